Source: an optimization exercise on an open RTL-to-GDS flow (aim: small area, a short achievable clock period and few clock cycles per item). Production flows keep margins and buffers that such runs may drop.
RTL that was checked went through simulation tests only; none was proved equivalent to the original.
Runs are listed by start time; runs that overlapped did not see each other's results, and the first one shown may already differ from the original design.
Some runs may be left out. An edit can pass the tests and still lose a function that they never use.
No functional check of the RTL was part of runs 2 to 11, 15, 16 and 19.
Power is estimated from default activity; no workload was simulated.

<file path="constraint.sdc">
create_clock -name core_clock -period 9.0 [get_ports {clk}]
set_input_delay 1.8000 -clock core_clock [delete_from_list [all_inputs] [get_ports {clk}]]
set_output_delay 1.8000 -clock core_clock [all_outputs]
set_load 0.01 [all_outputs]
</file>
<file path="config.mk">
export PLATFORM = sky130hd
export DESIGN_NAME = PipeIntMul
export DESIGN_NICKNAME = PipeIntMul
export VERILOG_FILES = /design/flow/design.v
export SDC_FILE = /design/flow/constraint.sdc
export NUM_CORES = 4
export LEC_CHECK = 0
export CAP_MARGIN = 20
export CORE_MARGIN = 2
export CORE_UTILIZATION = 40
export SLEW_MARGIN = 20
</file>
<file path="run.sh">
#!/bin/bash
# synth_recipe.tcl (not shown) runs the flow's synth.tcl, then flattens the netlist and writes it again
# the make line also repeats each setting of config.mk as NAME=value (left out here)
make -C /OpenROAD-flow-scripts/flow DESIGN_CONFIG=/design/flow/config.mk WORK_HOME=/design/flow/orfs CLKGATE_MAP_FILE= SYNTH_SCRIPT=/design/flow/synth_recipe.tcl finish
</file>
<file path="design.v">
module PipeIntMul(
  input  [31:0] intA,
  input  [31:0] intB,
  output [63:0] longP,
  input         val_op,
  output        commit,
  output        oprand_rdy,
  input         clk,
  input         reset
);
  reg [31:0] a_r, b_r;
  reg [63:0] p_r;
  reg v1, v2;
  assign oprand_rdy = 1'b1;
  assign commit = v2;
  assign longP = p_r;
  always @(posedge clk) begin
    a_r <= intA;
    b_r <= intB;
    p_r <= a_r * b_r;
  end
  always @(posedge clk) begin
    if (reset) begin
      v1 <= 1'b0;
      v2 <= 1'b0;
    end else begin
      v1 <= val_op;
      v2 <= v1;
    end
  end
endmodule
</file>
==> run summary, run 1 <==
- Max Fclk: 117 MHz
- Met2 usage: 0.388
- Top Usage Layer GRT: met2
- Met1 usage: 0.281
- Max-Cap Viols: 0
- Rows: 109
- PostCTS Resize Cnt: 0
- Cts hold-fix bufs: 0
- Worst Path Arrival: 8.96 ns
- Slew HR: 0.282
- Ports: 133
- Setup TNS: 0 ns
- Most common library cells after synthesis: 896 x fa_1, 861 x inv_1, 599 x and2_1, 473 x nand2_1, 263 x ha_1
- Slew at the pin with the worst max-slew slack: 1.07 ns
- Worst Path Buf+Inv: 4
- Worst Path Max Fanout: 18
- Largest stage delay on the critical path: 0.69 ns
- Most common cell in the synthesized netlist: fa_1
- GRT overflow: 0
- Post-DP HPWL: 79.9 mm
- Worst setup margin: 0.443 ns
- Share of cells above drive strength 1: 0.0450
- Synthesized cell area: 0.0359 mm2
- Largest net degree at the start of global routing: 33
- Sequential fraction of the synthesis area: 0.0725
- Number of global-route vias before repair: 27500
- CTS clk-pin slew, worst paths: 0.08 ns
- Synthesis-to-layout area growth: 9.47%
- Crit path max-delay cell type: dfxtp_1
- Most frequent CP cell: fa_1
- Status: finished clean
- Per-cell routed wire length: 18.9 um
- Post-CTS Setup Inserts: 0
- Critical path cell sequence: buf_4 > and2_1 > fa_1 > fa_1 > inv_1 > fa_1 > fa_1 > inv_1 > fa_1 > fa_1 > fa_1 > fa_1 > ha_1 > a21oi_1 > nor2_1 > a211o_2 > a2111o_1 > a32oi_1 > buf_4 > a31oi_1 > a221o_1 > a221oi_1 > o21ai_1 > xor2_1
- EDFF count, synth: 0
- Post-layout min period: 8.56 ns
- Die span in x: 304 um
- Core Footprint: 0.0886 mm2
- Place WS: 0.458 ns
- Post-synth top area share: 0.500
- Hold Violations, Final: 0
- Port Buf Inserts: 131
- Synth warnings: 1
- Final setup violation count: 0
- Min-delay worst type: register to register
- Clock Sinks: 130
- Critical path class: register to register
- Crit path required time: 9.40 ns
- Longest Clk Path Bufs: 2
- Cell family with most CP delay: adder cells
- Worst hold margin: 0.449 ns
- Die ar.: 0.0921 mm2
- GR Util met3: 0.0311
- Total CTS buffers: 17
- All-Layer GR Usage: 0.222
- Tcrit/Tclk final: 0.951
- Flops & latches, synth: 130
- NumNets Final: 5081
- Root Driver: clkbuf_16
- Pre-Repair DR Iteration Count: 5
- Clk_skew: 0.0217 ns
- H-tree Lvls: 4
- Syn avg cell area: 9.45 um2
- Slew Viols, Final: 0
- Setup crit end kind: register
- RSZ-0062 raised after global routing: false
- CTS tree: done
- ANT cells: 0
- Total Wirelength: 95.0 mm
- DRT iter0 DRCs: 1149
- Leading post-synthesis cells by cell area: fa_1 50%, and2_1 10%, ha_1 9.2%, inv_1 9.0%, dfxtp_1 7.3%
- Post-layout util: 0.443
- Crit start category: register
- Initial Util: 0.405
- Area leader, netlist: fa_1
- Post-synth top flop: dfxtp_1
- GPL Wtd Cong: 0.895
- Die height: 304 um
- Clk latency of the worst-skew pair: 0.53 ns
- Yosys cell types: 72
- Layout filler cell count: 8671
- DRC viols: 0
- Mapped Cells: 3797
- Synth async-reset ratio: 0
- First-pass GRT wire length: 154 mm
- Initial antenna violation count: 1
- Vias: 24800
- Post-route ant nets: 0
- Routed vias/inst: 4.93
-- through the flow --
stage	cells	cell area (um2)
6_report	5033	39300
3_3_place_gp	5001	38700
3_5_place_dp	5001	38700
2_1_floorplan	3797	35900
5_1_grt	5033	39300
4_1_cts	5033	39300
-- path summary, 6_finish.rpt --
check / end / start / depth (start not counted) / slack, ns
max: p_r[60] / b_r[8] / 24 / 0.44
min: v2 / v1 / 1 / 0.45
max reg2reg: p_r[60] / b_r[8] / 24 / 0.44
min reg2reg: v2 / v1 / 1 / 0.45
-- cell type report --
cell class,count,area [um2],area share
Timing Repair Buffer,254,2230,0.0569
Inverter,861,3230,0.0823
Multi-Input combinational cell,2591,29100,0.742
Sequential cell,130,2600,0.0663
Clock buffer,18,439,0.0112
Tap cell,1165,1460,0.0371
Clock inverter,14,166,0.00424
-- cells by family (layout without fill, tap and decap cells) --
family | Yosys count | after routing | share of synthesized area
mux | 1 | 1 | 0.000279
fa+ha+maj | 1159 | 1159 | 0.592
flops | 130 | 130 | 0.0725
other cells | 1 | 1 | 0.000105
buf+inv | 1076 | 1147 | 0.115
xor+xnor | 62 | 62 | 0.0151
compound gates | 202 | 202 | 0.0370
simple gates | 1166 | 1166 | 0.168
-- flip-flops by register name, indices dropped and copies added (netlist names) --
name / flops
v2: 1
p_r: 64
a_r: 32
b_r: 32
v1: 1
-- cells in the final DEF, fill, tap and decap left out, types with 35 or more instances in the layout --
master | synthesis | layout
clkdlybuf4s50_1 | 0 | 131
inv_1 | 861 | 861
buf_4 | 5 | 123
ha_1 | 263 | 263
nand2_1 | 473 | 473
and2_1 | 599 | 599
a21oi_1 | 65 | 65
o21ai_0 | 36 | 36
xnor2_1 | 35 | 35
fa_1 | 896 | 896
dfxtp_1 | 130 | 130
-- routing by layer --
metal,vias up,wire (um)
li1,11100,-
met1,12900,38600
met2,644,48800
met3,147,4330
met4,0,3210
met5,-,0
Testbench counts, summed over its fixed seeds: cycles 808, items 800.
Power of run 1 is left out: the tool's default activity adds up to more than one toggle a clock period on the data nets, which glitch-free logic cannot reach.
## Run 2: large edit since run 1, in outline
design.v: 31 -> 5925 lines; modules unchanged: 0
  PipeIntMul: edited, 31 -> 5925 lines, shown in part
==> module PipeIntMul, changes in run 2, first 104 of 5931 lines <==
@@ -9,23 +9,5917 @@
   input         reset
 );
-  reg [31:0] a_r, b_r;
+  reg [31:0] an_r, bn_r;
+  reg [124:0] m_r;
   reg [63:0] p_r;
-  reg v1, v2;
+  reg [2:0] val_r;
   assign oprand_rdy = 1'b1;
-  assign commit = v2;
+  assign commit = val_r[2];
   assign longP = p_r;
+  wire pp_0_0;
+  wire pp_0_1;
+  wire pp_0_2;
+  wire pp_0_3;
+  wire pp_0_4;
+  wire pp_0_5;
+  wire pp_0_6;
+  wire pp_0_7;
+  wire pp_0_8;
+  wire pp_0_9;
+  wire pp_0_10;
+  wire pp_0_11;
+  wire pp_0_12;
+  wire pp_0_13;
+  wire pp_0_14;
+  wire pp_0_15;
+  wire pp_0_16;
+  wire pp_0_17;
+  wire pp_0_18;
+  wire pp_0_19;
+  wire pp_0_20;
+  wire pp_0_21;
+  wire pp_0_22;
+  wire pp_0_23;
+  wire pp_0_24;
+  wire pp_0_25;
+  wire pp_0_26;
+  wire pp_0_27;
+  wire pp_0_28;
+  wire pp_0_29;
+  wire pp_0_30;
+  wire pp_0_31;
+  wire pp_1_0;
+  wire pp_1_1;
+  wire pp_1_2;
+  wire pp_1_3;
+  wire pp_1_4;
+  wire pp_1_5;
+  wire pp_1_6;
+  wire pp_1_7;
+  wire pp_1_8;
+  wire pp_1_9;
+  wire pp_1_10;
+  wire pp_1_11;
+  wire pp_1_12;
+  wire pp_1_13;
+  wire pp_1_14;
+  wire pp_1_15;
+  wire pp_1_16;
+  wire pp_1_17;
+  wire pp_1_18;
+  wire pp_1_19;
+  wire pp_1_20;
+  wire pp_1_21;
+  wire pp_1_22;
+  wire pp_1_23;
+  wire pp_1_24;
+  wire pp_1_25;
+  wire pp_1_26;
+  wire pp_1_27;
+  wire pp_1_28;
+  wire pp_1_29;
+  wire pp_1_30;
+  wire pp_1_31;
+  wire pp_2_0;
+  wire pp_2_1;
+  wire pp_2_2;
+  wire pp_2_3;
+  wire pp_2_4;
+  wire pp_2_5;
+  wire pp_2_6;
+  wire pp_2_7;
+  wire pp_2_8;
+  wire pp_2_9;
+  wire pp_2_10;
+  wire pp_2_11;
+  wire pp_2_12;
+  wire pp_2_13;
+  wire pp_2_14;
+  wire pp_2_15;
+  wire pp_2_16;
+  wire pp_2_17;
+  wire pp_2_18;
+  wire pp_2_19;
+  wire pp_2_20;
+  wire pp_2_21;
+  wire pp_2_22;
+  wire pp_2_23;
+  wire pp_2_24;
+  wire pp_2_25;
+  wire pp_2_26;
==> run 2 against run 1 <==
Net effect:
- clock skew increased by 0.011 ns
- still clean
- final area is 2.1% higher
- routed wire length is 19% higher
- critical path depth decreased by 10
- flip-flop and latch count up 126
- global-route usage grew 3.1 points
- count of clock-buffer cells in the layout is 30 higher
- register-to-register slack better by 3.1 ns
- die area increased by 1.0%
- sequential share of layout area increased by 6.2 points
- utilization rose by 0.31 points
- synthesized cell count rose by 1.4%
- critical path type unchanged
==> run summary, run 2 <==
- Max FFs per register: 125
- DRT iter0 DRCs: 2106
- H-tree Lvls: 2
- Initial antenna violation count: 1
- R2R depth: 14
- Power, Total: 13.8 mW
- Port Buf Inserts: 131
- Most common library cells after synthesis: 944 x inv_1, 900 x fa_1, 604 x nor2_1, 455 x or2_2, 256 x dfxtp_1
- Post-CTS Setup Inserts: 0
- Max Fclk: 183 MHz
- Synthesis-to-layout area growth: 10.6%
- Xor/xnor share of the synthesized area: 0.0138
- EDFF count, synth: 0
- Crit path to: m_r[58]
- Setup TNS: 0 ns
- Flops & latches, synth: 256
- Clk_skew: 0.0323 ns
- Sequential fraction of the synthesis area: 0.141
- Min-delay worst type: register to register
- RR Startpoint: bn_r[13]
- Slew Viols, Final: 0
- First-pass GRT wire length: 175 mm
- DRC viols: 0
- Post-synth top area share: 0.497
- Reg with most FFs: m_r
- Most frequent cells in the layout: 944 x inv_1, 900 x fa_1, 604 x nor2_1
- Worst Path Max Fanout: 22
- Die ar.: 0.0931 mm2
- Slew at the pin with the worst max-slew slack: 1.01 ns
- Synthesized cell area: 0.0363 mm2
- R2R Path End: m_r[58]
- All-Layer GR Usage: 0.253
- NumNets Final: 4934
- Mux cell area share after synthesis: 0.000276
- Post-layout util: 0.446
- GPL Wtd Cong: 0.852
- Complex-gate fraction of the synthesized area: 0.0375
- Most common cell after layout, fill and taps aside: inv_1
- Routed vias/inst: 5.08
- Largest net degree at the start of global routing: 33
- Post-synthesis simple-gate area fraction: 0.158
- Final instance area: 0.0401 mm2
- Leading post-synthesis cells by cell area: fa_1 50%, dfxtp_1 14%, inv_1 9.8%, or2_2 7.9%, nor2_1 6.3%
- Sw Ratio: 0.490
- Pre-Repair DR Iteration Count: 5
- PD cells: 343 mW/mm2
- Total CTS buffers: 38
- Rows: 110
- CTS tree: done
- Clock Sinks: 256
- Longest Clk Path Bufs: 3
- Vias: 25800
- Critical path class: register to register
- Status: finished clean
- Most common cell in the synthesized netlist: inv_1
- Synth warnings: 1
- Syn avg cell area: 9.42 um2
- Core Footprint: 0.0899 mm2
- Die span in x: 305 um
- Leak: 19.0 nW
- Max-Cap Viols: 0
- Tcrit/Tclk final: 0.606
- Yosys cell types: 57
- CTS clk-pin slew, worst paths: 0.06 ns
- Number of global-route vias before repair: 28700
- PostCTS Resize Cnt: 0
- Crit start category: register
- Crit path required time: 9.46 ns
- Sequential Power Share: 0.143
- Ports: 133
- Largest regs: m_r: 125 flops, p_r: 64 flops
- Hold Violations, Final: 0
- Initial Util: 0.403
- Place WS: 3.62 ns
- Cts hold-fix bufs: 0
- Worst VDD drop: 0.000269 V
- Sw power: 6.74 mW
- Per-cell routed wire length: 22.3 um
- Largest family of logic cells by synthesized area: adder cells
- Slew HR: 0.326
- Post-layout min period: 5.45 ns
- Clk latency of the worst-skew pair: 0.61 ns
- Mapped Cells: 3849
- Post-synth top flop: dfxtp_1
- R2R setup slack: 3.55 ns
- Area leader, netlist: fa_1
- Worst setup margin: 3.55 ns
- Clock share of power: 0.120
- Die height: 305 um
- Final setup violation count: 0
- Post-DP HPWL: 76.7 mm
- Setup crit end kind: register
- Total Wirelength: 113 mm
- Worst Path Arrival: 5.91 ns
- Synth async-reset ratio: 0
- Post-Synth Adder-Cell Area: 0.529
- Share of cells above drive strength 1: 0.153
- CP Launch Point: bn_r[13]
- GRT overflow: 0
- Gate power share: 0.737
- RSZ-0062 raised after global routing: false
- Root Driver: clkbuf_16
- Internal power: 7.02 mW
- Post-route ant nets: 0
- DP Area: 0.0387 mm2
[run 2: cells by family after synthesis]
group,count (synthesis)
mux,1
buf+inv,1154
fa+ha+maj,993
xor+xnor,57
compound gates,204
flops,256
other cells,1
simple gates,1183
[run 2: layout make-up]
cell class	instances	area [um2]
fillers	8712	49800
multi-input cells	2439	26800
flip-flops and latches	256	5130
inverters	944	3540
repair buffers	195	1790
well taps	1176	1470
clock buffers	48	1050
clock inverters	22	323
diodes	1	2.50
[run 2: power groups by stage]
stage / combinational (mW) / sequential [mW] / clock [mW]
after floorplan: 6.56 / 2.00 / 0
after global placement: 9.91 / 1.99 / 0
after detailed placement: 10.2 / 1.99 / 0
after CTS: 10.3 / 1.97 / 1.72
after global routing: 11.7 / 2.00 / 1.76
final: 10.1 / 1.96 / 1.65
[run 2: through the flow]
step,instances,hold slack [ns]
CTS,5080,0.328
global route,5080,0.340
global placement,5010,0.311
finish,5081,0.324
floorplan,3849,0.310
detailed placement,5010,0.316
[run 2: worst max-delay path, cell delays in order, from the launching register on]
cell,delay [ns]
dfxtp_1,0.77
buf_4,0.49
nor2_1,0.13
fa_1,0.55
fa_1,0.54
inv_1,0.06
fa_1,0.41
fa_1,0.50
inv_1,0.06
fa_1,0.41
inv_1,0.08
fa_1,0.44
fa_1,0.54
inv_1,0.04
ha_1,0.28
[run 2: per-layer routing]
layer / GRT usage / up-vias / routed length (um)
li1: - / 11000 / -
met4: 0.108 / 0 / 5170
met2: 0.412 / 1253 / 53100
met3: 0.0496 / 296 / 10400
met5: 0 / - / 0
met1: 0.329 / 13300 / 44800
[run 2: worst min-delay path by stage]
stage / from / to / slack (ns) / cells after the start
final: m_r[0] / p_r[0] / 0.32 / 0
after global routing: m_r[0] / p_r[0] / 0.34 / 0
after CTS: m_r[0] / p_r[0] / 0.33 / 0
after detailed placement: m_r[0] / p_r[0] / 0.32 / 0
after global placement: m_r[0] / p_r[0] / 0.31 / 0
after floorplan: m_r[0] / p_r[0] / 0.31 / 0
--- run 3: outline of the changes from run 2 ---
design.v: 5925 -> 4627 lines; modules unchanged: 0
  PipeIntMul: edited, 5925 -> 4627 lines, shown in part
==> module PipeIntMul, changes in run 3, first 104 of 7404 lines <==
@@ -9,6 +9,9 @@
   input         reset
 );
-  reg [31:0] an_r, bn_r;
-  reg [124:0] m_r;
+  reg [31:0] a_r;
+  reg [15:0] one_r, two_r, neg_r;
+  reg b31_r;
+  wire [32:0] bx = {intB, 1'b0};
+  reg [126:0] m_r;
   reg [63:0] p_r;
   reg [2:0] val_r;
@@ -48,4 +51,6 @@
   wire pp_0_30;
   wire pp_0_31;
+  wire pp_0_32;
+  wire ns1;
   wire pp_1_0;
   wire pp_1_1;
@@ -80,4 +85,6 @@
   wire pp_1_30;
   wire pp_1_31;
+  wire pp_1_32;
+  wire ns2;
   wire pp_2_0;
   wire pp_2_1;
@@ -112,4 +119,6 @@
   wire pp_2_30;
   wire pp_2_31;
+  wire pp_2_32;
+  wire ns3;
   wire pp_3_0;
   wire pp_3_1;
@@ -144,4 +153,6 @@
   wire pp_3_30;
   wire pp_3_31;
+  wire pp_3_32;
+  wire ns4;
   wire pp_4_0;
   wire pp_4_1;
@@ -176,4 +187,6 @@
   wire pp_4_30;
   wire pp_4_31;
+  wire pp_4_32;
+  wire ns5;
   wire pp_5_0;
   wire pp_5_1;
@@ -208,4 +221,6 @@
   wire pp_5_30;
   wire pp_5_31;
+  wire pp_5_32;
+  wire ns6;
   wire pp_6_0;
   wire pp_6_1;
@@ -240,4 +255,6 @@
   wire pp_6_30;
   wire pp_6_31;
+  wire pp_6_32;
+  wire ns7;
   wire pp_7_0;
   wire pp_7_1;
@@ -272,4 +289,6 @@
   wire pp_7_30;
   wire pp_7_31;
+  wire pp_7_32;
+  wire ns8;
   wire pp_8_0;
   wire pp_8_1;
@@ -304,4 +323,6 @@
   wire pp_8_30;
   wire pp_8_31;
+  wire pp_8_32;
+  wire ns9;
   wire pp_9_0;
   wire pp_9_1;
@@ -336,4 +357,6 @@
   wire pp_9_30;
   wire pp_9_31;
+  wire pp_9_32;
+  wire ns10;
   wire pp_10_0;
   wire pp_10_1;
@@ -368,4 +391,6 @@
   wire pp_10_30;
   wire pp_10_31;
+  wire pp_10_32;
+  wire ns11;
   wire pp_11_0;
   wire pp_11_1;
@@ -400,4 +425,6 @@
   wire pp_11_30;
   wire pp_11_31;
+  wire pp_11_32;
+  wire ns12;
   wire pp_12_0;
   wire pp_12_1;
@@ -432,4 +459,6 @@
   wire pp_12_30;
   wire pp_12_31;
+  wire pp_12_32;
+  wire ns13;
   wire pp_13_0;
   wire pp_13_1;
@@ -464,4 +493,6 @@
==> run 3 against run 2 <==
Net effect:
- largest cell class unchanged
- still clean
- critical endpoint is now m_r[74]
- final area decreased by 14%
- hold slack improved by 0.12 ns
- non-clock buffer count rose by 28
- highest routed layer is now met5
- utilization decreased by 0.20 points
- flip-flop and latch count is 18 higher
==> run summary, run 3 <==
- Min-delay worst type: register to register
- Total CTS buffers: 34
- First-pass GRT wire length: 163 mm
- Post-route ant nets: 0
- Worst Path Max Fanout: 14
- Synth async-reset ratio: 0
- Initial antenna violation count: 0
- Critical path class: register to register
- Yosys cell types: 72
- Clk_skew: 0.0292 ns
- Crit path max-delay cell type: dfxtp_1
- Mapped Cells: 3227
- Clock Sinks: 274
- Post-synth top flop: dfxtp_1
- Slew Viols, Final: 0
- Max FFs per register: 127
- Share of cells above drive strength 1: 0.0644
- EDFF count, synth: 0
- Area leader, netlist: fa_1
- Tcrit/Tclk final: 0.632
- Ports: 133
- Most frequent cells in the layout: 496 x a22oi_1, 487 x xnor2_1, 463 x fa_1
- Leading post-synthesis cells by cell area: fa_1 30%, dfxtp_1 18%, xnor2_1 14%, a22oi_1 12%, inv_1 5.4%
- CTS tree: done
- H-tree Lvls: 2
- GRT overflow: 0
- Synth warnings: 1
- Post-DP HPWL: 70.2 mm
- Crit start category: register
- Setup TNS: 0 ns
- Max Fclk: 176 MHz
- Largest regs: m_r: 127 flops, p_r: 64 flops, a_r: 32 flops
- Syn avg cell area: 9.66 um2
- Sequential fraction of the synthesis area: 0.176
- Slew at the pin with the worst max-slew slack: 1.01 ns
- Flops & latches, synth: 274
- Cell family with most CP delay: adder cells
- Largest stage delay on the critical path: 0.85 ns
- Most common cell in the synthesized netlist: a22oi_1
- Cts hold-fix bufs: 0
- Number of global-route vias before repair: 26000
- RR Startpoint: neg_r[9]
- Pre-Repair DR Iteration Count: 9
- DRC viols: 0
- GPL Wtd Cong: 0.918
- Worst Path Buf+Inv: 7
- Die height: 283 um
- PostCTS Resize Cnt: 0
- Largest net degree at the start of global routing: 39
- Die span in x: 283 um
- Layout filler cell count: 7512
- Hold Violations, Final: 0
- ANT cells: 0
- NumNets Final: 3834
- Most common library cells after synthesis: 496 x a22oi_1, 487 x xnor2_1, 463 x fa_1, 449 x inv_1, 274 x dfxtp_1
- Max-Cap Viols: 0
- CP Launch Point: neg_r[9]
- Core Footprint: 0.0773 mm2
- Worst Path Arrival: 6.09 ns
- Most common cell after layout, fill and taps aside: a22oi_1
- Post-CTS Setup Inserts: 0
- CTS clk-pin slew, worst paths: 0.06 ns
- RSZ-0062 raised after global routing: false
- All-Layer GR Usage: 0.266
- Per-cell routed wire length: 25.3 um
- Die ar.: 0.0802 mm2
- Worst hold margin: 0.442 ns
- Root Driver: clkbuf_16
- Synthesized cell area: 0.0312 mm2
- Clk latency of the worst-skew pair: 0.56 ns
- Critical path cell sequence: clkinv_1 > buf_4 > xnor2_1 > fa_1 > fa_1 > inv_1 > fa_1 > inv_1 > fa_1 > inv_1 > fa_1 > inv_1 > fa_1 > inv_1 > fa_1
- Final setup violation count: 0
- Post-layout min period: 5.68 ns
- Vias: 24600
- Longest Clk Path Bufs: 3
- Rows: 102
- Setup crit end kind: register
- Post-synth top area share: 0.297
- Routed vias/inst: 5.81
- Total Wirelength: 107 mm
- Most frequent CP cell: fa_1
- Reg with most FFs: m_r
- Synthesis-to-layout area growth: 10.2%
- HP Start: val_r[0]
- DRT iter0 DRCs: 2987
- Crit path required time: 9.41 ns
- Slew HR: 0.327
- Status: finished clean
- Initial Util: 0.403
- Port Buf Inserts: 131
## run 3: cell types whose count changed in the layout (fill, tap and decap cells not counted), sizes merged, moves of 437 or more
cell | before | now
fa | 900 | 463
inv | 951 | 454
xnor2 | 36 | 487
or2 | 455 | 2
nor2 | 604 | 34
a22oi | 0 | 496
## run 3: kinds of logic (layout without fill, tap and decap cells)
kind of cell	count (synthesis)	count (layout)	share of synthesized area
adders and majority gates	588	588	0.347
AOI/OAI and AO/OA	728	728	0.168
buffers and inverters	763	737	0.0949
DFF	274	274	0.176
xor gates and xnor gates	605	605	0.170
other	1	1	0.000120
and+or+nand+nor	268	268	0.0432
## run 3: worst paths after layout
path                   end  slack [ns]  cells past startpoint
hold / removal    val_r[1]        0.44                      1
setup / recovery   m_r[74]        3.32                     15
hold reg to reg   val_r[1]        0.44                      1
setup reg to reg   m_r[74]        3.32                     15
## run 3: cell type report
| type | instances | area (um2) | area share |
|---|---|---|---|
| clock inverters | 13 | 138 | 0.00401 |
| multi-input cells | 2190 | 22700 | 0.662 |
| flip-flops and latches | 274 | 5530 | 0.161 |
| repair buffers | 223 | 2000 | 0.0583 |
| inverters | 456 | 1710 | 0.0498 |
| clock buffers | 45 | 942 | 0.0274 |
| well taps | 1040 | 1300 | 0.0379 |
## run 3: metrics by stage
step           setup slack, ns  utilization  area (um2)  cells
6_report                  3.32        0.444       34400   4241
5_1_grt                   3.06        0.444       34400   4241
4_1_cts                   3.33        0.444       34400   4241
3_5_place_dp              3.36        0.430       33300   4183
3_3_place_gp              3.48        0.430       33300   4183
2_1_floorplan             4.07            -       31200   3227
## run 3: layer usage
| layer | vias to the layer above | GRT usage | share of wire |
|---|---|---|---|
| li1 | 10400 | - | - |
| met1 | 12100 | 0.344 | 0.39 |
| met2 | 1765 | 0.403 | 0.43 |
| met3 | 394 | 0.0866 | 0.13 |
| met4 | 4 | 0.118 | 0.048 |
| met5 | - | 0.0173 | 0.0018 |
Power of run 3 is not shown: the default activity estimate is doubtful for this run.
## Run 4: large edit since run 3, in outline
design.v: 4627 -> 5001 lines; modules unchanged: 0
  PipeIntMul: edited, 4627 -> 4995 lines, shown in part
  mul_fa: new, 3 lines
  mul_ha: new, 3 lines
==> module PipeIntMul as of run 4, first 108 of 4995 lines <==
module PipeIntMul(
  input  [31:0] intA,
  input  [31:0] intB,
  output [63:0] longP,
  input         val_op,
  output        commit,
  output        oprand_rdy,
  input         clk,
  input         reset
);
  reg [31:0] an_r, bn_r;
  reg [124:0] m_r;
  reg [63:0] p_r;
  reg [2:0] val_r;
  assign oprand_rdy = 1'b1;
  assign commit = val_r[2];
  assign longP = p_r;
  wire pp_0_0;
  wire pp_0_1;
  wire pp_0_2;
  wire pp_0_3;
  wire pp_0_4;
  wire pp_0_5;
  wire pp_0_6;
  wire pp_0_7;
  wire pp_0_8;
  wire pp_0_9;
  wire pp_0_10;
  wire pp_0_11;
  wire pp_0_12;
  wire pp_0_13;
  wire pp_0_14;
  wire pp_0_15;
  wire pp_0_16;
  wire pp_0_17;
  wire pp_0_18;
  wire pp_0_19;
  wire pp_0_20;
  wire pp_0_21;
  wire pp_0_22;
  wire pp_0_23;
  wire pp_0_24;
  wire pp_0_25;
  wire pp_0_26;
  wire pp_0_27;
  wire pp_0_28;
  wire pp_0_29;
  wire pp_0_30;
  wire pp_0_31;
  wire pp_1_0;
  wire pp_1_1;
  wire pp_1_2;
  wire pp_1_3;
  wire pp_1_4;
  wire pp_1_5;
  wire pp_1_6;
  wire pp_1_7;
  wire pp_1_8;
  wire pp_1_9;
  wire pp_1_10;
  wire pp_1_11;
  wire pp_1_12;
  wire pp_1_13;
  wire pp_1_14;
  wire pp_1_15;
  wire pp_1_16;
  wire pp_1_17;
  wire pp_1_18;
  wire pp_1_19;
  wire pp_1_20;
  wire pp_1_21;
  wire pp_1_22;
  wire pp_1_23;
  wire pp_1_24;
  wire pp_1_25;
  wire pp_1_26;
  wire pp_1_27;
  wire pp_1_28;
  wire pp_1_29;
  wire pp_1_30;
  wire pp_1_31;
  wire pp_2_0;
  wire pp_2_1;
  wire pp_2_2;
  wire pp_2_3;
  wire pp_2_4;
  wire pp_2_5;
  wire pp_2_6;
  wire pp_2_7;
  wire pp_2_8;
  wire pp_2_9;
  wire pp_2_10;
  wire pp_2_11;
  wire pp_2_12;
  wire pp_2_13;
  wire pp_2_14;
  wire pp_2_15;
  wire pp_2_16;
  wire pp_2_17;
  wire pp_2_18;
  wire pp_2_19;
  wire pp_2_20;
  wire pp_2_21;
  wire pp_2_22;
  wire pp_2_23;
  wire pp_2_24;
  wire pp_2_25;
  wire pp_2_26;
==> module mul_fa as of run 4 <==
module mul_fa(input a, input b, input c, output s, output co);
  assign {co, s} = a + b + c;
endmodule
==> module mul_ha as of run 4 <==
module mul_ha(input a, input b, output s, output co);
  assign {co, s} = a + b;
endmodule
--- a/config.mk
+++ b/config.mk
@@ -10,2 +10,4 @@
 export CORE_UTILIZATION = 40
 export SLEW_MARGIN = 20
+export SYNTH_HIERARCHICAL = 1
+export SYNTH_MINIMUM_KEEP_SIZE = 0
==> run 4 against run 3 <==
Net effect:
- die area rose by 3.8%
- count of clock-buffer cells in the layout fell by 9
- routed wire length rose by 3.6%
- synthesized cell count fell by 4.6%
==> run summary, run 4 <==
- Power, Total: 13.7 mW
- Clk latency of the worst-skew pair: 0.61 ns
- Syn avg cell area: 10.5 um2
- Min-delay worst type: register to register
- Slew Viols, Final: 0
- DRC viols: 0
- Tcrit/Tclk final: 0.580
- Post-Place Cells: 4105
- Clock share of power: 0.095
- Post-layout min period: 5.22 ns
- Port Buf Inserts: 131
- DRT iter0 DRCs: 2405
- Yosys cell types: 70
- Max Fclk: 192 MHz
- Sw power: 6.74 mW
- Synthesis-to-layout area growth: 10.2%
- Clk_skew: 0.0223 ns
- Setup TNS: 0 ns
- NumNets Final: 4137
- Hold Violations, Final: 0
- EDFF count, synth: 0
- Largest regs: m_r: 125 flops, p_r: 64 flops
- Most common cell after layout, fill and taps aside: nor2_1
- Per-cell routed wire length: 26.7 um
- Most common library cells after synthesis: 1069 x nor2_1, 900 x fa_1, 256 x dfxtp_1, 224 x clkbuf_1, 93 x ha_1
- Crit path required time: 9.49 ns
- Synthesized cell area: 0.0324 mm2
- Die span in x: 289 um
- Leading post-synthesis cells by cell area: fa_1 56%, dfxtp_1 16%, nor2_1 12%, ha_1 3.6%, clkbuf_1 2.6%
- Worst VDD drop: 0.000321 V
- Total CTS buffers: 30
- Final setup violation count: 0
- Pre-Repair DR Iteration Count: 6
- Max FFs per register: 125
- Worst Path Max Fanout: 19
- Status: finished clean
- Slew at the pin with the worst max-slew slack: 1.06 ns
- Most frequent CP cell: fa_1
- Place WS: 3.89 ns
- Initial antenna violation count: 3
- Longest Clk Path Bufs: 3
- Most frequent cells in the layout: 1069 x nor2_1, 900 x fa_1, 256 x dfxtp_1
- Post-synth top area share: 0.556
- Sequential Power Share: 0.149
- Post-layout util: 0.445
- Ports: 133
- Vias: 24000
- Sequential fraction of the synthesis area: 0.158
- Internal power: 6.96 mW
- Number of global-route vias before repair: 26500
- Largest stage delay on the critical path: 0.70 ns
- Total Wirelength: 111 mm
- Layout filler cell count: 7560
- Slew HR: 0.290
- GRT overflow: 0
- Post-synth top flop: dfxtp_1
- Die ar.: 0.0833 mm2
- Sw Ratio: 0.492
- CTS clk-pin slew, worst paths: 0.06 ns
- Gate power share: 0.756
- Initial Util: 0.403
- Cts hold-fix bufs: 0
- Most common cell in the synthesized netlist: nor2_1
- PostCTS Resize Cnt: 0
- Reg with most FFs: m_r
- Routed vias/inst: 5.77
- Flops & latches, synth: 256
- Post-DP HPWL: 74.8 mm
- Die height: 289 um
- GPL Wtd Cong: 0.946
- Core Footprint: 0.0803 mm2
- Leak: 15.9 nW
- Setup crit end kind: register
- RSZ-0062 raised after global routing: false
- Rows: 104
- Worst Path Arrival: 5.71 ns
- Worst setup margin: 3.78 ns
- Max-Cap Viols: 0
- Crit start category: register
- Largest net degree at the start of global routing: 33
- Synth async-reset ratio: 0
- Final std cells w/o fill: 4160
- All-Layer GR Usage: 0.274
- Clock Sinks: 256
- PD cells: 384 mW/mm2
- CTS tree: done
- Post-route ant nets: 0
- Critical path cell sequence: buf_4 > nor2_1 > fa_1 > fa_1 > fa_1 > fa_1 > fa_1 > fa_1 > fa_1 > fa_1
- Synth warnings: 7
- Area leader, netlist: fa_1
- First-pass GRT wire length: 168 mm
- Crit path max-delay cell type: dfxtp_1
- Root Driver: clkbuf_16
- H-tree Lvls: 1
- Mapped Cells: 3077
- Post-CTS Setup Inserts: 0
- ANT cells: 0
- Critical path class: register to register
- Share of cells above drive strength 1: 0.0452
## run 4: changes by cell type after synthesis, moves of 32 or more
cell	delta
a22oi_1	-495
clkbuf_1	-38
fa_1	+437
ha_1	-32
inv_1	-362
nand2_1	-43
nor2_1	+1035
xnor2_1	-449
xor2_1	-101
## run 4: kinds of logic (layout without fill, tap and decap cells)
| group | after synthesis | in the layout | share of synthesized area |
|---|---|---|---|
| adders and majority gates | 993 | 993 | 0.592 |
| muxes | 3 | 3 | 0.000966 |
| AOI/OAI and AO/OA | 227 | 227 | 0.0471 |
| DFF | 256 | 256 | 0.158 |
| and+or+nand+nor | 1228 | 1228 | 0.150 |
| xor gates and xnor gates | 55 | 55 | 0.0149 |
| buffers and inverters | 314 | 337 | 0.0368 |
| other | 1 | 1 | 0.000116 |
## run 4: worst paths after layout
kind,start,endpoint,slack (ns),depth (start not counted)
min reg2reg,m_r[0],p_r[0],0.33,0
max reg2reg,an_r[9],m_r[66],3.78,10
min,m_r[0],p_r[0],0.33,0
max,an_r[9],m_r[66],3.78,10
## run 4: stage by stage
stage	hold WS (ns)	cell area, um2
3_3_place_gp	0.313	34600
5_1_grt	0.342	35700
2_1_floorplan	0.310	32400
3_5_place_dp	0.323	34600
4_1_cts	0.337	35700
6_report	0.334	35700
## run 4: critical path: cells and delay by family, from the launching register on
family / cells / cell delay (ns)
fa+ha+maj: 8 / 3.83
flops: 1 / 0.70
buf+inv: 1 / 0.46
simple gates: 1 / 0.12
## run 4: per-module statistics from Yosys (local to each module, per instance)
| module | area, um2 | cells | copies in the design | flops+latches |
|---|---|---|---|---|
| PipeIntMul | 14000 | 2147 | 1 | 256 |
| mul_fa | 20.0 | 1 | 899 | 0 |
| mul_ha | 12.5 | 1 | 31 | 0 |
## run 4: cell type report
cell class | count | area (um2) | share of cell area
flip-flops and latches | 256 | 5120 | 0.144
clock inverters | 19 | 235 | 0.00659
repair buffers | 195 | 1790 | 0.0502
multi-input cells | 2507 | 26100 | 0.731
inverters | 87 | 327 | 0.00915
clock buffers | 36 | 813 | 0.0228
well taps | 1060 | 1330 | 0.0372
## run 4: metal layers
| layer | vias to the layer above | global-route usage | share of wire |
|---|---|---|---|
| met5 | - | 0 | 0.00036 |
| met4 | 6 | 0.0953 | 0.039 |
| met3 | 323 | 0.0712 | 0.12 |
| met2 | 1660 | 0.433 | 0.46 |
| li1 | 9476 | - | - |
| met1 | 12600 | 0.366 | 0.38 |
## run 4: power groups by stage
stage          Combinational [mW]  Sequential, mW  Clock [mW]
6_report                     10.4            2.04        1.30
5_1_grt                      11.4            2.06        1.37
4_1_cts                      10.2            2.03        1.33
3_5_place_dp                 10.1            2.06           0
3_3_place_gp                 9.87            2.05           0
2_1_floorplan                6.22            2.00           0
--- run 5: outline of the changes from run 4 ---
design.v: 5001 -> 4107 lines; modules unchanged: 2
  PipeIntMul: edited, 4995 -> 4101 lines, shown in part
==> module PipeIntMul, changes in run 5, first 104 of 5949 lines <==
@@ -9,6 +9,9 @@
   input         reset
 );
-  reg [31:0] an_r, bn_r;
-  reg [124:0] m_r;
+  reg [31:0] a_r;
+  reg [15:0] one_r, two_r, neg_r;
+  reg b31_r;
+  wire [32:0] bx = {intB, 1'b0};
+  reg [126:0] m_r;
   reg [63:0] p_r;
   reg [2:0] val_r;
@@ -48,4 +51,6 @@
   wire pp_0_30;
   wire pp_0_31;
+  wire pp_0_32;
+  wire ns1;
   wire pp_1_0;
   wire pp_1_1;
@@ -80,4 +85,6 @@
   wire pp_1_30;
   wire pp_1_31;
+  wire pp_1_32;
+  wire ns2;
   wire pp_2_0;
   wire pp_2_1;
@@ -112,4 +119,6 @@
   wire pp_2_30;
   wire pp_2_31;
+  wire pp_2_32;
+  wire ns3;
   wire pp_3_0;
   wire pp_3_1;
@@ -144,4 +153,6 @@
   wire pp_3_30;
   wire pp_3_31;
+  wire pp_3_32;
+  wire ns4;
   wire pp_4_0;
   wire pp_4_1;
@@ -176,4 +187,6 @@
   wire pp_4_30;
   wire pp_4_31;
+  wire pp_4_32;
+  wire ns5;
   wire pp_5_0;
   wire pp_5_1;
@@ -208,4 +221,6 @@
   wire pp_5_30;
   wire pp_5_31;
+  wire pp_5_32;
+  wire ns6;
   wire pp_6_0;
   wire pp_6_1;
@@ -240,4 +255,6 @@
   wire pp_6_30;
   wire pp_6_31;
+  wire pp_6_32;
+  wire ns7;
   wire pp_7_0;
   wire pp_7_1;
@@ -272,4 +289,6 @@
   wire pp_7_30;
   wire pp_7_31;
+  wire pp_7_32;
+  wire ns8;
   wire pp_8_0;
   wire pp_8_1;
@@ -304,4 +323,6 @@
   wire pp_8_30;
   wire pp_8_31;
+  wire pp_8_32;
+  wire ns9;
   wire pp_9_0;
   wire pp_9_1;
@@ -336,4 +357,6 @@
   wire pp_9_30;
   wire pp_9_31;
+  wire pp_9_32;
+  wire ns10;
   wire pp_10_0;
   wire pp_10_1;
@@ -368,4 +391,6 @@
   wire pp_10_30;
   wire pp_10_31;
+  wire pp_10_32;
+  wire ns11;
   wire pp_11_0;
   wire pp_11_1;
@@ -400,4 +425,6 @@
   wire pp_11_30;
   wire pp_11_31;
+  wire pp_11_32;
+  wire ns12;
   wire pp_12_0;
   wire pp_12_1;
@@ -432,4 +459,6 @@
   wire pp_12_30;
   wire pp_12_31;
+  wire pp_12_32;
+  wire ns13;
   wire pp_13_0;
   wire pp_13_1;
@@ -464,4 +493,6 @@
==> run 5 against run 4 <==
Net effect:
- still clean on timing, DRC and antenna
- flip-flop and latch count is 18 higher
- sequential share of layout area is 2.6 points higher
- sequential power is 5% higher
- final area is 8.8% lower
- maximum frequency is 4.2% higher
- cell count is 11% lower
- power is 3.9% higher
- global-route usage is 0.31 points lower
- via count is 6.5% lower
- synthesized area is 9.5% lower
- count of clock-buffer cells in the layout is 13 higher
- critical path depth is 1 lower
- critical path type unchanged
- critical endpoint is now m_r[70]
- largest cell class unchanged
- highest routed layer unchanged
==> run summary, run 5 <==
- Hold Path Depth: 1
- Die span in x: 275 um
- RSZ-0062 raised after global routing: false
- Critical path class: register to register
- Most common cell in the synthesized netlist: xnor2_1
- Slew Viols, Final: 0
- Clk_skew: 0.0242 ns
- DRC viols: 0
- Setup crit end kind: register
- First-pass GRT wire length: 154 mm
- Crit path required time: 9.43 ns
- Port Buf Inserts: 131
- Slew HR: 0.299
- Post-synth top area share: 0.328
- GPL Wtd Cong: 0.890
- Worst VDD drop: 0.000239 V
- Largest stage delay on the critical path: 0.86 ns
- Most frequent CP cell: fa_1
- Core Footprint: 0.0727 mm2
- Crit start category: register
- Min-delay worst type: register to register
- Initial Util: 0.403
- DRT iter0 DRCs: 2562
- Sequential fraction of the synthesis area: 0.187
- R2R depth: 9
- NumNets Final: 3356
- GRT overflow: 0
- Root Driver: clkbuf_16
- Post-route ant nets: 0
- Clk latency of the worst-skew pair: 0.57 ns
- EDFF count, synth: 0
- CTS tree: done
- Hold Violations, Final: 0
- Die ar.: 0.0755 mm2
- DP Area: 0.0313 mm2
- Die height: 275 um
- Most common library cells after synthesis: 571 x xnor2_1, 497 x a22oi_1, 480 x fa_1, 274 x dfxtp_1, 269 x clkbuf_1
- Initial antenna violation count: 2
- Largest regs: m_r: 127 flops, p_r: 64 flops, a_r: 32 flops
- Mapped Cells: 2745
- Worst Path Max Fanout: 35
- Total Wirelength: 102 mm
- PD cells: 437 mW/mm2
- Sw power: 6.58 mW
- CTS clk-pin slew, worst paths: 0.06 ns
- Vias: 22500
- Most common cell after layout, fill and taps aside: xnor2_1
- Synthesis-to-layout area growth: 11.0%
- Total CTS buffers: 36
- Post-CTS Setup Inserts: 0
- Most frequent cells in the layout: 571 x xnor2_1, 497 x a22oi_1, 480 x fa_1
- Sequential Power Share: 0.150
- Final setup violation count: 0
- Flops & latches, synth: 274
- Clock Sinks: 274
- Routed vias/inst: 6.09
- Synth async-reset ratio: 0
- Syn avg cell area: 10.7 um2
- Synth warnings: 7
- Slew at the pin with the worst max-slew slack: 1.05 ns
- All-Layer GR Usage: 0.270
- Leak: 11.9 nW
- Gate power share: 0.746
- Ports: 133
- Post-layout min period: 5.01 ns
- Tcrit/Tclk final: 0.556
- Critical path cell sequence: buf_4 > and2_1 > fa_1 > fa_1 > fa_1 > fa_1 > fa_1 > fa_1 > fa_1
- Area leader, netlist: fa_1
- Max FFs per register: 127
- Largest net degree at the start of global routing: 36
- Share of cells above drive strength 1: 0.0612
- Yosys cell types: 59
- Max Fclk: 200 MHz
- Leading post-synthesis cells by cell area: fa_1 33%, dfxtp_1 19%, xnor2_1 17%, a22oi_1 13%, ha_1 4.7%
- Layout filler cell count: 6658
- PostCTS Resize Cnt: 0
- Clock share of power: 0.104
- Synthesized cell area: 0.0293 mm2
- Crit path max-delay cell type: dfxtp_2
- Max-Cap Viols: 0
- H-tree Lvls: 2
- Sw Ratio: 0.462
- Final instance area: 0.0325 mm2
- Pre-Repair DR Iteration Count: 6
- Status: finished clean
- Cts hold-fix bufs: 0
- Post-synth top flop: dfxtp_1
- Setup TNS: 0 ns
- Number of global-route vias before repair: 24600
- Per-cell routed wire length: 27.5 um
- Longest Clk Path Bufs: 3
- Post-DP HPWL: 64.8 mm
- Worst Path Arrival: 5.44 ns
- Rows: 99
- Reg with most FFs: m_r
- Internal power: 7.65 mW
[run 5: changes by cell type in the layout (fill, tap and decap cells not counted), moves of 17 or more]
cell      previous run  this run
nand2_1             68        85
nor2_1            1069        25
o21ai_0             27        44
xnor2_1             38       571
nand2b_1             3        21
a22oi_1              1       497
and2_1               2        33
dfxtp_2              0        21
fa_1               900       480
inv_1               87        34
[run 5: power by group through the flow]
stage	clock network, mW	logic (mW)	registers (mW)
floorplan	0	7.01	2.20
global placement	0	10.4	2.17
detailed placement	0	10.5	2.17
CTS	1.53	10.6	2.14
global route	1.57	12.1	2.18
finish	1.48	10.6	2.14
[run 5: path summary, 6_finish.rpt]
kind             start  endpoint  slack (ns)
max          neg_r[15]   m_r[70]        3.99
min           val_r[1]  val_r[2]        0.44
max reg2reg  neg_r[15]   m_r[70]        3.99
min reg2reg   val_r[1]  val_r[2]        0.44
[run 5: per-stage QoR]
stage	power [mW]	util	setup WS [ns]	instances	hold slack (ns)
floorplan	9.20	-	4.55	2761	0.329
global placement	12.5	0.431	4.14	3621	0.420
detailed placement	12.7	0.431	4.09	3621	0.429
CTS	14.3	0.448	4.08	3686	0.449
global route	15.8	0.448	3.88	3686	0.456
finish	14.2	0.448	3.99	3688	0.443
[run 5: layout make-up]
cell class / instances / area (um2) / share of cell area
inverter: 34 / 128 / 0.00392
clock buffer: 49 / 1030 / 0.0317
tap: 959 / 1200 / 0.0369
multi-input combinational: 2147 / 22600 / 0.694
timing repair buffer: 207 / 1880 / 0.0578
clock inverter: 16 / 190 / 0.00584
antenna: 2 / 5.00 / 0.000154
sequential: 274 / 5510 / 0.169
[run 5: cells by family after synthesis]
logic type | synth area share
AOI/OAI and AO/OA | 0.173
xor gates and xnor gates | 0.180
adders and majority gates | 0.374
buffers and inverters | 0.0440
DFF | 0.187
muxes | 0.000683
other | 0.000128
and+or+nand+nor | 0.0404
[run 5: layer usage]
layer / vias up / track usage / share of wire
met5: - / 0 / 0.000089
met4: 2 / 0.129 / 0.045
met3: 318 / 0.0748 / 0.11
met2: 1461 / 0.418 / 0.45
met1: 11400 / 0.350 / 0.39
li1: 9294 / - / -
[run 5: worst max-delay path, delay by kind of cell (launching register included)]
kind | cells | cell delay [ns]
adder cells (fa/ha/maj) | 7 | 3.21
buffers and inverters | 1 | 0.55
flip-flops | 1 | 0.86
AND/OR/NAND/NOR | 1 | 0.22
[run 5: Yosys stat by module (local to each module, per instance)]
module | copies in the design | cells inside | area (um2)
PipeIntMul | 1 | 2219 | 19100
mul_fa | 480 | 1 | 20.0
mul_ha | 46 | 1 | 12.5
==> run 6, diff against run 5 <==
--- a/config.mk
+++ b/config.mk
@@ -9,5 +9,7 @@
 export CORE_MARGIN = 2
 export CORE_UTILIZATION = 40
+export SETUP_SLACK_MARGIN = 5
 export SLEW_MARGIN = 20
 export SYNTH_HIERARCHICAL = 1
 export SYNTH_MINIMUM_KEEP_SIZE = 0
+export TNS_END_PERCENT = 100
==> run 6 against run 5 <==
Net effect:
- final area up 13%
- count of clock-buffer cells in the layout unchanged
- cell count is 3.4% higher
- power rose by 3.6%
- sequential share of layout area down 1.6 points
- clock skew increased by 0.023 ns
- non-clock buffer count up 127
- critical path depth increased by 1
- largest cell class unchanged
- highest routed layer unchanged
==> run summary, run 6 <==
- Post-layout util: 0.505
- Mapped Cells: 2745
- Yosys cell types: 59
- CTS clk-pin slew, worst paths: 0.05 ns
- Worst Path Arrival: 4.57 ns
- Vias: 24000
- Clock Sinks: 274
- Share of cells above drive strength 1: 0.182
- Place WS: 4.34 ns
- Max-Cap Viols: 0
- Die height: 275 um
- Leading post-synthesis cells by cell area: fa_1 33%, dfxtp_1 19%, xnor2_1 17%, a22oi_1 13%, ha_1 4.7%
- Syn avg cell area: 10.7 um2
- Post-DP HPWL: 62.6 mm
- Worst VDD drop: 0.000305 V
- Total CTS buffers: 36
- Post-route ant nets: 0
- Leak: 13.7 nW
- Layout filler cell count: 6313
- Synth warnings: 7
- Most frequent cells in the layout: 554 x xnor2_1, 429 x a22oi_1, 394 x fa_1
- Largest net degree at the start of global routing: 36
- Min-delay worst type: register to register
- Multi-input logic area: 0.0233 mm2
- Clock share of power: 0.097
- FF/Latch Area: 0.00564 mm2
- Die ar.: 0.0755 mm2
- Sw power: 6.75 mW
- Largest regs: m_r: 127 flops, p_r: 64 flops, a_r: 32 flops
- Sw Ratio: 0.458
- Most common cell in the synthesized netlist: xnor2_1
- Final setup violation count: 0
- Total Wirelength: 112 mm
- Setup crit end kind: register
- Root Driver: clkbuf_16
- Sequential fraction of the synthesis area: 0.187
- PD cells: 401 mW/mm2
- All-Layer GR Usage: 0.290
- Core Footprint: 0.0727 mm2
- Initial antenna violation count: 2
- Per-cell routed wire length: 29.3 um
- Slew Viols, Final: 0
- Max FFs per register: 127
- Setup TNS: 0 ns
- First-pass GRT wire length: 162 mm
- Initial Util: 0.403
- Synthesis-to-layout area growth: 25.3%
- Post-synth top area share: 0.328
- Gate power share: 0.755
- Sequential Power Share: 0.148
- Area leader, netlist: fa_1
- Routed vias/inst: 6.28
- Rows: 99
- CTS tree: done
- ANT cells: 0
- NumNets Final: 3483
- GPL Wtd Cong: 0.883
- Internal power: 8.00 mW
- Clk latency of the worst-skew pair: 0.59 ns
- DRC viols: 0
- Flops & latches, synth: 274
- Pre-Repair DR Iteration Count: 7
- Clk_skew: 0.0472 ns
- Ports: 133
- Most common library cells after synthesis: 571 x xnor2_1, 497 x a22oi_1, 480 x fa_1, 274 x dfxtp_1, 269 x clkbuf_1
- Tcrit/Tclk final: 0.460
- Longest Clk Path Bufs: 3
- Crit path required time: 9.43 ns
- Max Fclk: 242 MHz
- Number of global-route vias before repair: 25300
- Most common cell after layout, fill and taps aside: xnor2_1
- GRT overflow: 0
- Worst setup margin: 4.86 ns
- Die span in x: 275 um
- Status: finished clean
- Port Buf Inserts: 131
- EDFF count, synth: 0
- H-tree Lvls: 2
- Final std cells w/o fill: 3812
- Reg with most FFs: m_r
- Slew at the pin with the worst max-slew slack: 0.819 ns
- Synthesized cell area: 0.0293 mm2
- RSZ-0062 raised after global routing: true
- Post-Place Cells: 3625
- Post-synth top flop: dfxtp_1
- Hold Violations, Final: 0
- Crit start category: register
- Synth async-reset ratio: 0
- Post-layout min period: 4.14 ns
- Worst Path Max Fanout: 14
- DRT iter0 DRCs: 2972
- Critical path class: register to register
- Slew HR: 0.449
==> run 6: cell counts after synthesis <==
Identical to the previous run, type by type.
==> run 6: timing repair <==
action	CTS	global route
setup buffers	49	17
cloned	52	5
gates resized for setup	345	126
endpoints found under the hold margin	0	0
pin swaps	33	42
hold buffers	0	0
endpoints found under the setup margin	62	38
==> run 6: metal layers <==
| layer | GRT usage | wire length, um | up-vias |
|---|---|---|---|
| met4 | 0.188 | 8440 | 2 |
| li1 | - | - | 9588 |
| met3 | 0.0898 | 14500 | 533 |
| met5 | 0 | 12 | - |
| met1 | 0.350 | 39100 | 11900 |
| met2 | 0.449 | 49800 | 1947 |
==> run 6: per-stage QoR <==
stage	hold slack, ns	total power, mW	instance area [um2]
2_1_floorplan	0.330	9.23	29700
3_3_place_gp	0.427	12.5	31400
3_5_place_dp	0.427	12.7	31400
4_1_cts	0.451	14.6	36000
5_1_grt	0.460	16.1	36700
6_report	0.446	14.7	36700
==> run 6: power groups by stage <==
stage / sequential (mW) / combinational [mW] / clock (mW)
2_1_floorplan: 2.20 / 7.03 / 0
3_3_place_gp: 2.18 / 10.3 / 0
3_5_place_dp: 2.18 / 10.5 / 0
4_1_cts: 2.19 / 11.0 / 1.47
5_1_grt: 2.21 / 12.4 / 1.52
6_report: 2.18 / 11.1 / 1.43
==> run 6: layout make-up <==
class	count	area share
clock buffers	49	0.0278
clock inverters	15	0.00436
inverters	34	0.00347
multi-input cells	2147	0.634
flip-flops and latches	274	0.153
well taps	959	0.0327
repair buffers	334	0.144
==> run 6: path summary, 6_finish.rpt <==
kind | startpoint | endpoint | slack, ns | cells after the start
max reg2reg | one_r[5] | m_r[70] | 4.86 | 10
min reg2reg | val_r[0] | val_r[1] | 0.45 | 1
min | val_r[0] | val_r[1] | 0.45 | 1
max | one_r[5] | m_r[70] | 4.86 | 10
==> run 6: cell families after synthesis <==
| family | synth area share |
|---|---|
| muxes | 0.000683 |
| buffers and inverters | 0.0440 |
| AOI/OAI and AO/OA | 0.173 |
| adders and majority gates | 0.374 |
| and+or+nand+nor | 0.0404 |
| xor gates and xnor gates | 0.180 |
| other | 0.000128 |
| DFF | 0.187 |
==> run 6: critical path: stages (launching register included) <==
cell and delay (ns):
dfxtp_2 0.42, buf_12 0.19, a22oi_2 0.10, xnor2_1 0.15, fa_2 0.43, fa_2 0.62
fa_1 0.46, fa_2 0.38, fa_1 0.46, fa_2 0.35, fa_1 0.42
==> run 6: per-module statistics from Yosys, one instance, submodules excluded <==
module      cell area [um2]  cells inside
PipeIntMul            19100          2219
mul_fa                 20.0             1
mul_ha                 12.5             1
==> run 7, diff against run 6 <==
==> design.v: back to that of run 4 <==
==> run 7 against run 6 <==
Net effect:
- utilization rose by 3.2 points
- flip-flop and latch count decreased by 18
- critical path depth did not move
- highest routed layer unchanged
- hold slack worse by 0.12 ns
- largest power group unchanged
- routed wire length grew 21%
==> run summary, run 7 <==
- CTS tree: done
- All-Layer GR Usage: 0.320
- Clock Sinks: 256
- Core Footprint: 0.0803 mm2
- Per-cell routed wire length: 30.2 um
- Post-DP HPWL: 73.5 mm
- Slew HR: 0.573
- Number of global-route vias before repair: 28700
- CTS clk-pin slew, worst paths: 0.08 ns
- Routed vias/inst: 6.03
- Ports: 133
- Post-layout util: 0.537
- Flops & latches, synth: 256
- Max FFs per register: 125
- Pre-Repair DR Iteration Count: 7
- EDFF count, synth: 0
- Synth warnings: 7
- Reg with most FFs: m_r
- Post-route ant nets: 0
- Die ar.: 0.0833 mm2
- Synth async-reset ratio: 0
- Total CTS buffers: 31
- Final std cells w/o fill: 4488
- PD cells: 370 mW/mm2
- Total Wirelength: 136 mm
- Post-Place Cells: 4080
- Die span in x: 289 um
- Cts hold-fix bufs: 0
- Setup crit end kind: register
- First-pass GRT wire length: 191 mm
- Crit start category: register
- Root Driver: clkbuf_16
- GRT overflow: 0
- Synthesis-to-layout area growth: 33.2%
- Port Buf Inserts: 131
- Most frequent CP cell: fa_2
- Post-layout min period: 4.63 ns
- Most frequent cells in the layout: 881 x nor2_1, 492 x fa_1, 408 x fa_2
- Final setup violation count: 0
- Initial Util: 0.403
- DRT iter0 DRCs: 3247
- Longest Clk Path Bufs: 3
- Setup TNS: 0 ns
- Die height: 289 um
- NumNets Final: 4454
- Worst VDD drop: 0.000344 V
- Crit path max-delay cell type: fa_1
- Critical path class: register to register
- Most common cell in the synthesized netlist: nor2_1
- Tcrit/Tclk final: 0.514
- Slew Viols, Final: 0
- Crit path required time: 9.54 ns
- Clk latency of the worst-skew pair: 0.66 ns
- Post-synth top area share: 0.556
- Largest stage delay on the critical path: 0.55 ns
- Clk_skew: 0.0556 ns
- Mapped Cells: 3077
- Max Fclk: 216 MHz
- Max-Cap Viols: 0
- Status: finished clean
- Hold Violations, Final: 0
- Share of cells above drive strength 1: 0.331
- Leak: 18.1 nW
- Initial antenna violation count: 12
- Worst Path Max Fanout: 7
- Critical path cell sequence: bufbuf_16 > nor2_1 > fa_1 > fa_2 > fa_2 > fa_2 > fa_1 > fa_2 > fa_1 > ha_2
- GPL Wtd Cong: 0.902
- Rows: 104
- Largest regs: m_r: 125 flops, p_r: 64 flops
- Worst Path Arrival: 5.17 ns
- Vias: 27100
- Slew at the pin with the worst max-slew slack: 0.639 ns
- Syn avg cell area: 10.5 um2
- Most common library cells after synthesis: 1069 x nor2_1, 900 x fa_1, 256 x dfxtp_1, 224 x clkbuf_1, 93 x ha_1
- Area leader, netlist: fa_1
- RSZ-0062 raised after global routing: true
- Sequential fraction of the synthesis area: 0.158
- Yosys cell types: 70
- DRC viols: 0
- Worst Path Buf+Inv: 1
- Leading post-synthesis cells by cell area: fa_1 56%, dfxtp_1 16%, nor2_1 12%, ha_1 3.6%, clkbuf_1 2.6%
- H-tree Lvls: 1
- Min-delay worst type: register to register
- Largest net degree at the start of global routing: 33
- Most common cell after layout, fill and taps aside: nor2_1
- Cell family with most CP delay: adder cells
- Synthesized cell area: 0.0324 mm2
- Post-synth top flop: dfxtp_1
==> run 7: cell types whose count changed after synthesis, moves of 18 or more <==
cell | previous run | this run
nor2_1 | 25 | 1069
xnor2_1 | 571 | 38
a22oi_1 | 497 | 1
fa_1 | 480 | 900
inv_1 | 34 | 87
clkbuf_1 | 269 | 224
buf_1 | 33 | 0
and2_1 | 33 | 2
dfxtp_1 | 274 | 256
nand2b_1 | 21 | 3
==> run 7: cell families after synthesis <==
kind of cell             count (synthesis)  share of synthesized area
flip-flops                             256                      0.158
buffers and inverters                  314                     0.0368
XOR/XNOR                                55                     0.0149
AND/OR/NAND/NOR                       1228                      0.150
other                                    1                   0.000116
AO/OA/AOI/OAI                          227                     0.0471
multiplexers                             3                   0.000966
adder cells (fa/ha/maj)                993                      0.592
==> run 7: per-module statistics from Yosys, one instance, submodules excluded <==
module / area [um2] / cells / flip-flops and latches
PipeIntMul: 14000 / 2147 / 256
mul_fa: 20.0 / 1 / 0
mul_ha: 12.5 / 1 / 0
==> run 7: final timing paths <==
check             startpoint  endpoint  slack (ns)  depth (start not counted)
setup / recovery    bn_r[11]   m_r[56]        4.37                         10
hold / removal        m_r[0]    p_r[0]        0.33                          0
setup reg to reg    bn_r[11]   m_r[56]        4.37                         10
hold reg to reg       m_r[0]    p_r[0]        0.33                          0
==> run 7: power breakdown <==
| group | internal [mW] | switching [mW] |
|---|---|---|
| registers | 1.80 | 0.262 |
| logic | 5.69 | 6.86 |
| clock network | 0.772 | 0.567 |
==> run 7: what timing repair did <==
| item | 4_1_cts | 5_1_grt |
|---|---|---|
| pin swaps | 175 | 196 |
| gates cloned | 40 | 5 |
| buffers inserted | 231 | 65 |
| gates resized for setup | 597 | 214 |
| endpoints found under the setup margin | 78 | 76 |
==> run 7: layout make-up <==
type / count / area, um2
fill: 6606 / 37100
multi-input combinational: 2507 / 28000
timing repair buffer: 511 / 7040
sequential: 256 / 5330
tap: 1060 / 1330
clock buffer: 42 / 867
inverter: 87 / 327
clock inverter: 16 / 208
antenna: 9 / 22.5
==> run 7: through the flow <==
step	power [mW]	area (um2)	setup slack (ns)	hold slack, ns
2_1_floorplan	8.40	33700	4.76	0.310
4_1_cts	15.0	41800	4.50	0.328
3_5_place_dp	12.5	34900	3.95	0.313
3_3_place_gp	12.3	34900	4.05	0.312
6_report	15.9	43100	4.37	0.328
5_1_grt	17.0	43100	4.32	0.330
==> run 7: per-layer routing <==
metal  GRT usage  vias to the layer above  part of all wire
met2       0.464                     2455              0.41
met4       0.205                       14             0.087
met1       0.383                    13600              0.34
met5    0.000568                        -            0.0020
li1            -                    10200                 -
met3       0.152                      825              0.16
## Run 8: large edit since run 7, in outline
design.v: 5001 -> 4277 lines; modules unchanged: 2
  PipeIntMul: edited, 4995 -> 4271 lines, shown in part
==> module PipeIntMul, changes in run 8, first 104 of 6122 lines <==
@@ -9,6 +9,14 @@
   input         reset
 );
-  reg [31:0] an_r, bn_r;
-  reg [124:0] m_r;
+  reg [31:0] a0_r;
+  reg [31:0] a1_r;
+  reg [15:0] one0_r;
+  reg [15:0] one1_r;
+  reg [15:0] two0_r;
+  reg [15:0] two1_r;
+  reg [15:0] neg0_r;
+  reg [15:0] neg1_r;
+  reg b31_r;
+  reg [242:0] m0_r;
   reg [63:0] p_r;
   reg [2:0] val_r;
@@ -48,4 +56,6 @@
   wire pp_0_30;
   wire pp_0_31;
+  wire pp_0_32;
+  wire ns1;
   wire pp_1_0;
   wire pp_1_1;
@@ -80,4 +90,6 @@
   wire pp_1_30;
   wire pp_1_31;
+  wire pp_1_32;
+  wire ns2;
   wire pp_2_0;
   wire pp_2_1;
@@ -112,4 +124,6 @@
   wire pp_2_30;
   wire pp_2_31;
+  wire pp_2_32;
+  wire ns3;
   wire pp_3_0;
   wire pp_3_1;
@@ -144,4 +158,6 @@
   wire pp_3_30;
   wire pp_3_31;
+  wire pp_3_32;
+  wire ns4;
   wire pp_4_0;
   wire pp_4_1;
@@ -176,4 +192,6 @@
   wire pp_4_30;
   wire pp_4_31;
+  wire pp_4_32;
+  wire ns5;
   wire pp_5_0;
   wire pp_5_1;
@@ -208,4 +226,6 @@
   wire pp_5_30;
   wire pp_5_31;
+  wire pp_5_32;
+  wire ns6;
   wire pp_6_0;
   wire pp_6_1;
@@ -240,4 +260,6 @@
   wire pp_6_30;
   wire pp_6_31;
+  wire pp_6_32;
+  wire ns7;
   wire pp_7_0;
   wire pp_7_1;
@@ -272,4 +294,6 @@
   wire pp_7_30;
   wire pp_7_31;
+  wire pp_7_32;
+  wire ns8;
   wire pp_8_0;
   wire pp_8_1;
@@ -304,4 +328,6 @@
   wire pp_8_30;
   wire pp_8_31;
+  wire pp_8_32;
+  wire ns9;
   wire pp_9_0;
   wire pp_9_1;
@@ -336,4 +362,6 @@
   wire pp_9_30;
   wire pp_9_31;
+  wire pp_9_32;
+  wire ns10;
   wire pp_10_0;
   wire pp_10_1;
@@ -368,4 +396,6 @@
   wire pp_10_30;
   wire pp_10_31;
+  wire pp_10_32;
+  wire ns11;
   wire pp_11_0;
   wire pp_11_1;
@@ -400,4 +430,6 @@
   wire pp_11_30;
   wire pp_11_31;
+  wire pp_11_32;
+  wire ns12;
   wire pp_12_0;
   wire pp_12_1;
@@ -432,4 +464,6 @@
   wire pp_12_30;
   wire pp_12_31;
==> run 8 against run 7 <==
Net effect:
- sequential share of layout area up 9.6 points
- critical path type unchanged
- die area decreased by 2.3%
- global-route usage is 5.7 points lower
- worst setup slack improved by 0.58 ns
- synthesized cell count decreased by 6.9%
- utilization decreased by 8.1 points
- first-iteration DRC count shrank 9.1%
- cell count shrank 13%
- via count fell by 11%
- highest routed layer is now met4
- flip-flop and latch count increased by 134
- count of clock-buffer cells in the layout increased by 16
==> run summary, run 8 <==
- Slew HR: 0.227
- Layout filler cell count: 7184
- Core Footprint: 0.0786 mm2
- H-tree Lvls: 2
- NumNets Final: 3490
- R2R depth: 13
- R2R Path End: p_r[60]
- Ports: 133
- RR Startpoint: m0_r[44]
- Post-synth top flop: dfxtp_1
- Multi-input logic area: 0.0230 mm2
- Die span in x: 285 um
- Port Buf Inserts: 131
- Most common library cells after synthesis: 570 x xnor2_1, 496 x a22oi_1, 480 x fa_1, 390 x dfxtp_1, 265 x clkbuf_1
- CP Launch Point: m0_r[44]
- Synth warnings: 7
- Yosys cell types: 62
- Synthesis-to-layout area growth: 13.5%
- Total Wirelength: 109 mm
- Final setup violation count: 0
- Leading post-synthesis cells by cell area: fa_1 30%, dfxtp_1 25%, xnor2_1 16%, a22oi_1 12%, ha_1 4.3%
- Clock Sinks: 390
- Per-cell routed wire length: 27.7 um
- Post-DP HPWL: 66.2 mm
- Mapped Cells: 2864
- Die ar.: 0.0813 mm2
- Slew Viols, Final: 0
- Longest Clk Path Bufs: 3
- Initial antenna violation count: 1
- HP Start: val_r[1]
- First-pass GRT wire length: 163 mm
- Largest net degree at the start of global routing: 46
- Die height: 285 um
- Hold Violations, Final: 0
- Pre-Repair DR Iteration Count: 7
- Share of cells above drive strength 1: 0.102
- Critical path class: register to register
- Largest regs: m0_r: 243 flops, p_r: 64 flops, a0_r: 32 flops
- Status: finished clean
- Syn avg cell area: 11.0 um2
- RSZ-0062 raised after global routing: true
- FF/Latch Area: 0.00788 mm2
- Most common cell after layout, fill and taps aside: xnor2_1
- Max FFs per register: 243
- CTS clk-pin slew, worst paths: 0.06 ns
- Worst Path Arrival: 4.55 ns
- Setup TNS: 0 ns
- DRT iter0 DRCs: 2951
- Post-layout min period: 4.05 ns
- Max-Cap Viols: 0
- CTS tree: done
- Most frequent cells in the layout: 570 x xnor2_1, 496 x a22oi_1, 477 x fa_1
- Setup crit end kind: register
- All-Layer GR Usage: 0.263
- Reg with most FFs: m0_r
- Crit path required time: 9.50 ns
- Slew at the pin with the worst max-slew slack: 1.16 ns
- Largest stage delay on the critical path: 0.56 ns
- Root Driver: clkbuf_16
- GPL Wtd Cong: 0.906
- DRC viols: 0
- Vias: 24000
- Post-route ant nets: 0
- Most common cell in the synthesized netlist: xnor2_1
- Number of global-route vias before repair: 26200
- Tcrit/Tclk final: 0.450
- Routed vias/inst: 6.12
- Crit path max-delay cell type: fa_1
- Critical path cell sequence: fa_1 > fa_1 > ha_4 > nand2_2 > or4_4 > o21ai_4 > a41oi_4 > a221o_2 > buf_6 > buf_6 > o31ai_4 > a21oi_2 > xnor2_1
- Post-synth top area share: 0.304
- Min-delay worst type: register to register
- Synthesized cell area: 0.0316 mm2
- Sequential fraction of the synthesis area: 0.247
- GRT overflow: 0
- Rows: 103
- Total CTS buffers: 47
- Initial Util: 0.402
- Crit path to: p_r[60]
- Max Fclk: 247 MHz
- Synth async-reset ratio: 0
- Flops & latches, synth: 390
- Clk latency of the worst-skew pair: 0.61 ns
- EDFF count, synth: 0
- Clk_skew: 0.0349 ns
- R2R setup slack: 4.95 ns
- Worst Path Max Fanout: 4
- Cts hold-fix bufs: 0
- Crit start category: register
- Area leader, netlist: fa_1
[run 8: cell types whose count changed after synthesis, moves of 31 or more]
cell | before | now
inv_1 | 87 | 34
clkbuf_1 | 224 | 265
dfxtp_1 | 256 | 390
and2_1 | 2 | 33
a22oi_1 | 1 | 496
fa_1 | 900 | 480
buf_1 | 0 | 33
nor2_1 | 1069 | 32
xnor2_1 | 38 | 570
[run 8: worst min path at each step]
stage | endpoint | slack [ns] | cells after the start
2_1_floorplan | m0_r[0] | 0.33 | 0
3_3_place_gp | val_r[1] | 0.42 | 1
3_5_place_dp | val_r[2] | 0.45 | 1
4_1_cts | val_r[2] | 0.45 | 1
5_1_grt | val_r[2] | 0.48 | 1
6_report | val_r[2] | 0.44 | 1
[run 8: cell families after synthesis]
logic type / after synthesis / synth area share
AND/OR/NAND/NOR: 237 / 0.0371
XOR/XNOR: 603 / 0.167
adder cells (fa/ha/maj): 589 / 0.347
flip-flops: 390 / 0.247
buffers and inverters: 336 / 0.0405
multiplexers: 1 / 0.000317
AO/OA/AOI/OAI: 707 / 0.161
other: 1 / 0.000119
[run 8: through the flow]
step                setup slack [ns]  instances  utilization  cell area, um2  hold slack [ns]
floorplan                       5.23       2880            -           31700            0.329
global placement                4.43       3819        0.428           33700            0.422
detailed placement              4.37       3819        0.428           33700            0.446
CTS                             4.90       3912        0.453           35600            0.452
global route                    4.89       3923        0.456           35900            0.476
finish                          4.95       3924        0.457           35900            0.442
[run 8: critical path, delay by kind of cell (launching register included)]
kind                     cells  cell delay, ns
adder cells (fa/ha/maj)      3            1.34
XOR/XNOR                     1            0.13
flip-flops                   1            0.32
buffers and inverters        2            0.27
AND/OR/NAND/NOR              2            0.60
AO/OA/AOI/OAI                5            1.29
[run 8: cell type report]
cell class / instances / share of cell area
clock buffers: 58 / 0.0365
multi-input cells: 2154 / 0.641
clock inverters: 29 / 0.0100
inverters: 34 / 0.00356
repair buffers: 207 / 0.0529
flip-flops and latches: 390 / 0.220
well taps: 1050 / 0.0366
diodes: 2 / 0.000139
[run 8: metal layers]
layer | vias to the layer above | part of all wire | global-route usage
met3 | 398 | 0.12 | 0.0900
met1 | 12200 | 0.38 | 0.324
met4 | 0 | 0.042 | 0.107
met2 | 1702 | 0.46 | 0.423
met5 | - | 0 | 0.000581
li1 | 9710 | - | -
[run 8: modules after synthesis, one instance, submodules excluded]
| module | cell area [um2] | flip-flops and latches |
|---|---|---|
| PipeIntMul | 21400 | 390 |
| mul_fa | 20.0 | 0 |
| mul_ha | 12.5 | 0 |
[run 8: timing repair]
action | in CTS | in global routing
buffers inserted | 6 | 10
pin swaps | 11 | 33
resized for setup | 36 | 50
setup endpoints to repair | 23 | 22
Power of run 8 is left out: the tool's default activity adds up to more than one toggle a clock period on the data nets, which glitch-free logic cannot reach.
==> run 9: too many edits to list; what changed since run 8 <==
design.v: 4277 -> 4503 lines; modules unchanged: 2
  PipeIntMul: edited, 4271 -> 4497 lines, shown in part
==> module PipeIntMul, changes in run 9, first 37 of 1768 lines <==
@@ -18,9 +18,10 @@
   reg [15:0] neg1_r;
   reg b31_r;
-  reg [242:0] m0_r;
+  reg [340:0] m0_r;
+  reg [126:0] m1_r;
   reg [63:0] p_r;
-  reg [2:0] val_r;
+  reg [3:0] val_r;
   assign oprand_rdy = 1'b1;
-  assign commit = val_r[2];
+  assign commit = val_r[3];
   assign longP = p_r;
   wire pp_0_0;
@@ -2808,532 +2809,532 @@
   assign pp_16_30 = b31_r & a1_r[30];
   assign pp_16_31 = b31_r & a1_r[31];
-  mul_ha us17 (.a(neg1_r[3]), .b(pp_0_6), .s(s17), .co(c18));
-  mul_ha us19 (.a(pp_0_7), .b(pp_1_5), .s(s19), .co(c20));
-  mul_fa us21 (.a(neg1_r[4]), .b(pp_0_8), .c(pp_1_6), .s(s21), .co(c22));
-  mul_ha us23 (.a(pp_2_4), .b(pp_3_2), .s(s23), .co(c24));
-  mul_fa us25 (.a(pp_0_9), .b(pp_1_7), .c(pp_2_5), .s(s25), .co(c26));
-  mul_ha us27 (.a(pp_3_3), .b(pp_4_1), .s(s27), .co(c28));
-  mul_fa us29 (.a(neg1_r[5]), .b(pp_0_10), .c(pp_1_8), .s(s29), .co(c30));
-  mul_fa us31 (.a(pp_2_6), .b(pp_3_4), .c(pp_4_2), .s(s31), .co(c32));
-  mul_ha us33 (.a(pp_5_0), .b(c28), .s(s33), .co(c34));
-  mul_fa us35 (.a(pp_0_11), .b(pp_1_9), .c(pp_2_7), .s(s35), .co(c36));
-  mul_fa us37 (.a(pp_3_5), .b(pp_4_3), .c(pp_5_1), .s(s37), .co(c38));
-  mul_ha us39 (.a(c30), .b(c32), .s(s39), .co(c40));
-  mul_fa us41 (.a(neg1_r[6]), .b(pp_0_12), .c(pp_1_10), .s(s41), .co(c42));
-  mul_fa us43 (.a(pp_2_8), .b(pp_3_6), .c(pp_4_4), .s(s43), .co(c44));
-  mul_fa us45 (.a(pp_5_2), .b(pp_6_0), .c(c36), .s(s45), .co(c46));
-  mul_ha us47 (.a(c38), .b(s41), .s(s47), .co(c48));
-  mul_fa us49 (.a(pp_0_13), .b(pp_1_11), .c(pp_2_9), .s(s49), .co(c50));
-  mul_fa us51 (.a(pp_3_7), .b(pp_4_5), .c(pp_5_3), .s(s51), .co(c52));
-  mul_fa us53 (.a(pp_6_1), .b(c42), .c(c44), .s(s53), .co(c54));
-  mul_ha us55 (.a(s49), .b(s51), .s(s55), .co(c56));
==> run 9 against run 8 <==
Net effect:
- still clean
- routed wire length increased by 6.6%
- flip-flop and latch count increased by 226
- maximum frequency increased by 9.0%
- first-iteration DRC count decreased by 7.1%
- global-route usage decreased by 1.6 points
- critical path depth decreased by 2
- via count increased by 3.8%
- hold slack got worse by 0.12 ns
- critical endpoint is now p_r[62]
==> run summary, run 9 <==
- Synth warnings: 7
- Longest Clk Path Bufs: 3
- Clk latency of the worst-skew pair: 0.63 ns
- Slew at the pin with the worst max-slew slack: 1.11 ns
- Total CTS buffers: 70
- Mapped Cells: 3095
- EDFF count, synth: 0
- Vias: 24900
- DP Area: 0.0384 mm2
- Post-synthesis simple-gate area fraction: 0.0324
- Syn avg cell area: 11.7 um2
- H-tree Lvls: 3
- Initial Util: 0.403
- Slew HR: 0.258
- Worst Path Arrival: 4.28 ns
- Worst Path Max Fanout: 5
- Crit start category: register
- Initial antenna violation count: 7
- Ports: 133
- Most common cell in the synthesized netlist: dfxtp_1
- Layout filler cell count: 8282
- RR Startpoint: m1_r[5]
- Slew Viols, Final: 0
- Die ar.: 0.0928 mm2
- All-Layer GR Usage: 0.248
- PD cells: 386 mW/mm2
- FF/Latch Area: 0.0124 mm2
- Root Driver: clkbuf_16
- CTS clk-pin slew, worst paths: 0.06 ns
- Worst hold margin: 0.326 ns
- Final std cells w/o fill: 4305
- Largest stage delay on the critical path: 0.56 ns
- Most common library cells after synthesis: 616 x dfxtp_1, 571 x xnor2_1, 497 x a22oi_1, 480 x fa_1, 269 x clkbuf_1
- Min-delay worst type: register to register
- Post-layout util: 0.454
- Post-layout min period: 3.72 ns
- Sequential fraction of the synthesis area: 0.341
- Critical path class: register to register
- Setup crit end kind: register
- Most frequent cells in the layout: 571 x xnor2_1, 568 x dfxtp_1, 497 x a22oi_1
- Tcrit/Tclk final: 0.413
- Post-CTS Setup Inserts: 0
- Synth async-reset ratio: 0
- Worst setup margin: 5.28 ns
- PostCTS Resize Cnt: 0
- Area leader, netlist: dfxtp_1
- CTS tree: done
- Flops & latches, synth: 616
- Crit path max-delay cell type: a31oi_2
- Place WS: 5.09 ns
- Total Wirelength: 116 mm
- Complex-gate fraction of the synthesized area: 0.140
- Post-DP HPWL: 69.8 mm
- Setup TNS: 0 ns
- Die span in x: 305 um
- Post-synth top flop: dfxtp_1
- Multi-input logic area: 0.0226 mm2
- Post-Place Cells: 4178
- Largest family of logic cells by synthesized area: adder cells
- First-pass GRT wire length: 172 mm
- Max Fclk: 269 MHz
- Die height: 305 um
- Worst VDD drop: 0.000182 V
- NumNets Final: 3730
- Largest net degree at the start of global routing: 49
- Largest regs: m0_r: 341 flops, m1_r: 127 flops, p_r: 64 flops
- Post-synth top area share: 0.341
- Synthesis-to-layout area growth: 12.8%
- Critical path cell sequence: ha_1 > a21oi_1 > a32oi_2 > a31oi_2 > o21ai_4 > a41oi_2 > a221o_1 > o22a_4 > o31ai_4 > a221oi_2 > xnor2_1
- Final instance area: 0.0408 mm2
- Crit path to: p_r[62]
- R2R Path End: p_r[62]
- Post-route ant nets: 0
- R2R setup slack: 5.28 ns
- Mux cell area share after synthesis: 0.000554
- Leak: 15.3 nW
- Pre-Repair DR Iteration Count: 6
- Leading post-synthesis cells by cell area: dfxtp_1 34%, fa_1 27%, xnor2_1 14%, a22oi_1 10%, ha_1 3.8%
- DRT iter0 DRCs: 2742
- CP Launch Point: m1_r[5]
- Share of cells above drive strength 1: 0.0770
- R2R depth: 11
- Max-Cap Viols: 0
- Number of global-route vias before repair: 26600
- Post-Synth Adder-Cell Area: 0.304
- Routed vias/inst: 5.79
- Power, Total: 15.7 mW
- Xor/xnor share of the synthesized area: 0.146
- Max FFs per register: 341
- Crit path required time: 9.56 ns
- Rows: 110
- Most common cell after layout, fill and taps aside: xnor2_1
- Core Footprint: 0.0897 mm2
- Reg with most FFs: m0_r
- Port Buf Inserts: 131
- Per-cell routed wire length: 26.9 um
- Yosys cell types: 59
- GPL Wtd Cong: 0.851
- DRC viols: 0
- Final setup violation count: 0
- Clk_skew: 0.0363 ns
- Cts hold-fix bufs: 0
- RSZ-0062 raised after global routing: false
- GRT overflow: 0
- Hold Violations, Final: 0
- Clock Sinks: 616
- Status: finished clean
- Synthesized cell area: 0.0361 mm2
==> run 9: cell types whose count changed after synthesis, moves of 2 or more <==
cell and change:
nor3_1 -2, nor2b_1 +2, nand2_1 +5, o21bai_1 -2, nand4_1 +3, a211oi_1 -2, clkbuf_1 +4, and3_1 -2
a21oi_1 -2, dfxtp_1 +226
==> run 9: layer usage <==
layer	track usage	vias to the layer above	wire length [um]
met5	0	-	73
met4	0.0892	10	3880
met3	0.0764	329	12500
met2	0.388	1499	52600
met1	0.323	12600	46700
li1	-	10400	-
==> run 9: final cells by class <==
cell class / instances / share of cell area
clock buffers: 88 / 0.0472
diodes: 1 / 0.0000614
flip-flops and latches: 616 / 0.304
inverters: 34 / 0.00313
multi-input cells: 2155 / 0.554
well taps: 1176 / 0.0361
clock inverters: 38 / 0.0111
repair buffers: 197 / 0.0443
==> run 9: cells by family (layout without fill, tap and decap cells) <==
family	Yosys count	after routing
other	1	18
DFF	616	616
muxes	2	2
AOI/OAI and AO/OA	704	704
buffers and inverters	340	357
adders and majority gates	589	589
xor gates and xnor gates	604	604
and+or+nand+nor	239	239
==> run 9: worst min-delay path by stage <==
stage                     startpoint  endpoint  slack [ns]  depth (start not counted)
after detailed placement     m0_r[0]   m1_r[0]        0.31                          0
final                        m0_r[0]   m1_r[0]        0.33                          0
after global routing         m0_r[0]   m1_r[0]        0.34                          0
after CTS                    m0_r[0]   m1_r[0]        0.33                          0
after global placement       m0_r[0]   m1_r[0]        0.32                          0
after floorplan              m0_r[0]   m1_r[0]        0.31                          0
==> run 9: modules after synthesis, one instance, submodules excluded <==
module | cells | copies in the design | flip-flops and latches
PipeIntMul | 2569 | 1 | 616
mul_ha | 1 | 46 | 0
mul_fa | 1 | 480 | 0
==> run 9: power by group <==
part	internal [mW]	switching, mW
clock network	1.76	1.19
logic	3.68	4.57
registers	3.97	0.567
==> run 9: worst max-delay path, delay by kind of cell (launching register included) <==
kind / cells / cell delay (ns)
xor gates and xnor gates: 1 / 0.14
adders and majority gates: 1 / 0.34
DFF: 1 / 0.30
AOI/OAI and AO/OA: 9 / 2.86
--- run 10: outline of the changes from run 9 ---
design.v: 4503 -> 4224 lines; modules unchanged: 2
  PipeIntMul: edited, 4497 -> 4218 lines, shown in part
==> module PipeIntMul as of run 10, first 108 of 4218 lines <==
module PipeIntMul(
  input  [31:0] intA,
  input  [31:0] intB,
  output [63:0] longP,
  input         val_op,
  output        commit,
  output        oprand_rdy,
  input         clk,
  input         reset
);
  reg [31:0] a0_r;
  reg [15:0] one0_r;
  reg [15:0] two0_r;
  reg [15:0] neg0_r;
  reg b31_r;
  reg [242:0] m0_r;
  reg [63:0] p_r;
  reg [2:0] val_r;
  assign oprand_rdy = 1'b1;
  assign commit = val_r[2];
  assign longP = p_r;
  wire pp_0_0;
  wire pp_0_1;
  wire pp_0_2;
  wire pp_0_3;
  wire pp_0_4;
  wire pp_0_5;
  wire pp_0_6;
  wire pp_0_7;
  wire pp_0_8;
  wire pp_0_9;
  wire pp_0_10;
  wire pp_0_11;
  wire pp_0_12;
  wire pp_0_13;
  wire pp_0_14;
  wire pp_0_15;
  wire pp_0_16;
  wire pp_0_17;
  wire pp_0_18;
  wire pp_0_19;
  wire pp_0_20;
  wire pp_0_21;
  wire pp_0_22;
  wire pp_0_23;
  wire pp_0_24;
  wire pp_0_25;
  wire pp_0_26;
  wire pp_0_27;
  wire pp_0_28;
  wire pp_0_29;
  wire pp_0_30;
  wire pp_0_31;
  wire pp_0_32;
  wire ns1;
  wire pp_1_0;
  wire pp_1_1;
  wire pp_1_2;
  wire pp_1_3;
  wire pp_1_4;
  wire pp_1_5;
  wire pp_1_6;
  wire pp_1_7;
  wire pp_1_8;
  wire pp_1_9;
  wire pp_1_10;
  wire pp_1_11;
  wire pp_1_12;
  wire pp_1_13;
  wire pp_1_14;
  wire pp_1_15;
  wire pp_1_16;
  wire pp_1_17;
  wire pp_1_18;
  wire pp_1_19;
  wire pp_1_20;
  wire pp_1_21;
  wire pp_1_22;
  wire pp_1_23;
  wire pp_1_24;
  wire pp_1_25;
  wire pp_1_26;
  wire pp_1_27;
  wire pp_1_28;
  wire pp_1_29;
  wire pp_1_30;
  wire pp_1_31;
  wire pp_1_32;
  wire ns2;
  wire pp_2_0;
  wire pp_2_1;
  wire pp_2_2;
  wire pp_2_3;
  wire pp_2_4;
  wire pp_2_5;
  wire pp_2_6;
  wire pp_2_7;
  wire pp_2_8;
  wire pp_2_9;
  wire pp_2_10;
  wire pp_2_11;
  wire pp_2_12;
  wire pp_2_13;
  wire pp_2_14;
  wire pp_2_15;
  wire pp_2_16;
  wire pp_2_17;
  wire pp_2_18;
==> run 10 against run 9 <==
Net effect:
- utilization fell by 0.12 points
- maximum frequency fell by 8.4%
- non-clock buffer count up 2
- final area decreased by 13%
- first-iteration DRC count up 4.8%
- critical path depth up 2
- routed wire length down 6.5%
- hold slack better by 0.11 ns
- die area fell by 12%
- cell count fell by 9.3%
- sequential share of layout area shrank 8.3 points
- critical endpoint unchanged
==> run summary, run 10 <==
- Longest Clk Path Bufs: 3
- Clk_skew: 0.0377 ns
- RSZ-0062 raised after global routing: true
- Root Driver: clkbuf_16
- Critical path class: register to register
- Most common library cells after synthesis: 571 x xnor2_1, 497 x a22oi_1, 480 x fa_1, 390 x dfxtp_1, 269 x clkbuf_1
- Largest regs: m0_r: 243 flops, p_r: 64 flops, a0_r: 32 flops
- Max-Cap Viols: 0
- Ports: 133
- Slew at the pin with the worst max-slew slack: 1.21 ns
- Mapped Cells: 2861
- Sequential fraction of the synthesis area: 0.247
- NumNets Final: 3474
- H-tree Lvls: 2
- Largest net degree at the start of global routing: 49
- Post-DP HPWL: 65.7 mm
- Routed vias/inst: 6.10
- Pre-Repair DR Iteration Count: 9
- GPL Wtd Cong: 0.921
- Die span in x: 285 um
- Synthesized cell area: 0.0316 mm2
- Setup crit end kind: register
- Initial antenna violation count: 1
- Final setup violation count: 0
- Post-layout min period: 4.06 ns
- Total CTS buffers: 46
- First-pass GRT wire length: 162 mm
- Cts hold-fix bufs: 0
- Synthesis-to-layout area growth: 12.6%
- Slew Viols, Final: 0
- Max FFs per register: 243
- Share of cells above drive strength 1: 0.0943
- DRT iter0 DRCs: 2873
- Min-delay worst type: register to register
- Initial Util: 0.402
- Most common cell in the synthesized netlist: xnor2_1
- Die ar.: 0.0814 mm2
- Crit path required time: 9.49 ns
- Reg with most FFs: m0_r
- Crit start category: register
- Worst Path Arrival: 4.55 ns
- Slew HR: 0.191
- Port Buf Inserts: 131
- CTS clk-pin slew, worst paths: 0.06 ns
- Core Footprint: 0.0786 mm2
- Leading post-synthesis cells by cell area: fa_1 30%, dfxtp_1 25%, xnor2_1 16%, a22oi_1 12%, ha_1 4.3%
- Number of global-route vias before repair: 26200
- Die height: 285 um
- Post-route ant nets: 0
- Total Wirelength: 108 mm
- All-Layer GR Usage: 0.263
- Setup TNS: 0 ns
- Synth warnings: 7
- Area leader, netlist: fa_1
- Post-synth top area share: 0.304
- R2R setup slack: 4.94 ns
- Max Fclk: 246 MHz
- Most frequent cells in the layout: 571 x xnor2_1, 497 x a22oi_1, 478 x fa_1
- CTS tree: done
- Yosys cell types: 59
- Most common cell after layout, fill and taps aside: xnor2_1
- Syn avg cell area: 11.1 um2
- Synth async-reset ratio: 0
- GRT overflow: 0
- Tcrit/Tclk final: 0.451
- Per-cell routed wire length: 27.7 um
- DRC viols: 0
- Hold Violations, Final: 0
- Post-synth top flop: dfxtp_1
- ANT cells: 0
- Rows: 103
- Flops & latches, synth: 390
- EDFF count, synth: 0
- Clk latency of the worst-skew pair: 0.60 ns
- Status: finished clean
- Vias: 23800
- Worst Path Max Fanout: 5
- Clock Sinks: 390
[run 10: cell types whose count changed after synthesis]
cell	previous run	this run
nor2_1	32	25
dfxtp_1	616	390
nor2b_1	8	7
nand2_1	99	85
nand3b_1	10	17
nand2b_1	14	21
[run 10: metal layers]
metal / part of all wire / track usage
met5: 0.00012 / 0
met4: 0.041 / 0.107
met3: 0.13 / 0.0961
met2: 0.46 / 0.420
met1: 0.37 / 0.322
[run 10: cell families (layout without fill, tap and decap cells)]
kind of cell / after synthesis / in the layout / share of synthesized area
compound gates: 704 / 704 / 0.160
xor+xnor: 604 / 604 / 0.167
fa+ha+maj: 589 / 589 / 0.347
buf+inv: 340 / 316 / 0.0407
flops: 390 / 390 / 0.247
mux: 2 / 2 / 0.000633
other cells: 1 / 17 / 0.000119
simple gates: 231 / 231 / 0.0374
[run 10: worst paths after layout]
path              cells past startpoint        to      from
hold / removal                        1  val_r[2]  val_r[1]
setup reg to reg                     13   p_r[62]  m0_r[43]
hold reg to reg                       1  val_r[2]  val_r[1]
setup / recovery                     13   p_r[62]  m0_r[43]
[run 10: final cells by class]
cell class                      count  area, um2
Sequential cell                   390       7890
Inverter                           34        128
Timing Repair Buffer              199       1840
Fill cell                        7212      43000
Clock buffer                       64       1350
Tap cell                         1050       1310
Clock inverter                     19        180
Multi-Input combinational cell   2147      22900
[run 10: repair_timing]
action,4_1_cts,5_1_grt
setup buffers,7,7
gates resized for setup,32,37
setup endpoints to repair,26,18
pin swaps,7,12
[run 10: critical path, cell delays in order, from the launching register on]
cell,delay [ns]
dfxtp_1,0.31
fa_1,0.56
fa_2,0.48
ha_4,0.31
nand2_1,0.08
or4_4,0.55
o21ai_4,0.22
a41oi_4,0.15
buf_12,0.17
a221o_2,0.44
o22a_4,0.24
o31ai_4,0.22
a221oi_2,0.10
xnor2_1,0.13
[run 10: modules after synthesis, one instance, submodules excluded]
module / cells inside / copies in the design / flops+latches / cell area [um2]
PipeIntMul: 2335 / 1 / 390 / 21500
mul_fa: 1 / 480 / 0 / 20.0
mul_ha: 1 / 46 / 0 / 12.5
[run 10: per-stage QoR]
stage                      util  instance area, um2  setup slack [ns]  cells  hold slack [ns]
after floorplan               -               31700              5.22   2877            0.329
after global placement    0.428               33600              4.41   3806            0.415
after detailed placement  0.428               33600              4.38   3806            0.427
after CTS                 0.450               35400              4.96   3896            0.440
after global routing      0.453               35600              4.82   3903            0.457
final                     0.453               35600              4.94   3903            0.436
Power of run 10 is left out: the tool's default activity adds up to more than one toggle a clock period on the data nets, which glitch-free logic cannot reach.
==> run 11, diff against run 10 <==
--- a/design.v
+++ b/design.v
@@ -15,8 +15,9 @@
   reg b31_r;
   reg [242:0] m0_r;
+  reg [126:0] m1_r;
   reg [63:0] p_r;
-  reg [2:0] val_r;
+  reg [3:0] val_r;
   assign oprand_rdy = 1'b1;
-  assign commit = val_r[2];
+  assign commit = val_r[3];
   assign longP = p_r;
   wire pp_0_0;
@@ -3330,6 +3331,6 @@
   mul_ha us1065 (.a(c1060), .b(s1063), .s(s1065), .co(c1066));
   mul_fa us1067 (.a(m0_r[241]), .b(m0_r[242]), .c(c1064), .s(s1067), .co(c1068));
-  wire [63:0] opx = {c1066, s1065, c1058, c1054, c1050, c1046, c1042, c1038, c1034, c1030, c1026, c1022, c1018, c1014, c1010, c1006, c1002, c998, c994, c990, c986, c982, c978, c974, c970, c966, c962, c958, c954, c950, c946, c942, c938, c934, c930, c926, c922, c918, c914, c910, c906, c902, c898, c894, c890, c886, c882, c878, c874, c870, c866, c862, c858, c854, c850, c846, c842, c838, s835, s831, c828, m0_r[5], m0_r[2], m0_r[0]};
-  wire [63:0] opy = {s1067, c1062, s1061, s1057, s1053, s1049, s1045, s1041, s1037, s1033, s1029, s1025, s1021, s1017, s1013, s1009, s1005, s1001, s997, s993, s989, s985, s981, s977, s973, s969, s965, s961, s957, s953, s949, s945, s941, s937, s933, s929, s925, s921, s917, s913, s909, s905, s901, s897, s893, s889, s885, s881, s877, s873, s869, s865, s861, s857, s853, s849, s845, s841, s837, s833, s829, s827, 1'b0, m0_r[1]};
+  wire [63:0] opx = {m1_r[125], m1_r[123], m1_r[121], m1_r[119], m1_r[117], m1_r[115], m1_r[113], m1_r[111], m1_r[109], m1_r[107], m1_r[105], m1_r[103], m1_r[101], m1_r[99], m1_r[97], m1_r[95], m1_r[93], m1_r[91], m1_r[89], m1_r[87], m1_r[85], m1_r[83], m1_r[81], m1_r[79], m1_r[77], m1_r[75], m1_r[73], m1_r[71], m1_r[69], m1_r[67], m1_r[65], m1_r[63], m1_r[61], m1_r[59], m1_r[57], m1_r[55], m1_r[53], m1_r[51], m1_r[49], m1_r[47], m1_r[45], m1_r[43], m1_r[41], m1_r[39], m1_r[37], m1_r[35], m1_r[33], m1_r[31], m1_r[29], m1_r[27], m1_r[25], m1_r[23], m1_r[21], m1_r[19], m1_r[17], m1_r[15], m1_r[13], m1_r[11], m1_r[9], m1_r[7], m1_r[5], m1_r[3], m1_r[2], m1_r[0]};
+  wire [63:0] opy = {m1_r[126], m1_r[124], m1_r[122], m1_r[120], m1_r[118], m1_r[116], m1_r[114], m1_r[112], m1_r[110], m1_r[108], m1_r[106], m1_r[104], m1_r[102], m1_r[100], m1_r[98], m1_r[96], m1_r[94], m1_r[92], m1_r[90], m1_r[88], m1_r[86], m1_r[84], m1_r[82], m1_r[80], m1_r[78], m1_r[76], m1_r[74], m1_r[72], m1_r[70], m1_r[68], m1_r[66], m1_r[64], m1_r[62], m1_r[60], m1_r[58], m1_r[56], m1_r[54], m1_r[52], m1_r[50], m1_r[48], m1_r[46], m1_r[44], m1_r[42], m1_r[40], m1_r[38], m1_r[36], m1_r[34], m1_r[32], m1_r[30], m1_r[28], m1_r[26], m1_r[24], m1_r[22], m1_r[20], m1_r[18], m1_r[16], m1_r[14], m1_r[12], m1_r[10], m1_r[8], m1_r[6], m1_r[4], 1'b0, m1_r[1]};
   wire [63:0] g0 = opx & opy;
   wire [63:0] p0 = opx ^ opy;
@@ -4208,11 +4209,138 @@
     m0_r[241] <= ns16;
     m0_r[242] <= pp_16_31;
+    m1_r[0] <= m0_r[0];
+    m1_r[1] <= m0_r[1];
+    m1_r[2] <= m0_r[2];
+    m1_r[3] <= m0_r[5];
+    m1_r[4] <= s827;
+    m1_r[5] <= c828;
+    m1_r[6] <= s829;
+    m1_r[7] <= s831;
+    m1_r[8] <= s833;
+    m1_r[9] <= s835;
+    m1_r[10] <= s837;
+    m1_r[11] <= c838;
+    m1_r[12] <= s841;
+    m1_r[13] <= c842;
+    m1_r[14] <= s845;
+    m1_r[15] <= c846;
+    m1_r[16] <= s849;
+    m1_r[17] <= c850;
+    m1_r[18] <= s853;
+    m1_r[19] <= c854;
+    m1_r[20] <= s857;
+    m1_r[21] <= c858;
+    m1_r[22] <= s861;
+    m1_r[23] <= c862;
+    m1_r[24] <= s865;
+    m1_r[25] <= c866;
+    m1_r[26] <= s869;
+    m1_r[27] <= c870;
+    m1_r[28] <= s873;
+    m1_r[29] <= c874;
+    m1_r[30] <= s877;
+    m1_r[31] <= c878;
+    m1_r[32] <= s881;
+    m1_r[33] <= c882;
+    m1_r[34] <= s885;
+    m1_r[35] <= c886;
+    m1_r[36] <= s889;
+    m1_r[37] <= c890;
+    m1_r[38] <= s893;
+    m1_r[39] <= c894;
+    m1_r[40] <= s897;
+    m1_r[41] <= c898;
+    m1_r[42] <= s901;
+    m1_r[43] <= c902;
+    m1_r[44] <= s905;
+    m1_r[45] <= c906;
+    m1_r[46] <= s909;
+    m1_r[47] <= c910;
+    m1_r[48] <= s913;
+    m1_r[49] <= c914;
+    m1_r[50] <= s917;
+    m1_r[51] <= c918;
+    m1_r[52] <= s921;
+    m1_r[53] <= c922;
+    m1_r[54] <= s925;
+    m1_r[55] <= c926;
+    m1_r[56] <= s929;
+    m1_r[57] <= c930;
+    m1_r[58] <= s933;
+    m1_r[59] <= c934;
+    m1_r[60] <= s937;
+    m1_r[61] <= c938;
+    m1_r[62] <= s941;
+    m1_r[63] <= c942;
+    m1_r[64] <= s945;
+    m1_r[65] <= c946;
+    m1_r[66] <= s949;
+    m1_r[67] <= c950;
+    m1_r[68] <= s953;
+    m1_r[69] <= c954;
+    m1_r[70] <= s957;
+    m1_r[71] <= c958;
+    m1_r[72] <= s961;
+    m1_r[73] <= c962;
+    m1_r[74] <= s965;
+    m1_r[75] <= c966;
+    m1_r[76] <= s969;
+    m1_r[77] <= c970;
+    m1_r[78] <= s973;
+    m1_r[79] <= c974;
+    m1_r[80] <= s977;
+    m1_r[81] <= c978;
+    m1_r[82] <= s981;
+    m1_r[83] <= c982;
+    m1_r[84] <= s985;
+    m1_r[85] <= c986;
+    m1_r[86] <= s989;
+    m1_r[87] <= c990;
+    m1_r[88] <= s993;
+    m1_r[89] <= c994;
+    m1_r[90] <= s997;
+    m1_r[91] <= c998;
+    m1_r[92] <= s1001;
+    m1_r[93] <= c1002;
+    m1_r[94] <= s1005;
+    m1_r[95] <= c1006;
+    m1_r[96] <= s1009;
+    m1_r[97] <= c1010;
+    m1_r[98] <= s1013;
+    m1_r[99] <= c1014;
+    m1_r[100] <= s1017;
+    m1_r[101] <= c1018;
+    m1_r[102] <= s1021;
+    m1_r[103] <= c1022;
+    m1_r[104] <= s1025;
+    m1_r[105] <= c1026;
+    m1_r[106] <= s1029;
+    m1_r[107] <= c1030;
+    m1_r[108] <= s1033;
+    m1_r[109] <= c1034;
+    m1_r[110] <= s1037;
+    m1_r[111] <= c1038;
+    m1_r[112] <= s1041;
+    m1_r[113] <= c1042;
+    m1_r[114] <= s1045;
+    m1_r[115] <= c1046;
+    m1_r[116] <= s1049;
+    m1_r[117] <= c1050;
+    m1_r[118] <= s1053;
+    m1_r[119] <= c1054;
+    m1_r[120] <= s1057;
+    m1_r[121] <= c1058;
+    m1_r[122] <= s1061;
+    m1_r[123] <= s1065;
+    m1_r[124] <= c1062;
+    m1_r[125] <= c1066;
+    m1_r[126] <= s1067;
     p_r <= prod;
   end
   always @(posedge clk) begin
     if (reset)
-      val_r <= 3'd0;
+      val_r <= 4'd0;
     else
-      val_r <= {val_r[1:0], val_op};
+      val_r <= {val_r[2:0], val_op};
   end
 endmodule
==> flow/run.sh (new file) <==
#!/bin/bash
set -euo pipefail
MARGIN=$(cat flow/margin.txt 2>/dev/null || echo 5)
bash standard.sh SETUP_SLACK_MARGIN="$MARGIN" TNS_END_PERCENT=100 finish > flow_make.log 2>&1
==> flow/margin.txt (new file) <==
6
==> standard.sh (new file) <==
#!/bin/bash
# synth_recipe.tcl (not shown) runs the flow's synth.tcl, then flattens the netlist and writes it again
# the make line also repeats each setting of config.mk as NAME=value (left out here)
make -C /OpenROAD-flow-scripts/flow DESIGN_CONFIG=/design/flow/config.mk WORK_HOME=/design/flow/orfs CLKGATE_MAP_FILE= SYNTH_SCRIPT=/design/flow/synth_recipe.tcl "${@:-finish}"
--- a/config.mk
+++ b/config.mk
@@ -9,7 +9,5 @@
 export CORE_MARGIN = 2
 export CORE_UTILIZATION = 40
-export SETUP_SLACK_MARGIN = 5
 export SLEW_MARGIN = 20
 export SYNTH_HIERARCHICAL = 1
 export SYNTH_MINIMUM_KEEP_SIZE = 0
-export TNS_END_PERCENT = 100
removed: run.sh
==> run 11 against run 10 <==
Net effect:
- still clean
- die area up 8.0%
- critical path depth down 2
- routed wire length up 15%
- cell count up 11%
- critical path type unchanged
- largest cell class unchanged
- highest routed layer unchanged
==> run summary, run 11 <==
- Mapped Cells: 2990
- GRT overflow: 0
- Crit path required time: 9.51 ns
- GPL Wtd Cong: 0.917
- Port Buf Inserts: 131
- Min-delay worst type: register to register
- Vias: 26300
- FF/Latch Area: 0.0106 mm2
- Tcrit/Tclk final: 0.349
- Max Fclk: 318 MHz
- RSZ-0062 raised after global routing: true
- Status: finished clean
- Worst hold margin: 0.329 ns
- Final std cells w/o fill: 4347
- Sw power: 6.27 mW
- Sequential fraction of the synthesis area: 0.303
- Setup crit end kind: register
- Total Wirelength: 125 mm
- Area leader, netlist: dfxtp_1
- Leak: 16.2 nW
- First-pass GRT wire length: 176 mm
- Post-route ant nets: 0
- Die ar.: 0.0879 mm2
- Multi-input logic area: 0.0237 mm2
- Post-synth top flop: dfxtp_1
- Clk_skew: 0.0343 ns
- Synth async-reset ratio: 0
- Power, Total: 15.0 mW
- Clock share of power: 0.158
- Ports: 133
- Final setup violation count: 0
- Clock Sinks: 518
- Slew Viols, Final: 0
- Per-cell routed wire length: 28.7 um
- Final instance area: 0.0429 mm2
- Synthesis-to-layout area growth: 25.5%
- Most common cell in the synthesized netlist: xnor2_1
- Initial antenna violation count: 4
- Most common library cells after synthesis: 571 x xnor2_1, 518 x dfxtp_1, 497 x a22oi_1, 480 x fa_1, 269 x clkbuf_1
- Post-DP HPWL: 67.0 mm
- Post-Place Cells: 4024
- Sw Ratio: 0.417
- Root Driver: clkbuf_16
- Largest net degree at the start of global routing: 36
- Worst Path Max Fanout: 5
- Die height: 296 um
- Setup TNS: 0 ns
- Reg with most FFs: m0_r
- Post-layout min period: 3.14 ns
- Post-synth top area share: 0.303
- Synth warnings: 7
- Internal power: 8.76 mW
- Yosys cell types: 59
- Slew at the pin with the worst max-slew slack: 0.760 ns
- Syn avg cell area: 11.4 um2
- DRC viols: 0
- Sequential Power Share: 0.261
- All-Layer GR Usage: 0.273
- Clk latency of the worst-skew pair: 0.63 ns
- NumNets Final: 3812
- Routed vias/inst: 6.06
- Most common cell after layout, fill and taps aside: xnor2_1
- Most frequent cells in the layout: 550 x xnor2_1, 447 x a22oi_1, 431 x dfxtp_1
- H-tree Lvls: 2
- Rows: 107
- DRT iter0 DRCs: 3288
- Share of cells above drive strength 1: 0.217
- Die span in x: 296 um
- Max-Cap Viols: 0
- Number of global-route vias before repair: 27400
- CTS clk-pin slew, worst paths: 0.06 ns
- Critical path class: register to register
- Gate power share: 0.581
- Leading post-synthesis cells by cell area: dfxtp_1 30%, fa_1 28%, xnor2_1 15%, a22oi_1 11%, ha_1 4.0%
- Longest Clk Path Bufs: 3
- Initial Util: 0.402
- Largest regs: m0_r: 243 flops, m1_r: 127 flops, p_r: 64 flops
- Layout filler cell count: 7252
- Max FFs per register: 243
- Worst VDD drop: 0.000183 V
- R2R setup slack: 5.86 ns
- Slew HR: 0.488
- Flops & latches, synth: 518
- Synthesized cell area: 0.0342 mm2
- Total CTS buffers: 57
- CTS tree: done
- Crit start category: register
- DP Area: 0.0363 mm2
- Worst setup margin: 5.86 ns
- Post-layout util: 0.505
- Hold Violations, Final: 0
- Pre-Repair DR Iteration Count: 9
- Core Footprint: 0.0850 mm2
- Place WS: 5.19 ns
- Worst Path Arrival: 3.65 ns
- PD cells: 350 mW/mm2
- EDFF count, synth: 0
-- run 11: changes by cell type after synthesis, sizes merged --
cell	delta
dfxtp	+128
nor2b	+1
-- run 11: layer usage --
metal	global-route usage	routed length, um	part of all wire	up-vias
li1	-	-	-	10500
met1	0.333	44900	0.36	13100
met2	0.425	55000	0.44	2136
met3	0.0878	16400	0.13	595
met4	0.156	8430	0.068	6
met5	0	64	0.00051	-
-- run 11: power groups by stage --
stage,Combinational [mW],Sequential (mW),Clock [mW]
2_1_floorplan,4.96,3.86,0
3_3_place_gp,7.51,4.02,0
3_5_place_dp,7.67,4.04,0
4_1_cts,8.09,3.94,2.42
5_1_grt,9.54,4.02,2.52
6_report,8.73,3.92,2.37
-- run 11: cell type report --
| cell class | count | share of cell area |
|---|---|---|
| antenna | 2 | 0.000117 |
| clock buffer | 78 | 0.0374 |
| clock inverter | 26 | 0.00708 |
| inverter | 34 | 0.00297 |
| multi-input combinational | 2148 | 0.551 |
| sequential | 518 | 0.247 |
| tap | 1144 | 0.0333 |
| timing repair buffer | 397 | 0.121 |
-- run 11: final timing paths --
kind                               from       to  depth (start not counted)
worst max-delay path            m1_r[6]  p_r[62]                         11
worst min-delay path            m0_r[0]  m1_r[0]                          0
worst max register to register  m1_r[6]  p_r[62]                         11
worst min register to register  m0_r[0]  m1_r[0]                          0
-- run 11: timing repair --
| action | 4_1_cts | 5_1_grt |
|---|---|---|
| cloned | 11 | 10 |
| buffers inserted | 98 | 98 |
| endpoints found under the setup margin | 200 | 88 |
| hold buffers | 0 | 0 |
| gates resized for setup | 387 | 240 |
| pin swaps | 19 | 114 |
-- run 11: cells by family (layout without fill, tap and decap cells) --
family | Yosys count | in the layout | synth area share
flip-flops | 518 | 518 | 0.303
other | 1 | 19 | 0.000110
AND/OR/NAND/NOR | 232 | 232 | 0.0348
buffers and inverters | 340 | 535 | 0.0377
AO/OA/AOI/OAI | 704 | 704 | 0.148
adder cells (fa/ha/maj) | 589 | 589 | 0.321
XOR/XNOR | 604 | 604 | 0.155
multiplexers | 2 | 2 | 0.000585
-- run 11: worst max-delay path: stages (launching register included) --
cell	delay [ns]
dfxtp_1	0.33
ha_4	0.31
nand3_4	0.08
a32oi_4	0.29
a31oi_4	0.20
o21ai_4	0.32
a41oi_4	0.24
a221o_2	0.53
o22a_4	0.24
o31ai_4	0.28
a221oi_2	0.09
xnor2_1	0.13
-- run 11: per-module statistics from Yosys (local to each module, per instance) --
module	cells	cell area (um2)	times used
PipeIntMul	2464	24000	1
mul_fa	1	20.0	480
mul_ha	1	12.5	46
## Run 12: large edit since run 11, in outline
design.v: 4352 -> 4169 lines; modules unchanged: 2
  PipeIntMul: edited, 4346 -> 4163 lines, shown in part
==> module PipeIntMul, changes in run 12, first 37 of 1616 lines <==
@@ -14,10 +14,9 @@
   reg [15:0] neg0_r;
   reg b31_r;
-  reg [242:0] m0_r;
-  reg [126:0] m1_r;
+  reg [187:0] m0_r;
   reg [63:0] p_r;
-  reg [3:0] val_r;
+  reg [2:0] val_r;
   assign oprand_rdy = 1'b1;
-  assign commit = val_r[3];
+  assign commit = val_r[2];
   assign longP = p_r;
   wire pp_0_0;
@@ -2805,192 +2804,192 @@
   assign pp_16_30 = b31_r & a0_r[30];
   assign pp_16_31 = b31_r & a0_r[31];
-  mul_ha us17 (.a(neg0_r[3]), .b(pp_0_6), .s(s17), .co(c18));
-  mul_ha us19 (.a(pp_0_7), .b(pp_1_5), .s(s19), .co(c20));
-  mul_fa us21 (.a(neg0_r[4]), .b(pp_0_8), .c(pp_1_6), .s(s21), .co(c22));
-  mul_ha us23 (.a(pp_2_4), .b(pp_3_2), .s(s23), .co(c24));
-  mul_fa us25 (.a(pp_0_9), .b(pp_1_7), .c(pp_2_5), .s(s25), .co(c26));
-  mul_ha us27 (.a(pp_3_3), .b(pp_4_1), .s(s27), .co(c28));
-  mul_fa us29 (.a(neg0_r[5]), .b(pp_0_10), .c(pp_1_8), .s(s29), .co(c30));
-  mul_fa us31 (.a(pp_2_6), .b(pp_3_4), .c(pp_4_2), .s(s31), .co(c32));
-  mul_ha us33 (.a(pp_5_0), .b(c28), .s(s33), .co(c34));
-  mul_fa us35 (.a(pp_0_11), .b(pp_1_9), .c(pp_2_7), .s(s35), .co(c36));
-  mul_fa us37 (.a(pp_3_5), .b(pp_4_3), .c(pp_5_1), .s(s37), .co(c38));
-  mul_ha us39 (.a(c30), .b(c32), .s(s39), .co(c40));
-  mul_fa us41 (.a(neg0_r[6]), .b(pp_0_12), .c(pp_1_10), .s(s41), .co(c42));
-  mul_fa us43 (.a(pp_2_8), .b(pp_3_6), .c(pp_4_4), .s(s43), .co(c44));
-  mul_fa us45 (.a(pp_5_2), .b(pp_6_0), .c(c36), .s(s45), .co(c46));
-  mul_ha us47 (.a(c38), .b(s41), .s(s47), .co(c48));
-  mul_fa us49 (.a(pp_0_13), .b(pp_1_11), .c(pp_2_9), .s(s49), .co(c50));
-  mul_fa us51 (.a(pp_3_7), .b(pp_4_5), .c(pp_5_3), .s(s51), .co(c52));
-  mul_fa us53 (.a(pp_6_1), .b(c42), .c(c44), .s(s53), .co(c54));
-  mul_ha us55 (.a(s49), .b(s51), .s(s55), .co(c56));
==> run 12 against run 11 <==
Net effect:
- still clean on timing, DRC and antenna
- critical path depth rose by 2
- global-route usage rose by 3.5 points
- maximum frequency shrank 13%
- final area rose by 0.41%
- utilization grew 6.4 points
- via count fell by 0.63%
- register-to-register slack worse by 0.47 ns
- flip-flop and latch count shrank 183
- synthesized cell count shrank 6.2%
- routed wire length rose by 1.5%
- sequential share of layout area down 8.6 points
- count of clock-buffer cells in the layout is 24 lower
- critical path type unchanged
==> run summary, run 12 <==
- Worst Path Arrival: 4.10 ns
- Tcrit/Tclk final: 0.401
- Final setup violation count: 0
- Rows: 101
- Slew Viols, Final: 0
- Die height: 280 um
- Largest regs: m0_r: 188 flops, p_r: 64 flops, a0_r: 32 flops
- Clock Sinks: 335
- Root Driver: clkbuf_16
- Post-layout util: 0.569
- Sequential fraction of the synthesis area: 0.220
- Max FFs per register: 188
- Most common cell after layout, fill and taps aside: xnor2_1
- Critical path cell sequence: fa_1 > ha_4 > nand2_2 > or4_4 > o21ai_4 > a41oi_4 > buf_12 > a221o_2 > o22a_4 > buf_6 > o21ai_2 > a21oi_2 > xnor2_2
- Mapped Cells: 2806
- Total Wirelength: 127 mm
- Per-cell routed wire length: 30.7 um
- Total CTS buffers: 41
- Setup TNS: 0 ns
- Status: finished clean
- Leading post-synthesis cells by cell area: fa_1 31%, dfxtp_1 22%, xnor2_1 16%, a22oi_1 12%, ha_1 4.5%
- Worst Path Buf+Inv: 2
- Port Buf Inserts: 131
- Vias: 26200
- Initial Util: 0.403
- Worst setup margin: 5.39 ns
- Cell family with most CP delay: compound AO/OA/AOI/OAI gates
- Share of cells above drive strength 1: 0.400
- Min-delay worst type: register to register
- Flops & latches, synth: 335
- Critical path class: register to register
- GRT overflow: 0
- Clk latency of the worst-skew pair: 0.62 ns
- Post-layout min period: 3.61 ns
- Area leader, netlist: fa_1
- DRC viols: 0
- Post-Place Cells: 3694
- Crit path required time: 9.49 ns
- Die ar.: 0.0786 mm2
- Pre-Repair DR Iteration Count: 9
- H-tree Lvls: 2
- Reg with most FFs: m0_r
- Syn avg cell area: 10.9 um2
- Synthesized cell area: 0.0305 mm2
- Max-Cap Viols: 0
- All-Layer GR Usage: 0.308
- Post-synth top area share: 0.315
- EDFF count, synth: 0
- Number of global-route vias before repair: 27400
- RSZ-0062 raised after global routing: true
- Post-synth top flop: dfxtp_1
- Routed vias/inst: 6.35
- Final std cells w/o fill: 4120
- Place WS: 4.68 ns
- Ports: 133
- Slew HR: 0.487
- Hold Violations, Final: 0
- Longest Clk Path Bufs: 3
- Core Footprint: 0.0757 mm2
- Worst Path Max Fanout: 3
- Yosys cell types: 59
- CTS tree: done
- Largest stage delay on the critical path: 0.53 ns
- Max Fclk: 277 MHz
- Crit start category: register
- Most frequent cells in the layout: 476 x xnor2_1, 316 x a22oi_1, 251 x dfxtp_1
- DRT iter0 DRCs: 3258
- Clk_skew: 0.0250 ns
- Crit path max-delay cell type: or4_4
- Synthesis-to-layout area growth: 41.1%
- CTS clk-pin slew, worst paths: 0.06 ns
- Most common library cells after synthesis: 571 x xnor2_1, 497 x a22oi_1, 480 x fa_1, 335 x dfxtp_1, 269 x clkbuf_1
- GPL Wtd Cong: 0.889
- Synth async-reset ratio: 0
- Synth warnings: 7
- Post-route ant nets: 0
- Slew at the pin with the worst max-slew slack: 0.764 ns
- Most common cell in the synthesized netlist: xnor2_1
- Largest net degree at the start of global routing: 38
- First-pass GRT wire length: 178 mm
- NumNets Final: 3764
- Initial antenna violation count: 1
- Setup crit end kind: register
- Die span in x: 280 um
- Post-DP HPWL: 64.5 mm
-- run 12: changes by cell type in the layout (fill, tap and decap cells not counted), sizes merged --
cell           before  now
dlygate4sd2         0   29
nor2b               8    7
dfxtp             518  335
bufinv              5    3
clkbuf            103   68
diode               2    1
clkinvlp            4    5
buf               266  387
clkdlybuf4s15      29   34
bufbuf             11   19
clkinv             13   10
-- run 12: worst register-to-register path, delay by kind of cell, from the launching register on --
family                     cells  cell delay [ns]
and+or+nand+nor                2             0.59
AOI/OAI and AO/OA              6             1.29
DFF                            1             0.32
buffers and inverters          2             0.31
xor gates and xnor gates       1             0.14
adders and majority gates      2             0.82
-- run 12: path summary, 6_finish.rpt --
| check | end | depth (start not counted) | from | slack, ns |
|---|---|---|---|---|
| max | p_r[56] | 13 | m0_r[43] | 5.39 |
| min | val_r[2] | 1 | val_r[1] | 0.45 |
| max reg2reg | p_r[56] | 13 | m0_r[43] | 5.39 |
| min reg2reg | val_r[2] | 1 | val_r[1] | 0.45 |
-- run 12: area by class of cell --
cell class	count	area, um2
fillers	5978	32600
multi-input cells	2147	26100
repair buffers	549	7350
flip-flops and latches	335	6930
well taps	978	1220
clock buffers	54	1140
clock inverters	22	253
inverters	34	128
diodes	1	2.50
-- run 12: logic make-up (layout without fill, tap and decap cells) --
family	after synthesis	after routing	synth area share
DFF	335	335	0.220
AOI/OAI and AO/OA	704	704	0.166
buffers and inverters	340	659	0.0422
and+or+nand+nor	231	231	0.0388
other	1	18	0.000123
xor gates and xnor gates	604	604	0.173
adders and majority gates	589	589	0.359
muxes	2	2	0.000656
-- run 12: what timing repair did --
item,in CTS,in global routing
hold buffers,0,0
endpoints found under the setup margin,209,166
pin swaps,194,280
gates cloned,43,11
setup buffers,196,99
resized for setup,772,371
-- run 12: per-stage QoR --
| step | cell area, um2 | hold slack [ns] |
|---|---|---|
| after floorplan | 32000 | 0.330 |
| after global placement | 33000 | 0.425 |
| after detailed placement | 33000 | 0.443 |
| after CTS | 40300 | 0.453 |
| after global routing | 43100 | 0.455 |
| final | 43100 | 0.451 |
-- run 12: routing by layer --
layer / global-route usage / vias to the layer above / share of wire
met3: 0.0953 / 697 / 0.12
met5: 0.00500 / - / 0.00084
met4: 0.199 / 6 / 0.085
li1: - / 10300 / -
met2: 0.479 / 2085 / 0.44
met1: 0.368 / 13100 / 0.35
-- run 12: per-module statistics from Yosys (local to each module, per instance) --
module | times used | cells
mul_ha | 46 | 1
mul_fa | 480 | 1
PipeIntMul | 1 | 2280
Testbench counts for the RTL of run 12, summed over its fixed seeds: cycles 816, items 800.
Power of run 12 is not shown: the default activity estimate is doubtful for this run.
==> run 13, diff against run 12 <==
==> run.sh (new file) <==
#!/bin/bash
# synth_recipe.tcl (not shown) runs the flow's synth.tcl, then flattens the netlist and writes it again
# the make line also repeats each setting of config.mk as NAME=value (left out here)
make -C /OpenROAD-flow-scripts/flow DESIGN_CONFIG=/design/flow/config.mk WORK_HOME=/design/flow/orfs CLKGATE_MAP_FILE= SYNTH_SCRIPT=/design/flow/synth_recipe.tcl finish
--- a/config.mk
+++ b/config.mk
@@ -9,5 +9,7 @@
 export CORE_MARGIN = 2
 export CORE_UTILIZATION = 40
+export SETUP_SLACK_MARGIN = 5
 export SLEW_MARGIN = 20
 export SYNTH_HIERARCHICAL = 1
 export SYNTH_MINIMUM_KEEP_SIZE = 0
+export TNS_END_PERCENT = 100
removed: flow/run.sh
removed: flow/margin.txt
removed: standard.sh
==> run 13 against run 12 <==
Net effect:
- maximum frequency fell by 8.7%
- hold slack got worse by 0.010 ns
- synthesized area did not move
- sequential share of layout area rose by 4.0 points
- count of clock-buffer cells in the layout rose by 4
- register-to-register slack got worse by 0.35 ns
- flip-flop and latch count did not move
- clock skew fell by 0.00095 ns
- critical endpoint is now m0_r[91]
- utilization fell by 12 points
- critical path depth fell by 4
- cell count fell by 8.7%
- via count fell by 11%
==> run summary, run 13 <==
- Total CTS buffers: 39
- Die span in x: 280 um
- Area leader, netlist: fa_1
- Setup crit end kind: register
- Root Driver: clkbuf_16
- Flops & latches, synth: 335
- Vias: 23200
- Cts hold-fix bufs: 0
- Port Buf Inserts: 131
- Die height: 280 um
- All-Layer GR Usage: 0.263
- Hold Violations, Final: 0
- Routed vias/inst: 6.17
- Post-layout min period: 3.96 ns
- NumNets Final: 3409
- Reg with most FFs: m0_r
- Clock Sinks: 335
- Longest Clk Path Bufs: 3
- Slew Viols, Final: 0
- Clk_skew: 0.0241 ns
- CTS clk-pin slew, worst paths: 0.06 ns
- FF/Latch Area: 0.00681 mm2
- Core Footprint: 0.0757 mm2
- Hold Path Depth: 1
- H-tree Lvls: 2
- Post-Place Cells: 3690
- Largest net degree at the start of global routing: 39
- Critical path class: register to register
- Rows: 101
- Slew HR: 0.390
- Most common library cells after synthesis: 571 x xnor2_1, 497 x a22oi_1, 480 x fa_1, 335 x dfxtp_1, 269 x clkbuf_1
- Final std cells w/o fill: 3763
- Initial Util: 0.403
- Synth warnings: 7
- Die ar.: 0.0786 mm2
- Worst Path Arrival: 4.40 ns
- Post-route ant nets: 0
- GPL Wtd Cong: 0.902
- GRT overflow: 0
- EDFF count, synth: 0
- Max-Cap Viols: 0
- Setup TNS: 0 ns
- Sequential fraction of the synthesis area: 0.220
- Ports: 133
- Post-synth top flop: dfxtp_1
- Initial antenna violation count: 1
- Crit start category: register
- Per-cell routed wire length: 27.4 um
- R2R depth: 9
- Pre-Repair DR Iteration Count: 7
- Synth async-reset ratio: 0
- Slew at the pin with the worst max-slew slack: 0.915 ns
- Total Wirelength: 103 mm
- Crit path required time: 9.45 ns
- Share of cells above drive strength 1: 0.0668
- Synthesized cell area: 0.0305 mm2
- DRC viols: 0
- Max Fclk: 253 MHz
- Most common cell after layout, fill and taps aside: xnor2_1
- Synthesis-to-layout area growth: 11.2%
- Yosys cell types: 59
- DRT iter0 DRCs: 2732
- Leading post-synthesis cells by cell area: fa_1 31%, dfxtp_1 22%, xnor2_1 16%, a22oi_1 12%, ha_1 4.5%
- Multi-input logic area: 0.0226 mm2
- Max FFs per register: 188
- Final setup violation count: 0
- Layout filler cell count: 6845
- Number of global-route vias before repair: 25500
- Syn avg cell area: 10.9 um2
- Most common cell in the synthesized netlist: xnor2_1
- CTS tree: done
- Mapped Cells: 2806
- Most frequent cells in the layout: 571 x xnor2_1, 497 x a22oi_1, 480 x fa_1
- RSZ-0062 raised after global routing: true
- Largest regs: m0_r: 188 flops, p_r: 64 flops, a0_r: 32 flops
- Post-DP HPWL: 65.9 mm
- Post-synth top area share: 0.315
- Worst Path Max Fanout: 33
- First-pass GRT wire length: 156 mm
- Status: finished clean
- Tcrit/Tclk final: 0.440
- Post-CTS Setup Inserts: 0
- Clk latency of the worst-skew pair: 0.58 ns
- Min-delay worst type: register to register
==> run 13: routing by layer <==
metal,GRT usage,up-vias,share of wire
li1,-,9481,-
met3,0.0808,402,0.12
met5,0,-,0
met2,0.410,1640,0.45
met4,0.122,0,0.047
met1,0.333,11700,0.38
==> run 13: per-stage QoR <==
stage	worst slack, ns	util	area (um2)	hold WS (ns)
floorplan	5.23	-	30600	0.329
global placement	4.87	0.429	32500	0.422
detailed placement	4.84	0.429	32500	0.434
CTS	5.02	0.448	33900	0.450
global route	4.93	0.448	33900	0.461
finish	5.04	0.448	33900	0.441
==> run 13: area by class of cell <==
type / count / share of cell area
flip-flops and latches: 335 / 0.201
clock buffers: 58 / 0.0338
inverters: 34 / 0.00376
clock inverters: 14 / 0.00560
diodes: 1 / 0.0000737
repair buffers: 196 / 0.0532
multi-input cells: 2147 / 0.667
well taps: 978 / 0.0360
==> run 13: logic make-up after synthesis <==
kind of cell | count (synthesis) | synth area share
other cells | 1 | 0.000123
xor+xnor | 604 | 0.173
compound gates | 704 | 0.166
buf+inv | 340 | 0.0422
fa+ha+maj | 589 | 0.359
mux | 2 | 0.000656
flops | 335 | 0.220
simple gates | 231 | 0.0388
==> run 13: Yosys stat by module (local to each module, per instance) <==
module,cells,copies in the design
mul_ha,1,46
mul_fa,1,480
PipeIntMul,2280,1
==> run 13: path summary, 6_finish.rpt <==
check	slack, ns	to	start
max reg2reg	5.04	m0_r[91]	a0_r[4]
min	0.44	val_r[2]	val_r[1]
max	5.04	m0_r[91]	a0_r[4]
min reg2reg	0.44	val_r[2]	val_r[1]
==> run 13: timing repair <==
item,CTS,global route
gates resized for setup,18,12
cloned,0,0
setup endpoints to repair,17,18
pin swaps,0,2
==> run 13: worst max-delay path: stages, from the launching register on <==
cell	delay, ns
dfxtp_1	0.32
buf_4	0.48
a22oi_1	0.22
xnor2_1	0.20
fa_1	0.49
fa_1	0.46
fa_1	0.54
fa_1	0.43
fa_1	0.37
ha_1	0.28
Power of run 13 is not shown: the default activity estimate is doubtful for this run.
==> run 14, diff against run 13 <==
--- a/config.mk
+++ b/config.mk
@@ -8,5 +8,6 @@
 export CAP_MARGIN = 20
 export CORE_MARGIN = 2
-export CORE_UTILIZATION = 40
+export CORE_UTILIZATION = 60
+export CTS_BUF_LIST = sky130_fd_sc_hd__clkbuf_4 sky130_fd_sc_hd__clkbuf_8
 export SETUP_SLACK_MARGIN = 5
 export SLEW_MARGIN = 20
==> run 14 against run 13 <==
Net effect:
- still clean on timing, DRC and antenna
- utilization grew 22 points
- critical path type unchanged
- critical path depth is the same
- first-iteration DRC count grew 5.1%
- via count grew 0.65%
- final area shrank 0.98%
- highest routed layer is now met5
- clock skew grew 0.028 ns
==> run summary, run 14 <==
- Status: finished clean
- H-tree Lvls: 2
- Largest regs: m0_r: 188 flops, p_r: 64 flops, a0_r: 32 flops
- Slew HR: 0.453
- GRT overflow: 0
- Post-DP HPWL: 63.1 mm
- Critical path class: register to register
- Hold Violations, Final: 0
- Slew at the pin with the worst max-slew slack: 0.821 ns
- DRT iter0 DRCs: 2871
- Routed vias/inst: 6.71
- Leading post-synthesis cells by cell area: fa_1 31%, dfxtp_1 22%, xnor2_1 16%, a22oi_1 12%, ha_1 4.5%
- Setup TNS: 0 ns
- Core Footprint: 0.0502 mm2
- Final setup violation count: 0
- Crit start category: register
- Worst Path Arrival: 4.52 ns
- Yosys cell types: 59
- Synth async-reset ratio: 0
- Total Wirelength: 99.3 mm
- GPL Wtd Cong: 0.939
- Pre-Repair DR Iteration Count: 8
- Rows: 82
- Most common cell after layout, fill and taps aside: xnor2_1
- Total CTS buffers: 56
- Post-synth top area share: 0.315
- Clk_skew: 0.0519 ns
- Initial antenna violation count: 0
- Synthesis-to-layout area growth: 10.1%
- Post-route ant nets: 0
- Area leader, netlist: fa_1
- Reg with most FFs: m0_r
- Ports: 133
- Syn avg cell area: 10.9 um2
- Setup crit end kind: register
- Largest net degree at the start of global routing: 36
- Max Fclk: 253 MHz
- Per-cell routed wire length: 28.5 um
- Die span in x: 230 um
- Clock Sinks: 335
- Slew Viols, Final: 0
- Synthesized cell area: 0.0305 mm2
- Initial Util: 0.609
- Tcrit/Tclk final: 0.438
- First-pass GRT wire length: 151 mm
- Number of global-route vias before repair: 25000
- Post-synth top flop: dfxtp_1
- Port Buf Inserts: 131
- Worst Path Max Fanout: 33
- Crit path required time: 9.57 ns
- Share of cells above drive strength 1: 0.0812
- Die ar.: 0.0527 mm2
- Clk latency of the worst-skew pair: 0.69 ns
- Flops & latches, synth: 335
- Max FFs per register: 188
- Vias: 23400
- DRC viols: 0
- Mapped Cells: 2806
- Most frequent cells in the layout: 571 x xnor2_1, 497 x a22oi_1, 480 x fa_1
- Post-layout min period: 3.95 ns
- NumNets Final: 3419
- Synth warnings: 7
- RSZ-0062 raised after global routing: false
- Most common library cells after synthesis: 571 x xnor2_1, 497 x a22oi_1, 480 x fa_1, 335 x dfxtp_1, 269 x clkbuf_1
- Min-delay worst type: register to register
- Longest Clk Path Bufs: 3
- Root Driver: clkbuf_8
- EDFF count, synth: 0
- Cts hold-fix bufs: 0
- All-Layer GR Usage: 0.378
- Die height: 230 um
- Sequential fraction of the synthesis area: 0.220
- Most common cell in the synthesized netlist: xnor2_1
- Max-Cap Viols: 0
- CTS tree: done
- CTS clk-pin slew, worst paths: 0.06 ns
==> run 14: cell counts after synthesis <==
Identical to the previous run, type by type.
==> run 14: cells by family after synthesis <==
family	count (synthesis)	share of synthesized area
multiplexers	2	0.000656
AO/OA/AOI/OAI	704	0.166
AND/OR/NAND/NOR	231	0.0388
buffers and inverters	340	0.0422
XOR/XNOR	604	0.173
flip-flops	335	0.220
other	1	0.000123
adder cells (fa/ha/maj)	589	0.359
==> run 14: final cells by class <==
| type | instances | area, um2 |
|---|---|---|
| repair buffers | 189 | 1780 |
| clock buffers | 85 | 1090 |
| fillers | 3929 | 16600 |
| flip-flops and latches | 335 | 6840 |
| inverters | 34 | 128 |
| well taps | 672 | 841 |
| multi-input cells | 2147 | 22600 |
| clock inverters | 19 | 294 |
| diodes | 1 | 2.50 |
==> run 14: path summary, 6_finish.rpt <==
check                              start        to  slack [ns]  cells past startpoint
worst min register to register  val_r[0]  val_r[1]        0.45                      1
worst max-delay path            a0_r[21]  m0_r[91]        5.05                      9
worst min-delay path            val_r[0]  val_r[1]        0.45                      1
worst max register to register  a0_r[21]  m0_r[91]        5.05                      9
==> run 14: repair_timing <==
action	in CTS	in global routing
pin swaps	1	3
buffers inserted	1	1
gates resized for setup	17	27
setup endpoints to repair	20	31
==> run 14: worst max-delay path: stages (launching register included) <==
cell and delay (ns):
dfxtp_1 0.31, buf_4 0.49, a22oi_1 0.22, xnor2_1 0.20, fa_1 0.52, fa_1 0.41
fa_1 0.56, fa_1 0.44, fa_1 0.38, ha_1 0.29
==> run 14: per-module statistics from Yosys, one instance, submodules excluded <==
| module | area (um2) | flip-flops and latches | copies in the design |
|---|---|---|---|
| mul_fa | 20.0 | 0 | 480 |
| PipeIntMul | 20400 | 335 | 1 |
| mul_ha | 12.5 | 0 | 46 |
==> run 14: per-stage QoR <==
stage | util | instances | hold slack (ns) | instance area (um2) | worst slack, ns
2_1_floorplan | - | 2822 | 0.329 | 30600 | 5.23
3_3_place_gp | 0.639 | 3375 | 0.428 | 32100 | 4.89
3_5_place_dp | 0.639 | 3375 | 0.437 | 32100 | 4.83
6_report | 0.670 | 3482 | 0.452 | 33600 | 5.05
5_1_grt | 0.670 | 3481 | 0.477 | 33600 | 5.00
4_1_cts | 0.668 | 3480 | 0.455 | 33500 | 4.97
==> run 14: metal layers <==
metal  track usage  up-vias  wire, um
met1         0.496    11700     38100
met4         0.157        2      4380
met3         0.137      428     13400
li1              -     9496         -
met2         0.568     1732     43300
met5             0        -        51
Power of run 14 is not shown: the default activity estimate is doubtful for this run.
## Run 15: large edit since run 14, in outline
design.v: 4169 -> 4175 lines; modules unchanged: 2
  PipeIntMul: edited, 4163 -> 4157 lines, shown in part
  mul_aoi: new, 3 lines
  mul_oai: new, 3 lines
  mul_nand: new, 3 lines
  mul_nor: new, 3 lines
==> module PipeIntMul as of run 15, first 108 of 4157 lines <==
module PipeIntMul(
  input  [31:0] intA,
  input  [31:0] intB,
  output [63:0] longP,
  input         val_op,
  output        commit,
  output        oprand_rdy,
  input         clk,
  input         reset
);
  reg [31:0] a0_r;
  reg [15:0] one0_r;
  reg [15:0] two0_r;
  reg [15:0] neg0_r;
  reg b31_r;
  reg [139:0] m0_r;
  reg [63:0] p_r;
  reg [2:0] val_r;
  assign oprand_rdy = 1'b1;
  assign commit = val_r[2];
  assign longP = p_r;
  wire pp_0_0;
  wire pp_0_1;
  wire pp_0_2;
  wire pp_0_3;
  wire pp_0_4;
  wire pp_0_5;
  wire pp_0_6;
  wire pp_0_7;
  wire pp_0_8;
  wire pp_0_9;
  wire pp_0_10;
  wire pp_0_11;
  wire pp_0_12;
  wire pp_0_13;
  wire pp_0_14;
  wire pp_0_15;
  wire pp_0_16;
  wire pp_0_17;
  wire pp_0_18;
  wire pp_0_19;
  wire pp_0_20;
  wire pp_0_21;
  wire pp_0_22;
  wire pp_0_23;
  wire pp_0_24;
  wire pp_0_25;
  wire pp_0_26;
  wire pp_0_27;
  wire pp_0_28;
  wire pp_0_29;
  wire pp_0_30;
  wire pp_0_31;
  wire pp_0_32;
  wire ns1;
  wire pp_1_0;
  wire pp_1_1;
  wire pp_1_2;
  wire pp_1_3;
  wire pp_1_4;
  wire pp_1_5;
  wire pp_1_6;
  wire pp_1_7;
  wire pp_1_8;
  wire pp_1_9;
  wire pp_1_10;
  wire pp_1_11;
  wire pp_1_12;
  wire pp_1_13;
  wire pp_1_14;
  wire pp_1_15;
  wire pp_1_16;
  wire pp_1_17;
  wire pp_1_18;
  wire pp_1_19;
  wire pp_1_20;
  wire pp_1_21;
  wire pp_1_22;
  wire pp_1_23;
  wire pp_1_24;
  wire pp_1_25;
  wire pp_1_26;
  wire pp_1_27;
  wire pp_1_28;
  wire pp_1_29;
  wire pp_1_30;
  wire pp_1_31;
  wire pp_1_32;
  wire ns2;
  wire pp_2_0;
  wire pp_2_1;
  wire pp_2_2;
  wire pp_2_3;
  wire pp_2_4;
  wire pp_2_5;
  wire pp_2_6;
  wire pp_2_7;
  wire pp_2_8;
  wire pp_2_9;
  wire pp_2_10;
  wire pp_2_11;
  wire pp_2_12;
  wire pp_2_13;
  wire pp_2_14;
  wire pp_2_15;
  wire pp_2_16;
  wire pp_2_17;
  wire pp_2_18;
==> module mul_aoi as of run 15 <==
module mul_aoi(input a, input b, input c, output y);
  assign y = ~(a | (b & c));
endmodule
==> module mul_oai as of run 15 <==
module mul_oai(input a, input b, input c, output y);
  assign y = ~(a & (b | c));
endmodule
==> module mul_nand as of run 15 <==
module mul_nand(input a, input b, output y);
  assign y = ~(a & b);
endmodule
==> module mul_nor as of run 15 <==
module mul_nor(input a, input b, output y);
  assign y = ~(a | b);
endmodule
removed: run.sh
==> flow/run.sh (new file) <==
#!/bin/bash
set -euo pipefail
MARGIN=$(cat flow/margin.txt 2>/dev/null || echo 5)
bash standard.sh SETUP_SLACK_MARGIN="$MARGIN" TNS_END_PERCENT=100 finish > flow_make.log 2>&1
==> flow/margin.txt (new file) <==
6
==> standard.sh (new file) <==
#!/bin/bash
# synth_recipe.tcl (not shown) runs the flow's synth.tcl, then flattens the netlist and writes it again
# the make line also repeats each setting of config.mk as NAME=value (left out here)
make -C /OpenROAD-flow-scripts/flow DESIGN_CONFIG=/design/flow/config.mk WORK_HOME=/design/flow/orfs CLKGATE_MAP_FILE= SYNTH_SCRIPT=/design/flow/synth_recipe.tcl "${@:-finish}"
--- a/config.mk
+++ b/config.mk
@@ -8,9 +8,6 @@
 export CAP_MARGIN = 20
 export CORE_MARGIN = 2
-export CORE_UTILIZATION = 60
-export CTS_BUF_LIST = sky130_fd_sc_hd__clkbuf_4 sky130_fd_sc_hd__clkbuf_8
-export SETUP_SLACK_MARGIN = 5
+export CORE_UTILIZATION = 40
 export SLEW_MARGIN = 20
 export SYNTH_HIERARCHICAL = 1
 export SYNTH_MINIMUM_KEEP_SIZE = 0
-export TNS_END_PERCENT = 100
==> run 15 against run 14 <==
Net effect:
- highest routed layer unchanged
- largest cell class unchanged
- critical path type unchanged
- synthesized area grew 15%
- synthesized cell count increased by 6.1%
- die area increased by 71%
- flip-flop and latch count is 48 lower
- still clean on timing, DRC and antenna
- worst setup slack improved by 0.37 ns
- clock skew down 0.0043 ns
- register-to-register slack improved by 0.37 ns
==> run summary, run 15 <==
- DRT iter0 DRCs: 3911
- Synthesized cell area: 0.0350 mm2
- Slew Viols, Final: 0
- Top layer in use: met5
- R2R setup slack: 5.42 ns
- Die ar.: 0.0899 mm2
- Mapped Cells: 2977
- Clock Sinks: 287
- Synth async-reset ratio: 0
- Max FFs per register: 140
- All-Layer GR Usage: 0.311
- Initial Util: 0.403
- Ports: 133
- Synth warnings: 7
- Routed met1 length: 55.2 mm
- Largest net degree at the start of global routing: 68
- Die height: 300 um
- Total CTS buffers: 37
- Worst Path Arrival: 4.00 ns
- RR Startpoint: one0_r[7]
- Most common cell after layout, fill and taps aside: a22oi_2
- Setup TNS: 0 ns
- CTS clk-pin slew, worst paths: 0.07 ns
- GPL Wtd Cong: 0.971
- Cts hold-fix bufs: 0
- Flops & latches, synth: 287
- Worst Path Max Fanout: 16
- Leading post-synthesis cells by cell area: fa_1 28%, a22oi_2 18%, dfxtp_1 16%, xnor2_1 14%, buf_6 5.1%
- Min-delay worst type: register to register
- Post-Place Cells: 4082
- Root Driver: clkbuf_16
- Post-route ant nets: 0
- Most frequent cells in the layout: 496 x a22oi_2, 470 x xnor2_1, 261 x fa_1
- CTS tree: done
- Share of cells above drive strength 1: 0.497
- EDFF count, synth: 0
- Post-layout min period: 3.58 ns
- Number of global-route vias before repair: 27300
- Post-DP HPWL: 76.6 mm
- Max-Cap Viols: 0
- Sequential fraction of the synthesis area: 0.164
- Setup crit end kind: register
- Critical path class: register to register
- Largest regs: m0_r: 140 flops, p_r: 64 flops, a0_r: 32 flops
- H-tree Lvls: 2
- Post-synth top area share: 0.279
- Core Footprint: 0.0868 mm2
- Post-synth top flop: dfxtp_1
- Routed vias/inst: 6.28
- Max Fclk: 280 MHz
- Post-layout util: 0.514
- Hold Violations, Final: 0
- First-pass GRT wire length: 200 mm
- Tcrit/Tclk final: 0.397
- Total Wirelength: 156 mm
- Final setup violation count: 0
- Per-cell routed wire length: 34.7 um
- Rows: 108
- Area leader, netlist: fa_1
- Final std cells w/o fill: 4510
- Most common library cells after synthesis: 551 x xnor2_1, 496 x a22oi_2, 488 x fa_1, 287 x dfxtp_1, 179 x nand2_1
- HP Start: val_r[0]
- Clk_skew: 0.0475 ns
- RSZ-0062 raised after global routing: true
- Met3 WL: 24.8 mm
- Pre-Repair DR Iteration Count: 9
- Yosys cell types: 23
- DRC viols: 0
- Initial antenna violation count: 3
- Synthesis-to-layout area growth: 27.5%
- Crit start category: register
- Port Buf Inserts: 131
- Status: finished clean
- Longest Clk Path Bufs: 3
- NumNets Final: 3971
- Reg with most FFs: m0_r
- Slew at the pin with the worst max-slew slack: 0.687 ns
- Vias: 28300
- Syn avg cell area: 11.8 um2
- Met2 routed WL: 63.6 mm
- GRT overflow: 0
- CP Launch Point: one0_r[7]
- Clk latency of the worst-skew pair: 0.61 ns
- Die span in x: 300 um
- Slew HR: 0.541
- Crit path required time: 9.42 ns
- Most common cell in the synthesized netlist: xnor2_1
-- run 15: cell count changes after synthesis, moves of 60 or more --
cell | before | now
a21oi_1 | 69 | 0
a21oi_2 | 0 | 168
a22oi_1 | 497 | 0
a22oi_2 | 0 | 496
buf_4 | 3 | 63
buf_6 | 0 | 159
clkbuf_1 | 269 | 2
nand2_1 | 85 | 179
nor2_1 | 25 | 106
o21ai_1 | 4 | 147
-- run 15: path summary, 6_finish.rpt --
check                   to  cells after the start
hold reg to reg   val_r[1]                      1
hold / removal    val_r[1]                      1
setup reg to reg  m0_r[40]                      8
setup / recovery  m0_r[40]                      8
-- run 15: critical path: stages (launching register included) --
cell       delay, ns
dfxtp_4         0.42
bufbuf_16       0.39
a22oi_2         0.12
xnor2_1         0.17
fa_1            0.43
fa_2            0.36
fa_2            0.42
fa_2            0.56
fa_2            0.51
-- run 15: final cells by class --
class	instances	area [um2]
fill	7474	42100
multi-input combinational	2398	28100
timing repair buffer	568	7700
sequential	287	5980
tap	1155	1450
clock buffer	47	1020
clock inverter	20	211
inverter	32	120
antenna	3	7.51
-- run 15: per-stage QoR --
step           hold slack, ns  instance area, um2  setup WS (ns)
6_report                0.441               44600           5.42
5_1_grt                 0.464               44600           5.42
4_1_cts                 0.446               41300           5.56
3_5_place_dp            0.433               36000           4.95
3_3_place_gp            0.420               36000           4.98
2_1_floorplan           0.332               35700           5.75
-- run 15: what timing repair did --
action                     CTS  global route
pin swaps                   34           110
resized for setup          457           300
setup endpoints to repair  215           140
cloned                      49            28
setup buffers              110           171
-- run 15: cells by family after synthesis --
kind of cell / synth area share
AO/OA/AOI/OAI: 0.243
XOR/XNOR: 0.152
adder cells (fa/ha/maj): 0.312
buffers and inverters: 0.0863
flip-flops: 0.164
other: 0.000215
AND/OR/NAND/NOR: 0.0429
-- run 15: routing by layer --
| layer | track usage | up-vias |
|---|---|---|
| met4 | 0.181 | 16 |
| met5 | 0 | - |
| met3 | 0.126 | 797 |
| met1 | 0.386 | 14100 |
| met2 | 0.454 | 2593 |
| li1 | - | 10800 |
-- run 15: per-module statistics from Yosys (local to each module, per instance) --
module | cells inside | times used | flops+latches
PipeIntMul | 1883 | 1 | 287
mul_fa | 1 | 488 | 0
mul_ha | 1 | 38 | 0
mul_aoi | 1 | 168 | 0
mul_oai | 1 | 147 | 0
mul_nand | 1 | 147 | 0
mul_nor | 1 | 106 | 0
Power of run 15 is not shown: the default activity estimate is doubtful for this run.
==> run 16: too many edits to list; what changed since run 15 <==
design.v: 4175 -> 4314 lines; modules unchanged: 6
  PipeIntMul: edited, 4157 -> 4296 lines, shown in part
==> module PipeIntMul, changes in run 16, first 36 of 1472 lines <==
@@ -14,9 +14,10 @@
   reg [15:0] neg0_r;
   reg b31_r;
-  reg [139:0] m0_r;
+  reg [173:0] m0_r;
+  reg [103:0] m1_r;
   reg [63:0] p_r;
-  reg [2:0] val_r;
+  reg [3:0] val_r;
   assign oprand_rdy = 1'b1;
-  assign commit = val_r[2];
+  assign commit = val_r[3];
   assign longP = p_r;
   wire pp_0_0;
@@ -2833,524 +2834,524 @@
   mul_fa us29 (.a(neg0_r[3]), .b(pp_0_6), .c(pp_1_4), .s(s29), .co(c30));
   mul_fa us31 (.a(pp_2_2), .b(pp_3_0), .c(c26), .s(s31), .co(c32));
-  mul_fa us33 (.a(s29), .b(s31), .c(c28), .s(s33), .co(c34));
-  mul_fa us35 (.a(pp_0_7), .b(pp_1_5), .c(pp_2_3), .s(s35), .co(c36));
-  mul_fa us37 (.a(pp_3_1), .b(c30), .c(s35), .s(s37), .co(c38));
-  mul_fa us39 (.a(neg0_r[4]), .b(pp_0_8), .c(pp_1_6), .s(s39), .co(c40));
-  mul_fa us41 (.a(pp_2_4), .b(pp_3_2), .c(pp_4_0), .s(s41), .co(c42));
-  mul_fa us43 (.a(c36), .b(s39), .c(s41), .s(s43), .co(c44));
-  mul_fa us45 (.a(pp_0_9), .b(pp_1_7), .c(pp_2_5), .s(s45), .co(c46));
-  mul_fa us47 (.a(pp_3_3), .b(pp_4_1), .c(c40), .s(s47), .co(c48));
-  mul_fa us49 (.a(c42), .b(s45), .c(c44), .s(s49), .co(c50));
-  mul_fa us51 (.a(neg0_r[5]), .b(pp_0_10), .c(pp_1_8), .s(s51), .co(c52));
-  mul_fa us53 (.a(pp_2_6), .b(pp_3_4), .c(pp_4_2), .s(s53), .co(c54));
-  mul_fa us55 (.a(pp_5_0), .b(c46), .c(s51), .s(s55), .co(c56));
-  mul_fa us57 (.a(s53), .b(c48), .c(s55), .s(s57), .co(c58));
-  mul_fa us59 (.a(pp_0_11), .b(pp_1_9), .c(pp_2_7), .s(s59), .co(c60));
-  mul_fa us61 (.a(pp_3_5), .b(pp_4_3), .c(pp_5_1), .s(s61), .co(c62));
-  mul_fa us63 (.a(c52), .b(c54), .c(s59), .s(s63), .co(c64));
-  mul_fa us65 (.a(s61), .b(c56), .c(s63), .s(s65), .co(c66));
-  mul_fa us67 (.a(neg0_r[6]), .b(pp_0_12), .c(pp_1_10), .s(s67), .co(c68));
-  mul_fa us69 (.a(pp_2_8), .b(pp_3_6), .c(pp_4_4), .s(s69), .co(c70));
==> run 16 against run 15 <==
Net effect:
- cell count increased by 2.8%
- synthesized cell count increased by 4.2%
- critical path depth decreased by 1
- non-clock buffer count decreased by 143
- hold slack got worse by 0.12 ns
- global-route usage decreased by 2.9 points
- sequential share of layout area increased by 5.9 points
- register-to-register slack improved by 0.46 ns
- final area increased by 1.5%
==> run summary, run 16 <==
- Slew at the pin with the worst max-slew slack: 0.633 ns
- Max-Cap Viols: 0
- Layout filler cell count: 8291
- Leading post-synthesis cells by cell area: fa_1 27%, dfxtp_1 23%, a22oi_2 16%, xnor2_1 13%, buf_6 4.7%
- EDFF count, synth: 0
- Clk_skew: 0.0251 ns
- Post-synth top flop: dfxtp_1
- Multi-input logic area: 0.0270 mm2
- Initial antenna violation count: 4
- Tcrit/Tclk final: 0.346
- Root Driver: clkbuf_16
- Largest stage delay on the critical path: 0.54 ns
- Most frequent cells in the layout: 503 x xnor2_1, 496 x a22oi_2, 398 x fa_1
- Mapped Cells: 3102
- Die span in x: 311 um
- Per-cell routed wire length: 32.4 um
- Min-delay worst type: register to register
- Most frequent CP cell: fa_1
- Sequential Power Share: 0.222
- Clock Sinks: 426
- Hold Violations, Final: 0
- Longest Clk Path Bufs: 3
- H-tree Lvls: 2
- Vias: 27500
- DRT iter0 DRCs: 3248
- NumNets Final: 3980
- Initial Util: 0.404
- Ports: 133
- Port Buf Inserts: 131
- Largest regs: m0_r: 174 flops, m1_r: 104 flops, p_r: 64 flops
- Leak: 15.8 nW
- Final std cells w/o fill: 4637
- Max FFs per register: 174
- Sequential fraction of the synthesis area: 0.226
- Most common library cells after synthesis: 551 x xnor2_1, 503 x fa_1, 496 x a22oi_2, 426 x dfxtp_1, 179 x nand2_1
- CTS tree: done
- Crit path required time: 9.57 ns
- Post-layout min period: 3.12 ns
- CTS clk-pin slew, worst paths: 0.06 ns
- Die ar.: 0.0968 mm2
- Area leader, netlist: fa_1
- Flops & latches, synth: 426
- Routed vias/inst: 5.92
- Sw power: 7.27 mW
- PD cells: 342 mW/mm2
- Slew HR: 0.577
- Cts hold-fix bufs: 0
- Post-DP HPWL: 77.2 mm
- Final setup violation count: 0
- Largest net degree at the start of global routing: 49
- Yosys cell types: 23
- Gate power share: 0.643
- Crit start category: register
- Share of cells above drive strength 1: 0.392
- DRC viols: 0
- FF/Latch Area: 0.00873 mm2
- Status: finished clean
- Die height: 311 um
- Number of global-route vias before repair: 27500
- Cell family with most CP delay: adder cells
- All-Layer GR Usage: 0.281
- Power, Total: 15.5 mW
- Synthesis-to-layout area growth: 20.1%
- Total CTS buffers: 49
- Synth warnings: 7
- Most common cell after layout, fill and taps aside: xnor2_1
- Clk latency of the worst-skew pair: 0.64 ns
- GPL Wtd Cong: 0.934
- Pre-Repair DR Iteration Count: 8
- Sw Ratio: 0.470
- Total Wirelength: 150 mm
- First-pass GRT wire length: 197 mm
- Post-Place Cells: 4335
- Crit path max-delay cell type: fa_2
- Setup crit end kind: register
- Synth async-reset ratio: 0
- Worst Path Max Fanout: 9
- Critical path class: register to register
- Max Fclk: 321 MHz
- Synthesized cell area: 0.0377 mm2
- Setup TNS: 0 ns
- Worst Path Buf+Inv: 1
- Post-synth top area share: 0.267
- Critical path cell sequence: buf_12 > a22oi_2 > xnor2_1 > fa_1 > fa_1 > fa_1 > fa_2
- Rows: 112
- RSZ-0062 raised after global routing: true
- Reg with most FFs: m0_r
- Syn avg cell area: 12.2 um2
- Clock share of power: 0.135
- Core Footprint: 0.0933 mm2
- Internal power: 8.21 mW
- GRT overflow: 0
- Worst Path Arrival: 3.68 ns
- Slew Viols, Final: 0
- Post-route ant nets: 0
- Most common cell in the synthesized netlist: xnor2_1
- Worst VDD drop: 0.000214 V
run 16: cell types whose count changed in the layout (fill, tap and decap cells not counted), sizes merged, moves of 2 or more:
cell,previous run,this run
dfxtp,287,426
buf,391,277
dlygate4sd2,62,0
clkdlybuf4s15,2,35
conb,34,64
ha,92,62
clkbuf,74,98
fa,488,503
bufbuf,20,8
clkinv,8,15
bufinv,2,6
clkinvlp,8,4
diode,3,1
run 16: per-stage QoR:
step | hold WS, ns | setup slack, ns | utilization | instance area (um2)
6_report | 0.323 | 5.88 | 0.485 | 45300
5_1_grt | 0.336 | 5.86 | 0.485 | 45300
4_1_cts | 0.324 | 5.94 | 0.465 | 43400
3_5_place_dp | 0.312 | 5.35 | 0.414 | 38600
3_3_place_gp | 0.311 | 5.42 | 0.414 | 38600
2_1_floorplan | 0.310 | 6.02 | - | 37900
run 16: per-module statistics from Yosys, one instance, submodules excluded:
| module | copies in the design | area [um2] | cells | flip-flops and latches |
|---|---|---|---|---|
| mul_oai | 147 | 5.00 | 1 | 0 |
| PipeIntMul | 1 | 24200 | 2008 | 426 |
| mul_nand | 147 | 3.75 | 1 | 0 |
| mul_fa | 503 | 20.0 | 1 | 0 |
| mul_aoi | 168 | 8.76 | 1 | 0 |
| mul_nor | 106 | 3.75 | 1 | 0 |
| mul_ha | 23 | 12.5 | 1 | 0 |
run 16: final cells by class:
class	count	area share
repair buffers	425	0.137
clock buffers	59	0.0290
clock inverters	26	0.00754
well taps	1254	0.0346
flip-flops and latches	426	0.193
diodes	1	0.0000553
multi-input cells	2414	0.597
inverters	32	0.00265
run 16: worst reg2reg max path, stage by stage, from the launching register on:
cell	delay, ns
dfxtp_4	0.45
buf_12	0.23
a22oi_2	0.14
xnor2_1	0.25
fa_1	0.48
fa_1	0.52
fa_1	0.44
fa_2	0.54
run 16: worst paths after layout:
kind | cells after the start | slack [ns] | to | startpoint
worst min register to register | 0 | 0.32 | m1_r[12] | m0_r[17]
worst max-delay path | 7 | 5.88 | m0_r[33] | a0_r[18]
worst max register to register | 7 | 5.88 | m0_r[33] | a0_r[18]
worst min-delay path | 0 | 0.32 | m1_r[12] | m0_r[17]
run 16: power by group through the flow:
stage	Clock [mW]	Sequential, mW	Combinational [mW]
2_1_floorplan	0	3.36	5.84
3_3_place_gp	0	3.45	9.05
3_5_place_dp	0	3.46	9.16
4_1_cts	2.13	3.44	9.45
5_1_grt	2.20	3.52	10.6
6_report	2.08	3.44	9.95
run 16: cell families after synthesis:
group	after synthesis	synth area share
AO/OA/AOI/OAI	826	0.225
XOR/XNOR	607	0.141
AND/OR/NAND/NOR	352	0.0400
other	2	0.000199
buffers and inverters	324	0.0801
adder cells (fa/ha/maj)	565	0.288
flip-flops	426	0.226
run 16: metal layers:
| metal | part of all wire | global-route usage |
|---|---|---|
| met5 | 0.0017 | 0 |
| met4 | 0.079 | 0.155 |
| met3 | 0.14 | 0.0856 |
| met2 | 0.42 | 0.423 |
| met1 | 0.36 | 0.361 |
run 16: what timing repair did:
action                     CTS  global route
gates resized for setup    507           153
gates cloned                36            30
pin swaps                   44            44
setup endpoints to repair  196            96
setup buffers               74            76
--- run 17: outline of the changes from run 16 ---
design.v: 4314 -> 4119 lines; modules unchanged: 2
  PipeIntMul: edited, 4296 -> 4113 lines, shown in part
  removed: mul_aoi, mul_oai, mul_nand, mul_nor
==> module PipeIntMul, changes in run 17, first 106 of 3224 lines <==
@@ -14,10 +14,9 @@
   reg [15:0] neg0_r;
   reg b31_r;
-  reg [173:0] m0_r;
-  reg [103:0] m1_r;
+  reg [137:0] m0_r;
   reg [63:0] p_r;
-  reg [3:0] val_r;
+  reg [2:0] val_r;
   assign oprand_rdy = 1'b1;
-  assign commit = val_r[3];
+  assign commit = val_r[2];
   assign longP = p_r;
   wire pp_0_0;
@@ -1774,132 +1773,132 @@
   wire pg1192;
   wire pp1193;
-  wire iv1194;
+  wire pg1194;
   wire pg1195;
   wire pg1196;
-  wire pg1197;
-  wire pp1198;
-  wire pg1199;
-  wire pp1200;
-  wire pg1201;
-  wire pp1202;
-  wire pg1203;
-  wire pp1204;
-  wire pg1205;
-  wire pp1206;
-  wire pg1207;
-  wire pp1208;
-  wire pg1209;
-  wire pp1210;
-  wire pg1211;
-  wire pp1212;
-  wire pg1213;
-  wire pp1214;
-  wire pg1215;
-  wire pp1216;
-  wire pg1217;
-  wire pp1218;
-  wire pg1219;
-  wire pp1220;
-  wire pg1221;
-  wire pp1222;
-  wire pg1223;
-  wire pp1224;
-  wire pg1225;
-  wire pp1226;
-  wire pg1227;
-  wire pp1228;
-  wire pg1229;
-  wire pp1230;
-  wire pg1231;
-  wire pp1232;
-  wire pg1233;
-  wire pp1234;
-  wire pg1235;
-  wire pp1236;
-  wire pg1237;
-  wire pp1238;
-  wire pg1239;
-  wire pp1240;
-  wire pg1241;
-  wire pp1242;
-  wire pg1243;
-  wire pp1244;
-  wire pg1245;
-  wire pp1246;
-  wire pg1247;
-  wire pp1248;
-  wire pg1249;
-  wire pp1250;
-  wire pg1251;
-  wire pp1252;
-  wire pg1253;
-  wire pp1254;
-  wire pg1255;
-  wire pp1256;
-  wire pg1257;
-  wire pp1258;
-  wire pg1259;
-  wire pp1260;
-  wire pg1261;
-  wire pp1262;
-  wire pg1263;
-  wire pp1264;
-  wire pg1265;
-  wire pp1266;
-  wire pg1267;
-  wire pp1268;
-  wire pg1269;
-  wire pp1270;
-  wire pg1271;
-  wire pp1272;
-  wire pg1273;
-  wire pp1274;
-  wire pg1275;
-  wire pp1276;
-  wire pg1277;
-  wire pp1278;
-  wire pg1279;
-  wire pp1280;
-  wire pg1281;
removed: flow/run.sh
removed: flow/margin.txt
removed: standard.sh
==> run.sh (new file) <==
#!/bin/bash
# synth_recipe.tcl (not shown) runs the flow's synth.tcl, then flattens the netlist and writes it again
# the make line also repeats each setting of config.mk as NAME=value (left out here)
make -C /OpenROAD-flow-scripts/flow DESIGN_CONFIG=/design/flow/config.mk WORK_HOME=/design/flow/orfs CLKGATE_MAP_FILE= SYNTH_SCRIPT=/design/flow/synth_recipe.tcl finish
--- a/config.mk
+++ b/config.mk
@@ -9,5 +9,7 @@
 export CORE_MARGIN = 2
 export CORE_UTILIZATION = 40
+export SETUP_SLACK_MARGIN = 5
 export SLEW_MARGIN = 20
 export SYNTH_HIERARCHICAL = 1
 export SYNTH_MINIMUM_KEEP_SIZE = 0
+export TNS_END_PERCENT = 100
==> run 17 against run 16 <==
Net effect:
- still clean on timing, DRC and antenna
- maximum frequency decreased by 23%
- cell count shrank 20%
- global-route usage fell by 1.2 points
- clock skew is 0.0069 ns higher
- via count down 17%
- worst setup slack worse by 0.91 ns
- die area fell by 21%
- highest routed layer unchanged
==> run summary, run 17 <==
- Status: finished clean
- Setup TNS: 0 ns
- DRT iter0 DRCs: 2532
- Tcrit/Tclk final: 0.448
- Number of global-route vias before repair: 24800
- Synthesis-to-layout area growth: 10.8%
- R2R depth: 7
- Final std cells w/o fill: 3690
- CTS clk-pin slew, worst paths: 0.06 ns
- Longest Clk Path Bufs: 3
- Largest net degree at the start of global routing: 60
- Yosys cell types: 63
- Routed vias/inst: 6.19
- Flops & latches, synth: 285
- Pre-Repair DR Iteration Count: 6
- Slew HR: 0.348
- Leading post-synthesis cells by cell area: fa_1 33%, dfxtp_1 19%, xnor2_1 17%, a22oi_1 13%, ha_1 3.9%
- Post-Place Cells: 3620
- Share of cells above drive strength 1: 0.0707
- Most common library cells after synthesis: 568 x xnor2_1, 496 x a22oi_1, 488 x fa_1, 285 x dfxtp_1, 271 x clkbuf_1
- Synth warnings: 7
- Max FFs per register: 138
- Total CTS buffers: 37
- GPL Wtd Cong: 0.942
- CTS tree: done
- RSZ-0062 raised after global routing: true
- Initial Util: 0.405
- Reg with most FFs: m0_r
- Root Driver: clkbuf_16
- NumNets Final: 3349
- Per-cell routed wire length: 28.2 um
- Crit start category: register
- Worst hold margin: 0.435 ns
- Ports: 133
- Min-delay worst type: register to register
- Port Buf Inserts: 131
- Vias: 22800
- Post-synth top area share: 0.330
- Final setup violation count: 0
- Cts hold-fix bufs: 0
- H-tree Lvls: 2
- Die span in x: 276 um
- Core Footprint: 0.0732 mm2
- GRT overflow: 0
- Worst Path Arrival: 4.43 ns
- Max-Cap Viols: 0
- Max Fclk: 248 MHz
- Area leader, netlist: fa_1
- Hold Path Depth: 1
- Most common cell in the synthesized netlist: xnor2_1
- Rows: 99
- Layout filler cell count: 6702
- Hold Violations, Final: 0
- First-pass GRT wire length: 156 mm
- Slew at the pin with the worst max-slew slack: 0.977 ns
- Clk latency of the worst-skew pair: 0.58 ns
- Die ar.: 0.0763 mm2
- Die height: 276 um
- Synthesized cell area: 0.0296 mm2
- Worst Path Max Fanout: 32
- Mapped Cells: 2779
- Post-DP HPWL: 67.4 mm
- Most frequent cells in the layout: 568 x xnor2_1, 496 x a22oi_1, 488 x fa_1
- Syn avg cell area: 10.7 um2
- EDFF count, synth: 0
- DRC viols: 0
- Post-synth top flop: dfxtp_1
- Sequential fraction of the synthesis area: 0.193
- Clock Sinks: 285
- Total Wirelength: 104 mm
- All-Layer GR Usage: 0.269
- Clk_skew: 0.0320 ns
- Largest regs: m0_r: 138 flops, p_r: 64 flops, a0_r: 32 flops
- Post-layout util: 0.448
- Post-layout min period: 4.03 ns
- Synth async-reset ratio: 0
- Post-route ant nets: 0
- Most common cell after layout, fill and taps aside: xnor2_1
- Setup crit end kind: register
- Slew Viols, Final: 0
- Critical path class: register to register
- Crit path required time: 9.40 ns
- Initial antenna violation count: 5
==> run 17: cell count changes after synthesis, moves of 64 or more <==
cell / delta
a22oi_1: +496
a22oi_2: -496
clkbuf_1: +269
a21oi_2: -166
buf_6: -159
o21ai_1: -144
dfxtp_1: -141
nand2_1: -99
a21oi_1: +69
nor2_1: -64
==> run 17: area by class of cell <==
cell class                      instances  area, um2  area share
Sequential cell                       285       5880       0.179
Timing Repair Buffer                  173       1650      0.0502
Multi-Input combinational cell       2171      22700       0.692
Clock inverter                         17        186     0.00568
Tap cell                              959       1200      0.0366
Clock buffer                           50       1060      0.0322
Antenna cell                            2       5.00    0.000152
Inverter                               33        124     0.00377
==> run 17: path summary, 6_finish.rpt <==
path | from | end | slack [ns]
setup / recovery | two0_r[8] | m0_r[48] | 4.97
hold / removal | val_r[0] | val_r[1] | 0.44
setup reg to reg | two0_r[8] | m0_r[48] | 4.97
hold reg to reg | val_r[0] | val_r[1] | 0.44
==> run 17: per-module statistics from Yosys (local to each module, per instance) <==
module | flip-flops and latches | area, um2 | cells inside | copies in the design
PipeIntMul | 285 | 19400 | 2253 | 1
mul_fa | 0 | 20.0 | 1 | 488
mul_ha | 0 | 12.5 | 1 | 38
==> run 17: worst max-delay path: stages, from the launching register on <==
cell,delay (ns)
dfxtp_2,0.92
a22oi_1,0.18
xnor2_1,0.19
fa_1,0.59
fa_1,0.47
fa_1,0.40
fa_1,0.57
fa_1,0.50
==> run 17: repair_timing <==
| item | 4_1_cts | 5_1_grt |
|---|---|---|
| setup endpoints to repair | 22 | 36 |
| gates resized for setup | 19 | 23 |
| pin swaps | 0 | 0 |
| buffers inserted | 0 | 1 |
| hold endpoints to repair | 0 | 0 |
==> run 17: layer usage <==
metal / wire length [um] / vias up / track usage / share of wire
met2: 45800 / 1606 / 0.411 / 0.44
met3: 13100 / 318 / 0.0921 / 0.13
met5: 126 / - / 0.0106 / 0.0012
met1: 40800 / 11600 / 0.347 / 0.39
li1: - / 9350 / - / -
met4: 4110 / 4 / 0.113 / 0.040
==> run 17: logic make-up after synthesis <==
logic type,after synthesis,share of synthesized area
flip-flops,285,0.193
AO/OA/AOI/OAI,712,0.172
adder cells (fa/ha/maj),581,0.369
multiplexers,2,0.000676
buffers and inverters,339,0.0432
AND/OR/NAND/NOR,257,0.0446
other,1,0.000127
XOR/XNOR,602,0.178
==> run 17: stage by stage <==
step / worst slack (ns) / area [um2]
2_1_floorplan: 5.14 / 29700
3_3_place_gp: 4.81 / 31500
3_5_place_dp: 4.85 / 31500
4_1_cts: 4.95 / 32700
5_1_grt: 4.92 / 32800
6_report: 4.97 / 32800
Testbench counts for the RTL of run 17, summed over its fixed seeds: cycles 816, items 800.
Power of run 17 is not shown: the default activity estimate is doubtful for this run.
==> run 18, diff against run 17 <==
--- a/config.mk
+++ b/config.mk
@@ -6,4 +6,5 @@
 export NUM_CORES = 4
 export LEC_CHECK = 0
+export ABC_AREA = 1
 export CAP_MARGIN = 20
 export CORE_MARGIN = 2
==> run 18 against run 17 <==
Net effect:
- still clean
- first-iteration DRC count rose by 5.6%
- maximum frequency fell by 0.61%
- hold slack got worse by 0.032 ns
- clock skew fell by 0.0013 ns
- critical endpoint is now m0_r[87]
==> run summary, run 18 <==
- Vias: 25800
- Setup crit end kind: register
- Initial Util: 0.404
- Met3 WL: 14.3 mm
- DRC viols: 0
- Syn avg cell area: 8.90 um2
- Slew Viols, Final: 0
- Number of global-route vias before repair: 26600
- Core Footprint: 0.0773 mm2
- Hold Path Depth: 2
- Yosys cell types: 33
- Cts hold-fix bufs: 0
- Crit path required time: 9.45 ns
- Clock Sinks: 285
- Longest Clk Path Bufs: 3
- First-pass GRT wire length: 167 mm
- Setup TNS: 0 ns
- Synth warnings: 7
- Post-layout min period: 4.05 ns
- Routed vias/inst: 5.62
- Mapped Cells: 3509
- Most common cell after layout, fill and taps aside: nand2_1
- Share of cells above drive strength 1: 0.0695
- Crit path max-delay cell type: fa_1
- Critical path class: register to register
- Total Wirelength: 112 mm
- Layout filler cell count: 7542
- Sequential fraction of the synthesis area: 0.183
- Largest stage delay on the critical path: 0.60 ns
- Synth async-reset ratio: 0
- Port Buf Inserts: 131
- Most common library cells after synthesis: 595 x nand2_1, 561 x xor2_1, 496 x o22ai_1, 488 x fa_1, 403 x inv_1
- Most common cell in the synthesized netlist: nand2_1
- NumNets Final: 4174
- Routed met1 length: 42.3 mm
- CTS tree: done
- Largest net degree at the start of global routing: 43
- Max-Cap Viols: 0
- Most frequent cells in the layout: 595 x nand2_1, 560 x xor2_1, 496 x o22ai_1
- Post-synth top area share: 0.313
- Status: finished clean
- Initial antenna violation count: 1
- Max Fclk: 247 MHz
- Pre-Repair DR Iteration Count: 5
- H-tree Lvls: 2
- Slew at the pin with the worst max-slew slack: 0.796 ns
- Slew HR: 0.469
- Total CTS buffers: 37
- Most frequent CP cell: fa_1
- Rows: 102
- Flops & latches, synth: 285
- Synthesized cell area: 0.0312 mm2
- Per-cell routed wire length: 24.4 um
- Crit start category: register
- Synthesis-to-layout area growth: 11.6%
- Ports: 133
- Top layer in use: met4
- Final setup violation count: 0
- Critical path cell sequence: buf_6 > inv_1 > xor2_1 > fa_1 > fa_1 > fa_1 > fa_1 > fa_1
- Clk latency of the worst-skew pair: 0.58 ns
- Root Driver: clkbuf_16
- Largest regs: m0_r: 138 flops, p_r: 64 flops, a0_r: 32 flops
- Hold Violations, Final: 0
- Post-synth top flop: dfxtp_1
- Worst Path Arrival: 4.50 ns
- Clk_skew: 0.0307 ns
- Leading post-synthesis cells by cell area: fa_1 31%, dfxtp_1 18%, xor2_1 16%, o22ai_1 9.9%, nand2_1 7.2%
- GRT overflow: 0
- Min-delay worst type: register to register
- Reg with most FFs: m0_r
- RSZ-0062 raised after global routing: true
- DRT iter0 DRCs: 2674
- Met2 routed WL: 49.1 mm
- All-Layer GR Usage: 0.276
- Worst Path Max Fanout: 33
- Die ar.: 0.0803 mm2
- Die span in x: 283 um
- Tcrit/Tclk final: 0.450
- GPL Wtd Cong: 0.935
- Area leader, netlist: fa_1
- CTS clk-pin slew, worst paths: 0.06 ns
- Post-DP HPWL: 77.2 mm
- R2R depth: 8
- EDFF count, synth: 0
- Post-route ant nets: 0
- Max FFs per register: 138
- Die height: 283 um
## run 18: timing repair
| action | CTS | global route |
|---|---|---|
| buffers inserted | 5 | 5 |
| setup endpoints to repair | 33 | 23 |
| cloned | 0 | 0 |
| resized for setup | 10 | 19 |
| endpoints found under the hold margin | 0 | 0 |
## run 18: final timing paths
| kind | from | end | slack (ns) |
|---|---|---|---|
| setup / recovery | neg0_r[3] | m0_r[87] | 4.95 |
| hold / removal | val_r[0] | val_r[1] | 0.40 |
| setup reg to reg | neg0_r[3] | m0_r[87] | 4.95 |
| hold reg to reg | val_r[0] | val_r[1] | 0.40 |
## run 18: Yosys stat by module (local to each module, per instance)
module	cells	cell area, um2	copies in the design	flops+latches
PipeIntMul	2983	21000	1	285
mul_ha	1	12.5	38	0
mul_fa	1	20.0	488	0
## run 18: area by class of cell
cell class | instances | area (um2) | share of cell area
clock buffer | 46 | 990 | 0.0284
antenna | 1 | 2.50 | 0.0000718
sequential | 285 | 5730 | 0.164
tap | 1040 | 1300 | 0.0373
timing repair buffer | 222 | 2080 | 0.0597
inverter | 409 | 1550 | 0.0446
multi-input combinational | 2571 | 23000 | 0.660
clock inverter | 19 | 195 | 0.00560
## run 18: cells by family after synthesis
| kind of cell | Yosys count | synth area share |
|---|---|---|
| AO/OA/AOI/OAI | 548 | 0.108 |
| other | 1 | 0.000120 |
| flip-flops | 285 | 0.183 |
| AND/OR/NAND/NOR | 845 | 0.112 |
| buffers and inverters | 669 | 0.0826 |
| XOR/XNOR | 565 | 0.158 |
| adder cells (fa/ha/maj) | 581 | 0.350 |
| multiplexers | 15 | 0.00541 |
## run 18: metal layers
metal | vias to the layer above | global-route usage
li1 | 11300 | -
met1 | 12400 | 0.344
met2 | 1806 | 0.425
met3 | 410 | 0.0867
met4 | 0 | 0.150
met5 | - | 0
## run 18: per-stage QoR
step / std cells / hold slack [ns] / instance area [um2] / util / setup slack, ns
floorplan: 3525 / 0.329 / 31300 / - / 5.49
global placement: 4517 / 0.390 / 33500 / 0.433 / 4.82
detailed placement: 4517 / 0.394 / 33500 / 0.433 / 4.81
CTS: 4587 / 0.403 / 34800 / 0.449 / 5.00
global route: 4592 / 0.439 / 34900 / 0.451 / 4.96
finish: 4593 / 0.403 / 34900 / 0.451 / 4.95
## run 18: critical path: cells and delay by family, from the launching register on
family / cells / cell delay, ns
adders and majority gates: 5 / 2.40
buffers and inverters: 2 / 0.79
xor gates and xnor gates: 1 / 0.38
DFF: 1 / 0.32
Power of run 18 is not shown: the default activity estimate is doubtful for this run.
## Run 19: large edit since run 18, in outline
design.v: 4119 -> 4152 lines; modules unchanged: 2
  PipeIntMul: edited, 4113 -> 4146 lines, shown in part
==> module PipeIntMul, changes in run 19, first 32 of 1990 lines <==
@@ -11,8 +11,11 @@
   reg [31:0] a0_r;
   reg [15:0] one0_r;
+  reg [15:0] one1_r;
   reg [15:0] two0_r;
+  reg [15:0] two1_r;
   reg [15:0] neg0_r;
+  reg [15:0] neg1_r;
   reg b31_r;
-  reg [137:0] m0_r;
+  reg [119:0] m0_r;
   reg [63:0] p_r;
   reg [2:0] val_r;
@@ -2245,21 +2248,21 @@
   assign pp_0_15 = ((one0_r[0] & a0_r[15]) | (two0_r[0] & a0_r[14])) ^ neg0_r[0];
   assign pp_0_16 = ((one0_r[0] & a0_r[16]) | (two0_r[0] & a0_r[15])) ^ neg0_r[0];
-  assign pp_0_17 = ((one0_r[0] & a0_r[17]) | (two0_r[0] & a0_r[16])) ^ neg0_r[0];
-  assign pp_0_18 = ((one0_r[0] & a0_r[18]) | (two0_r[0] & a0_r[17])) ^ neg0_r[0];
-  assign pp_0_19 = ((one0_r[0] & a0_r[19]) | (two0_r[0] & a0_r[18])) ^ neg0_r[0];
-  assign pp_0_20 = ((one0_r[0] & a0_r[20]) | (two0_r[0] & a0_r[19])) ^ neg0_r[0];
-  assign pp_0_21 = ((one0_r[0] & a0_r[21]) | (two0_r[0] & a0_r[20])) ^ neg0_r[0];
-  assign pp_0_22 = ((one0_r[0] & a0_r[22]) | (two0_r[0] & a0_r[21])) ^ neg0_r[0];
-  assign pp_0_23 = ((one0_r[0] & a0_r[23]) | (two0_r[0] & a0_r[22])) ^ neg0_r[0];
-  assign pp_0_24 = ((one0_r[0] & a0_r[24]) | (two0_r[0] & a0_r[23])) ^ neg0_r[0];
-  assign pp_0_25 = ((one0_r[0] & a0_r[25]) | (two0_r[0] & a0_r[24])) ^ neg0_r[0];
-  assign pp_0_26 = ((one0_r[0] & a0_r[26]) | (two0_r[0] & a0_r[25])) ^ neg0_r[0];
-  assign pp_0_27 = ((one0_r[0] & a0_r[27]) | (two0_r[0] & a0_r[26])) ^ neg0_r[0];
-  assign pp_0_28 = ((one0_r[0] & a0_r[28]) | (two0_r[0] & a0_r[27])) ^ neg0_r[0];
-  assign pp_0_29 = ((one0_r[0] & a0_r[29]) | (two0_r[0] & a0_r[28])) ^ neg0_r[0];
-  assign pp_0_30 = ((one0_r[0] & a0_r[30]) | (two0_r[0] & a0_r[29])) ^ neg0_r[0];
-  assign pp_0_31 = ((one0_r[0] & a0_r[31]) | (two0_r[0] & a0_r[30])) ^ neg0_r[0];
-  assign pp_0_32 = ((one0_r[0] & 1'b0) | (two0_r[0] & a0_r[31])) ^ neg0_r[0];
removed: run.sh
==> flow/run.sh (new file) <==
#!/bin/bash
# Own layout flow: the standard ORFS flow (standard.sh, with its synthesis
# unchanged) with two knobs set on the make command line:
#  - SETUP_SLACK_MARGIN: timing repair aims this many ns below the clock period
#    (flow/margin.txt), so the achieved period is pushed down;
set -euo pipefail
MARGIN=$(cat flow/margin.txt 2>/dev/null || echo 5)
bash standard.sh SETUP_SLACK_MARGIN="$MARGIN" TNS_END_PERCENT=100 \
  BUFFER_PORTS_ARGS="-buffer_cell sky130_fd_sc_hd__buf_1" finish > flow_make.log 2>&1
==> flow/margin.txt (new file) <==
5
==> standard.sh (new file) <==
#!/bin/bash
# synth_recipe.tcl (not shown) runs the flow's synth.tcl, then flattens the netlist and writes it again
# the make line also repeats each setting of config.mk as NAME=value (left out here)
make -C /OpenROAD-flow-scripts/flow DESIGN_CONFIG=/design/flow/config.mk WORK_HOME=/design/flow/orfs CLKGATE_MAP_FILE= SYNTH_SCRIPT=/design/flow/synth_recipe.tcl "${@:-finish}"
--- a/config.mk
+++ b/config.mk
@@ -6,11 +6,9 @@
 export NUM_CORES = 4
 export LEC_CHECK = 0
-export ABC_AREA = 1
 export CAP_MARGIN = 20
 export CORE_MARGIN = 2
-export CORE_UTILIZATION = 40
-export SETUP_SLACK_MARGIN = 5
+export CORE_UTILIZATION = 60
+export CTS_BUF_LIST = sky130_fd_sc_hd__clkbuf_4 sky130_fd_sc_hd__clkbuf_8
 export SLEW_MARGIN = 20
 export SYNTH_HIERARCHICAL = 1
 export SYNTH_MINIMUM_KEEP_SIZE = 0
-export TNS_END_PERCENT = 100
==> run 19 against run 18 <==
Net effect:
- flip-flop and latch count down 18
- critical path type unchanged
- via count down 4.7%
- final area down 4.2%
- synthesized cell count down 21%
- first-iteration DRC count up 49%
- hold slack better by 0.041 ns
- count of clock-buffer cells in the layout up 25
- still clean
- largest cell class unchanged
- critical path depth up 1
- maximum frequency up 1.0%
- die area down 37%
- clock skew up 0.0078 ns
- utilization up 24 points
==> run summary, run 19 <==
- Status: finished clean
- R2R Path End: m0_r[62]
- Synth async-reset ratio: 0
- Vias: 24600
- Worst Path Arrival: 4.56 ns
- Reg with most FFs: m0_r
- Largest regs: m0_r: 120 flops, p_r: 64 flops, a0_r: 32 flops
- Synth warnings: 7
- Min-delay worst type: register to register
- Total CTS buffers: 50
- Mapped Cells: 2779
- Initial antenna violation count: 1
- Tcrit/Tclk final: 0.446
- Final instance area: 0.0334 mm2
- Share of cells above drive strength 1: 0.122
- Setup TNS: 0 ns
- Die height: 225 um
- R2R setup slack: 4.99 ns
- Post-synth top flop: dfxtp_1
- Hold Path Depth: 1
- Crit path required time: 9.55 ns
- Largest family of logic cells by synthesized area: adder cells
- All-Layer GR Usage: 0.403
- Sequential fraction of the synthesis area: 0.182
- HP Start: m0_r[1]
- Max Fclk: 249 MHz
- DRC viols: 0
- Post-synth top area share: 0.336
- Flops & latches, synth: 267
- Hold Violations, Final: 0
- Post-layout min period: 4.01 ns
- Setup crit end kind: register
- Die span in x: 225 um
- Leading post-synthesis cells by cell area: fa_1 34%, dfxtp_1 18%, xnor2_1 17%, a22oi_1 13%, ha_1 3.6%
- Initial Util: 0.604
- CTS tree: done
- EDFF count, synth: 0
- Clk latency of the worst-skew pair: 0.68 ns
- First-pass GRT wire length: 151 mm
- Max-Cap Viols: 0
- Synthesized cell area: 0.0293 mm2
- Complex-gate fraction of the synthesized area: 0.173
- Syn avg cell area: 10.5 um2
- Post-Synth Adder-Cell Area: 0.372
- Post-synthesis simple-gate area fraction: 0.0491
- Crit start category: register
- Pre-Repair DR Iteration Count: 8
- Ports: 133
- Root Driver: clkbuf_8
- RR Startpoint: two0_r[10]
- Core Footprint: 0.0485 mm2
- Most common cell after layout, fill and taps aside: xnor2_1
- Yosys cell types: 64
- Max FFs per register: 120
- Slew HR: 0.510
- Critical path class: register to register
- Die ar.: 0.0506 mm2
- R2R depth: 9
- Final setup violation count: 0
- Area leader, netlist: fa_1
- Rows: 81
- Xor/xnor share of the synthesized area: 0.179
- GPL Wtd Cong: 0.979
- Hold Path Sink: p_r[0]
- RSZ-0062 raised after global routing: false
- DP Area: 0.0300 mm2
- CTS clk-pin slew, worst paths: 0.07 ns
- Clock Sinks: 267
- Per-cell routed wire length: 31.5 um
- Number of global-route vias before repair: 24900
- Post-route ant nets: 0
- Most frequent cells in the layout: 560 x xnor2_1, 490 x a22oi_1, 482 x fa_1
- H-tree Lvls: 2
- Most common cell in the synthesized netlist: xnor2_1
- Worst Path Max Fanout: 17
- Port Buf Inserts: 131
- Slew at the pin with the worst max-slew slack: 0.735 ns
- Layout filler cell count: 3734
- Clk_skew: 0.0386 ns
- Mux cell area share after synthesis: 0.000341
- Post-layout util: 0.688
- DRT iter0 DRCs: 3987
- Synthesis-to-layout area growth: 13.9%
- Total Wirelength: 110 mm
- NumNets Final: 3474
- Routed vias/inst: 7.05
- GRT overflow: 0
- Post-DP HPWL: 62.5 mm
- Largest net degree at the start of global routing: 68
- Slew Viols, Final: 0
- Most common library cells after synthesis: 561 x xnor2_1, 496 x a22oi_1, 492 x fa_1, 272 x clkbuf_1, 267 x dfxtp_1
- Longest Clk Path Bufs: 3
## run 19: per-module statistics from Yosys, one instance, submodules excluded
| module | times used | cells inside | flops+latches |
|---|---|---|---|
| mul_ha | 34 | 1 | 0 |
| mul_fa | 492 | 1 | 0 |
| PipeIntMul | 1 | 2253 | 267 |
## run 19: cell families (layout without fill, tap and decap cells)
family,after synthesis,after routing
AO/OA/AOI/OAI,709,709
XOR/XNOR,598,598
adder cells (fa/ha/maj),577,577
buffers and inverters,342,416
AND/OR/NAND/NOR,284,284
flip-flops,267,267
other,1,18
multiplexers,1,1
## run 19: per-layer routing
metal  vias to the layer above  global-route usage  routed length (um)
met1                     12100               0.524               39500
met4                         4               0.188                6530
met2                      2280               0.578               44700
li1                       9661                   -                   -
met3                       598               0.175               19200
met5                         -                   0                  38
## run 19: worst max-delay path: stages, from the launching register on
cell	delay, ns
dfxtp_4	0.61
buf_16	0.24
a22oi_1	0.11
xnor2_1	0.25
fa_1	0.49
fa_1	0.42
fa_1	0.42
fa_1	0.39
fa_1	0.52
fa_1	0.43
## run 19: layout make-up
cell class | instances | area [um2] | area share
timing repair buffer | 289 | 3010 | 0.0900
sequential | 267 | 5530 | 0.166
clock buffer | 71 | 896 | 0.0268
tap | 622 | 778 | 0.0233
multi-input combinational | 2186 | 22800 | 0.684
inverter | 36 | 135 | 0.00405
clock inverter | 20 | 223 | 0.00667
antenna | 1 | 2.50 | 0.0000749
## run 19: worst max-delay path by stage
stage / depth (start not counted) / start / endpoint / slack (ns)
2_1_floorplan: 10 / neg0_r[0] / m0_r[74] / 4.98
3_3_place_gp: 8 / a0_r[16] / m0_r[53] / 4.71
3_5_place_dp: 8 / one0_r[13] / m0_r[96] / 4.61
4_1_cts: 8 / two0_r[13] / m0_r[96] / 4.96
5_1_grt: 8 / a0_r[19] / m0_r[53] / 4.98
6_report: 9 / two0_r[10] / m0_r[62] / 4.99
## run 19: through the flow
| step | setup WS (ns) | hold WS, ns | instances |
|---|---|---|---|
| 3_3_place_gp | 4.71 | 0.429 | 3295 |
| 3_5_place_dp | 4.61 | 0.434 | 3295 |
| 6_report | 4.99 | 0.444 | 3492 |
| 5_1_grt | 4.98 | 0.461 | 3491 |
| 4_1_cts | 4.96 | 0.450 | 3396 |
| 2_1_floorplan | 4.98 | 0.329 | 2795 |
## run 19: timing repair
item	4_1_cts	5_1_grt
pin swaps	0	11
setup endpoints to repair	58	38
hold buffers	0	0
resized for setup	80	164
gates cloned	0	11
setup buffers	10	84
Power of run 19 is not shown: the default activity estimate is doubtful for this run.
==> run 20, diff against run 19 <==
==> design.v: back to that of run 17 <==
==> run 20 against run 19 <==
Net effect:
- cell count fell by 2.1%
- final area shrank 5.6%
- register-to-register slack improved by 0.11 ns
- still clean on timing, DRC and antenna
- count of clock-buffer cells in the layout up 8
- critical endpoint is now p_r[59]
- via count shrank 5.3%
- clock skew is 0.0027 ns lower
- critical path depth increased by 3
- highest routed layer unchanged
==> run summary, run 20 <==
- Status: finished clean
- Worst Path Max Fanout: 6
- Post-Place Cells: 3326
- Min-delay worst type: register to register
- Share of cells above drive strength 1: 0.0785
- Leading post-synthesis cells by cell area: fa_1 33%, dfxtp_1 19%, xnor2_1 17%, a22oi_1 13%, ha_1 3.9%
- Post-synth top area share: 0.330
- Final setup violation count: 0
- Post-DP HPWL: 62.1 mm
- Core Footprint: 0.0488 mm2
- Max Fclk: 256 MHz
- Area leader, netlist: fa_1
- DRT iter0 DRCs: 3195
- Port Buf Inserts: 131
- DP Area: 0.0303 mm2
- Sequential fraction of the synthesis area: 0.193
- GRT overflow: 0
- Initial Util: 0.607
- Synthesized cell area: 0.0296 mm2
- Post-route ant nets: 0
- Yosys cell types: 63
- Most common library cells after synthesis: 568 x xnor2_1, 496 x a22oi_1, 488 x fa_1, 285 x dfxtp_1, 271 x clkbuf_1
- Synthesis-to-layout area growth: 6.45%
- Cts hold-fix bufs: 0
- Crit start category: register
- Setup crit end kind: register
- Tcrit/Tclk final: 0.434
- Pre-Repair DR Iteration Count: 13
- Critical path cell sequence: fa_1 > fa_1 > ha_1 > nand2_1 > nor2_1 > a211oi_1 > a211oi_1 > nor3_1 > o211ai_1 > a31oi_4 > mux2i_1 > nand4bb_1
- Met1 usage: 0.530
- CTS clk-pin slew, worst paths: 0.06 ns
- Die ar.: 0.0512 mm2
- Initial antenna violation count: 2
- Largest regs: m0_r: 138 flops, p_r: 64 flops, a0_r: 32 flops
- Die height: 226 um
- DRC viols: 0
- Clock Sinks: 285
- Crit path required time: 9.52 ns
- Max-Cap Viols: 0
- RSZ-0062 raised after global routing: false
- Clk_skew: 0.0359 ns
- Post-synth top flop: dfxtp_1
- Most common cell in the synthesized netlist: xnor2_1
- First-pass GRT wire length: 150 mm
- GR Util met3: 0.179
- Met2 usage: 0.574
- Mapped Cells: 2779
- Root Driver: clkbuf_8
- Syn avg cell area: 10.7 um2
- R2R setup slack: 5.09 ns
- Crit path max-delay cell type: fa_1
- Routed vias/inst: 6.82
- Largest stage delay on the critical path: 0.55 ns
- Top Usage Layer GRT: met2
- Synth async-reset ratio: 0
- Total CTS buffers: 50
- Reg with most FFs: m0_r
- Slew Viols, Final: 0
- Synth warnings: 7
- CTS tree: done
- Clk latency of the worst-skew pair: 0.66 ns
- Final instance area: 0.0315 mm2
- H-tree Lvls: 2
- Most frequent cells in the layout: 568 x xnor2_1, 496 x a22oi_1, 488 x fa_1
- EDFF count, synth: 0
- Worst Path Arrival: 4.43 ns
- Die span in x: 226 um
- Number of global-route vias before repair: 24200
- Vias: 23300
- All-Layer GR Usage: 0.399
- Slew HR: 0.377
- NumNets Final: 3364
- Hold Violations, Final: 0
- Per-cell routed wire length: 29.4 um
- GPL Wtd Cong: 0.964
- Final std cells w/o fill: 3418
- Setup TNS: 0 ns
- Largest net degree at the start of global routing: 50
- Flops & latches, synth: 285
- Longest Clk Path Bufs: 3
- Most common cell after layout, fill and taps aside: xnor2_1
- Max FFs per register: 138
- Slew at the pin with the worst max-slew slack: 0.934 ns
- Rows: 81
- Post-layout min period: 3.91 ns
- Ports: 133
- Total Wirelength: 101 mm
- Critical path class: register to register
run 20: changes by cell type after synthesis, moves of 6 or more:
cell	previous run	this run
o21ai_0	35	50
o21ai_1	16	3
dfxtp_1	267	285
nand3_1	11	23
nand4_1	21	9
a21oi_1	61	69
a211oi_1	8	2
xnor2_1	561	568
ha_1	85	93
nand2_1	104	80
run 20: metal layers:
layer  up-vias  part of all wire
met5         -            0.0013
met1     11700              0.38
met4         6             0.039
met3       361              0.15
li1       9384                 -
met2      1877              0.42
run 20: final cells by class:
| type | instances | area, um2 |
|---|---|---|
| multi-input combinational | 2171 | 22700 |
| antenna | 2 | 5.00 |
| inverter | 33 | 124 |
| fill | 4032 | 17300 |
| timing repair buffer | 175 | 830 |
| clock buffer | 79 | 1020 |
| clock inverter | 9 | 125 |
| tap | 664 | 831 |
| sequential | 285 | 5880 |
run 20: modules after synthesis, one instance, submodules excluded:
module / cells / flops+latches / cell area [um2] / times used
mul_fa: 1 / 0 / 20.0 / 488
PipeIntMul: 2253 / 285 / 19400 / 1
mul_ha: 1 / 0 / 12.5 / 38
run 20: what timing repair did:
| item | CTS | global route |
|---|---|---|
| setup buffers | 0 | 2 |
| setup endpoints to repair | 8 | 46 |
| pin swaps | 1 | 1 |
| resized for setup | 13 | 33 |
run 20: cell families (layout without fill, tap and decap cells):
group / after synthesis / after routing / share of synthesized area
compound gates: 712 / 712 / 0.172
mux: 2 / 2 / 0.000676
other cells: 1 / 19 / 0.000127
fa+ha+maj: 581 / 581 / 0.369
buf+inv: 339 / 296 / 0.0432
flops: 285 / 285 / 0.193
simple gates: 257 / 257 / 0.0446
xor+xnor: 602 / 602 / 0.178
run 20: worst paths after layout:
kind                               start  endpoint  cells after the start
worst min register to register  val_r[0]  val_r[1]                      1
worst max register to register  m0_r[73]   p_r[59]                     12
worst min-delay path            val_r[0]  val_r[1]                      1
worst max-delay path            m0_r[73]   p_r[59]                     12
run 20: through the flow:
step / hold slack, ns / setup WS (ns) / util
2_1_floorplan: 0.329 / 5.14 / -
3_3_place_gp: 0.430 / 4.98 / 0.619
3_5_place_dp: 0.425 / 4.91 / 0.619
4_1_cts: 0.453 / 5.00 / 0.643
5_1_grt: 0.467 / 5.01 / 0.646
6_report: 0.450 / 5.09 / 0.646
run 20: worst max-delay path, delay by kind of cell, from the launching register on:
family	cells	cell delay [ns]
adder cells (fa/ha/maj)	3	1.34
AO/OA/AOI/OAI	4	1.27
AND/OR/NAND/NOR	4	0.69
flip-flops	1	0.32
multiplexers	1	0.14
Testbench counts for the RTL of run 20, summed over its fixed seeds: cycles 816, items 800.
Power of run 20 is not shown: the default activity estimate is doubtful for this run.
==> run 21, diff against run 20 <==
==> flow/margin.txt (replaced) <==
5.5
==> run 21 against run 20 <==
Net effect:
- still clean
- utilization grew 9.7 points
- cell count grew 6.3%
- non-clock buffer count up 217
- maximum frequency is 4.2% higher
- count of clock-buffer cells in the layout down 4
- critical path type unchanged
==> run summary, run 21 <==
- Total Wirelength: 122 mm
- Post-synth top flop: dfxtp_1
- RSZ-0062 raised after global routing: true
- Most common library cells after synthesis: 568 x xnor2_1, 496 x a22oi_1, 488 x fa_1, 285 x dfxtp_1, 271 x clkbuf_1
- Post-route ant nets: 0
- DRT iter0 DRCs: 4673
- Core Footprint: 0.0488 mm2
- Flops & latches, synth: 285
- Number of global-route vias before repair: 25800
- Synth warnings: 7
- H-tree Lvls: 2
- Synth async-reset ratio: 0
- Area leader, netlist: fa_1
- CTS clk-pin slew, worst paths: 0.07 ns
- Tcrit/Tclk final: 0.416
- Leading post-synthesis cells by cell area: fa_1 33%, dfxtp_1 19%, xnor2_1 17%, a22oi_1 13%, ha_1 3.9%
- Synthesized cell area: 0.0296 mm2
- Longest Clk Path Bufs: 3
- Max FFs per register: 138
- DP Area: 0.0302 mm2
- First-pass GRT wire length: 167 mm
- Die ar.: 0.0512 mm2
- Root Driver: clkbuf_8
- Ports: 133
- Complex-gate fraction of the synthesized area: 0.172
- Initial Util: 0.607
- Critical path class: register to register
- Most common cell after layout, fill and taps aside: xnor2_1
- Die span in x: 226 um
- Slew at the pin with the worst max-slew slack: 0.630 ns
- Worst Path Max Fanout: 8
- Max-Cap Viols: 0
- Largest family of logic cells by synthesized area: adder cells
- Slew HR: 0.577
- Syn avg cell area: 10.7 um2
- Die height: 226 um
- Sequential fraction of the synthesis area: 0.193
- Post-DP HPWL: 62.3 mm
- Total CTS buffers: 49
- Post-synthesis simple-gate area fraction: 0.0446
- Post-Synth Adder-Cell Area: 0.369
- Critical path cell sequence: buf_12 > a22oi_1 > xnor2_1 > fa_2 > fa_2 > fa_1 > fa_1 > fa_1
- Yosys cell types: 63
- Cell family with most CP delay: adder cells
- Hold Violations, Final: 0
- Most common cell in the synthesized netlist: xnor2_1
- Per-cell routed wire length: 33.5 um
- Largest net degree at the start of global routing: 43
- Routed vias/inst: 7.24
- Crit path required time: 9.49 ns
- Worst Path Arrival: 4.24 ns
- DRC viols: 0
- All-Layer GR Usage: 0.452
- Slew Viols, Final: 0
- Min-delay worst type: register to register
- Post-synth top area share: 0.330
- Reg with most FFs: m0_r
- EDFF count, synth: 0
- Mapped Cells: 2779
- Setup TNS: 0 ns
- Port Buf Inserts: 131
- Pre-Repair DR Iteration Count: 10
- Max Fclk: 267 MHz
- Status: finished clean
- Largest stage delay on the critical path: 0.58 ns
- NumNets Final: 3580
- GRT overflow: 0
- Worst Path Buf+Inv: 1
- Clk_skew: 0.0385 ns
- Mux cell area share after synthesis: 0.000676
- Clock Sinks: 285
- Post-layout min period: 3.75 ns
- Share of cells above drive strength 1: 0.213
- Final instance area: 0.0363 mm2
- Crit path max-delay cell type: fa_1
- CTS tree: done
- Clk latency of the worst-skew pair: 0.65 ns
- Final setup violation count: 0
- Crit start category: register
- Largest regs: m0_r: 138 flops, p_r: 64 flops, a0_r: 32 flops
- Xor/xnor share of the synthesized area: 0.178
- Most frequent CP cell: fa_1
- Synthesis-to-layout area growth: 22.4%
- Vias: 26300
- GPL Wtd Cong: 0.965
- Setup crit end kind: register
- Most frequent cells in the layout: 555 x xnor2_1, 424 x a22oi_1, 416 x fa_1
- Initial antenna violation count: 2
- Rows: 81
[run 21: cell types whose count changed in the layout (fill, tap and decap cells not counted), moves of 16 or more]
cell | before | now
buf_12 | 0 | 96
a22oi_1 | 496 | 424
a22oi_2 | 0 | 72
fa_1 | 488 | 416
fa_2 | 0 | 72
buf_4 | 42 | 91
buf_8 | 0 | 31
buf_16 | 0 | 23
dfxtp_4 | 38 | 57
dfxtp_1 | 224 | 208
[run 21: routing by layer]
layer | global-route usage | wire, um | up-vias
li1 | - | - | 9856
met1 | 0.570 | 42000 | 12800
met2 | 0.628 | 48200 | 2759
met3 | 0.234 | 21600 | 861
met4 | 0.233 | 9730 | 12
met5 | 0.0215 | 351 | -
[run 21: modules after synthesis, one instance, submodules excluded]
module / cells / cell area (um2)
mul_ha: 1 / 12.5
PipeIntMul: 2253 / 19400
mul_fa: 1 / 20.0
[run 21: layout make-up]
cell class | count | area [um2]
antenna | 8 | 20.0
multi-input combinational | 2171 | 23600
fill | 3278 | 12600
clock buffer | 75 | 913
inverter | 33 | 124
sequential | 285 | 5940
clock inverter | 6 | 108
timing repair buffer | 392 | 4710
tap | 664 | 831
[run 21: repair_timing]
action / 4_1_cts / 5_1_grt
hold endpoints to repair: 0 / 0
buffers inserted: 140 / 66
hold buffers: 0 / 0
pin swaps: 16 / 102
resized for setup: 158 / 228
cloned: 7 / 13
setup endpoints to repair: 110 / 80
[run 21: path summary, 6_finish.rpt]
| path | cells after the start | start | to | slack, ns |
|---|---|---|---|---|
| worst max-delay path | 8 | a0_r[27] | m0_r[65] | 5.25 |
| worst max register to register | 8 | a0_r[27] | m0_r[65] | 5.25 |
| worst min register to register | 1 | val_r[0] | val_r[1] | 0.45 |
| worst min-delay path | 1 | val_r[0] | val_r[1] | 0.45 |
[run 21: cells by family after synthesis]
family          count (synthesis)
compound gates                712
xor+xnor                      602
fa+ha+maj                     581
buf+inv                       339
flops                         285
mux                             2
other cells                     1
simple gates                  257
[run 21: metrics by stage]
step	hold WS [ns]	setup slack [ns]	cells	util
final	0.448	5.25	3634	0.743
after global routing	0.465	5.29	3626	0.742
after CTS	0.457	5.42	3547	0.702
after detailed placement	0.441	4.94	3319	0.618
after global placement	0.428	4.93	3319	0.618
after floorplan	0.330	5.47	2795	-
Power of run 21 is not shown: the default activity estimate is doubtful for this run.
## Run 22: large edit since run 21, in outline
design.v: 4119 -> 4504 lines; modules unchanged: 2
  PipeIntMul: edited, 4113 -> 4486 lines, shown in part
  mul_aoi: new, 3 lines
  mul_oai: new, 3 lines
  mul_nand: new, 3 lines
  mul_nor: new, 3 lines
==> module PipeIntMul, changes in run 22, first 104 of 6645 lines <==
@@ -10,9 +10,9 @@
 );
   reg [31:0] a0_r;
-  reg [15:0] one0_r;
-  reg [15:0] two0_r;
-  reg [15:0] neg0_r;
-  reg b31_r;
-  reg [137:0] m0_r;
+  reg [33:0] t0_r;
+  reg [15:0] s10_r;
+  reg [15:0] s20_r;
+  reg [15:0] s30_r;
+  reg [150:0] m0_r;
   reg [63:0] p_r;
   reg [2:0] val_r;
@@ -20,854 +20,838 @@
   assign commit = val_r[2];
   assign longP = p_r;
-  wire pp_0_0;
-  wire pp_0_1;
-  wire pp_0_2;
-  wire pp_0_3;
-  wire pp_0_4;
-  wire pp_0_5;
-  wire pp_0_6;
-  wire pp_0_7;
-  wire pp_0_8;
-  wire pp_0_9;
-  wire pp_0_10;
-  wire pp_0_11;
-  wire pp_0_12;
-  wire pp_0_13;
-  wire pp_0_14;
-  wire pp_0_15;
-  wire pp_0_16;
-  wire pp_0_17;
-  wire pp_0_18;
-  wire pp_0_19;
-  wire pp_0_20;
-  wire pp_0_21;
-  wire pp_0_22;
-  wire pp_0_23;
-  wire pp_0_24;
-  wire pp_0_25;
-  wire pp_0_26;
-  wire pp_0_27;
-  wire pp_0_28;
-  wire pp_0_29;
-  wire pp_0_30;
-  wire pp_0_31;
-  wire pp_0_32;
-  wire ns1;
-  wire pp_1_0;
-  wire pp_1_1;
-  wire pp_1_2;
-  wire pp_1_3;
-  wire pp_1_4;
-  wire pp_1_5;
-  wire pp_1_6;
-  wire pp_1_7;
-  wire pp_1_8;
-  wire pp_1_9;
-  wire pp_1_10;
-  wire pp_1_11;
-  wire pp_1_12;
-  wire pp_1_13;
-  wire pp_1_14;
-  wire pp_1_15;
-  wire pp_1_16;
-  wire pp_1_17;
-  wire pp_1_18;
-  wire pp_1_19;
-  wire pp_1_20;
-  wire pp_1_21;
-  wire pp_1_22;
-  wire pp_1_23;
-  wire pp_1_24;
-  wire pp_1_25;
-  wire pp_1_26;
-  wire pp_1_27;
-  wire pp_1_28;
-  wire pp_1_29;
-  wire pp_1_30;
-  wire pp_1_31;
-  wire pp_1_32;
-  wire ns2;
-  wire pp_2_0;
-  wire pp_2_1;
-  wire pp_2_2;
-  wire pp_2_3;
-  wire pp_2_4;
-  wire pp_2_5;
-  wire pp_2_6;
-  wire pp_2_7;
-  wire pp_2_8;
-  wire pp_2_9;
-  wire pp_2_10;
-  wire pp_2_11;
-  wire pp_2_12;
-  wire pp_2_13;
-  wire pp_2_14;
-  wire pp_2_15;
-  wire pp_2_16;
-  wire pp_2_17;
==> module mul_aoi as of run 22 <==
module mul_aoi(input a, input b, input c, output y);
  assign y = ~(a | (b & c));
endmodule
==> module mul_oai as of run 22 <==
module mul_oai(input a, input b, input c, output y);
  assign y = ~(a & (b | c));
endmodule
==> module mul_nand as of run 22 <==
module mul_nand(input a, input b, output y);
  assign y = ~(a & b);
endmodule
==> module mul_nor as of run 22 <==
module mul_nor(input a, input b, output y);
  assign y = ~(a | b);
endmodule
==> flow/margin.txt (replaced) <==
5.4
--- a/config.mk
+++ b/config.mk
@@ -7,6 +7,8 @@
 export LEC_CHECK = 0
 export CAP_MARGIN = 20
+export CELL_PAD_IN_SITES_DETAIL_PLACEMENT = 1
+export CELL_PAD_IN_SITES_GLOBAL_PLACEMENT = 1
 export CORE_MARGIN = 2
-export CORE_UTILIZATION = 60
+export CORE_UTILIZATION = 45
 export CTS_BUF_LIST = sky130_fd_sc_hd__clkbuf_4 sky130_fd_sc_hd__clkbuf_8
 export SLEW_MARGIN = 20
==> run 22 against run 21 <==
Net effect:
- flip-flop and latch count grew 46
- cell count shrank 1.3%
- synthesized cell count down 4.1%
- worst setup slack improved by 0.077 ns
- routed wire length grew 13%
- via count up 3.3%
- critical path type unchanged
- first-iteration DRC count up 48%
- register-to-register slack improved by 0.08 ns
- critical path depth fell by 1
- sequential share of layout area rose by 4.8 points
- still clean
==> run summary, run 22 <==
- GRT overflow: 0
- Vias: 27200
- Die ar.: 0.0676 mm2
- Largest regs: m0_r: 151 flops, p_r: 64 flops, t0_r: 34 flops
- Clk latency of the worst-skew pair: 0.71 ns
- DRC viols: 0
- Number of global-route vias before repair: 29100
- DRT iter0 DRCs: 6931
- Root Driver: clkbuf_8
- EDFF count, synth: 0
- Setup TNS: 0 ns
- Share of cells above drive strength 1: 0.171
- Tcrit/Tclk final: 0.408
- R2R Path End: m0_r[113]
- Slew Viols, Final: 0
- H-tree Lvls: 2
- First-pass GRT wire length: 196 mm
- GPL Wtd Cong: 0.998
- CTS clk-pin slew, worst paths: 0.06 ns
- Total Wirelength: 137 mm
- Total CTS buffers: 60
- Mapped Cells: 2665
- Min-delay worst type: register to register
- Synth warnings: 7
- Max-Cap Viols: 0
- Final setup violation count: 0
- Sequential fraction of the synthesis area: 0.225
- Most frequent cells in the layout: 496 x a222oi_1, 448 x fa_1, 307 x dfxtp_1
- Pre-Repair DR Iteration Count: 19
- Worst Path Arrival: 4.22 ns
- Post-layout util: 0.486
- Worst Path Max Fanout: 32
- Synthesized cell area: 0.0295 mm2
- Per-cell routed wire length: 38.3 um
- Reg with most FFs: m0_r
- Post-layout min period: 3.67 ns
- Die span in x: 260 um
- Crit start category: register
- Routed vias/inst: 7.57
- NumNets Final: 3280
- Die height: 260 um
- Setup crit end kind: register
- Initial Util: 0.457
- R2R setup slack: 5.33 ns
- Synth async-reset ratio: 0
- Post-DP HPWL: 90.7 mm
- Hold Path Sink: p_r[0]
- HP Start: m0_r[0]
- Core Footprint: 0.0646 mm2
- Most common library cells after synthesis: 496 x a222oi_1, 448 x fa_1, 331 x dfxtp_1, 240 x a21oi_2, 215 x nand2_1
- Yosys cell types: 21
- Initial antenna violation count: 6
- Post-synth top flop: dfxtp_1
- Most common cell in the synthesized netlist: a222oi_1
- FF/Latch Area: 0.00666 mm2
- Hold Violations, Final: 0
- Synthesis-to-layout area growth: 6.29%
- Max Fclk: 272 MHz
- Post-synth top area share: 0.304
- Crit path required time: 9.55 ns
- Post-route ant nets: 0
- Max FFs per register: 151
- Longest Clk Path Bufs: 3
- Slew at the pin with the worst max-slew slack: 0.915 ns
- Area leader, netlist: fa_1
- Leading post-synthesis cells by cell area: fa_1 30%, dfxtp_1 22%, a222oi_1 17%, a21oi_2 7.1%, ha_1 3.6%
- Worst hold margin: 0.365 ns
- Port Buf Inserts: 131
- Largest net degree at the start of global routing: 35
- Most common cell after layout, fill and taps aside: a222oi_1
- CTS tree: done
- All-Layer GR Usage: 0.397
- Clk_skew: 0.0474 ns
- Rows: 93
- Clock Sinks: 331
- R2R depth: 7
- Flops & latches, synth: 331
- RR Startpoint: a0_r[14]
- Hold Path Depth: 1
- Multi-input logic area: 0.0209 mm2
- Syn avg cell area: 11.1 um2
- Layout filler cell count: 6998
- RSZ-0062 raised after global routing: true
- Slew HR: 0.390
- Status: finished clean
- Critical path class: register to register
- Ports: 133
## run 22: cell types whose count changed in the layout (fill, tap and decap cells not counted), moves of 32 or more
| cell | previous run | this run |
|---|---|---|
| a21oi_1 | 60 | 0 |
| a21oi_2 | 8 | 240 |
| a222oi_1 | 0 | 496 |
| a22oi_1 | 424 | 16 |
| a22oi_2 | 72 | 0 |
| buf_12 | 96 | 0 |
| dfxtp_1 | 208 | 307 |
| dfxtp_4 | 57 | 1 |
| fa_1 | 416 | 448 |
| fa_2 | 72 | 0 |
| nand2_1 | 80 | 215 |
| nor2_1 | 40 | 147 |
| o21ai_1 | 5 | 197 |
| xnor2_1 | 555 | 54 |
## run 22: area by class of cell
type | instances | area share
clock buffer | 92 | 0.0372
clock inverter | 19 | 0.00846
antenna | 2 | 0.000160
sequential | 331 | 0.212
inverter | 35 | 0.00419
multi-input combinational | 2032 | 0.666
timing repair buffer | 221 | 0.0377
tap | 855 | 0.0341
## run 22: metal layers
layer,GRT usage,wire length [um],up-vias
li1,-,-,10300
met1,0.465,47300,13500
met2,0.604,59200,2576
met3,0.176,20900,729
met4,0.226,9820,10
met5,0.0142,194,-
## run 22: kinds of logic (layout without fill, tap and decap cells)
kind of cell / Yosys count / count (layout) / synth area share
flip-flops: 331 / 331 / 0.225
other: 2 / 29 / 0.000255
XOR/XNOR: 92 / 92 / 0.0273
AO/OA/AOI/OAI: 967 / 967 / 0.280
adder cells (fa/ha/maj): 532 / 532 / 0.340
AND/OR/NAND/NOR: 414 / 414 / 0.0570
buffers and inverters: 327 / 367 / 0.0712
## run 22: Yosys stat by module, one instance, submodules excluded
module,cells inside,flip-flops and latches
mul_fa,1,0
mul_nor,1,0
mul_nand,1,0
mul_oai,1,0
PipeIntMul,1431,331
mul_aoi,1,0
## run 22: critical path, stage by stage, from the launching register on
cell	delay, ns
dfxtp_1	0.31
buf_4	0.52
a222oi_1	0.28
fa_1	0.51
fa_1	0.46
fa_1	0.45
fa_1	0.51
fa_1	0.48
## run 22: repair_timing
action,in CTS,in global routing
cloned,0,0
hold buffers,0,0
buffers inserted,0,0
setup endpoints to repair,13,15
resized for setup,14,17
pin swaps,0,5
## run 22: per-stage QoR
step	cells	setup WS, ns	cell area [um2]
final	3587	5.33	31400
after CTS	3585	5.39	31300
after global routing	3586	5.36	31400
after global placement	3474	5.23	29900
after detailed placement	3474	5.17	29900
after floorplan	2690	5.71	29600
## run 22: how the worst max path moves through the flow
| stage | to | startpoint | cells past startpoint | slack [ns] |
|---|---|---|---|---|
| 2_1_floorplan | t0_r[32] | intA[2] | 8 | 5.71 |
| 3_3_place_gp | m0_r[113] | t0_r[25] | 6 | 5.23 |
| 3_5_place_dp | m0_r[113] | t0_r[25] | 6 | 5.17 |
| 4_1_cts | m0_r[113] | t0_r[33] | 6 | 5.39 |
| 5_1_grt | m0_r[113] | s10_r[7] | 7 | 5.36 |
| 6_report | m0_r[113] | a0_r[14] | 7 | 5.33 |
Testbench counts for the RTL of run 22, summed over its fixed seeds: cycles 816, items 800.
Power of run 22 is not shown: the default activity estimate is doubtful for this run.

separate check: timing with driven ports:
The results above use ideal ports. As a check the final layouts listed here were re-extracted and re-timed, cells and wires unchanged. Step 1 assumes that a clkbuf_16 drives the clock port and a buf_2 every other input. Step 2 also shifts input and output timing later by t, the mid clock arrival at the registers, as if the neighbouring blocks saw the same clock. a / b / c = no drivers / after step 1 / after step 2; a / b = the first two.
| run | shift t [ns] | setup slack, ns | clock arrival spread, ns | worst register clock-pin slew, ns |
|---|---|---|---|---|
| run 1 | 0.585 | 0.443 / 0.443 / 0.443 | 0.022 / 0.022 | 0.09 / 0.09 |
| run 2 | 0.658 | 3.549 / 3.549 / 3.549 | 0.034 / 0.034 | 0.07 / 0.07 |
| run 3 | 0.615 | 3.316 / 3.316 / 3.316 | 0.030 / 0.030 | 0.07 / 0.07 |
| run 4 | 0.661 | 3.782 / 3.782 / 3.782 | 0.022 / 0.023 | 0.07 / 0.07 |
| run 5 | 0.633 | 3.994 / 3.994 / 3.994 | 0.025 / 0.025 | 0.07 / 0.07 |
| run 6 | 0.633 | 4.860 / 4.860 / 4.860 | 0.048 / 0.048 | 0.07 / 0.07 |
| run 7 | 0.694 | 4.370 / 4.370 / 4.370 | 0.055 / 0.056 | 0.08 / 0.08 |
| run 8 | 0.655 | 4.948 / 4.948 / 4.948 | 0.038 / 0.038 | 0.07 / 0.07 |
| run 9 | 0.680 | 5.281 / 5.281 / 5.281 | 0.044 / 0.044 | 0.07 / 0.07 |
| run 10 | 0.651 | 4.938 / 4.938 / 4.938 | 0.039 / 0.039 | 0.06 / 0.06 |
| run 11 | 0.682 | 5.858 / 5.858 / 5.858 | 0.035 / 0.035 | 0.07 / 0.07 |
| run 12 | 0.676 | 5.390 / 5.390 / 5.390 | 0.025 / 0.026 | 0.06 / 0.06 |
| run 13 | 0.629 | 5.044 / 5.044 / 5.044 | 0.024 / 0.025 | 0.06 / 0.06 |
| run 14 | 0.721 | 5.054 / 5.054 / 5.054 | 0.057 / 0.056 | 0.07 / 0.07 |
| run 15 | 0.661 | 5.423 / 5.423 / 5.423 | 0.048 / 0.047 | 0.07 / 0.07 |
| run 16 | 0.701 | 5.884 / 5.884 / 5.884 | 0.026 / 0.026 | 0.07 / 0.07 |
| run 17 | 0.632 | 4.971 / 4.971 / 4.971 | 0.032 / 0.032 | 0.07 / 0.07 |
| run 18 | 0.631 | 4.947 / 4.947 / 4.947 | 0.030 / 0.031 | 0.07 / 0.07 |
| run 19 | 0.718 | 4.988 / 4.988 / 4.988 | 0.039 / 0.039 | 0.07 / 0.07 |
| run 20 | 0.701 | 5.094 / 5.094 / 5.094 | 0.036 / 0.036 | 0.08 / 0.08 |
| run 21 | 0.695 | 5.252 / 5.252 / 5.252 | 0.039 / 0.038 | 0.07 / 0.07 |
| run 22 | 0.752 | 5.330 / 5.330 / 5.223 | 0.048 / 0.047 | 0.07 / 0.07 |
After both steps setup and hold are still met in every run listed. For run 22, which loses most, drivers alone change the setup slack by 0.000 ns; drivers and shift together by -0.107 ns.
